This is an optimization exercise on Yosys and OpenROAD, whose aim is small area and a short achievable clock period, not a production implementation.
Where RTL was checked, it was by simulation tests only, not by an equivalence proof against the original.
Runs are listed by start time; runs that overlapped did not see each other's results, and the first one shown may already differ from the original design.
Some runs may be left out. An edit can pass the tests and still lose a function that they never use.
No functional check of the RTL was part of run 6.

<file path="design.v">
module FPU_normalize (
    input [24:0] src,
    output [22:0] result,
    output [4:0] shifted
);
wire [24:0] layer_0 = src;
wire [24:0] layer_1 = layer_0[24:9]  == 0 ? { layer_0[8:0], 16'd0 } : layer_0;
wire [24:0] layer_2 = layer_1[24:17] == 0 ? { layer_1[16:0], 8'd0 } : layer_1;
wire [24:0] layer_3 = layer_2[24:21] == 0 ? { layer_2[20:0], 4'd0 } : layer_2;
wire [24:0] layer_4 = layer_3[24:23] == 0 ? { layer_3[22:0], 2'd0 } : layer_3;
wire [22:0] layer_5 = layer_4[24]    == 0 ? layer_4[22:0] : layer_4[23:1]; 
assign result = layer_5;
assign shifted = { layer_0[24:9] == 0, layer_1[24:17] == 0, layer_2[24:21] == 0, layer_3[24:23] == 0, layer_4[24] == 0 };
endmodule
module FPU_CAL (clk, start, A, B, sel, round_mode, error, over_flow, Y);
input clk, start;
input [31:0] A, B;
input [1:0] sel;
input round_mode;
output reg error,over_flow;
output reg [31:0] Y;
reg error_n, over_flow_n;
reg [31:0] Y_n;
wire S1, S2;
wire [7:0] E1, E2;
wire [22:0] M1, M2;
wire [22:0] result;
wire [4:0] shifted;
reg [24:0] M1_t, M2_t,M_sum;
reg S;
reg [8:0] E;
reg [47:0] M1M2;
reg [47:0] div;
reg [23:0] divider;
reg [24:0] quotient;
FPU_normalize fpu_normalize(M_sum, result, shifted);	 
assign S1 = A[31];
assign E1 = A[30:23];
assign M1 = A[22:0];
assign S2 = B[31];
assign E2 = B[30:23];
assign M2 = B[22:0];
parameter NaN = 32'b0_11111111_10000000000000000000000,
	  INF = 31'b11111111_00000000000000000000000;
parameter STATE1 = 0,	 
	  STATE2 = 1,	 
	  STATE3 = 2,	 
	  STATE4 = 3;	 
reg [2:0] next_state;
always @(posedge clk) begin
	error_n = error;
	over_flow_n = over_flow;
	Y_n = Y;
        if(start) begin
		error_n=0;
		over_flow_n=0;
 		next_state=STATE1;
	end
	else if(next_state==STATE1) begin
		next_state=STATE2;
		case (sel)
		2'b00, 2'b01 : begin
			if ((A[30:0]==INF && B[30:0]==INF) && (A[31]^B[31]^sel[0])) begin
				Y_n = NaN;
				error_n = 1;
				next_state=STATE4;
			end	
			else begin
				M1_t={2'b01,M1};
				M2_t={2'b01,M2};
				if (E1 > E2) begin
					M2_t = M2_t >> E1-E2;
					E = {1'b0,E1};
				end
				else begin
					M1_t = M1_t >> E2-E1;
					E = {1'b0,E2};
				end
				if (M1_t>M2_t) begin
					S=S1;
					if (S1^S2^sel[0])
						M_sum = M1_t-M2_t;
					else
						M_sum = M1_t+M2_t;
				end
				else begin
					if (S1^S2^sel[0]) begin
						M_sum = M2_t-M1_t;
						S = 1-S1;
					end
					else begin
						M_sum = M2_t+M1_t;
						S = S1;
					end
				end
			end
		end		
		2'b10 : begin
			if ((A[30:23] == 8'b0 && B[30:0]==INF) || (A[30:0] == INF && B[30:23]==8'b0)) begin
				Y_n = NaN;
				error_n = 1;
				next_state=STATE4;
				end	
			else if ((A[30:0] == INF) || (B[30:0] == INF)) begin
				Y_n={S1^S2,INF};
				over_flow_n=1;
				next_state=STATE4;
				end				
			else if ((A[30:23] == 8'b0) || (B[30:23] == 8'b0)) begin
				Y_n={S1^S2,31'b0};
				next_state=STATE4;
				end
			else if (E1+E2<9'b0_0111_1111) begin
				Y_n={S1^S2,31'b0};
				next_state=STATE4;
				end
			else begin
				E=E1+E2-8'b0111_1111;
				M1M2={1'b1,M1}*{1'b1,M2};
			end
		end
		2'b11 : begin
			if ((A[30:0]==INF) && (B[30:0]==INF)) begin
				error_n = 1;
				Y_n=NaN;
				next_state=STATE4;
				end
			else if ((A[30:23]==8'b0) && (B[30:23]==8'b0)) begin
				error_n = 1;
				Y_n=NaN;
				next_state=STATE4;
				end
			else if (B[30:23]==8'b0) begin
				Y_n={S1^S2,INF};
				over_flow_n=1;
				next_state=STATE4;
				end
			else if (E1<=E2-8'b0111_1111) begin 
				Y_n={S1^S2,31'b0};
				next_state=STATE4;
				end
			else begin
				div={1'b1,M1,24'b0};
				divider = {1'b1,M2};
				E=E1-E2+8'b0111_1111;
			end
		  end
	endcase
	end
	else if(next_state==STATE2) begin
	next_state=STATE3;
	case (sel)
		2'b00, 2'b01 : begin
			if (M_sum == 25'b0) begin
				Y_n=0;
				next_state = STATE4;
				end
			else if (E < shifted) begin
				Y_n=0;
				next_state = STATE4;
				end
			else begin
				E = E - shifted + 1; 
			end				
		end		
		2'b10 : begin
			if (M1M2[47]==1) begin
				E=E+1'b1;
			end
			else begin
				M1M2=M1M2 << 1;
			end
		end
		2'b11 : begin
			if (M2>M1)begin
				E=E-1'b1;
				quotient={div/divider,1'b0};
				end				
			else begin
				E=E;
				quotient=div/divider;
			end
		end
	endcase
	end
	else if(next_state==STATE3) begin
	case (sel)
		2'b00, 2'b01 : begin
				if (E >= 9'b0_1111_1111 ) begin	 
					over_flow_n=1;
					Y_n = (S==0) ? {1'b0,INF} : {1'b1,INF};
				end
				else if ({M_sum[15:14],round_mode}==3'b110) 
					Y_n={S,E[7:0],result[22:15]+1'b1,15'b0};
				else
					Y_n={S,E[7:0],result[22:15],15'b0};
		end		
		2'b10 : begin
				if (E >= 9'b0_1111_1111) begin
					Y_n={S1^S2,8'b1111_1111,23'b0};
					over_flow_n = 1;
					end
				else if (E == 9'b0) begin
					Y_n={S1^S2,31'b0};
					end
				else if ({M1M2[39:38],round_mode}==3'b110) begin
					Y_n={S1^S2,E[7:0],M1M2[46:39]+1'b1,15'b0};
					end
				else 
					Y_n={S1^S2,E[7:0],M1M2[46:39],15'b0};
		end
		2'b11 : begin
				if (E >= 9'b0_1111_1111) begin
					Y_n={S1^S2,8'b1111_1111,23'b0};
					over_flow_n = 1;
					end
				else if (E == 9'b0) begin
					Y_n={S1^S2,31'b0};
					end
				else if ({quotient[16:15],round_mode}==3'b110)
					Y_n={S1^S2,E[7:0],quotient[23:16]+1'b1,15'b0};
				else 
					Y_n={S1^S2,E[7:0],quotient[23:16],15'b0};
		end
	endcase
	end
	else begin
		Y_n = Y_n;
	end
	Y <= Y_n;
	error <= error_n;
	over_flow <= over_flow_n;
end
endmodule
module FPU(clk, reset, A, B, sel, round_mode, start, error, over_flow, Y);
input clk, reset;
input [31:0] A, B;
input [1:0] sel;
input round_mode, start;
output reg error, over_flow;
output reg [31:0] Y;
reg [31:0] A_fpu, B_fpu;
reg [1:0] sel_fpu;
reg round_fpu;
wire error_fpu, over_flow_fpu;
wire [31:0] Y_fpu;
FPU_CAL fpu_cal(clk, start, A_fpu, B_fpu, sel_fpu, round_fpu, error_fpu, over_flow_fpu, Y_fpu);
always @(posedge clk, negedge reset) begin
	if(~reset) begin
		A_fpu <=0;
		B_fpu <=0;
		sel_fpu <=0;
		round_fpu <=0;
		Y<=0;
	 end
	else begin
		if(start) begin
			A_fpu <=A;
			B_fpu <=B;
			sel_fpu <=sel;
			round_fpu <=round_mode;
		end
		else begin
			A_fpu <=A_fpu;
			B_fpu <=B_fpu;
			sel_fpu <=sel_fpu;
			round_fpu <=round_fpu;
			Y <= Y_fpu;
		end
	end
end
always @(posedge clk) begin
	if(reset && !start) begin
		over_flow <= over_flow_fpu;
		error <= error_fpu;
	end
end
endmodule
</file>
<file path="run.sh">
#!/bin/bash
# synth_recipe.tcl (not shown) runs the flow's synth.tcl, then flattens the netlist and writes it again
# the make line also repeats each setting of config.mk as NAME=value (left out here)
make -C /OpenROAD-flow-scripts/flow DESIGN_CONFIG=/design/flow/config.mk WORK_HOME=/design/flow/orfs CLKGATE_MAP_FILE= SYNTH_SCRIPT=/design/flow/synth_recipe.tcl finish
</file>
<file path="config.mk">
export PLATFORM = sky130hd
export DESIGN_NAME = FPU
export DESIGN_NICKNAME = FPU
export VERILOG_FILES = /design/flow/design.v
export SDC_FILE = /design/flow/constraint.sdc
export NUM_CORES = 4
export LEC_CHECK = 0
export CAP_MARGIN = 20
export CORE_MARGIN = 2
export CORE_UTILIZATION = 40
export SLEW_MARGIN = 20
</file>
<file path="constraint.sdc">
create_clock -name core_clock -period 37.0 [get_ports {clk}]
set_input_delay 7.4000 -clock core_clock [delete_from_list [all_inputs] [get_ports {clk}]]
set_output_delay 7.4000 -clock core_clock [all_outputs]
set_load 0.01 [all_outputs]
</file>
==> results.yml, run 1 <==
worst_hold_path:
  worstHoldPathCells: 0
  min_to: "over_flow"
  hold_path.startpoint: "fpu_cal.over_flow"
  hp-class: "reg -> reg"
setup_path:
  cp-end-kind: "flop"
  r2r_end: "fpu_cal.quotient[15]"
  cp.buffers_inverters: 11
  critPathRequiredTime_ns: 37.34
  critPathKind: "reg -> reg"
  cp_top_family: "compound AO/OA/AOI/OAI gates"
  cp.depth: 186
  r2r_slack_ns: 1.29
  reg2reg_depth: 186
  startpoint_type: "flop"
  cp.arrival_ns: 36.06
  slowest_delay_ns: 0.54
  cpMostUsedCell: "a21o_1"
  crit_slowest_cell: "or4b_4"
  r2r-start: "fpu_cal.divider[1]"
  crit_fanout: 11
logic_synthesis:
  synth.cell_area_mm2: 0.0528
  ys.flop_type: "edfxtp_1"
  syn_area_per_cell_um2: 8.16
  yosys_warnings: 2
  synth-async-reset-ratio_pct: 34.3
  yosysSeqAreaShare_pct: 13.1
  ys_types: 115
  netlist_instances: 6466
  synth_seq_cells: 245
  synth_edf_count: 157
layout:
  drive_gt1_share_pct: 9.86
  seqCellArea_mm2: 0.00690
  area_delta_synth_final_pct: 11.7
  nets: 7729
  multiInputGateArea_mm2: 0.0428
  nFillCells: 13100
drt:
  drt-initial-drc-count: 3838
  first_pass_iters: 9
  ant_nets: 0
  vias_per_cell: 5.77
  via_count: 48100
  totalWireLength_um: 187000
  wire_per_inst_um: 22.4
  drc: 0
die:
  rows: 133
  die_h_um: 367
  die-area_mm2: 0.135
  io_pins: 104
  coreArea_mm2: 0.131
  die_w_um: 367
  start_util_pct: 40.2
placed_design:
  pre_cts_ws_ns: -0.503
  gp_congestion: 0.944
  dp_hpwl_um: 139000
  numPortBuffers: 88
cts:
  clockRootBuffer: "clkbuf_16"
  clock-sinks: 245
  clockBufferDepth: 3
  path_clk_slew_ns: 0.07
  cts_htree_levels: 1
  clkLatencyLatePin_ns: 0.66
  numCtsBuffers: 31
  postCtsHoldBufs: 0
  cts_tree: "yes"
global_routing:
  grt_max_degree: 89
  antenna_found_initial: 4
  grt_pass1_wl_um: 285000
  grt_pass1_vias: 47100
  grt.overflow.total: 0
  gr-usage-all-layers_pct: 27.0
timing:
  relSlewSlack_pct: 26.4
  worstMarginPinSlew_ns: 1.10
  skew_ns: 0.0338
  fmax_mhz: 28.0
  fin_ws_ns: 1.29
  hold_viol: 0
  period_needed_ns: 35.71
  setup_viol: 0
  period_share_pct: 96.5
  report.final.slew_viol_count: 0
flow_run:
  maxCapViolations: 0
run_status:
  outcome: "complete, no violations"
[worst max path at each step]
| stage | startpoint | end | slack (ns) |
|---|---|---|---|
| floorplan | fpu_cal.divider[1] | fpu_cal.quotient[15] | 0.02 |
| detailed placement | fpu_cal.divider[1] | fpu_cal.quotient[15] | -0.50 |
| finish | fpu_cal.divider[1] | fpu_cal.quotient[15] | 1.29 |
| global placement | fpu_cal.divider[1] | fpu_cal.quotient[15] | -0.02 |
| CTS | fpu_cal.divider[1] | fpu_cal.quotient[15] | 0.008 |
| global route | fpu_cal.divider[1] | fpu_cal.quotient[15] | -0.40 |
[cell families (layout without fill, tap and decap cells)]
family,after synthesis,count (layout),share of synthesized area [%]
buffers and inverters,1051,1152,7.63
XOR/XNOR,326,326,5.42
flip-flops,245,245,13.1
AO/OA/AOI/OAI,1564,1564,18.8
adder cells (fa/ha/maj),1103,1103,33.3
other,1,17,0.00711
AND/OR/NAND/NOR,2000,2000,17.8
multiplexers,176,176,4.09
[per-layer routing]
| layer | part of all wire, % | GRT usage, % | routed length (µm) |
|---|---|---|---|
| met2 | 45 | 43.8 | 84400 |
| met1 | 43 | 36.5 | 79800 |
| met3 | 7.9 | 4.26 | 14800 |
| met4 | 4.2 | 9.43 | 7760 |
| met5 | 0 | 0 | 0 |
[cell type report]
cell class / count / area share [%]
antenna: 2 / 0.00849
multi-input combinational: 5184 / 72.7
clock inverter: 27 / 0.533
sequential: 245 / 11.7
tap: 1755 / 3.73
clock buffer: 31 / 1.32
timing repair buffer: 359 / 5.37
inverter: 735 / 4.69
[through the flow]
stage	instances	hold WS, ns	setup TNS, ns	cell area (µm²)	util, %
global placement	8202	0.425	-0.0185	56300	43.0
detailed placement	8202	0.448	-0.503	56300	43.0
CTS	8262	0.468	0	57500	43.8
global route	8337	0.474	-0.404	58900	45.0
floorplan	6480	0.409	0	53000	-
finish	8338	0.466	0	58900	45.0
[flip-flops by register name, summed over array words and instances (netlist names), 9 cells and up]
name / flops
fpu_cal.M_sum: 25
A_fpu: 32
fpu_cal.M1M2: 48
fpu_cal.E: 9
fpu_cal.Y: 17
fpu_cal.quotient: 9
Y: 17
fpu_cal.div: 23
B_fpu: 32
fpu_cal.divider: 23
[timing repair]
action	CTS	global route
cloned	0	6
resized for setup	9	174
setup buffers	2	68
pin swaps	4	97
endpoints found under the setup margin	1	2
endpoints found under the hold margin	0	0
[cell usage in the layout, fill, tap and decap left out, types with 151 or more instances in the layout]
cell	n
edfxtp_1	157
inv_1	727
buf_4	247
o21ai_0	389
and2_1	176
a21oi_1	396
a21o_1	151
ha_1	585
fa_1	499
nor2_1	449
xnor2_1	218
nand2_1	802
[Yosys cell counts (48+ instances only)]
cell | count | share of area (%)
nor2_1 | 460 | 3.3
clkbuf_1 | 261 | 1.9
nand2_1 | 806 | 5.7
ha_1 | 604 | 14
dfrtp_1 | 84 | 4.0
o21bai_1 | 119 | 1.7
nand3b_1 | 51 | 0.73
inv_1 | 729 | 5.2
o31ai_1 | 50 | 0.71
nand4_1 | 48 | 0.57
a21o_1 | 151 | 2.1
mux2_2 | 87 | 1.9
and2_1 | 177 | 2.1
xnor2_1 | 220 | 3.7
nand2b_1 | 56 | 0.66
nand3_1 | 93 | 0.88
edfxtp_1 | 157 | 8.9
a21oi_1 | 425 | 4.0
mux2i_1 | 63 | 1.2
nor3_1 | 77 | 0.73
o21ai_0 | 413 | 3.9
xor2_1 | 105 | 1.7
fa_1 | 499 | 19
Power of run 1 is left out: the tool's default activity adds up to more than one toggle a clock period on the data nets, which glitch-free logic cannot reach.
==> inputs of run 2 (changes only) <==
==> design.v (replaced) <==
module FPU_normalize (
    input [24:0] src,
    output [22:0] result,
    output [4:0] shifted
);
wire [24:0] layer_0 = src;
wire [24:0] layer_1 = layer_0[24:9]  == 0 ? { layer_0[8:0], 16'd0 } : layer_0;
wire [24:0] layer_2 = layer_1[24:17] == 0 ? { layer_1[16:0], 8'd0 } : layer_1;
wire [24:0] layer_3 = layer_2[24:21] == 0 ? { layer_2[20:0], 4'd0 } : layer_2;
wire [24:0] layer_4 = layer_3[24:23] == 0 ? { layer_3[22:0], 2'd0 } : layer_3;
wire [22:0] layer_5 = layer_4[24]    == 0 ? layer_4[22:0] : layer_4[23:1];
assign result = layer_5;
assign shifted = { layer_0[24:9] == 0, layer_1[24:17] == 0, layer_2[24:21] == 0, layer_3[24:23] == 0, layer_4[24] == 0 };
endmodule
module FPU_CAL (clk, s1, s2, s3, A, B, sel, round_mode, error, over_flow, Y);
input clk, s1, s2, s3;
input [31:0] A, B;
input [1:0] sel;
input round_mode;
output error, over_flow;
output [31:15] Y;
localparam [30:0] INF = 31'b11111111_00000000000000000000000;
wire is_add = ~sel[1];
wire is_mul = sel == 2'b10;
wire is_div = sel == 2'b11;
wire S1 = A[31], S2 = B[31];
wire [7:0] E1 = A[30:23], E2 = B[30:23];
wire [22:0] M1 = A[22:0], M2 = B[22:0];
wire [23:0] X = {1'b1, M1};
wire [23:0] Yb = {1'b1, M2};
reg [26:0] SR, CR;	 
reg cin_r;		 
reg [8:0] QP, QN;	 
reg abig_r;
function [31:0] csa_s(input [31:0] a, input [31:0] b, input [31:0] c);
	csa_s = a ^ b ^ c;
endfunction
function [31:0] csa_c(input [31:0] a, input [31:0] b, input [31:0] c);
	csa_c = {(a[30:0] & b[30:0]) | (a[30:0] & c[30:0]) | (b[30:0] & c[30:0]), 1'b0};
endfunction
wire [5:0] chunk = s1 ? Yb[5:0] : s2 ? Yb[11:6] : s3 ? Yb[17:12] : Yb[23:18];
wire [5:0] mb = chunk & {6{is_mul}};
wire [31:0] pp0 = mb[0] ? {8'b0, X}      : 32'b0;
wire [31:0] pp1 = mb[1] ? {7'b0, X, 1'b0} : 32'b0;
wire [31:0] pp2 = mb[2] ? {6'b0, X, 2'b0} : 32'b0;
wire [31:0] pp3 = mb[3] ? {5'b0, X, 3'b0} : 32'b0;
wire [31:0] pp4 = mb[4] ? {4'b0, X, 4'b0} : 32'b0;
wire [31:0] pp5 = mb[5] ? {3'b0, X, 5'b0} : 32'b0;
wire [31:0] TS = s1 ? 32'b0 : {7'b0, SR[24:0]};
wire [31:0] TC = s1 ? 32'b0 : {7'b0, CR[24:0]};
wire tcin = ~s1 & cin_r;
wire [31:0] sa = csa_s(pp0, pp1, pp2);
wire [31:0] ca = csa_c(pp0, pp1, pp2) | {31'b0, tcin};
wire [31:0] sb = csa_s(pp3, pp4, pp5);
wire [31:0] cb = csa_c(pp3, pp4, pp5);
wire [31:0] sc = csa_s(TS, TC, sa);
wire [31:0] cc = csa_c(TS, TC, sa);
wire [31:0] sd = csa_s(ca, sb, cb);
wire [31:0] cd = csa_c(ca, sb, cb);
wire [31:0] se = csa_s(sc, cc, sd);
wire [31:0] ce = csa_c(sc, cc, sd);
wire [31:0] MS = csa_s(se, ce, cd);
wire [31:0] MC = csa_c(se, ce, cd);
wire [6:0] low = MS[5:0] + MC[5:0];
wire [30:0] R = MS[30:0] + MC[30:0];
wire [24:0] D2 = {Yb, 1'b0};
wire [26:0] dS0 = s1 ? {2'b00, X, 1'b1} : SR;
wire [26:0] dC0 = s1 ? ~{2'b00, D2} : CR;
function [55:0] srt_step(input [26:0] S, input [26:0] C, input [24:0] D);
	reg [3:0] e;
	reg qp, qn;
	reg [26:0] ad, S2, C2, Sn, Cn;
	begin
		e = S[26:23] + C[26:23];
		qp = ~e[3];
		qn = e[3] & ~(&e);
		ad = qp ? ~{2'b00, D} : (qn ? {2'b00, D} : 27'b0);
		S2 = {S[25:0], 1'b0};
		C2 = {C[25:0], 1'b0};
		Sn = S2 ^ C2 ^ ad;
		Cn = {(S2[25:0] & C2[25:0]) | (S2[25:0] & ad[25:0]) | (C2[25:0] & ad[25:0]), qp};
		srt_step = {qp, qn, Sn, Cn};
	end
endfunction
wire [55:0] st1 = srt_step(dS0, dC0, D2);
wire [55:0] st2 = srt_step(st1[53:27], st1[26:0], D2);
wire [55:0] st3 = srt_step(st2[53:27], st2[26:0], D2);
wire abig = A[30:0] > B[30:0];
wire [7:0] Eb = abig ? E1 : E2;
wire [7:0] Es = abig ? E2 : E1;
wire [22:0] Mb = abig ? M1 : M2;
wire [22:0] Ms = abig ? M2 : M1;
wire [7:0] shamt = Eb - Es;
wire [24:0] sml = {2'b01, Ms} >> shamt;
wire eff_sub = S1 ^ S2 ^ sel[0];
always @(posedge clk) begin
	if (is_mul) begin
		SR <= {2'b00, MS[30:6]};
		CR <= {2'b00, MC[30:6]};
		cin_r <= low[6];
	end
	else if (is_div) begin
		SR <= st3[53:27];
		CR <= st3[26:0];
		cin_r <= 1'b0;
	end
	else if (s1) begin
		SR <= {4'b0001, Mb};
		CR <= {2'b00, eff_sub ? ~sml : sml};
		cin_r <= eff_sub;
	end
	else begin
		SR <= {2'b00, R[24:0]};
		CR <= 27'b0;
		cin_r <= 1'b0;
	end
	QP <= {QP[5:0], st1[55], st2[55], st3[55]};
	QN <= {QN[5:0], st1[54], st2[54], st3[54]};
	if (s1) abig_r <= abig;
end
wire [24:0] M_sum = SR[24:0];
wire [22:0] nres;
wire [4:0] shifted;
FPU_normalize fpu_normalize(M_sum, nres, shifted);
wire [7:0] Emax = abig_r ? E1 : E2;
wire S_add = S1 ^ (~abig_r & eff_sub);
wire [8:0] E_add = {1'b0, Emax} - shifted + 1'b1;
wire add_zero = (M_sum == 25'b0) || ({1'b0, Emax} < {4'b0, shifted});
wire add_nan = (A[30:0] == INF) && (B[30:0] == INF) && eff_sub;
wire P47 = R[29];
wire [8:0] E_mul = {1'b0, E1} + {1'b0, E2} - 9'd127 + P47;
wire [7:0] m_mul = P47 ? R[28:21] : R[27:20];
wire [1:0] r_mul = P47 ? R[21:20] : R[20:19];
wire mul_nan = ((E1 == 8'b0) && (B[30:0] == INF)) || ((A[30:0] == INF) && (E2 == 8'b0));
wire mul_inf = (A[30:0] == INF) || (B[30:0] == INF);
wire mul_zero = (E1 == 8'b0) || (E2 == 8'b0) || ({1'b0, E1} + {1'b0, E2} < 9'd127);
wire [55:0] st4 = srt_step(SR, CR, D2);
wire [26:0] wsum = st4[53:27] + st4[26:0];
wire neg = wsum[26];
wire [10:0] Q10 = {1'b1, QP, st4[55]} - {1'b0, QN, st4[54]} - neg;
wire [8:0] E_div0 = {1'b0, E1} - {1'b0, E2} + 9'd127;
wire [8:0] E_div = E_div0 - {8'b0, ~Q10[10]};
wire [7:0] m_div = Q10[10] ? Q10[9:2] : Q10[8:1];
wire [1:0] r_div = Q10[10] ? Q10[2:1] : Q10[1:0];
wire div_nan = ((A[30:0] == INF) && (B[30:0] == INF)) || ((E1 == 8'b0) && (E2 == 8'b0));
wire div_inf = (E2 == 8'b0);
wire div_zero = (E1 <= E2 - 8'b0111_1111);
wire S_md = S1 ^ S2;
reg [31:15] Yo;
reg err_o, ovf_o;
wire [7:0] mant = is_add ? nres[22:15] : is_mul ? m_mul : m_div;
wire [1:0] rbits = is_add ? M_sum[15:14] : is_mul ? r_mul : r_div;
wire [8:0] Ef = is_add ? E_add : is_mul ? E_mul : E_div;
wire sgn = is_add ? S_add : S_md;
wire [7:0] mant_r = mant + {7'b0, (rbits == 2'b11) & ~round_mode};
always @(*) begin
	err_o = 1'b0;
	ovf_o = 1'b0;
	Yo = {sgn, Ef[7:0], mant_r};
	if (is_add) begin
		if (add_nan) begin
			Yo = 17'h0ff80; err_o = 1'b1;
		end else if (add_zero) begin
			Yo = 17'b0;
		end else if (Ef >= 9'd255) begin
			Yo = {sgn, 8'hff, 8'h00}; ovf_o = 1'b1;
		end
	end else begin
		if (is_mul ? mul_nan : div_nan) begin
			Yo = 17'h0ff80; err_o = 1'b1;
		end else if (is_mul ? mul_inf : div_inf) begin
			Yo = {sgn, 8'hff, 8'h00}; ovf_o = 1'b1;
		end else if (is_mul ? mul_zero : div_zero) begin
			Yo = {sgn, 16'b0};
		end else if (Ef >= 9'd255) begin
			Yo = {sgn, 8'hff, 8'h00}; ovf_o = 1'b1;
		end else if (Ef == 9'd0) begin
			Yo = {sgn, 16'b0};
		end
	end
end
assign Y = Yo;
assign error = err_o;
assign over_flow = ovf_o;
endmodule
module FPU(clk, reset, A, B, sel, round_mode, start, error, over_flow, Y);
input clk, reset;
input [31:0] A, B;
input [1:0] sel;
input round_mode, start;
output reg error, over_flow;
output [31:0] Y;
reg s1, s2, s3, s4;
always @(posedge clk, negedge reset) begin
	if (~reset) {s1, s2, s3, s4} <= 4'b0;
	else        {s1, s2, s3, s4} <= {start, s1, s2, s3};
end
wire busy = s1 | s2 | s3;
reg [31:0] A_r, B_r;
reg [1:0] sel_r;
reg rnd_r;
always @(posedge clk) begin
	if (~busy) begin
		A_r <= A;
		B_r <= B;
		sel_r <= sel;
		rnd_r <= round_mode;
	end
end
wire [31:15] Y_n;
wire error_n, over_flow_n;
FPU_CAL fpu_cal(clk, s1, s2, s3, A_r, B_r, sel_r, rnd_r, error_n, over_flow_n, Y_n);
reg [31:15] Y_r;
always @(posedge clk) begin
	if (s4) begin
		Y_r <= Y_n;
		error <= error_n;
		over_flow <= over_flow_n;
	end
end
assign Y = {Y_r, 15'b0};
endmodule
==> run 2 against run 1 <==
Compared with the run above: sequential share of layout area rose by 3.8 points; synthesized cell count down 55%; clock skew shrank 0.016 ns; register-to-register slack improved by 24 ns; final cell count fell by 55%.
==> results.yml, run 2 <==
run_status:
  outcome: "complete, no violations"
drt:
  drt-met1-wl_um: 40500
  wire_per_inst_um: 26.5
  via_count: 22700
  routed.top_layer: "met5"
  first_pass_iters: 6
  totalWireLength_um: 98900
  vias_per_cell: 6.10
  drc: 0
  routed-wl-met3_um: 9350
  drt-initial-drc-count: 2710
  ant_nets: 0
  route.met2.wl_um: 42600
cts:
  cts_htree_levels: 4
  postCtsHoldBufs: 0
  cts_resized: 0
  clkLatencyLatePin_ns: 0.51
  path_clk_slew_ns: 0.08
  clockBufferDepth: 2
  numCtsBuffers: 17
  clockRootBuffer: "clkbuf_16"
  cts_tree: "yes"
  postCtsSetupBuffers: 0
  clock-sinks: 164
die:
  start_util_pct: 40.6
  die_w_um: 252
  io_pins: 104
  die_h_um: 252
  die-area_mm2: 0.0635
  rows: 90
  coreArea_mm2: 0.0606
timing:
  setup_viol: 0
  relSlewSlack_pct: 19.5
  finalSetupTns_ns: 0
  report.final.slew_viol_count: 0
  skew_ns: 0.0182
  rsz0062_at_grt: "no"
  worstMarginPinSlew_ns: 1.20
  hold_viol: 0
  period_needed_ns: 11.90
  fmax_mhz: 84.1
  period_share_pct: 32.2
layout:
  drive_gt1_share_pct: 6.42
  n_antenna_cell: 0
  area_delta_synth_final_pct: 9.49
  nets: 3435
  nFillCells: 5961
  layout_commonest_cell: "inv_1"
  layout_common_cells: "inv_1, nand2_1, fa_1"
logic_synthesis:
  yosys_warnings: 2
  synthTopCellsByCount: "inv_1, nand2_1, fa_1"
  synthXorXnorAreaFrac_pct: 2.49
  synth_compound_area_share_pct: 18.0
  synth_top_family_by_area: "adder cells"
  synth.most_common_cell: "inv_1"
  synthTopCellsByArea: "fa_1, edfxtp_1, ha_1"
  yosys.area_share.simple_pct: 15.9
  synth_seq_cells: 164
  ys.flop_type: "edfxtp_1"
  yosysSeqAreaShare_pct: 17.0
  synth.cell_area_mm2: 0.0246
  yosys.area.top_type: "fa_1"
  synthAdderAreaFrac_pct: 29.6
  synth-async-reset-ratio_pct: 2.44
  synth.top_cell.area_share_pct: 20.0
  synth_mux_area_share_pct: 7.22
  ys_types: 96
  synth_edf_count: 87
  netlist_instances: 2923
  syn_area_per_cell_um2: 8.41
global_routing:
  grt_max_degree: 68
  grt.overflow.total: 0
  gr-usage-all-layers_pct: 31.3
  grt_pass1_vias: 22400
  antenna_found_initial: 1
  grt_pass1_wl_um: 146000
setup_path:
  cp.buffers_inverters: 4
  cp.arrival_ns: 12.15
  crit_fanout: 27
  critPathKind: "reg -> reg"
  cp_top_family: "compound AO/OA/AOI/OAI gates"
  cp.depth: 49
  r2r-start: "fpu_cal.SR[24]"
  crit_path_start: "fpu_cal.SR[24]"
  startpoint_type: "flop"
  critPathRequiredTime_ns: 37.25
  cp-end-kind: "flop"
  slowest_delay_ns: 0.66
  r2r_end: "Y_r[22]"
  reg2reg_depth: 49
  crit_slowest_cell: "xor2_1"
  r2r_slack_ns: 25.10
worst_hold_path:
  hp-class: "reg -> reg"
  worstHoldPathCells: 0
  min_to: "fpu_cal.QP[8]"
  hold_path.startpoint: "fpu_cal.QP[5]"
placed_design:
  gp_congestion: 1.08
  numPortBuffers: 88
  dp_hpwl_um: 77400
flow_run:
  maxCapViolations: 0
-- run 2: area by class of cell --
| cell class | count | area, µm² | area share [%] |
|---|---|---|---|
| flip-flops and latches | 164 | 4180 | 15.5 |
| multi-input cells | 2156 | 18200 | 67.5 |
| clock inverters | 15 | 179 | 0.665 |
| repair buffers | 150 | 1350 | 5.00 |
| clock buffers | 17 | 425 | 1.58 |
| inverters | 441 | 1660 | 6.15 |
| well taps | 782 | 978 | 3.63 |
-- run 2: how the worst max path moves through the flow --
stage | endpoint | slack, ns
after detailed placement | fpu_cal.SR[5] | 25.35
after global placement | fpu_cal.SR[5] | 25.58
after CTS | Y_r[22] | 25.28
after global routing | Y_r[22] | 24.25
final | Y_r[22] | 25.10
after floorplan | Y_r[22] | 26.99
-- run 2: logic make-up (layout without fill, tap and decap cells) --
| group | count (synthesis) | after routing |
|---|---|---|
| AO/OA/AOI/OAI | 692 | 692 |
| XOR/XNOR | 69 | 69 |
| adder cells (fa/ha/maj) | 435 | 435 |
| buffers and inverters | 617 | 623 |
| flip-flops | 164 | 164 |
| multiplexers | 132 | 132 |
| other | 1 | 15 |
| AND/OR/NAND/NOR | 813 | 813 |
-- run 2: stage by stage --
| stage | utilization (%) | hold slack [ns] | setup slack (ns) | std cells | instance area [µm²] |
|---|---|---|---|---|---|
| 2_1_floorplan | - | 0.331 | 26.99 | 2937 | 24600 |
| 3_3_place_gp | 43.4 | 0.343 | 25.58 | 3693 | 26300 |
| 3_5_place_dp | 43.4 | 0.342 | 25.35 | 3693 | 26300 |
| 4_1_cts | 44.4 | 0.349 | 25.28 | 3725 | 26900 |
| 5_1_grt | 44.4 | 0.356 | 24.25 | 3725 | 26900 |
| 6_report | 44.4 | 0.346 | 25.10 | 3725 | 26900 |
-- run 2: per-layer routing --
layer,vias up,track usage (%)
li1,9960,-
met1,11100,41.6
met2,1340,47.6
met3,297,6.11
met4,2,17.7
met5,-,0
-- run 2: worst reg2reg max path, delay by kind of cell (launching register included) --
family / cells / cell delay, ns
buffers and inverters: 4 / 0.85
DFF: 1 / 0.54
AOI/OAI and AO/OA: 22 / 4.41
xor gates and xnor gates: 3 / 0.95
muxes: 1 / 0.15
and+or+nand+nor: 10 / 1.49
adders and majority gates: 9 / 3.28
Power of run 2 is left out for the same reason.
==> inputs of run 3 (changes only) <==
--- a/config.mk
+++ b/config.mk
@@ -5,6 +5,7 @@
 export SDC_FILE = /design/flow/constraint.sdc
 export NUM_CORES = 4
 export LEC_CHECK = 0
+export ABC_AREA = 1
 export CAP_MARGIN = 20
 export CORE_MARGIN = 2
 export CORE_UTILIZATION = 40
==> run 3 against run 2 <==
Compared with the run above: area after synthesis fell by 1.8%; hold slack improved by 0.0042 ns; clock skew rose by 0.0026 ns; sequential share of layout area rose by 0.36 points; non-clock buffer count fell by 28; synthesized cell count rose by 15%; die area fell by 1.8%; critical path depth rose by 9; highest routed layer is now met4.
==> results.yml, run 3 <==
drt:
  wire_per_inst_um: 22.9
  drc: 0
  via_count: 23400
  drt-initial-drc-count: 2559
  ant_nets: 0
  totalWireLength_um: 95400
  first_pass_iters: 8
  vias_per_cell: 5.62
setup_path:
  critPathKind: "reg -> reg"
  r2r-start: "fpu_cal.SR[24]"
  cp.depth: 58
  crit_slowest_cell: "nor2_2"
  crit_fanout: 26
  cp_top_family: "simple AND/OR/NAND/NOR gates"
  reg2reg_depth: 58
  cpMostUsedCell: "nand2_1"
  r2r_end: "Y_r[20]"
  critPathRequiredTime_ns: 37.26
  r2r_slack_ns: 25.56
  cp.buffers_inverters: 7
  slowest_delay_ns: 0.87
  cp-end-kind: "flop"
  cp.arrival_ns: 11.70
  startpoint_type: "flop"
global_routing:
  gr-usage-all-layers_pct: 30.8
  grt.overflow.total: 0
  grt_pass1_vias: 22800
  grt_max_degree: 57
  antenna_found_initial: 1
  grt_pass1_wl_um: 143000
flow_run:
  maxCapViolations: 0
die:
  die-area_mm2: 0.0623
  coreArea_mm2: 0.0600
  die_h_um: 250
  start_util_pct: 40.2
  rows: 90
  io_pins: 104
  die_w_um: 250
logic_synthesis:
  yosys_warnings: 2
  synth_top_family_by_area: "adder cells"
  synthAdderAreaFrac_pct: 30.2
  synthTopCellsByArea: "fa_1, edfxtp_1, nand2_1"
  ys.flop_type: "edfxtp_1"
  ys_types: 66
  synth.cell_area_mm2: 0.0241
  synth_compound_area_share_pct: 12.9
  synthTopCellsByCount: "nand2_1, inv_1, o21ai_0"
  synthXorXnorAreaFrac_pct: 2.29
  yosys.area_share.simple_pct: 24.9
  synth.most_common_cell: "nand2_1"
  synth-async-reset-ratio_pct: 2.44
  synth_edf_count: 87
  netlist_instances: 3351
  syn_area_per_cell_um2: 7.20
  yosysSeqAreaShare_pct: 17.3
  synth_mux_area_share_pct: 0
  synth.top_cell.area_share_pct: 20.4
  yosys.area.top_type: "fa_1"
  synth_seq_cells: 164
timing:
  period_share_pct: 30.9
  period_needed_ns: 11.44
  fmax_mhz: 87.4
  skew_ns: 0.0208
  finalSetupTns_ns: 0
  worstMarginPinSlew_ns: 1.08
  fin_ws_ns: 25.56
  setup_viol: 0
  hold_viol: 0
  relSlewSlack_pct: 28.2
  rsz0062_at_grt: "no"
  report.final.slew_viol_count: 0
run_status:
  outcome: "complete, no violations"
placed_design:
  pre_cts_ws_ns: 25.67
  dp.cells: 4126
  numPortBuffers: 88
  gp_congestion: 1.05
  postPlaceCellArea_mm2: 0.0257
  dp_hpwl_um: 76100
worst_hold_path:
  hold_path.startpoint: "fpu_cal.QP[3]"
  hp-class: "reg -> reg"
  worstHoldPathCells: 0
  min_to: "fpu_cal.QP[6]"
layout:
  nFillCells: 6311
  area_delta_synth_final_pct: 8.92
  drive_gt1_share_pct: 4.86
  layout.cells.non_filler: 4159
  final_area_mm2: 0.0263
  nets: 3868
  layout_commonest_cell: "nand2_1"
  layout_common_cells: "nand2_1, inv_1, o21ai_0"
cts:
  clockRootBuffer: "clkbuf_16"
  postCtsHoldBufs: 0
  numCtsBuffers: 17
  clock-sinks: 164
  cts_htree_levels: 4
  cts_resized: 0
  clkLatencyLatePin_ns: 0.52
  clockBufferDepth: 2
  postCtsSetupBuffers: 0
  path_clk_slew_ns: 0.09
  cts_tree: "yes"
run 3: cell count changes after synthesis, sizes merged, moves of 39 or more:
cell,change
nor2b,-39
mux2i,-84
a21oi,-71
inv,+160
a21o,-45
nand4,+46
and2,-85
nand3,+197
nand2,+445
nor2,+79
o21ai,+141
run 3: worst max-delay path by stage:
stage / from / slack, ns / endpoint
detailed placement: fpu_cal.SR[24] / 25.67 / Y_r[19]
global placement: fpu_cal.SR[24] / 25.77 / Y_r[21]
global route: fpu_cal.SR[24] / 24.53 / Y_r[20]
CTS: fpu_cal.SR[24] / 25.61 / Y_r[20]
finish: fpu_cal.SR[24] / 25.56 / Y_r[20]
floorplan: fpu_cal.SR[24] / 27.63 / Y_r[21]
run 3: cells by family after synthesis:
| kind of cell | Yosys count |
|---|---|
| and+or+nand+nor | 1373 |
| buffers and inverters | 760 |
| AOI/OAI and AO/OA | 557 |
| adders and majority gates | 435 |
| DFF | 164 |
| xor gates and xnor gates | 61 |
| other | 1 |
run 3: per-layer routing:
layer  global-route usage (%)  vias up  part of all wire (%)
met2                     46.8     1204                    43
met5                        0        -                     0
met1                     41.2    11200                    41
met3                     6.05      260                   9.2
li1                         -    10700                     -
met4                     17.2        0                   6.3
run 3: per-stage QoR:
step	util (%)	hold slack [ns]
after floorplan	-	0.331
after global placement	42.8	0.337
after detailed placement	42.8	0.335
after CTS	43.8	0.350
after global routing	43.8	0.360
final	43.8	0.351
run 3: final cells by class:
type | count | area, µm² | share of cell area (%)
multi-input cells | 2441 | 17100 | 65.0
repair buffers | 122 | 1140 | 4.32
clock inverters | 14 | 153 | 0.580
clock buffers | 18 | 450 | 1.71
inverters | 617 | 2320 | 8.83
diodes | 1 | 2.50 | 0.00952
flip-flops and latches | 164 | 4180 | 15.9
well taps | 782 | 978 | 3.72
Power of run 3 is not shown: the default activity estimate is doubtful for this run.
==> inputs of run 4 (changes only) <==
--- a/design.v
+++ b/design.v
@@ -30,7 +30,7 @@
 wire [23:0] Yb = {1'b1, M2};
 reg [26:0] SR, CR;	 
 reg cin_r;		 
-reg [8:0] QP, QN;	 
+reg [10:0] QV, QM;	 
 reg abig_r;
 function [31:0] csa_s(input [31:0] a, input [31:0] b, input [31:0] c);
 	csa_s = a ^ b ^ c;
@@ -46,9 +46,9 @@
 wire [31:0] pp3 = mb[3] ? {5'b0, X, 3'b0} : 32'b0;
 wire [31:0] pp4 = mb[4] ? {4'b0, X, 4'b0} : 32'b0;
 wire [31:0] pp5 = mb[5] ? {3'b0, X, 5'b0} : 32'b0;
-wire [31:0] TS = s1 ? 32'b0 : {7'b0, SR[24:0]};
-wire [31:0] TC = s1 ? 32'b0 : {7'b0, CR[24:0]};
-wire tcin = ~s1 & cin_r;
+wire [31:0] TS = {7'b0, SR[24:0]};
+wire [31:0] TC = {7'b0, CR[24:0]};
+wire tcin = cin_r;
 wire [31:0] sa = csa_s(pp0, pp1, pp2);
 wire [31:0] ca = csa_c(pp0, pp1, pp2) | {31'b0, tcin};
 wire [31:0] sb = csa_s(pp3, pp4, pp5);
@@ -63,28 +63,53 @@
 wire [31:0] MC = csa_c(se, ce, cd);
 wire [6:0] low = MS[5:0] + MC[5:0];
 wire [30:0] R = MS[30:0] + MC[30:0];
-wire [24:0] D2 = {Yb, 1'b0};
-wire [26:0] dS0 = s1 ? {2'b00, X, 1'b1} : SR;
-wire [26:0] dC0 = s1 ? ~{2'b00, D2} : CR;
-function [55:0] srt_step(input [26:0] S, input [26:0] C, input [24:0] D);
-	reg [3:0] e;
-	reg qp, qn;
-	reg [26:0] ad, S2, C2, Sn, Cn;
+localparam [55:0] T2  = {7'd23, 7'd21, 7'd19, 7'd18, 7'd16, 7'd15, 7'd14, 7'd12};
+localparam [55:0] T1  = {7'd7, 7'd6, 7'd6, 7'd6, 7'd5, 7'd4, 7'd4, 7'd3};
+localparam [55:0] T0  = {7'd119, 7'd120, 7'd121, 7'd121, 7'd122, 7'd122, 7'd122, 7'd123};
+localparam [55:0] TN1 = {7'd104, 7'd106, 7'd107, 7'd108, 7'd110, 7'd112, 7'd113, 7'd115};
+function [2:0] srt4_sel(input [6:0] est, input [2:0] di);
+	reg signed [6:0] e;
+	reg signed [6:0] m2, m1, m0, mn1;
 	begin
-		e = S[26:23] + C[26:23];
-		qp = ~e[3];
-		qn = e[3] & ~(&e);
-		ad = qp ? ~{2'b00, D} : (qn ? {2'b00, D} : 27'b0);
-		S2 = {S[25:0], 1'b0};
-		C2 = {C[25:0], 1'b0};
-		Sn = S2 ^ C2 ^ ad;
-		Cn = {(S2[25:0] & C2[25:0]) | (S2[25:0] & ad[25:0]) | (C2[25:0] & ad[25:0]), qp};
-		srt_step = {qp, qn, Sn, Cn};
-	end
-endfunction
-wire [55:0] st1 = srt_step(dS0, dC0, D2);
-wire [55:0] st2 = srt_step(st1[53:27], st1[26:0], D2);
-wire [55:0] st3 = srt_step(st2[53:27], st2[26:0], D2);
+		e = est;
+		m2  = T2[di*7 +: 7];
+		m1  = T1[di*7 +: 7];
+		m0  = T0[di*7 +: 7];
+		mn1 = TN1[di*7 +: 7];
+		if (e >= m2)       srt4_sel = 3'b011;
+		else if (e >= m1)  srt4_sel = 3'b001;
+		else if (e >= m0)  srt4_sel = 3'b000;
+		else if (e >= mn1) srt4_sel = 3'b101;
+		else               srt4_sel = 3'b111;
+	end
+endfunction
+function [52:0] srt4_row(input [26:0] S4, input [26:0] C4, input [23:0] D);
+	reg [6:0] est;
+	reg [2:0] q;
+	reg [26:0] mlt, ad;
+	reg [24:0] Sn, Cn;
+	begin
+		est = S4[26:20] + C4[26:20];
+		q = srt4_sel(est, D[22:20]);
+		mlt = q[1] ? {2'b00, D, 1'b0} : {3'b000, D};
+		ad = ~q[0] ? 27'b0 : (q[2] ? mlt : ~mlt);
+		Sn = S4[24:0] ^ C4[24:0] ^ ad[24:0];
+		Cn = {(S4[23:0] & C4[23:0]) | (S4[23:0] & ad[23:0]) | (C4[23:0] & ad[23:0]), q[0] & ~q[2]};
+		srt4_row = {q, Sn, Cn};
+	end
+endfunction
+wire [26:0] dS0 = {SR[24:0], 2'b00} | {3'b000, X & {24{s1}}};
+wire [26:0] dC0 = {CR[24:0], 2'b00};
+wire [52:0] st1 = srt4_row(dS0, dC0, Yb);
+wire [52:0] st2 = srt4_row({st1[49:25], 2'b00}, {st1[24:0], 2'b00}, Yb);
+wire [4:0] qa = ~st1[50] ? 5'd0 : st1[52] ? (st1[51] ? 5'd24 : 5'd28) : (st1[51] ? 5'd8 : 5'd4);
+wire [4:0] qb = ~st2[50] ? 5'd0 : st2[52] ? (st2[51] ? 5'd30 : 5'd31) : (st2[51] ? 5'd2 : 5'd1);
+wire [4:0] v = qa + qb;
+wire [4:0] vm1 = v - 5'd1;
+wire qsel0 = ~v[4];			 
+wire qsel1 = ~v[4] & (v != 5'd0);	 
+wire [6:0] qv0 = s1 ? 7'd0 : QV[6:0];
+wire [6:0] qm0 = s1 ? 7'h7f : QM[6:0];
 wire abig = A[30:0] > B[30:0];
 wire [7:0] Eb = abig ? E1 : E2;
 wire [7:0] Es = abig ? E2 : E1;
@@ -94,14 +119,19 @@
 wire [24:0] sml = {2'b01, Ms} >> shamt;
 wire eff_sub = S1 ^ S2 ^ sel[0];
 always @(posedge clk) begin
-	if (is_mul) begin
+	if (~(s1 | s2 | s3)) begin
+		SR <= 27'b0;
+		CR <= 27'b0;
+		cin_r <= 1'b0;
+	end
+	else if (is_mul) begin
 		SR <= {2'b00, MS[30:6]};
 		CR <= {2'b00, MC[30:6]};
 		cin_r <= low[6];
 	end
 	else if (is_div) begin
-		SR <= st3[53:27];
-		CR <= st3[26:0];
+		SR <= {2'b00, st2[49:25]};
+		CR <= {2'b00, st2[24:0]};
 		cin_r <= 1'b0;
 	end
 	else if (s1) begin
@@ -114,8 +144,8 @@
 		CR <= 27'b0;
 		cin_r <= 1'b0;
 	end
-	QP <= {QP[5:0], st1[55], st2[55], st3[55]};
-	QN <= {QN[5:0], st1[54], st2[54], st3[54]};
+	QV <= {qsel0 ? qv0 : qm0, v[3:0]};
+	QM <= {qsel1 ? qv0 : qm0, vm1[3:0]};
 	if (s1) abig_r <= abig;
 end
 wire [24:0] M_sum = SR[24:0];
@@ -128,55 +158,59 @@
 wire add_zero = (M_sum == 25'b0) || ({1'b0, Emax} < {4'b0, shifted});
 wire add_nan = (A[30:0] == INF) && (B[30:0] == INF) && eff_sub;
 wire P47 = R[29];
-wire [8:0] E_mul = {1'b0, E1} + {1'b0, E2} - 9'd127 + P47;
+wire [8:0] Em0 = {1'b0, E1} + {1'b0, E2} - 9'd127;
+wire [8:0] Em1 = Em0 + 9'd1;
 wire [7:0] m_mul = P47 ? R[28:21] : R[27:20];
 wire [1:0] r_mul = P47 ? R[21:20] : R[20:19];
 wire mul_nan = ((E1 == 8'b0) && (B[30:0] == INF)) || ((A[30:0] == INF) && (E2 == 8'b0));
 wire mul_inf = (A[30:0] == INF) || (B[30:0] == INF);
 wire mul_zero = (E1 == 8'b0) || (E2 == 8'b0) || ({1'b0, E1} + {1'b0, E2} < 9'd127);
-wire [55:0] st4 = srt_step(SR, CR, D2);
-wire [26:0] wsum = st4[53:27] + st4[26:0];
-wire neg = wsum[26];
-wire [10:0] Q10 = {1'b1, QP, st4[55]} - {1'b0, QN, st4[54]} - neg;
-wire [8:0] E_div0 = {1'b0, E1} - {1'b0, E2} + 9'd127;
-wire [8:0] E_div = E_div0 - {8'b0, ~Q10[10]};
+wire [24:0] wsum = SR[24:0] + CR[24:0];
+wire neg = wsum[24];
+wire [10:0] Q10 = neg ? QM : QV;
+wire [8:0] Ed1 = {1'b0, E1} - {1'b0, E2} + 9'd127;	 
+wire [8:0] Ed0 = Ed1 - 9'd1;				 
 wire [7:0] m_div = Q10[10] ? Q10[9:2] : Q10[8:1];
 wire [1:0] r_div = Q10[10] ? Q10[2:1] : Q10[1:0];
 wire div_nan = ((A[30:0] == INF) && (B[30:0] == INF)) || ((E1 == 8'b0) && (E2 == 8'b0));
 wire div_inf = (E2 == 8'b0);
 wire div_zero = (E1 <= E2 - 8'b0111_1111);
+wire sp_nan  = is_add ? add_nan : is_mul ? mul_nan : div_nan;
+wire sp_inf  = ~is_add & (is_mul ? mul_inf : div_inf);
+wire sp_zero = is_add ? add_zero : (is_mul ? mul_zero : div_zero);
+wire [8:0] Ec0 = is_add ? E_add : is_mul ? Em0 : Ed0;
+wire [8:0] Ec1 = is_add ? E_add : is_mul ? Em1 : Ed1;
+wire ovf0 = Ec0 >= 9'd255, ovf1 = Ec1 >= 9'd255;
+wire zr0 = ~is_add & (Ec0 == 9'd0), zr1 = ~is_add & (Ec1 == 9'd0);
+wire late = is_mul ? P47 : Q10[10];
+wire [7:0] Ef = late ? Ec1[7:0] : Ec0[7:0];
+wire e_ovf = late ? ovf1 : ovf0;
+wire e_zero = late ? zr1 : zr0;
 wire S_md = S1 ^ S2;
+wire sgn = is_add ? S_add : S_md;
+wire [7:0] mant = is_add ? nres[22:15] : is_mul ? m_mul : m_div;
+wire [1:0] rbits = is_add ? M_sum[15:14] : is_mul ? r_mul : r_div;
+wire rnd = (rbits == 2'b11) & ~round_mode;
+wire [7:0] mant_i = {mant[7] ^ (&mant[6:0]), mant[6] ^ (&mant[5:0]), mant[5] ^ (&mant[4:0]),
+		mant[4] ^ (&mant[3:0]), mant[3] ^ (&mant[2:0]), mant[2] ^ (&mant[1:0]),
+		mant[1] ^ mant[0], ~mant[0]};
+wire [7:0] mant_r = rnd ? mant_i : mant;
 reg [31:15] Yo;
 reg err_o, ovf_o;
-wire [7:0] mant = is_add ? nres[22:15] : is_mul ? m_mul : m_div;
-wire [1:0] rbits = is_add ? M_sum[15:14] : is_mul ? r_mul : r_div;
-wire [8:0] Ef = is_add ? E_add : is_mul ? E_mul : E_div;
-wire sgn = is_add ? S_add : S_md;
-wire [7:0] mant_r = mant + {7'b0, (rbits == 2'b11) & ~round_mode};
 always @(*) begin
 	err_o = 1'b0;
 	ovf_o = 1'b0;
-	Yo = {sgn, Ef[7:0], mant_r};
-	if (is_add) begin
-		if (add_nan) begin
-			Yo = 17'h0ff80; err_o = 1'b1;
-		end else if (add_zero) begin
-			Yo = 17'b0;
-		end else if (Ef >= 9'd255) begin
-			Yo = {sgn, 8'hff, 8'h00}; ovf_o = 1'b1;
-		end
-	end else begin
-		if (is_mul ? mul_nan : div_nan) begin
-			Yo = 17'h0ff80; err_o = 1'b1;
-		end else if (is_mul ? mul_inf : div_inf) begin
-			Yo = {sgn, 8'hff, 8'h00}; ovf_o = 1'b1;
-		end else if (is_mul ? mul_zero : div_zero) begin
-			Yo = {sgn, 16'b0};
-		end else if (Ef >= 9'd255) begin
-			Yo = {sgn, 8'hff, 8'h00}; ovf_o = 1'b1;
-		end else if (Ef == 9'd0) begin
-			Yo = {sgn, 16'b0};
-		end
+	Yo = {sgn, Ef, mant_r};
+	if (sp_nan) begin
+		Yo = 17'h0ff80; err_o = 1'b1;
+	end else if (sp_inf) begin
+		Yo = {sgn, 8'hff, 8'h00}; ovf_o = 1'b1;
+	end else if (sp_zero) begin
+		Yo = {sgn & ~is_add, 16'b0};
+	end else if (e_ovf) begin
+		Yo = {sgn, 8'hff, 8'h00}; ovf_o = 1'b1;
+	end else if (e_zero) begin
+		Yo = {sgn, 16'b0};
 	end
 end
 assign Y = Yo;
--- a/config.mk
+++ b/config.mk
@@ -5,7 +5,6 @@
 export SDC_FILE = /design/flow/constraint.sdc
 export NUM_CORES = 4
 export LEC_CHECK = 0
-export ABC_AREA = 1
 export CAP_MARGIN = 20
 export CORE_MARGIN = 2
 export CORE_UTILIZATION = 40
==> run 4 against run 3 <==
Compared with the run above: worst setup slack improved by 1.5 ns; cell area decreased by 0.59%; wire length shrank 0.95%; still clean on timing, DRC and antenna; first-iteration DRC count down 11%; hold slack better by 0.17 ns; critical path type unchanged; non-clock buffer count is 11 higher; core utilization increased by 0.40 points; register-to-register slack improved by 1.5 ns.
==> results.yml, run 4 <==
run_status:
  outcome: "complete, no violations"
layout:
  layout_common_cells: "inv_1, nand2_1, ha_1"
  layout_commonest_cell: "inv_1"
  nFillCells: 5813
  area_delta_synth_final_pct: 9.26
  drive_gt1_share_pct: 5.62
  utilization_pct: 44.2
  nets: 3339
worst_hold_path:
  hp-class: "reg -> reg"
  worstHoldPathCells: 1
  min_to: "fpu_cal.QM[4]"
  hold_path.startpoint: "fpu_cal.QV[0]"
cts:
  clockBufferDepth: 2
  postCtsSetupBuffers: 0
  numCtsBuffers: 17
  cts_tree: "yes"
  cts_resized: 0
  path_clk_slew_ns: 0.07
  cts_htree_levels: 4
  clock-sinks: 164
  postCtsHoldBufs: 0
  clockRootBuffer: "clkbuf_16"
  clkLatencyLatePin_ns: 0.51
global_routing:
  antenna_found_initial: 5
  grt_pass1_vias: 21600
  gr-usage-all-layers_pct: 30.1
  grt_max_degree: 63
  grt_pass1_wl_um: 139000
  grt.overflow.total: 0
flow_run:
  maxCapViolations: 0
logic_synthesis:
  synth.top_cell.area_share_pct: 16.2
  synth_seq_cells: 164
  ys_types: 105
  netlist_instances: 2865
  synth_edf_count: 87
  syn_area_per_cell_um2: 8.35
  synthTopCellsByCount: "inv_1, nand2_1, nor2_1"
  yosys.area.top_type: "fa_1"
  synth.cell_area_mm2: 0.0239
  yosys_warnings: 2
  yosysSeqAreaShare_pct: 17.4
  synth.most_common_cell: "inv_1"
  ys.flop_type: "edfxtp_1"
  synth-async-reset-ratio_pct: 2.44
  synthTopCellsByArea: "fa_1, edfxtp_1, ha_1"
setup_path:
  startpoint_type: "flop"
  r2r_end: "fpu_cal.QM[9]"
  reg2reg_depth: 34
  r2r-start: "s1"
  cp.buffers_inverters: 4
  r2r_slack_ns: 27.07
  cp.arrival_ns: 10.35
  slowest_delay_ns: 0.79
  crit_slowest_cell: "mux2_2"
  critPathRequiredTime_ns: 37.42
  cp_top_family: "adder cells"
  crit_fanout: 48
  critPathKind: "reg -> reg"
  cp-end-kind: "flop"
timing:
  period_needed_ns: 9.93
  fin_hold_ws_ns: 0.519
  relSlewSlack_pct: 27.7
  skew_ns: 0.0223
  rsz0062_at_grt: "no"
  fmax_mhz: 101
  finalSetupTns_ns: 0
  worstMarginPinSlew_ns: 1.08
  hold_viol: 0
  setup_viol: 0
  report.final.slew_viol_count: 0
  period_share_pct: 26.8
die:
  start_util_pct: 40.5
  coreArea_mm2: 0.0591
  die_w_um: 249
  io_pins: 104
  die-area_mm2: 0.0618
  die_h_um: 249
  rows: 89
drt:
  ant_nets: 0
  drc: 0
  vias_per_cell: 6.06
  totalWireLength_um: 94500
  drt-initial-drc-count: 2278
  wire_per_inst_um: 25.8
  via_count: 22100
  first_pass_iters: 21
placed_design:
  gp_congestion: 0.983
  dp_hpwl_um: 73700
  numPortBuffers: 88
## run 4: cell count changes after synthesis, moves of 46 or more
cell | before | now
a211oi_1 | 4 | 59
a21oi_1 | 138 | 184
and2_1 | 2 | 89
fa_1 | 246 | 194
inv_1 | 579 | 328
mux2i_1 | 0 | 159
nand2_1 | 687 | 279
nand3_1 | 223 | 41
nand4_1 | 70 | 18
nor2_1 | 276 | 207
o21ai_0 | 284 | 155
## run 4: cell families (layout without fill, tap and decap cells)
group / Yosys count / count (layout) / share of synthesized area (%)
and+or+nand+nor: 821 / 821 / 16.4
xor gates and xnor gates: 94 / 94 / 3.56
muxes: 189 / 189 / 8.35
buffers and inverters: 497 / 500 / 8.23
DFF: 164 / 164 / 17.4
other: 1 / 17 / 0.0157
adders and majority gates: 400 / 400 / 27.0
AOI/OAI and AO/OA: 699 / 699 / 19.0
## run 4: worst register-to-register path, delay by kind of cell, from the launching register on
kind	cells	cell delay [ns]
xor+xnor	4	1.09
flops	1	0.74
buf+inv	4	0.94
fa+ha+maj	8	2.70
simple gates	7	1.69
mux	1	0.79
compound gates	10	1.92
## run 4: layer usage
layer	GRT usage [%]	vias to the layer above	wire (µm)
li1	-	9916	-
met1	40.2	10800	39600
met2	45.6	1179	40600
met3	6.42	217	8910
met4	16.3	4	5310
met5	0	-	32
## run 4: metrics by stage
step | setup WS (ns) | area [µm²] | std cells
2_1_floorplan | 27.80 | 24000 | 2879
3_3_place_gp | 27.44 | 25500 | 3623
3_5_place_dp | 27.16 | 25500 | 3623
4_1_cts | 27.15 | 26100 | 3655
5_1_grt | 26.21 | 26100 | 3655
6_report | 27.07 | 26100 | 3657
## run 4: final cells by class
| type | count | area [µm²] | share of cell area, % |
|---|---|---|---|
| Antenna cell | 2 | 5.00 | 0.0191 |
| Clock buffer | 17 | 425 | 1.63 |
| Clock inverter | 15 | 215 | 0.823 |
| Inverter | 335 | 1260 | 4.82 |
| Multi-Input combinational cell | 2218 | 17900 | 68.4 |
| Sequential cell | 164 | 4180 | 16.0 |
| Tap cell | 773 | 967 | 3.70 |
| Timing Repair Buffer | 133 | 1220 | 4.66 |
## run 4: how the worst max path moves through the flow
stage,from,endpoint,slack [ns],cells after the start
2_1_floorplan,s1,fpu_cal.QM[10],27.80,41
3_3_place_gp,s1,fpu_cal.QM[9],27.44,34
3_5_place_dp,s1,fpu_cal.QM[9],27.16,34
4_1_cts,s1,fpu_cal.QM[9],27.15,34
5_1_grt,s1,fpu_cal.QM[5],26.21,34
6_report,s1,fpu_cal.QM[9],27.07,34
Power of run 4 is not shown: default switching activity piles up to over one toggle a cycle in this logic, so the estimate is an artifact.
==> inputs of run 5 (changes only) <==
--- a/config.mk
+++ b/config.mk
@@ -5,6 +5,7 @@
 export SDC_FILE = /design/flow/constraint.sdc
 export NUM_CORES = 4
 export LEC_CHECK = 0
+export ABC_AREA = 1
 export CAP_MARGIN = 20
 export CORE_MARGIN = 2
 export CORE_UTILIZATION = 40
==> run 5 against run 4 <==
Compared with the run above: hold slack got worse by 0.015 ns; via count grew 6.9%; highest routed layer is now met4; core utilization down 0.24 points.
==> results.yml, run 5 <==
setup_path:
  critPathKind: "reg -> reg"
  cp.arrival_ns: 10.79
  slowest_delay_ns: 0.64
  critPathRequiredTime_ns: 37.38
  cpMostUsedCell: "o21ai_0"
  cp-end-kind: "flop"
  r2r_slack_ns: 26.59
  crit_slowest_cell: "o21ai_0"
  startpoint_type: "flop"
  crit_fanout: 53
die:
  io_pins: 104
  die_h_um: 248
  start_util_pct: 40.3
  die_w_um: 248
  die-area_mm2: 0.0614
  rows: 89
  coreArea_mm2: 0.0589
timing:
  period_share_pct: 28.1
  fmax_mhz: 96.0
  hold_viol: 0
  worstMarginPinSlew_ns: 1.11
  skew_ns: 0.0191
  setup_viol: 0
  period_needed_ns: 10.41
  finalSetupTns_ns: 0
  relSlewSlack_pct: 25.9
  report.final.slew_viol_count: 0
  rsz0062_at_grt: "no"
logic_synthesis:
  synth_edf_count: 87
  ys_types: 68
  yosysSeqAreaShare_pct: 17.6
  synthTopCellsByCount: "nand2_1, inv_1, nor2_1"
  synth_seq_cells: 164
  synth-async-reset-ratio_pct: 2.44
  ys.flop_type: "edfxtp_1"
  netlist_instances: 3364
  syn_area_per_cell_um2: 7.06
  yosys.area.top_type: "fa_1"
  synth.cell_area_mm2: 0.0238
  synth.most_common_cell: "nand2_1"
  synth.top_cell.area_share_pct: 16.3
  yosys_warnings: 2
  synthTopCellsByArea: "fa_1, nand2_1, edfxtp_1"
global_routing:
  gr-usage-all-layers_pct: 32.0
  grt.overflow.total: 0
  antenna_found_initial: 1
  grt_max_degree: 89
  grt_pass1_vias: 22400
  grt_pass1_wl_um: 144000
placed_design:
  gp_congestion: 1.05
  postPlaceCellArea_mm2: 0.0253
  numPortBuffers: 88
  dp_hpwl_um: 76000
worst_hold_path:
  hp-class: "reg -> reg"
layout:
  utilization_pct: 44.0
  final_area_mm2: 0.0259
  layout_commonest_cell: "nand2_1"
  nets: 3848
  nFillCells: 6176
  area_delta_synth_final_pct: 9.04
  layout_common_cells: "nand2_1, inv_1, nor2_1"
  drive_gt1_share_pct: 4.45
flow_run:
  maxCapViolations: 0
drt:
  totalWireLength_um: 97200
  ant_nets: 0
  wire_per_inst_um: 23.3
  first_pass_iters: 6
  via_count: 23700
  vias_per_cell: 5.68
  drt-initial-drc-count: 2931
  drc: 0
cts:
  clock-sinks: 164
  clockBufferDepth: 2
  clockRootBuffer: "clkbuf_16"
  postCtsSetupBuffers: 0
  cts_tree: "yes"
  cts_htree_levels: 4
  numCtsBuffers: 17
  path_clk_slew_ns: 0.06
  clkLatencyLatePin_ns: 0.52
  cts_resized: 0
  postCtsHoldBufs: 0
run_status:
  outcome: "complete, no violations"
run 5: cell count changes after synthesis, sizes merged, moves of 89 or more:
| cell | previous run | this run |
|---|---|---|
| nand3 | 41 | 255 |
| o21ai | 190 | 299 |
| inv | 330 | 549 |
| mux2i | 159 | 2 |
| and2 | 90 | 1 |
| nand2 | 280 | 742 |
run 5: kinds of logic (layout without fill, tap and decap cells):
kind of cell / Yosys count / in the layout / synth area share [%]
other: 1 / 16 / 0.0158
flip-flops: 164 / 164 / 17.6
multiplexers: 2 / 2 / 0.0843
buffers and inverters: 690 / 703 / 11.4
AO/OA/AOI/OAI: 602 / 602 / 14.4
XOR/XNOR: 81 / 81 / 3.05
AND/OR/NAND/NOR: 1424 / 1424 / 26.3
adder cells (fa/ha/maj): 400 / 400 / 27.2
run 5: area by class of cell:
type | count | area, µm² | share of cell area [%]
Clock inverter | 11 | 178 | 0.686
Tap cell | 773 | 967 | 3.73
Multi-Input combinational cell | 2524 | 16900 | 65.4
Timing Repair Buffer | 116 | 1090 | 4.21
Clock buffer | 21 | 450 | 1.74
Antenna cell | 1 | 2.50 | 0.00966
Inverter | 555 | 2090 | 8.07
Sequential cell | 164 | 4180 | 16.1
run 5: worst paths after layout:
path / start / to / cells past startpoint
min in group asynchronous: reset / s4 / 1
worst min-delay path: fpu_cal.QV[4] / fpu_cal.QV[8] / 2
max in group asynchronous: reset / s1 / 1
worst max register to register: s1 / fpu_cal.QM[7] / 41
worst min register to register: fpu_cal.QV[4] / fpu_cal.QV[8] / 2
worst max-delay path: s1 / fpu_cal.QM[7] / 41
run 5: per-layer routing:
metal / share of wire [%] / global-route usage, %
met3: 11 / 8.52
met1: 41 / 42.0
met4: 4.9 / 14.4
met2: 43 / 49.3
met5: 0 / 0
run 5: critical path: cells and delay by family, from the launching register on:
kind / cells / cell delay, ns
AND/OR/NAND/NOR: 8 / 1.71
AO/OA/AOI/OAI: 14 / 2.46
flip-flops: 1 / 0.34
XOR/XNOR: 2 / 0.75
buffers and inverters: 8 / 1.78
adder cells (fa/ha/maj): 9 / 3.12
run 5: stage by stage:
step                worst slack (ns)  instances  hold WS [ns]
finish                         26.59       4165         0.504
global route                   25.95       4164         0.535
CTS                            26.84       4164         0.507
detailed placement             26.86       4132         0.493
global placement               27.15       4132         0.495
floorplan                      28.49       3378         0.409
Power of run 5 is left out for the same reason.
==> inputs of run 6 (changes only) <==
--- a/design.v
+++ b/design.v
@@ -158,13 +158,14 @@
 wire add_zero = (M_sum == 25'b0) || ({1'b0, Emax} < {4'b0, shifted});
 wire add_nan = (A[30:0] == INF) && (B[30:0] == INF) && eff_sub;
 wire P47 = R[29];
-wire [8:0] Em0 = {1'b0, E1} + {1'b0, E2} - 9'd127;
+wire [9:0] Em = {2'b0, E1} + {2'b0, E2} - 10'd127;
+wire [8:0] Em0 = Em[8:0];
 wire [8:0] Em1 = Em0 + 9'd1;
 wire [7:0] m_mul = P47 ? R[28:21] : R[27:20];
 wire [1:0] r_mul = P47 ? R[21:20] : R[20:19];
 wire mul_nan = ((E1 == 8'b0) && (B[30:0] == INF)) || ((A[30:0] == INF) && (E2 == 8'b0));
 wire mul_inf = (A[30:0] == INF) || (B[30:0] == INF);
-wire mul_zero = (E1 == 8'b0) || (E2 == 8'b0) || ({1'b0, E1} + {1'b0, E2} < 9'd127);
+wire mul_zero = (E1 == 8'b0) || (E2 == 8'b0) || Em[9];
 wire [24:0] wsum = SR[24:0] + CR[24:0];
 wire neg = wsum[24];
 wire [10:0] Q10 = neg ? QM : QV;
@@ -222,35 +223,32 @@
 input [31:0] A, B;
 input [1:0] sel;
 input round_mode, start;
-output reg error, over_flow;
+output error, over_flow;
 output [31:0] Y;
 reg s1, s2, s3, s4;
 always @(posedge clk, negedge reset) begin
 	if (~reset) {s1, s2, s3, s4} <= 4'b0;
 	else        {s1, s2, s3, s4} <= {start, s1, s2, s3};
 end
-wire busy = s1 | s2 | s3;
 reg [31:0] A_r, B_r;
 reg [1:0] sel_r;
 reg rnd_r;
+wire [31:15] Y_n;
+wire error_n, over_flow_n;
 always @(posedge clk) begin
-	if (~busy) begin
+	if (start) begin
 		A_r <= A;
 		B_r <= B;
 		sel_r <= sel;
 		rnd_r <= round_mode;
 	end
-end
-wire [31:15] Y_n;
-wire error_n, over_flow_n;
+	else if (s4) begin
+		A_r[31:15] <= Y_n;
+		B_r[1:0] <= {error_n, over_flow_n};
+	end
+end
 FPU_CAL fpu_cal(clk, s1, s2, s3, A_r, B_r, sel_r, rnd_r, error_n, over_flow_n, Y_n);
-reg [31:15] Y_r;
-always @(posedge clk) begin
-	if (s4) begin
-		Y_r <= Y_n;
-		error <= error_n;
-		over_flow <= over_flow_n;
-	end
-end
-assign Y = {Y_r, 15'b0};
+assign Y = {A_r[31:15], 15'b0};
+assign error = B_r[1];
+assign over_flow = B_r[0];
 endmodule
==> flow/run.sh (new file) <==
#!/bin/bash
# standard layout; timing repair aims for 9 ns paths (setup margin 28 ns at the 37 ns clock)
bash standard.sh SETUP_SLACK_MARGIN=28 TNS_END_PERCENT=100 finish > standard.log 2>&1
==> standard.sh (new file) <==
#!/bin/bash
# synth_recipe.tcl (not shown) runs the flow's synth.tcl, then flattens the netlist and writes it again
# the make line also repeats each setting of config.mk as NAME=value (left out here)
make -C /OpenROAD-flow-scripts/flow DESIGN_CONFIG=/design/flow/config.mk WORK_HOME=/design/flow/orfs CLKGATE_MAP_FILE= SYNTH_SCRIPT=/design/flow/synth_recipe.tcl "${@:-finish}"
--- a/config.mk
+++ b/config.mk
@@ -5,7 +5,6 @@
 export SDC_FILE = /design/flow/constraint.sdc
 export NUM_CORES = 4
 export LEC_CHECK = 0
-export ABC_AREA = 1
 export CAP_MARGIN = 20
 export CORE_MARGIN = 2
 export CORE_UTILIZATION = 40
removed: run.sh
==> run 6 against run 5 <==
Compared with the run above: still clean; final cell count is 9.9% lower; clock skew is 0.0020 ns lower; die area is 3.4% higher; via count is 0.63% higher; hold slack hardly changed; global-route usage is 0.65 points higher; critical path type is now reg -> out.
==> results.yml, run 6 <==
logic_synthesis:
  yosys_warnings: 2
  synth_seq_cells: 145
  netlist_instances: 2941
  ys_types: 107
  synth-async-reset-ratio_pct: 2.76
  synth.top_cell.area_share_pct: 15.8
  yosysSeqAreaShare_pct: 14.7
  syn_area_per_cell_um2: 8.36
  ys.flop_type: "dfxtp_1"
  synth_edf_count: 68
  synthTopCellsByArea: "fa_1, ha_1, edfxtp_1"
  yosys.area.top_type: "fa_1"
  synth.cell_area_mm2: 0.0246
  synth.most_common_cell: "inv_1"
  synthTopCellsByCount: "inv_1, nand2_1, nor2_1"
drt:
  ant_nets: 0
  vias_per_cell: 6.35
  via_count: 23800
  drt-initial-drc-count: 3047
  first_pass_iters: 6
  drc: 0
  wire_per_inst_um: 27.9
  totalWireLength_um: 105000
global_routing:
  grt.overflow.total: 0
  gr-usage-all-layers_pct: 32.7
  grt_pass1_vias: 23100
  grt_max_degree: 60
  antenna_found_initial: 0
  grt_pass1_wl_um: 153000
cts:
  clockRootBuffer: "clkbuf_16"
  clkLatencyLatePin_ns: 0.51
  cts_tree: "yes"
  cts_htree_levels: 4
  path_clk_slew_ns: 0.07
  clock-sinks: 145
  clockBufferDepth: 2
  postCtsHoldBufs: 0
  numCtsBuffers: 17
timing:
  fin_hold_ws_ns: 0.503
  worstMarginPinSlew_ns: 1.05
  rsz0062_at_grt: "no"
  setup_viol: 0
  period_needed_ns: 8.95
  hold_viol: 0
  period_share_pct: 24.2
  relSlewSlack_pct: 29.6
  finalSetupTns_ns: 0
  report.final.slew_viol_count: 0
  skew_ns: 0.0171
  fin_ws_ns: 28.05
  fmax_mhz: 112
setup_path:
  crit_slowest_cell: "clkdlybuf4s50_1"
  critPathRequiredTime_ns: 29.60
  cp-end-kind: "primary output"
  cp.arrival_ns: 1.55
  crit_fanout: 2
  startpoint_type: "flop"
  crit_chain: "buf_12, clkdlybuf4s50_1"
  critPathKind: "reg -> out"
  slowest_delay_ns: 0.47
layout:
  utilization_pct: 44.9
  nets: 3427
  layout_commonest_cell: "inv_1"
  drive_gt1_share_pct: 9.23
  area_delta_synth_final_pct: 10.7
  layout_common_cells: "inv_1, nand2_1, ha_1"
  nFillCells: 5936
die:
  die-area_mm2: 0.0634
  die_w_um: 252
  io_pins: 104
  start_util_pct: 40.6
  rows: 90
  die_h_um: 252
  coreArea_mm2: 0.0606
placed_design:
  pre_cts_ws_ns: 27.02
  dp_hpwl_um: 80300
  gp_congestion: 1.05
  numPortBuffers: 88
run_status:
  outcome: "complete, no violations"
flow_run:
  maxCapViolations: 0
worst_hold_path:
  hp-class: "reg -> reg"
[run 6: layout make-up]
type | instances | area [µm²] | share of cell area [%]
diodes | 1 | 2.50 | 0.00920
clock inverters | 14 | 144 | 0.529
clock buffers | 18 | 429 | 1.58
well taps | 782 | 978 | 3.60
inverters | 350 | 1330 | 4.87
repair buffers | 181 | 1720 | 6.34
flip-flops and latches | 145 | 3610 | 13.3
multi-input cells | 2262 | 19000 | 69.8
[run 6: through the flow]
stage,area (µm²),std cells
after detailed placement,26000,3682
after global routing,27200,3752
after floorplan,24600,2955
after global placement,26000,3682
after CTS,27000,3743
final,27200,3753
[run 6: metal layers]
layer	track usage [%]	routed length, µm
met1	42.0	41400
met2	49.8	45200
met3	9.67	12100
met4	16.7	6070
met5	0	0
[run 6: logic make-up (layout without fill, tap and decap cells)]
family | count (synthesis) | after routing | synth area share (%)
buffers and inverters | 549 | 563 | 9.12
flip-flops | 145 | 145 | 14.7
AO/OA/AOI/OAI | 728 | 728 | 20.0
multiplexers | 200 | 200 | 9.85
other | 1 | 16 | 0.0153
adder cells (fa/ha/maj) | 400 | 400 | 26.3
XOR/XNOR | 89 | 89 | 3.29
AND/OR/NAND/NOR | 829 | 830 | 16.7
[run 6: timing repair]
item                                    in CTS  in global routing
endpoints found under the setup margin      76                 76
gates cloned                                 1                  0
pin swaps                                    2                  4
setup buffers                               28                  8
endpoints found under the hold margin        0                  0
resized for setup                           34                 36
[run 6: path summary, 6_finish.rpt]
check	slack (ns)	to	from	cells after the start
worst min register to register	0.50	fpu_cal.QM[4]	fpu_cal.QV[0]	2
worst max register to register	28.14	A_r[22]	B_r[6]	27
worst min-delay path	0.50	fpu_cal.QM[4]	fpu_cal.QV[0]	2
worst max-delay path	28.05	Y[16]	A_r[16]	2
min in group asynchronous	7.11	s1	reset	1
max in group asynchronous	29.69	s1	reset	1
[run 6: critical path: cells and delay by family, from the launching register on]
kind	cells	cell delay, ns
buf+inv	2	0.63
flops	1	0.42
Power of run 6 is left out for the same reason.
==> inputs of run 7 (changes only) <==
--- a/design.v
+++ b/design.v
@@ -38,6 +38,25 @@
 function [31:0] csa_c(input [31:0] a, input [31:0] b, input [31:0] c);
 	csa_c = {(a[30:0] & b[30:0]) | (a[30:0] & c[30:0]) | (b[30:0] & c[30:0]), 1'b0};
 endfunction
+function [30:0] bk_gen31(input [30:0] g, input [30:0] p);
+	reg [30:0] G, P;
+	integer s, i;
+	begin
+		G = g;
+		P = p;
+		for (s = 1; s < 31; s = s * 2)
+			for (i = 2 * s - 1; i < 31; i = i + 2 * s) begin
+				G[i] = G[i] | (P[i] & G[i - s]);
+				P[i] = P[i] & P[i - s];
+			end
+		for (s = 8; s >= 1; s = s / 2)
+			for (i = 3 * s - 1; i < 31; i = i + 2 * s) begin
+				G[i] = G[i] | (P[i] & G[i - s]);
+				P[i] = P[i] & P[i - s];
+			end
+		bk_gen31 = G;
+	end
+endfunction
 wire [5:0] chunk = s1 ? Yb[5:0] : s2 ? Yb[11:6] : s3 ? Yb[17:12] : Yb[23:18];
 wire [5:0] mb = chunk & {6{is_mul}};
 wire [31:0] pp0 = mb[0] ? {8'b0, X}      : 32'b0;
@@ -62,7 +81,9 @@
 wire [31:0] MS = csa_s(se, ce, cd);
 wire [31:0] MC = csa_c(se, ce, cd);
 wire [6:0] low = MS[5:0] + MC[5:0];
-wire [30:0] R = MS[30:0] + MC[30:0];
+wire [30:0] Rp = MS[30:0] ^ MC[30:0];
+wire [30:0] Rg = bk_gen31(MS[30:0] & MC[30:0], Rp);
+wire [30:0] R = Rp ^ {Rg[29:0], 1'b0};
 localparam [55:0] T2  = {7'd23, 7'd21, 7'd19, 7'd18, 7'd16, 7'd15, 7'd14, 7'd12};
 localparam [55:0] T1  = {7'd7, 7'd6, 7'd6, 7'd6, 7'd5, 7'd4, 7'd4, 7'd3};
 localparam [55:0] T0  = {7'd119, 7'd120, 7'd121, 7'd121, 7'd122, 7'd122, 7'd122, 7'd123};
@@ -166,8 +187,9 @@
 wire mul_nan = ((E1 == 8'b0) && (B[30:0] == INF)) || ((A[30:0] == INF) && (E2 == 8'b0));
 wire mul_inf = (A[30:0] == INF) || (B[30:0] == INF);
 wire mul_zero = (E1 == 8'b0) || (E2 == 8'b0) || Em[9];
-wire [24:0] wsum = SR[24:0] + CR[24:0];
-wire neg = wsum[24];
+wire [30:0] Wp = {6'b0, SR[24:0] ^ CR[24:0]};
+wire [30:0] Wg = bk_gen31({6'b0, SR[24:0] & CR[24:0]}, Wp);
+wire neg = Wp[24] ^ Wg[23];
 wire [10:0] Q10 = neg ? QM : QV;
 wire [8:0] Ed1 = {1'b0, E1} - {1'b0, E2} + 9'd127;	 
 wire [8:0] Ed0 = Ed1 - 9'd1;				 
==> flow/run.sh (replaced) <==
#!/bin/bash
# Standard ORFS layout (standard.sh: standard synthesis, floorplan, place,
# CTS, route, finish) with the timing repair steps asked to leave a setup margin of
# 28.3 ns at the design's 37 ns clock, i.e. to shorten every register path to about
# 8.7 ns. The SDC and clock period are unchanged. ORFS writes each
# tool's log under orfs/logs; make's own output goes to standard.log.
bash standard.sh SETUP_SLACK_MARGIN=28.3 TNS_END_PERCENT=100 finish > standard.log 2>&1
==> run 7 against run 6 <==
Compared with the run above: register-to-register slack better by 0.06 ns; critical path depth rose by 35; cell area down 1.2%; sequential share of layout area up 0.18 points; hold slack worse by 0.010 ns; first-iteration DRC count is 17% lower; wire length fell by 7.3%; non-clock buffer count increased by 69; clock-buffer cell count stayed put; final cell count shrank 3.7%; via count fell by 7.2%; sequential cell count is the same; critical endpoint is now A_r[22]; largest cell class unchanged; highest routed layer is now met5.
==> results.yml, run 7 <==
run_status:
  outcome: "complete, no violations"
global_routing:
  grt.overflow.total: 0
  grt_pass1_wl_um: 140000
  grt_max_degree: 68
  antenna_found_initial: 2
  gr-usage-all-layers_pct: 31.7
  grt_pass1_vias: 21700
setup_path:
  r2r_slack_ns: 28.20
  r2r-start: "s3"
  cp.buffers_inverters: 8
  critPathKind: "reg -> reg"
  crit_slowest_cell: "fa_2"
  slowest_delay_ns: 0.58
  cp_top_family: "adder cells"
  crit_path_start: "s3"
  critPathRequiredTime_ns: 37.24
  r2r_end: "A_r[22]"
  startpoint_type: "flop"
  cp.arrival_ns: 9.04
  reg2reg_depth: 37
  cpMostUsedCell: "buf_4"
  crit_fanout: 14
  cp-end-kind: "flop"
  cp.depth: 37
  worstSetupEndpoint: "A_r[22]"
logic_synthesis:
  yosys_warnings: 2
  synth_compound_area_share_pct: 17.2
  netlist_instances: 2743
  ys.flop_type: "dfxtp_1"
  synth.top_cell.area_share_pct: 17.9
  synth_top_family_by_area: "adder cells"
  synth_edf_count: 68
  yosys.area.top_type: "fa_1"
  synthAdderAreaFrac_pct: 28.9
  ys_types: 98
  yosysSeqAreaShare_pct: 15.6
  synthTopCellsByCount: "inv_1, nand2_1, fa_1"
  syn_area_per_cell_um2: 8.43
  synthXorXnorAreaFrac_pct: 4.05
  synthTopCellsByArea: "fa_1, ha_1, edfxtp_1"
  synth.most_common_cell: "inv_1"
  synth.cell_area_mm2: 0.0231
  synth-async-reset-ratio_pct: 2.76
  synth_mux_area_share_pct: 8.98
  synth_seq_cells: 145
  yosys.area_share.simple_pct: 16.0
timing:
  worstMarginPinSlew_ns: 1.20
  period_share_pct: 23.8
  relSlewSlack_pct: 19.5
  report.final.slew_viol_count: 0
  skew_ns: 0.0120
  period_needed_ns: 8.80
  rsz0062_at_grt: "yes"
  hold_viol: 0
  fin_hold_ws_ns: 0.493
  finalSetupTns_ns: 0
  setup_viol: 0
  fmax_mhz: 114
cts:
  cts_tree: "yes"
  postCtsHoldBufs: 0
  clockBufferDepth: 2
  clockRootBuffer: "clkbuf_16"
  numCtsBuffers: 17
  clock-sinks: 145
  clkLatencyLatePin_ns: 0.51
  cts_htree_levels: 4
  path_clk_slew_ns: 0.07
die:
  die_w_um: 245
  rows: 88
  coreArea_mm2: 0.0575
  start_util_pct: 40.3
  io_pins: 104
  die_h_um: 245
  die-area_mm2: 0.0598
layout:
  layout_commonest_cell: "inv_1"
  nets: 3317
  nFillCells: 5557
  layout_common_cells: "inv_1, nand2_1, fa_1"
  drive_gt1_share_pct: 13.5
  area_delta_synth_final_pct: 16.1
worst_hold_path:
  hp-class: "reg -> reg"
drt:
  drc: 0
  via_count: 22100
  drt-initial-drc-count: 2519
  wire_per_inst_um: 26.9
  ant_nets: 0
  totalWireLength_um: 97100
  vias_per_cell: 6.12
  first_pass_iters: 7
placed_design:
  numPortBuffers: 88
  gp_congestion: 0.997
  dp_hpwl_um: 69900
flow_run:
  maxCapViolations: 0
run 7: cell types whose count changed in the layout (fill, tap and decap cells not counted), sizes merged, moves of 13 or more:
cell    before  now
buf         92  169
o22ai        4   26
nor3        50   30
nand2b      35   17
nor2b       17   34
xor2        29   43
a211oi      55   42
fa         194  207
run 7: logic make-up (layout without fill, tap and decap cells):
kind of cell    after synthesis  in the layout
simple gates                764            764
compound gates              614            615
buf+inv                     532            623
flops                       145            145
xor+xnor                    102            102
other cells                   1             17
mux                         174            174
fa+ha+maj                   411            411
run 7: worst reg2reg max path: cells and delay by family, from the launching register on:
kind	cells	cell delay, ns
buf+inv	8	1.03
flops	1	0.48
fa+ha+maj	7	3.00
xor+xnor	2	0.44
simple gates	7	0.97
compound gates	13	2.62
run 7: timing repair:
item / 4_1_cts / 5_1_grt
setup endpoints to repair: 98 / 76
gates resized for setup: 137 / 99
gates cloned: 1 / 6
pin swaps: 11 / 46
buffers inserted: 51 / 54
run 7: metrics by stage:
step	utilization, %	worst slack [ns]	instance area [µm²]	std cells
floorplan	-	28.33	23200	2757
global placement	42.9	26.55	24600	3470
detailed placement	42.9	26.41	24600	3470
CTS	45.1	28.18	25900	3554
global route	46.7	27.93	26900	3614
finish	46.7	28.20	26900	3616
run 7: layer usage:
layer	vias to the layer above	GRT usage (%)	part of all wire (%)
li1	9553	-	-
met1	10800	40.6	39
met2	1435	48.1	43
met3	334	10.2	13
met4	2	15.8	6.0
met5	-	0	0.039
run 7: layout make-up:
cell class	instances	area, µm²	area share (%)
Clock buffer	18	429	1.60
Clock inverter	14	123	0.456
Tap cell	765	957	3.56
Multi-Input combinational cell	2081	18000	67.1
Timing Repair Buffer	250	2410	8.96
Antenna cell	2	5.00	0.0186
Inverter	341	1290	4.82
Sequential cell	145	3610	13.4
run 7: worst min path at each step:
stage          slack, ns          start  depth (start not counted)             to
6_report            0.49  fpu_cal.QV[0]                          1  fpu_cal.QM[4]
5_1_grt             0.51             s3                          0             s4
4_1_cts             0.49  fpu_cal.QV[0]                          1  fpu_cal.QM[4]
3_5_place_dp        0.49  fpu_cal.QV[0]                          1  fpu_cal.QM[4]
3_3_place_gp        0.48  fpu_cal.QV[0]                          1  fpu_cal.QM[4]
2_1_floorplan       0.41             s3                          0             s4
Power of run 7 is left out for the same reason.
==> inputs of run 8 (changes only) <==
==> flow/run.sh (replaced) <==
#!/bin/bash
# Standard ORFS layout (standard.sh: standard synthesis, floorplan, place,
# CTS, route, finish) with the timing repair steps asked to leave a setup margin of
# 28.8 ns at the design's 37 ns clock, i.e. to shorten every register path to about
# 8.2 ns. The SDC and clock period are unchanged. ORFS writes each
# tool's log under orfs/logs; make's own output goes to standard.log.
bash standard.sh SETUP_SLACK_MARGIN=28.8 TNS_END_PERCENT=100 finish > standard.log 2>&1
==> run 8 against run 7 <==
Compared with the run above: synthesized cell count stayed put; cell area grew 5.9%; critical path depth down 3; via count increased by 2.6%; final cell count rose by 2.0%; sequential cell count is the same; first-iteration DRC count rose by 9.5%; wire length increased by 3.4%; worst setup slack better by 0.14 ns; critical endpoint is now A_r[19]; highest routed layer unchanged.
==> results.yml, run 8 <==
logic_synthesis:
  synth_compound_area_share_pct: 17.2
  synthTopCellsByCount: "inv_1, nand2_1, fa_1"
  yosys.area.top_type: "fa_1"
  netlist_instances: 2743
  ys_types: 98
  ys.flop_type: "dfxtp_1"
  synth-async-reset-ratio_pct: 2.76
  synth_seq_cells: 145
  synth.cell_area_mm2: 0.0231
  yosys_warnings: 2
  synth.top_cell.area_share_pct: 17.9
  synth_mux_area_share_pct: 8.98
  synthTopCellsByArea: "fa_1, ha_1, edfxtp_1"
  yosysSeqAreaShare_pct: 15.6
  syn_area_per_cell_um2: 8.43
  synthAdderAreaFrac_pct: 28.9
  synthXorXnorAreaFrac_pct: 4.05
  synth.most_common_cell: "inv_1"
  synth_top_family_by_area: "adder cells"
  yosys.area_share.simple_pct: 16.0
  synth_edf_count: 68
setup_path:
  startpoint_type: "flop"
  critPathKind: "reg -> reg"
  slowest_delay_ns: 0.69
  cp-end-kind: "flop"
  critPathRequiredTime_ns: 37.21
  cp.arrival_ns: 8.86
  crit_slowest_cell: "edfxtp_1"
  crit_fanout: 15
die:
  die-area_mm2: 0.0598
  die_w_um: 245
  coreArea_mm2: 0.0575
  die_h_um: 245
  io_pins: 104
  rows: 88
  start_util_pct: 40.3
timing:
  hold_viol: 0
  worstMarginPinSlew_ns: 1.03
  setup_viol: 0
  relSlewSlack_pct: 30.8
  skew_ns: 0.0102
  report.final.slew_viol_count: 0
  period_share_pct: 23.4
  rsz0062_at_grt: "yes"
  fmax_mhz: 116
  period_needed_ns: 8.66
  finalSetupTns_ns: 0
placed_design:
  dp_hpwl_um: 69800
  gp_congestion: 0.993
  numPortBuffers: 88
layout:
  n_antenna_cell: 0
  drive_gt1_share_pct: 19.3
  layout_common_cells: "inv_1, nand2_1, fa_1"
  nFillCells: 5372
  layout_commonest_cell: "inv_1"
  area_delta_synth_final_pct: 23.0
  nets: 3390
global_routing:
  grt_pass1_wl_um: 145000
  gr-usage-all-layers_pct: 32.9
  antenna_found_initial: 1
  grt.overflow.total: 0
  grt_pass1_vias: 21900
  grt_max_degree: 70
cts:
  path_clk_slew_ns: 0.06
  clkLatencyLatePin_ns: 0.47
  cts_tree: "yes"
  cts_htree_levels: 4
  clockBufferDepth: 2
  clock-sinks: 145
  clockRootBuffer: "clkbuf_16"
  numCtsBuffers: 17
flow_run:
  maxCapViolations: 0
worst_hold_path:
  hp-class: "reg -> reg"
drt:
  wire_per_inst_um: 27.2
  vias_per_cell: 6.16
  drt-initial-drc-count: 2758
  drc: 0
  first_pass_iters: 7
  via_count: 22700
  ant_nets: 0
  totalWireLength_um: 100000
run_status:
  outcome: "complete, no violations"
[run 8: changes by cell type in the layout (fill, tap and decap cells not counted), moves of 8 or more]
| cell | change |
|---|---|
| buf_4 | +42 |
| a21oi_1 | -28 |
| a21oi_2 | +23 |
| buf_6 | +16 |
| buf_12 | +15 |
| mux2i_1 | -14 |
| inv_1 | -9 |
| mux2i_2 | +9 |
| o21ai_0 | -9 |
| dlygate4sd2_1 | -8 |
[run 8: what timing repair did]
| action | in CTS | in global routing |
|---|---|---|
| endpoints found under the setup margin | 127 | 98 |
| hold endpoints to repair | 0 | 0 |
| hold buffers | 0 | 0 |
| cloned | 12 | 3 |
| setup buffers | 121 | 52 |
| pin swaps | 56 | 110 |
| resized for setup | 279 | 154 |
[run 8: per-stage QoR]
| stage | util, % | instances | instance area, µm² | hold WS (ns) | setup WS (ns) |
|---|---|---|---|---|---|
| global route | 49.5 | 3687 | 28500 | 0.511 | 28.07 |
| finish | 49.5 | 3687 | 28500 | 0.485 | 28.34 |
| detailed placement | 43.0 | 3467 | 24700 | 0.484 | 26.69 |
| floorplan | - | 2757 | 23300 | 0.407 | 28.76 |
| global placement | 43.0 | 3467 | 24700 | 0.478 | 26.86 |
| CTS | 47.3 | 3632 | 27200 | 0.489 | 28.39 |
[run 8: worst paths after layout]
check,slack [ns],to,from,cells past startpoint
max reg2reg,28.34,A_r[19],B_r[16],34
min,0.49,fpu_cal.QV[4],fpu_cal.QV[0],1
max,28.34,A_r[19],B_r[16],34
max in group asynchronous,29.50,s1,reset,1
min reg2reg,0.49,fpu_cal.QV[4],fpu_cal.QV[0],1
min in group asynchronous,7.21,s4,reset,1
[run 8: kinds of logic (layout without fill, tap and decap cells)]
family,count (synthesis),after routing
flops,145,145
mux,174,174
xor+xnor,102,102
buf+inv,532,694
fa+ha+maj,411,411
simple gates,764,766
compound gates,614,615
other cells,1,15
[run 8: layout make-up]
type / count / area (µm²) / share of cell area, %
sequential: 145 / 3610 / 12.7
multi-input combinational: 2083 / 18700 / 65.7
clock inverter: 12 / 111 / 0.391
timing repair buffer: 321 / 3350 / 11.8
inverter: 341 / 1300 / 4.57
tap: 765 / 957 / 3.36
clock buffer: 20 / 437 / 1.53
[run 8: per-layer routing]
| metal | vias up | routed length (µm) | global-route usage, % |
|---|---|---|---|
| li1 | 9669 | - | - |
| met1 | 11100 | 37900 | 42.3 |
| met2 | 1549 | 42800 | 49.1 |
| met3 | 390 | 12400 | 8.91 |
| met4 | 2 | 7350 | 20.0 |
| met5 | - | 15 | 0 |
[run 8: critical path, delay by kind of cell, from the launching register on]
family,cells,cell delay (ns)
muxes,1,0.13
AOI/OAI and AO/OA,13,2.59
xor gates and xnor gates,1,0.22
DFF,1,0.69
and+or+nand+nor,6,0.83
adders and majority gates,8,3.33
buffers and inverters,5,0.59
Power of run 8 is left out for the same reason.
==> inputs of run 9 (changes only) <==
==> flow/run.sh (replaced) <==
#!/bin/bash
# Layout flow: the standard synthesis, then a polarity pass over the mapped
# netlist (flow/polarity.py: full adders are self-dual, so their polarity is
# chosen to need as few inverters as possible; registers are untouched), then
# the standard ORFS floorplan/place/CTS/route/finish with the timing repair steps
# asked for a 28.3 ns setup margin at the design's 37 ns clock (paths of about
# 8.7 ns). The SDC and the clock period are unchanged.
set -euo pipefail
RES=$PWD/orfs/results/sky130hd/FPU/base
bash standard.sh $RES/1_2_yosys.v > synth.log 2>&1
cp $RES/1_2_yosys.v $RES/1_2_yosys_std.v
python3 flow/polarity.py $RES/1_2_yosys_std.v $RES/1_2_yosys.v > polarity.log 2>&1
bash standard.sh SETUP_SLACK_MARGIN=28.3 TNS_END_PERCENT=100 finish > layout.log 2>&1
==> flow/polarity.py (new file) <==
#!/usr/bin/env python3
"""Re-assign the polarity of full-adder cells in a mapped sky130 netlist to remove
inverters. A full adder is self-dual (FA(~a,~b,~c) = ~FA(a,b,c) for SUM and COUT),
so a cell may take complemented inputs and give complemented outputs. All
inverters (except those driving module ports) are dissolved, each load is
traced to its true source and polarity, FA polarities are chosen greedily to
minimize the number of inverters that must be rebuilt, and inverters are
re-created only where needed. Registers and all other cells are unchanged.
usage: polarity.py in.v out.v"""
import re, sys
from collections import defaultdict

src = open(sys.argv[1]).read()
m = re.search(r'(module\s+\w+\s*\(.*?\);)(.*?)(endmodule)', src, re.S)
head, body = m.group(1), m.group(2)
cell_re = re.compile(r'^\s*(sky130_fd_sc_hd__\w+)\s+(\S+)\s*\((.*?)\);\s*$', re.S | re.M)
pin_re = re.compile(r'\.(\w+)\(\s*(.*?)\s*\)(?=\s*,|\s*$)', re.S)
decls = []
cells = []
pos = 0
first_cell = None
for cm in cell_re.finditer(body):
    if first_cell is None:
        first_cell = cm.start()
    typ, name, pins = cm.group(1), cm.group(2), cm.group(3)
    pl = [(p, n.strip()) for p, n in pin_re.findall(pins)]
    cells.append([typ, name, pl])
decl_text = body[:first_cell]
tail_text = body[cell_re.finditer(body).__iter__().__next__().start():]  # unused
OUTS = {'X', 'Y', 'Q', 'Q_N', 'SUM', 'COUT', 'HI', 'LO'}
ports_out = set()
for dm in re.finditer(r'^\s*output\s+(\[[^\]]*\]\s*)?(\S+);', decl_text, re.M):
    rng, nm = dm.group(1), dm.group(2)
    if rng:
        hi, lo = map(int, re.findall(r'-?\d+', rng))
        for i in range(min(hi, lo), max(hi, lo) + 1):
            ports_out.add(f'{nm}[{i}]')
    ports_out.add(nm)

def is_inv(t):
    return re.match(r'sky130_fd_sc_hd__(clk)?inv_\d+$', t) is not None
def is_fa(t):
    return re.match(r'sky130_fd_sc_hd__fa_\d+$', t) is not None

driver = {}
for ci, (t, n, pl) in enumerate(cells):
    for p, net in pl:
        if p in OUTS:
            driver[net] = (ci, p)
# inverters that are kept: those driving a module output port
fixed = set()
for ci, (t, n, pl) in enumerate(cells):
    if is_inv(t):
        y = dict(pl)['Y']
        if y in ports_out:
            fixed.add(ci)

def resolve(net):
    """true source net and inversion of a net, looking through removable inverters"""
    k = 0
    seen = 0
    while net in driver and is_inv(cells[driver[net][0]][0]) and driver[net][0] not in fixed:
        net = dict(cells[driver[net][0]][2])['A']
        k ^= 1
        seen += 1
        if seen > 100:
            raise SystemExit('inverter loop')
    return net, k

# loads: (cell index, pin) -> (source net, k)
loads = []
for ci, (t, n, pl) in enumerate(cells):
    if is_inv(t) and ci not in fixed:
        continue
    for p, net in pl:
        if p in OUTS or not net or net.startswith("1'") :
            continue
        s, k = resolve(net)
        loads.append((ci, p, s, k))
by_src = defaultdict(list)
for L in loads:
    by_src[L[2]].append(L)
fa_cells = [ci for ci, c in enumerate(cells) if is_fa(c[0])]
flip = defaultdict(int)
def src_flip(s):
    d = driver.get(s)
    return flip[d[0]] if d and is_fa(cells[d[0]][0]) else 0
def cost(s):
    fs = src_flip(s)
    for (ci, p, _, k) in by_src[s]:
        if k ^ (flip[ci] if is_fa(cells[ci][0]) else 0) ^ fs:
            return 1
    return 0
def touched(ci):
    ss = set()
    for p, net in cells[ci][2]:
        if p in OUTS:
            ss.add(net)
        else:
            ss.add(resolve(net)[0])
    return ss
before = sum(cost(s) for s in by_src)
improved = True
passes = 0
while improved and passes < 50:
    improved = False
    passes += 1
    for ci in fa_cells:
        ss = touched(ci)
        c0 = sum(cost(s) for s in ss)
        flip[ci] ^= 1
        c1 = sum(cost(s) for s in ss)
        if c1 < c0:
            improved = True
        else:
            flip[ci] ^= 1
after = sum(cost(s) for s in by_src)
n_inv_orig = sum(1 for c in cells if is_inv(c[0]))
sys.stderr.write(f'inverters: {n_inv_orig} originally ({len(fixed)} kept); needed {before} before flips, {after} after {passes} passes\n')

# rebuild
invnet = {}
new_cells = []
new_wires = []
cnt = [0]
def inv_of(s):
    if s not in invnet:
        cnt[0] += 1
        nn = f'_polinv{cnt[0]}_'
        invnet[s] = nn
        new_wires.append(nn)
        new_cells.append(['sky130_fd_sc_hd__inv_1', f'_polinvc{cnt[0]}_', [('A', s), ('Y', nn)]])
    return invnet[s]
out_cells = []
for ci, (t, n, pl) in enumerate(cells):
    if is_inv(t) and ci not in fixed:
        continue
    f = flip[ci] if is_fa(t) else 0
    npl = []
    for p, net in pl:
        if p in OUTS or not net or net.startswith("1'"):
            npl.append((p, net))
            continue
        s, k = resolve(net)
        need = k ^ f ^ src_flip(s)
        npl.append((p, inv_of(s) if need else s))
    out_cells.append([t, n, npl])
def fmt(c):
    t, n, pl = c
    esc = lambda x: x + ' ' if x.startswith('\\') else x
    return f'  {t} {esc(n)} (\n' + ',\n'.join(f'    .{p}({esc(net)})' for p, net in pl) + '\n  );\n'
out = head + decl_text + ''.join(f'  wire {w};\n' for w in new_wires) + ''.join(fmt(c) for c in out_cells + new_cells) + 'endmodule\n'
open(sys.argv[2], 'w').write(src[:m.start()] + out + src[m.end():])
==> run 9 against run 8 <==
Compared with the run above: first-iteration DRC count grew 4.1%; die area shrank 2.1%; via count shrank 4.4%; critical endpoint is now A_r[22]; wire length shrank 4.2%; non-clock buffer count shrank 82; critical path depth grew 2; cell area shrank 7.9%; sequential share of layout area grew 1.1 points; hold slack gained 0.014 ns.
==> results.yml, run 9 <==
run_status:
  outcome: "complete, no violations"
timing:
  hold_viol: 0
  rsz0062_at_grt: "yes"
  finalSetupTns_ns: 0
  skew_ns: 0.0121
  report.final.slew_viol_count: 0
  setup_viol: 0
  relSlewSlack_pct: 13.4
  period_share_pct: 23.7
  worstMarginPinSlew_ns: 1.30
  period_needed_ns: 8.77
  fmax_mhz: 114
flow_run:
  maxCapViolations: 0
cts:
  clock-sinks: 145
  clkLatencyLatePin_ns: 0.47
  cts_htree_levels: 4
  postCtsHoldBufs: 0
  clockBufferDepth: 2
  clockRootBuffer: "clkbuf_16"
  cts_tree: "yes"
  path_clk_slew_ns: 0.07
  numCtsBuffers: 17
global_routing:
  antenna_found_initial: 6
  grt.overflow.total: 0
  grt_max_degree: 58
  grt_pass1_wl_um: 139000
  gr-usage-all-layers_pct: 32.1
  grt_pass1_vias: 21100
placed_design:
  dp_hpwl_um: 69900
  gp_congestion: 0.985
  postPlaceCellArea_mm2: 0.0242
  numPortBuffers: 88
setup_path:
  critPathKind: "reg -> reg"
  crit_slowest_cell: "fa_1"
  slowest_delay_ns: 0.57
  cp_top_family: "compound AO/OA/AOI/OAI gates"
  startpoint_type: "flop"
  cp.buffers_inverters: 2
  critPathRequiredTime_ns: 37.21
  cpMostUsedCell: "fa_1"
  cp.arrival_ns: 8.98
  crit_fanout: 7
  cp-end-kind: "flop"
drt:
  first_pass_iters: 8
  via_count: 21700
  totalWireLength_um: 96200
  drt-initial-drc-count: 2870
  vias_per_cell: 6.26
  wire_per_inst_um: 27.8
  drc: 0
  ant_nets: 0
layout:
  area_delta_synth_final_pct: 15.7
  layout_commonest_cell: "nand2_1"
  drive_gt1_share_pct: 13.2
  layout_common_cells: "nand2_1, inv_1, fa_1, ha_1"
  final_area_mm2: 0.0262
  nets: 3176
  nFillCells: 5354
logic_synthesis:
  yosys_warnings: 2
  synth.cell_area_mm2: 0.0226
  syn_area_per_cell_um2: 8.67
  netlist_instances: 2613
die:
  die_h_um: 242
  start_util_pct: 40.3
  io_pins: 104
  die-area_mm2: 0.0585
  rows: 87
  coreArea_mm2: 0.0562
  die_w_um: 242
worst_hold_path:
  hp-class: "reg -> reg"
-- run 9: repair_timing --
item,CTS,global route
setup endpoints to repair,97,78
gates cloned,2,4
setup buffers,48,41
pin swaps,12,46
resized for setup,129,82
-- run 9: worst reg2reg max path: cells and delay by family (launching register included) --
kind                     cells  cell delay (ns)
XOR/XNOR                     2             0.46
flip-flops                   1             0.55
adder cells (fa/ha/maj)      7             3.05
buffers and inverters        2             0.29
AO/OA/AOI/OAI               17             3.14
AND/OR/NAND/NOR              8             1.02
-- run 9: per-stage QoR --
stage	utilization (%)	hold slack, ns	instances	setup slack, ns
finish	46.6	0.499	3465	28.23
global route	46.6	0.519	3464	28.01
CTS	45.5	0.502	3419	28.21
detailed placement	43.0	0.496	3337	26.82
global placement	43.0	0.480	3337	26.95
floorplan	-	0.407	2627	28.42
-- run 9: per-layer routing --
| layer | part of all wire, % | vias to the layer above | track usage (%) |
|---|---|---|---|
| met5 | 0.022 | - | 0 |
| met4 | 6.6 | 4 | 18.0 |
| met3 | 13 | 353 | 9.72 |
| met2 | 42 | 1491 | 47.8 |
| met1 | 38 | 10600 | 41.4 |
| li1 | - | 9255 | - |
-- run 9: final cells by class --
class | instances | area (µm²) | area share (%)
Multi-Input combinational cell | 2081 | 17900 | 68.5
Clock buffer | 21 | 504 | 1.92
Antenna cell | 1 | 2.50 | 0.00955
Inverter | 211 | 806 | 3.08
Tap cell | 756 | 946 | 3.61
Sequential cell | 145 | 3610 | 13.8
Clock inverter | 11 | 85.1 | 0.325
Timing Repair Buffer | 239 | 2310 | 8.81
-- run 9: final timing paths --
path	startpoint	endpoint	slack, ns	cells after the start
max	B_r[12]	A_r[22]	28.23	36
min	fpu_cal.QV[0]	fpu_cal.QV[4]	0.50	1
max reg2reg	B_r[12]	A_r[22]	28.23	36
min reg2reg	fpu_cal.QV[0]	fpu_cal.QV[4]	0.50	1
max in group asynchronous	reset	s2	29.53	1
min in group asynchronous	reset	s3	7.19	1
Power of run 9 is left out for the same reason.
==> inputs of run 10 (changes only) <==
==> flow/run.sh (replaced) <==
#!/bin/bash
# Layout flow: the standard synthesis, then a polarity pass over the mapped
# netlist (flow/polarity.py: full adders are self-dual, so their polarity is
# chosen to need as few inverters as possible; registers are untouched), then
# the standard ORFS floorplan/place/CTS/route/finish with the timing repair steps
# asked for a 28.3 ns setup margin at the design's 37 ns clock (ABC area mapping; paths of about
# 8.7 ns). The SDC and the clock period are unchanged.
set -euo pipefail
RES=$PWD/orfs/results/sky130hd/FPU/base
bash standard.sh ABC_AREA=1 $RES/1_2_yosys.v > synth.log 2>&1
cp $RES/1_2_yosys.v $RES/1_2_yosys_std.v
python3 flow/polarity.py $RES/1_2_yosys_std.v $RES/1_2_yosys.v > polarity.log 2>&1
bash standard.sh SETUP_SLACK_MARGIN=28.3 TNS_END_PERCENT=100 finish > layout.log 2>&1
==> run 10 against run 9 <==
Compared with the run above: critical endpoint is now Y[29]; critical path depth decreased by 35; sequential share of layout area about the same; clock skew increased by 0.010 ns; via count increased by 8.7%.
==> results.yml, run 10 <==
cts:
  cts_tree: "yes"
  cts_htree_levels: 4
  clockRootBuffer: "clkbuf_16"
  postCtsHoldBufs: 0
  numCtsBuffers: 17
  clockBufferDepth: 2
  path_clk_slew_ns: 0.07
  clkLatencyLatePin_ns: 0.52
  clock-sinks: 145
logic_synthesis:
  yosys_warnings: 2
  syn_area_per_cell_um2: 7.18
  synth.cell_area_mm2: 0.0227
  netlist_instances: 3161
drt:
  drt-initial-drc-count: 2993
  totalWireLength_um: 99500
  wire_per_inst_um: 24.6
  first_pass_iters: 10
  vias_per_cell: 5.84
  via_count: 23600
  drc: 0
  ant_nets: 0
timing:
  finalSetupTns_ns: 0
  fin_hold_ws_ns: 0.518
  worstMarginPinSlew_ns: 1.15
  rsz0062_at_grt: "yes"
  period_share_pct: 23.5
  fin_ws_ns: 28.30
  fmax_mhz: 115
  hold_viol: 0
  setup_viol: 0
  period_needed_ns: 8.70
  relSlewSlack_pct: 23.1
  skew_ns: 0.0225
  report.final.slew_viol_count: 0
layout:
  layout_common_cells: "nand2_1, inv_1, nor2_1"
  drive_gt1_share_pct: 10.4
  nets: 3750
  layout_commonest_cell: "nand2_1"
  area_delta_synth_final_pct: 14.8
die:
  die_h_um: 242
  rows: 87
  coreArea_mm2: 0.0563
  die-area_mm2: 0.0587
  io_pins: 104
  die_w_um: 242
  start_util_pct: 40.3
setup_path:
  cp-end-kind: "primary output"
  r2r_slack_ns: 28.64
  crit_chain: "clkdlybuf4s15_1"
  critPathKind: "reg -> out"
  r2r-start: "s1"
  crit_fanout: 2
  startpoint_type: "flop"
  cp.buffers_inverters: 1
  critPathRequiredTime_ns: 29.60
  cp.arrival_ns: 1.30
  cp.depth: 1
  reg2reg_depth: 52
  r2r_end: "A_r[19]"
  crit_slowest_cell: "edfxtp_1"
  slowest_delay_ns: 0.51
  cp_top_family: "flip-flops"
global_routing:
  antenna_found_initial: 3
  grt.overflow.total: 0
  grt_max_degree: 95
  gr-usage-all-layers_pct: 33.3
  grt_pass1_vias: 21900
  grt_pass1_wl_um: 144000
flow_run:
  maxCapViolations: 0
placed_design:
  numPortBuffers: 88
  gp_congestion: 1.05
  dp_hpwl_um: 72200
  pre_cts_ws_ns: 26.11
worst_hold_path:
  worstHoldPathCells: 2
  hold_path.startpoint: "fpu_cal.QV[5]"
  min_to: "fpu_cal.QM[9]"
  hp-class: "reg -> reg"
run_status:
  outcome: "complete, no violations"
-- run 10: per-layer routing --
layer	routed length (µm)	GRT usage, %	up-vias
li1	-	-	10600
met4	7460	19.9	4
met5	33	0	-
met3	13200	10.8	383
met2	40200	47.9	1583
met1	38700	43.5	11000
-- run 10: area by class of cell --
type                            instances  area (µm²)
Sequential cell                       145        3600
Clock inverter                         13         130
Multi-Input combinational cell       2470       17100
Tap cell                              756         946
Fill cell                            5784       30200
Antenna cell                            2        5.00
Clock buffer                           19         433
Timing Repair Buffer                  228        2220
Inverter                              405        1570
Timing Repair inverter                  2        13.8
-- run 10: how the worst max path moves through the flow --
stage              from      end  slack (ns)
6_report        A_r[29]    Y[29]       28.30
5_1_grt              s1  A_r[19]       28.14
4_1_cts              s1  A_r[19]       28.20
3_5_place_dp   sel_r[1]  A_r[19]       26.11
3_3_place_gp   sel_r[1]  A_r[19]       26.27
2_1_floorplan  sel_r[0]  A_r[19]       28.42
-- run 10: metrics by stage --
stage	std cells	area, µm²	util [%]
2_1_floorplan	3175	22800	-
3_3_place_gp	3897	24000	42.7
3_5_place_dp	3897	24000	42.7
4_1_cts	3990	25400	45.2
5_1_grt	4038	26100	46.3
6_report	4040	26100	46.3
-- run 10: what timing repair did --
item,in CTS,in global routing
resized for setup,113,66
pin swaps,9,30
endpoints found under the setup margin,121,101
cloned,10,3
buffers inserted,51,45
Power of run 10 is left out for the same reason.
==> inputs of run 11 (changes only) <==
--- a/design.v
+++ b/design.v
@@ -66,21 +66,17 @@
 wire [31:0] pp4 = mb[4] ? {4'b0, X, 4'b0} : 32'b0;
 wire [31:0] pp5 = mb[5] ? {3'b0, X, 5'b0} : 32'b0;
 wire [31:0] TS = {7'b0, SR[24:0]};
-wire [31:0] TC = {7'b0, CR[24:0]};
-wire tcin = cin_r;
-wire [31:0] sa = csa_s(pp0, pp1, pp2);
-wire [31:0] ca = csa_c(pp0, pp1, pp2) | {31'b0, tcin};
+wire [31:0] pp0x = pp0 | {7'b0, CR[24:0]};
+wire [31:0] sa = csa_s(pp0x, pp1, pp2);
+wire [31:0] ca = csa_c(pp0x, pp1, pp2) | {31'b0, cin_r};
 wire [31:0] sb = csa_s(pp3, pp4, pp5);
 wire [31:0] cb = csa_c(pp3, pp4, pp5);
-wire [31:0] sc = csa_s(TS, TC, sa);
-wire [31:0] cc = csa_c(TS, TC, sa);
-wire [31:0] sd = csa_s(ca, sb, cb);
-wire [31:0] cd = csa_c(ca, sb, cb);
-wire [31:0] se = csa_s(sc, cc, sd);
-wire [31:0] ce = csa_c(sc, cc, sd);
-wire [31:0] MS = csa_s(se, ce, cd);
-wire [31:0] MC = csa_c(se, ce, cd);
-wire [6:0] low = MS[5:0] + MC[5:0];
+wire [31:0] sc = csa_s(TS, sa, ca);
+wire [31:0] cc = csa_c(TS, sa, ca);
+wire [31:0] sd = csa_s(sb, cb, sc);
+wire [31:0] cd = csa_c(sb, cb, sc);
+wire [31:0] MS = csa_s(cc, sd, cd);
+wire [31:0] MC = csa_c(cc, sd, cd);
 wire [30:0] Rp = MS[30:0] ^ MC[30:0];
 wire [30:0] Rg = bk_gen31(MS[30:0] & MC[30:0], Rp);
 wire [30:0] R = Rp ^ {Rg[29:0], 1'b0};
@@ -137,7 +133,7 @@
 wire [22:0] Mb = abig ? M1 : M2;
 wire [22:0] Ms = abig ? M2 : M1;
 wire [7:0] shamt = Eb - Es;
-wire [24:0] sml = {2'b01, Ms} >> shamt;
+wire [24:0] sml = (shamt[7:5] != 3'b0) ? 25'b0 : {2'b01, Ms} >> shamt[4:0];
 wire eff_sub = S1 ^ S2 ^ sel[0];
 always @(posedge clk) begin
 	if (~(s1 | s2 | s3)) begin
@@ -146,9 +142,9 @@
 		cin_r <= 1'b0;
 	end
 	else if (is_mul) begin
-		SR <= {2'b00, MS[30:6]};
-		CR <= {2'b00, MC[30:6]};
-		cin_r <= low[6];
+		SR <= {2'b00, R[30:6]};
+		CR <= 27'b0;
+		cin_r <= 1'b0;
 	end
 	else if (is_div) begin
 		SR <= {2'b00, st2[49:25]};
@@ -175,24 +171,18 @@
 FPU_normalize fpu_normalize(M_sum, nres, shifted);
 wire [7:0] Emax = abig_r ? E1 : E2;
 wire S_add = S1 ^ (~abig_r & eff_sub);
-wire [8:0] E_add = {1'b0, Emax} - shifted + 1'b1;
 wire add_zero = (M_sum == 25'b0) || ({1'b0, Emax} < {4'b0, shifted});
 wire add_nan = (A[30:0] == INF) && (B[30:0] == INF) && eff_sub;
 wire P47 = R[29];
-wire [9:0] Em = {2'b0, E1} + {2'b0, E2} - 10'd127;
-wire [8:0] Em0 = Em[8:0];
-wire [8:0] Em1 = Em0 + 9'd1;
 wire [7:0] m_mul = P47 ? R[28:21] : R[27:20];
 wire [1:0] r_mul = P47 ? R[21:20] : R[20:19];
 wire mul_nan = ((E1 == 8'b0) && (B[30:0] == INF)) || ((A[30:0] == INF) && (E2 == 8'b0));
 wire mul_inf = (A[30:0] == INF) || (B[30:0] == INF);
-wire mul_zero = (E1 == 8'b0) || (E2 == 8'b0) || Em[9];
+wire mul_zero = (E1 == 8'b0) || (E2 == 8'b0) || Ec[9];	 
 wire [30:0] Wp = {6'b0, SR[24:0] ^ CR[24:0]};
 wire [30:0] Wg = bk_gen31({6'b0, SR[24:0] & CR[24:0]}, Wp);
 wire neg = Wp[24] ^ Wg[23];
 wire [10:0] Q10 = neg ? QM : QV;
-wire [8:0] Ed1 = {1'b0, E1} - {1'b0, E2} + 9'd127;	 
-wire [8:0] Ed0 = Ed1 - 9'd1;				 
 wire [7:0] m_div = Q10[10] ? Q10[9:2] : Q10[8:1];
 wire [1:0] r_div = Q10[10] ? Q10[2:1] : Q10[1:0];
 wire div_nan = ((A[30:0] == INF) && (B[30:0] == INF)) || ((E1 == 8'b0) && (E2 == 8'b0));
@@ -201,12 +191,18 @@
 wire sp_nan  = is_add ? add_nan : is_mul ? mul_nan : div_nan;
 wire sp_inf  = ~is_add & (is_mul ? mul_inf : div_inf);
 wire sp_zero = is_add ? add_zero : (is_mul ? mul_zero : div_zero);
-wire [8:0] Ec0 = is_add ? E_add : is_mul ? Em0 : Ed0;
-wire [8:0] Ec1 = is_add ? E_add : is_mul ? Em1 : Ed1;
-wire ovf0 = Ec0 >= 9'd255, ovf1 = Ec1 >= 9'd255;
-wire zr0 = ~is_add & (Ec0 == 9'd0), zr1 = ~is_add & (Ec1 == 9'd0);
-wire late = is_mul ? P47 : Q10[10];
-wire [7:0] Ef = late ? Ec1[7:0] : Ec0[7:0];
+wire [9:0] eA = {2'b0, is_add ? Emax : E1};
+wire [9:0] eB = is_add ? {5'b11111, ~shifted} : is_mul ? {2'b0, E2} : ~{2'b0, E2};
+wire [9:0] eK = is_add ? 10'd2 : is_mul ? 10'h381 : 10'd127;
+wire [9:0] Ec = eA + eB + eK;
+wire [8:0] Ec0 = Ec[8:0];
+wire [7:0] Ec1 = Ec0[7:0] + 8'd1;
+wire ovf0 = Ec0 >= 9'd255;
+wire ovf1 = (Ec0 >= 9'd254) & (Ec0 != 9'd511);
+wire zr0 = ~is_add & (Ec0 == 9'd0);
+wire zr1 = ~is_add & (Ec0 == 9'd511);
+wire late = ~is_add & (is_mul ? P47 : Q10[10]);
+wire [7:0] Ef = late ? Ec1 : Ec0[7:0];
 wire e_ovf = late ? ovf1 : ovf0;
 wire e_zero = late ? zr1 : zr0;
 wire S_md = S1 ^ S2;
==> flow/run.sh (replaced) <==
#!/bin/bash
# Layout flow: the standard synthesis (ABC area script, set in config.mk),
# then a polarity pass over the mapped netlist (flow/polarity.py: full adders
# are self-dual, so their polarity is chosen to need as few inverters as
# possible; registers are untouched), then the standard ORFS floorplan, place,
# CTS, route and finish with the timing repair steps asked for a 28.3 ns setup
# margin at the design's 37 ns clock (paths of about 8.7 ns). The SDC and the
# clock period are unchanged. Logs: synth.log, polarity.log, layout.log and
# ORFS's per-step logs under orfs/logs.
set -euo pipefail
RES=$PWD/orfs/results/sky130hd/FPU/base
bash standard.sh $RES/1_2_yosys.v > synth.log 2>&1
cp $RES/1_2_yosys.v $RES/1_2_yosys_std.v
python3 flow/polarity.py $RES/1_2_yosys_std.v $RES/1_2_yosys.v > polarity.log 2>&1
bash standard.sh SETUP_SLACK_MARGIN=28.3 TNS_END_PERCENT=100 finish > layout.log 2>&1
--- a/config.mk
+++ b/config.mk
@@ -5,6 +5,7 @@
 export SDC_FILE = /design/flow/constraint.sdc
 export NUM_CORES = 4
 export LEC_CHECK = 0
+export ABC_AREA = 1
 export CAP_MARGIN = 20
 export CORE_MARGIN = 2
 export CORE_UTILIZATION = 40
==> run 11 against run 10 <==
Compared with the run above: die area shrank 5.3%; core utilization grew 1.3 points; critical endpoint is now Y[18]; global-route usage grew 0.23 points.
==> results.yml, run 11 <==
run_status:
  outcome: "complete, no violations"
setup_path:
  cp.buffers_inverters: 1
  critPathKind: "reg -> out"
  crit_fanout: 2
  cp-end-kind: "primary output"
  critPathRequiredTime_ns: 29.60
  slowest_delay_ns: 0.48
  crit_chain: "dlygate4sd2_1"
  cp_top_family: "flip-flops"
  crit_slowest_cell: "edfxtp_1"
  cp.arrival_ns: 1.30
  startpoint_type: "flop"
drt:
  drt-initial-drc-count: 3004
  first_pass_iters: 7
  via_count: 23000
  ant_nets: 0
  vias_per_cell: 5.88
  drc: 0
  totalWireLength_um: 96000
  wire_per_inst_um: 24.5
die:
  start_util_pct: 40.6
  die_w_um: 236
  io_pins: 104
  coreArea_mm2: 0.0529
  die-area_mm2: 0.0556
  rows: 84
  die_h_um: 236
placed_design:
  numPortBuffers: 88
  dp.cells: 3751
  dp_hpwl_um: 72800
  gp_congestion: 1.04
cts:
  path_clk_slew_ns: 0.07
  clockRootBuffer: "clkbuf_16"
  clock-sinks: 145
  clockBufferDepth: 2
  clkLatencyLatePin_ns: 0.49
  cts_htree_levels: 4
  numCtsBuffers: 17
  cts_tree: "yes"
layout:
  layout_commonest_cell: "nand2_1"
  area_delta_synth_final_pct: 17.2
  layout_common_cells: "nand2_1, inv_1, nand3_1"
  layout.cells.non_filler: 3915
  drive_gt1_share_pct: 10.4
  nets: 3649
  nFillCells: 5427
global_routing:
  gr-usage-all-layers_pct: 33.6
  antenna_found_initial: 4
  grt_max_degree: 77
  grt_pass1_wl_um: 139000
  grt.overflow.total: 0
  grt_pass1_vias: 22000
timing:
  report.final.slew_viol_count: 0
  setup_viol: 0
  fmax_mhz: 115
  finalSetupTns_ns: 0
  rsz0062_at_grt: "yes"
  period_share_pct: 23.5
  skew_ns: 0.0101
  relSlewSlack_pct: 22.1
  hold_viol: 0
  worstMarginPinSlew_ns: 1.17
  period_needed_ns: 8.70
logic_synthesis:
  synth.cell_area_mm2: 0.0215
  netlist_instances: 3079
  yosys_warnings: 2
  syn_area_per_cell_um2: 6.98
worst_hold_path:
  hp-class: "reg -> reg"
flow_run:
  maxCapViolations: 0
run 11: cell types whose count changed in the layout (fill, tap and decap cells not counted), moves of 11 or more:
cell and change:
nor2_1 -53, nand3_1 +25, o21ai_0 -26, o21ai_1 -11, dlygate4sd2_1 +13, a21oi_1 -18, buf_6 -12, nand2_1 +96
buf_4 +18, ha_1 -21, fa_1 -26, xor2_1 -16
run 11: final timing paths:
check	from	to	slack (ns)	cells after the start
hold / removal	s3	s4	0.50	0
min in group asynchronous	reset	s3	7.15	1
max in group asynchronous	reset	s1	29.61	1
hold reg to reg	s3	s4	0.50	0
setup / recovery	A_r[18]	Y[18]	28.30	1
setup reg to reg	s1	fpu_cal.SR[8]	28.60	37
run 11: layout make-up:
cell class / instances / area [µm²] / area share (%)
antenna: 1 / 2.50 / 0.00994
multi-input combinational: 2409 / 16400 / 64.9
sequential: 145 / 3600 / 14.3
clock inverter: 15 / 183 / 0.725
tap: 688 / 861 / 3.42
timing repair inverter: 3 / 17.5 / 0.0696
timing repair buffer: 229 / 2170 / 8.60
inverter: 408 / 1570 / 6.25
clock buffer: 17 / 425 / 1.69
run 11: timing repair:
action / in CTS / in global routing
endpoints found under the setup margin: 126 / 78
hold buffers: 0 / 0
endpoints found under the hold margin: 0 / 0
buffers inserted: 57 / 54
gates cloned: 14 / 6
pin swaps: 15 / 36
gates resized for setup: 111 / 56
run 11: stage by stage:
| stage | hold WS, ns | area [µm²] | worst slack (ns) | util [%] |
|---|---|---|---|---|
| after global routing | 0.511 | 25200 | 28.26 | 47.6 |
| after floorplan | 0.381 | 21500 | 28.65 | - |
| after detailed placement | 0.448 | 22800 | 25.28 | 43.1 |
| final | 0.504 | 25200 | 28.30 | 47.6 |
| after CTS | 0.476 | 24400 | 28.30 | 46.1 |
| after global placement | 0.457 | 22800 | 25.64 | 43.1 |
run 11: layer usage:
| layer | vias to the layer above | track usage, % | routed length (µm) |
|---|---|---|---|
| li1 | 10300 | - | - |
| met1 | 10900 | 43.6 | 38500 |
| met2 | 1416 | 53.1 | 41800 |
| met3 | 312 | 7.06 | 10000 |
| met4 | 6 | 16.3 | 5620 |
| met5 | - | 0 | 34 |
Power of run 11 is left out for the same reason.
==> inputs of run 12 (changes only) <==
==> flow/run.sh (replaced) <==
#!/bin/bash
# Layout flow: the standard synthesis (ABC area script, set in config.mk),
# then a polarity pass over the mapped netlist (flow/polarity.py: full adders
# are self-dual, so their polarity is chosen to need as few inverters as
# possible; registers are untouched), then the standard ORFS floorplan, place,
# CTS, route and finish with the timing repair steps asked for a 28.5 ns setup
# margin at the design's 37 ns clock (paths of about 8.5 ns); ports are buffered with buf_2. The SDC and the
# clock period are unchanged. Logs: synth.log, polarity.log, layout.log and
# ORFS's per-step logs under orfs/logs.
set -euo pipefail
RES=$PWD/orfs/results/sky130hd/FPU/base
bash standard.sh $RES/1_2_yosys.v > synth.log 2>&1
cp $RES/1_2_yosys.v $RES/1_2_yosys_std.v
python3 flow/polarity.py $RES/1_2_yosys_std.v $RES/1_2_yosys.v > polarity.log 2>&1
bash standard.sh SETUP_SLACK_MARGIN=28.5 "BUFFER_PORTS_ARGS=-buffer_cell sky130_fd_sc_hd__buf_2" TNS_END_PERCENT=100 finish > layout.log 2>&1
==> run 12 against run 11 <==
Compared with the run above: area after synthesis stayed put; hold slack worse by 0.029 ns; register-to-register slack better by 0.11 ns; still clean on timing, DRC and antenna; wire length is 2.5% higher; clock skew is 0.014 ns higher; first-iteration DRC count is 1.0% higher; critical path depth is 1 higher; core utilization is 0.58 points lower; cell area is 1.2% lower; maximum frequency is 1.3% higher; worst setup slack better by 0.11 ns.
==> results.yml, run 12 <==
cts:
  path_clk_slew_ns: 0.09
  clkLatencyLatePin_ns: 0.49
  postCtsHoldBufs: 0
  clockBufferDepth: 2
  cts_tree: "yes"
  clock-sinks: 145
  clockRootBuffer: "clkbuf_16"
  cts_htree_levels: 4
  numCtsBuffers: 17
global_routing:
  grt_pass1_wl_um: 142000
  grt_pass1_vias: 22500
  grt.overflow.total: 0
  gr-usage-all-layers_pct: 34.4
  antenna_found_initial: 3
  grt_max_degree: 59
layout:
  nets: 3657
  n_antenna_cell: 0
  layout_commonest_cell: "nand2_1"
  drive_gt1_share_pct: 13.6
  area_delta_synth_final_pct: 15.8
  seqCellArea_mm2: 0.00360
  final_area_mm2: 0.0249
  nFillCells: 5387
  layout_common_cells: "nand2_1, inv_1, nand3_1"
  multiInputGateArea_mm2: 0.0164
timing:
  skew_ns: 0.0237
  period_share_pct: 23.2
  rsz0062_at_grt: "yes"
  hold_viol: 0
  report.final.slew_viol_count: 0
  finalSetupTns_ns: 0
  period_needed_ns: 8.59
  fmax_mhz: 116
  worstMarginPinSlew_ns: 1.07
  fin_ws_ns: 28.41
  setup_viol: 0
  relSlewSlack_pct: 28.4
placed_design:
  numPortBuffers: 88
  postPlaceCellArea_mm2: 0.0223
  gp_congestion: 1.03
  dp_hpwl_um: 73900
  pre_cts_ws_ns: 25.59
setup_path:
  cp-end-kind: "primary output"
  crit_slowest_cell: "edfxtp_1"
  critPathKind: "reg -> out"
  cp_top_family: "flip-flops"
  crit_chain: "buf_6, buf_6"
  critPathRequiredTime_ns: 29.60
  crit_fanout: 2
  cp.buffers_inverters: 2
  cp.arrival_ns: 1.19
  startpoint_type: "flop"
  slowest_delay_ns: 0.44
  cpMostUsedCell: "buf_6"
logic_synthesis:
  synth.cell_area_mm2: 0.0215
  yosys_warnings: 2
  netlist_instances: 3079
  syn_area_per_cell_um2: 6.98
die:
  start_util_pct: 40.6
  io_pins: 104
  die-area_mm2: 0.0556
  rows: 84
  coreArea_mm2: 0.0529
  die_w_um: 236
  die_h_um: 236
drt:
  via_count: 23400
  wire_per_inst_um: 25.1
  first_pass_iters: 10
  drt-initial-drc-count: 3034
  vias_per_cell: 5.96
  totalWireLength_um: 98300
  ant_nets: 0
  drc: 0
run_status:
  outcome: "complete, no violations"
worst_hold_path:
  hp-class: "reg -> reg"
flow_run:
  maxCapViolations: 0
==> run 12: cell count changes in the layout (fill, tap and decap cells not counted), sizes merged, moves of 3 or more <==
| cell | change |
|---|---|
| dlygate4sd2 | -17 |
| clkdlybuf4s50 | -68 |
| buf | +94 |
| inv | +4 |
| clkbuf | +3 |
==> run 12: path summary, 6_finish.rpt <==
kind                         start        endpoint  slack, ns  depth (start not counted)
hold / removal                  s3              s4       0.48                          0
setup / recovery           A_r[22]           Y[22]      28.41                          2
setup reg to reg           A_r[22]  fpu_cal.SR[10]      28.71                         38
min in group asynchronous    reset              s4       6.70                          1
max in group asynchronous    reset              s1      30.16                          1
hold reg to reg                 s3              s4       0.48                          0
==> run 12: final cells by class <==
type / instances / share of cell area [%]
Multi-Input combinational cell: 2409 / 66.0
Timing Repair Buffer: 237 / 7.32
Timing Repair inverter: 3 / 0.0704
Clock buffer: 19 / 1.83
Tap cell: 688 / 3.46
Clock inverter: 13 / 0.503
Inverter: 408 / 6.30
Sequential cell: 145 / 14.5
==> run 12: metal layers <==
layer | track usage [%] | wire length, µm | up-vias
met5 | 0 | 13 | -
met4 | 18.4 | 6720 | 2
met3 | 7.14 | 11300 | 371
met2 | 52.2 | 41500 | 1584
met1 | 45.9 | 38800 | 11100
li1 | - | - | 10400
==> run 12: worst register-to-register path, delay by kind of cell (launching register included) <==
kind | cells | cell delay [ns]
compound gates | 8 | 1.31
xor+xnor | 2 | 0.49
simple gates | 15 | 2.22
fa+ha+maj | 6 | 2.45
buf+inv | 7 | 1.24
flops | 1 | 0.44
==> run 12: timing repair <==
item,in CTS,in global routing
pin swaps,17,35
resized for setup,105,51
buffers inserted,53,64
gates cloned,13,7
endpoints found under the setup margin,106,96
==> run 12: per-stage QoR <==
stage	utilization, %	cells	hold WS [ns]
3_5_place_dp	42.3	3753	0.439
5_1_grt	47.1	3922	0.481
3_3_place_gp	42.3	3753	0.455
2_1_floorplan	-	3093	0.381
6_report	47.1	3922	0.475
4_1_cts	45.4	3851	0.449
Power of run 12 is left out for the same reason.
==> inputs of run 13 (changes only) <==
--- a/design.v
+++ b/design.v
@@ -12,13 +12,15 @@
 assign result = layer_5;
 assign shifted = { layer_0[24:9] == 0, layer_1[24:17] == 0, layer_2[24:21] == 0, layer_3[24:23] == 0, layer_4[24] == 0 };
 endmodule
-module FPU_CAL (clk, s1, s2, s3, A, B, sel, round_mode, error, over_flow, Y);
+module FPU_CAL (clk, s1, s2, s3, A, B, sel, round_mode, error, over_flow, Y, q_we, q_n);
 input clk, s1, s2, s3;
 input [31:0] A, B;
 input [1:0] sel;
 input round_mode;
 output error, over_flow;
 output [31:15] Y;
+output q_we;		 
+output [21:0] q_n;
 localparam [30:0] INF = 31'b11111111_00000000000000000000000;
 wire is_add = ~sel[1];
 wire is_mul = sel == 2'b10;
@@ -30,8 +32,10 @@
 wire [23:0] Yb = {1'b1, M2};
 reg [26:0] SR, CR;	 
 reg cin_r;		 
-reg [10:0] QV, QM;	 
+wire [10:0] QV = A[21:11];
+wire [10:0] QM = A[10:0];
 reg abig_r;
+reg am_zero;	 
 function [31:0] csa_s(input [31:0] a, input [31:0] b, input [31:0] c);
 	csa_s = a ^ b ^ c;
 endfunction
@@ -127,6 +131,8 @@
 wire qsel1 = ~v[4] & (v != 5'd0);	 
 wire [6:0] qv0 = s1 ? 7'd0 : QV[6:0];
 wire [6:0] qm0 = s1 ? 7'h7f : QM[6:0];
+assign q_we = is_div & (s1 | s2 | s3);
+assign q_n = {qsel0 ? qv0 : qm0, v[3:0], qsel1 ? qv0 : qm0, vm1[3:0]};
 wire abig = A[30:0] > B[30:0];
 wire [7:0] Eb = abig ? E1 : E2;
 wire [7:0] Es = abig ? E2 : E1;
@@ -161,10 +167,12 @@
 		CR <= 27'b0;
 		cin_r <= 1'b0;
 	end
-	QV <= {qsel0 ? qv0 : qm0, v[3:0]};
-	QM <= {qsel1 ? qv0 : qm0, vm1[3:0]};
-	if (s1) abig_r <= abig;
-end
+	if (s1) begin
+		abig_r <= abig;
+		am_zero <= (M1 == 23'b0);
+	end
+end
+wire A_inf = (E1 == 8'hff) & am_zero;
 wire [24:0] M_sum = SR[24:0];
 wire [22:0] nres;
 wire [4:0] shifted;
@@ -172,20 +180,18 @@
 wire [7:0] Emax = abig_r ? E1 : E2;
 wire S_add = S1 ^ (~abig_r & eff_sub);
 wire add_zero = (M_sum == 25'b0) || ({1'b0, Emax} < {4'b0, shifted});
-wire add_nan = (A[30:0] == INF) && (B[30:0] == INF) && eff_sub;
+wire add_nan = A_inf && (B[30:0] == INF) && eff_sub;
 wire P47 = R[29];
 wire [7:0] m_mul = P47 ? R[28:21] : R[27:20];
 wire [1:0] r_mul = P47 ? R[21:20] : R[20:19];
-wire mul_nan = ((E1 == 8'b0) && (B[30:0] == INF)) || ((A[30:0] == INF) && (E2 == 8'b0));
-wire mul_inf = (A[30:0] == INF) || (B[30:0] == INF);
+wire mul_nan = ((E1 == 8'b0) && (B[30:0] == INF)) || (A_inf && (E2 == 8'b0));
+wire mul_inf = A_inf || (B[30:0] == INF);
 wire mul_zero = (E1 == 8'b0) || (E2 == 8'b0) || Ec[9];	 
-wire [30:0] Wp = {6'b0, SR[24:0] ^ CR[24:0]};
-wire [30:0] Wg = bk_gen31({6'b0, SR[24:0] & CR[24:0]}, Wp);
-wire neg = Wp[24] ^ Wg[23];
+wire neg = R[24];
 wire [10:0] Q10 = neg ? QM : QV;
 wire [7:0] m_div = Q10[10] ? Q10[9:2] : Q10[8:1];
 wire [1:0] r_div = Q10[10] ? Q10[2:1] : Q10[1:0];
-wire div_nan = ((A[30:0] == INF) && (B[30:0] == INF)) || ((E1 == 8'b0) && (E2 == 8'b0));
+wire div_nan = (A_inf && (B[30:0] == INF)) || ((E1 == 8'b0) && (E2 == 8'b0));
 wire div_inf = (E2 == 8'b0);
 wire div_zero = (E1 <= E2 - 8'b0111_1111);
 wire sp_nan  = is_add ? add_nan : is_mul ? mul_nan : div_nan;
@@ -253,19 +259,32 @@
 reg rnd_r;
 wire [31:15] Y_n;
 wire error_n, over_flow_n;
+wire q_we;
+wire [21:0] q_n;
+wire busy = s1 | s2 | s3;
 always @(posedge clk) begin
 	if (start) begin
-		A_r <= A;
-		B_r <= B;
-		sel_r <= sel;
-		rnd_r <= round_mode;
+		A_r[31:15] <= A[31:15];
+		B_r[1:0] <= B[1:0];
 	end
 	else if (s4) begin
 		A_r[31:15] <= Y_n;
 		B_r[1:0] <= {error_n, over_flow_n};
 	end
-end
-FPU_CAL fpu_cal(clk, s1, s2, s3, A_r, B_r, sel_r, rnd_r, error_n, over_flow_n, Y_n);
+	else if (q_we) begin
+		A_r[21:15] <= q_n[21:15];
+	end
+	if (~busy) begin
+		A_r[14:0] <= A[14:0];
+		B_r[31:2] <= B[31:2];
+		sel_r <= sel;
+		rnd_r <= round_mode;
+	end
+	else if (q_we) begin
+		A_r[14:0] <= q_n[14:0];
+	end
+end
+FPU_CAL fpu_cal(clk, s1, s2, s3, A_r, B_r, sel_r, rnd_r, error_n, over_flow_n, Y_n, q_we, q_n);
 assign Y = {A_r[31:15], 15'b0};
 assign error = B_r[1];
 assign over_flow = B_r[0];
==> run 13 against run 12 <==
Compared with the run above: cell area fell by 4.3%; hold slack improved by 0.036 ns; largest cell class unchanged; area after synthesis fell by 5.5%; synthesized cell count fell by 3.6%; non-clock buffer count rose by 25; worst setup slack improved by 0.040 ns; register-to-register slack barely moved; clock-buffer cell count fell by 1; sequential share of layout area fell by 1.1 points; still clean.
==> results.yml, run 13 <==
run_status:
  outcome: "complete, no violations"
drt:
  drc: 0
  first_pass_iters: 7
  totalWireLength_um: 96800
  drt-initial-drc-count: 2806
  via_count: 22600
  wire_per_inst_um: 25.5
  vias_per_cell: 5.95
  ant_nets: 0
timing:
  period_share_pct: 23.1
  skew_ns: 0.00952
  relSlewSlack_pct: 31.5
  finalSetupTns_ns: 0
  setup_viol: 0
  rsz0062_at_grt: "yes"
  report.final.slew_viol_count: 0
  fmax_mhz: 117
  hold_viol: 0
  worstMarginPinSlew_ns: 1.03
  period_needed_ns: 8.54
cts:
  cts_tree: "yes"
  clkLatencyLatePin_ns: 0.46
  clockRootBuffer: "clkbuf_16"
  postCtsHoldBufs: 0
  clock-sinks: 124
  clockBufferDepth: 2
  path_clk_slew_ns: 0.07
  numCtsBuffers: 17
  cts_htree_levels: 4
die:
  die_h_um: 229
  die_w_um: 229
  coreArea_mm2: 0.0502
  io_pins: 104
  rows: 82
  start_util_pct: 40.5
  die-area_mm2: 0.0526
logic_synthesis:
  synth.cell_area_mm2: 0.0203
  syn_area_per_cell_um2: 6.84
  yosys_warnings: 2
  netlist_instances: 2969
layout:
  layout_common_cells: "nand2_1, inv_1, nand3_1"
  layout_commonest_cell: "nand2_1"
  area_delta_synth_final_pct: 17.3
  drive_gt1_share_pct: 13.9
  layout.cells.non_filler: 3800
  nets: 3522
placed_design:
  dp.cells: 3632
  gp_congestion: 1.03
  dp_hpwl_um: 71600
  numPortBuffers: 88
setup_path:
  r2r-start: "B_r[7]"
  cp-end-kind: "primary output"
  startpoint_type: "flop"
  reg2reg_depth: 40
  crit_fanout: 2
  cp.arrival_ns: 1.14
  r2r_end: "A_r[16]"
  critPathRequiredTime_ns: 29.60
  r2r_slack_ns: 28.70
  critPathKind: "reg -> out"
global_routing:
  grt_pass1_vias: 21400
  antenna_found_initial: 5
  grt_max_degree: 64
  grt.overflow.total: 0
  gr-usage-all-layers_pct: 35.9
  grt_pass1_wl_um: 139000
worst_hold_path:
  worstHoldPathCells: 0
  min_to: "s4"
  hp-class: "reg -> reg"
  hold_path.startpoint: "s3"
flow_run:
  maxCapViolations: 0
## run 13: cell count changes in the layout (fill, tap and decap cells not counted), sizes merged, moves of 21 or more
cell / previous run / this run
nor2: 237 / 272
ha: 185 / 160
dfxtp: 73 / 51
or2: 40 / 5
nand3: 291 / 315
nand2: 800 / 770
buf: 231 / 252
inv: 405 / 354
## run 13: worst max-delay path, cell delays in order (launching register included)
cell      delay (ns)
edfxtp_1        0.41
buf_12          0.16
buf_6           0.11
## run 13: timing repair
item,in CTS,in global routing
buffers inserted,69,49
setup endpoints to repair,105,86
gates resized for setup,116,85
gates cloned,10,4
pin swaps,14,31
## run 13: worst max-delay path by stage
stage          cells past startpoint  startpoint              to  slack (ns)
2_1_floorplan                      4       start         A_r[15]       28.54
3_3_place_gp                      41     A_r[22]  fpu_cal.SR[20]       26.31
5_1_grt                            2      B_r[0]       over_flow       28.43
4_1_cts                            1     A_r[29]           Y[29]       28.44
3_5_place_dp                      41     A_r[22]  fpu_cal.SR[20]       26.34
6_report                           2      B_r[0]       over_flow       28.46
## run 13: through the flow
step | worst slack [ns] | instance area [µm²] | util (%) | hold WS (ns)
after floorplan | 28.54 | 20400 | - | 0.390
after global placement | 26.31 | 21200 | 42.3 | 0.444
after detailed placement | 26.34 | 21300 | 42.4 | 0.433
after CTS | 28.44 | 23100 | 46.0 | 0.478
after global routing | 28.43 | 23800 | 47.4 | 0.529
final | 28.46 | 23800 | 47.4 | 0.512
## run 13: layout make-up
type	instances	area, µm²
fill	5074	26400
multi-input combinational	2345	15500
sequential	124	3190
timing repair buffer	262	2230
inverter	361	1410
tap	672	841
clock buffer	18	439
clock inverter	14	144
antenna	4	10.0
## run 13: metal layers
layer,global-route usage [%],wire length (µm)
met1,44.8,36700
met2,56.1,42600
met3,8.54,10600
met4,21.9,6970
met5,0,0
Power of run 13 is left out for the same reason.
==> inputs of run 14 (changes only) <==
--- a/config.mk
+++ b/config.mk
@@ -8,5 +8,5 @@
 export ABC_AREA = 1
 export CAP_MARGIN = 20
 export CORE_MARGIN = 2
-export CORE_UTILIZATION = 40
+export CORE_UTILIZATION = 55
 export SLEW_MARGIN = 20
==> run 14 against run 13 <==
Compared with the run above: still clean; wire length down 6.8%; clock-buffer cell count down 1; sequential cell count unchanged; cell area down 1.1%; die area down 27%; maximum frequency up 0.12%; global-route usage up 10 points; via count up 1.6%; critical path type unchanged; critical endpoint is now Y[20].
==> results.yml, run 14 <==
drt:
  routed.top_layer: "met5"
  first_pass_iters: 10
  routed-wl-met3_um: 13000
  drt-met1-wl_um: 32800
  vias_per_cell: 6.41
  ant_nets: 0
  via_count: 23000
  wire_per_inst_um: 25.2
  drt-initial-drc-count: 3635
  totalWireLength_um: 90200
  drc: 0
  route.met2.wl_um: 36500
timing:
  period_share_pct: 23.1
  setup_viol: 0
  skew_ns: 0.0203
  report.final.slew_viol_count: 0
  rsz0062_at_grt: "yes"
  hold_viol: 0
  fmax_mhz: 117
  relSlewSlack_pct: 30.5
  period_needed_ns: 8.53
  worstMarginPinSlew_ns: 1.04
  finalSetupTns_ns: 0
die:
  die_h_um: 196
  die-area_mm2: 0.0385
  coreArea_mm2: 0.0364
  rows: 70
  io_pins: 104
  die_w_um: 196
  start_util_pct: 55.7
setup_path:
  r2r_slack_ns: 28.64
  startpoint_type: "flop"
  crit_fanout: 2
  critPathKind: "reg -> out"
  critPathRequiredTime_ns: 29.60
  cp-end-kind: "primary output"
  cp.arrival_ns: 1.13
run_status:
  outcome: "complete, no violations"
cts:
  numCtsBuffers: 17
  clock-sinks: 124
  clkLatencyLatePin_ns: 0.46
  clockRootBuffer: "clkbuf_16"
  postCtsHoldBufs: 0
  cts_tree: "yes"
  cts_htree_levels: 4
  path_clk_slew_ns: 0.07
  clockBufferDepth: 2
global_routing:
  grt_pass1_vias: 21400
  grt.overflow.total: 0
  gr-usage-all-layers_pct: 46.1
  grt_max_degree: 64
  grt_pass1_wl_um: 132000
  antenna_found_initial: 1
logic_synthesis:
  synth.cell_area_mm2: 0.0203
  netlist_instances: 2969
  yosys_warnings: 2
  syn_area_per_cell_um2: 6.84
layout:
  nets: 3514
  nFillCells: 3337
  drive_gt1_share_pct: 14.6
  seqCellArea_mm2: 0.00319
  multiInputGateArea_mm2: 0.0158
  layout_common_cells: "nand2_1, inv_1, nand3_1"
  layout_commonest_cell: "nand2_1"
  area_delta_synth_final_pct: 16.0
worst_hold_path:
  hp-class: "reg -> reg"
flow_run:
  maxCapViolations: 0
placed_design:
  gp_congestion: 1.05
  numPortBuffers: 88
  dp_hpwl_um: 65700
-- run 14: area by class of cell --
| class | instances | share of cell area [%] |
|---|---|---|
| Multi-Input combinational cell | 2345 | 67.0 |
| Sequential cell | 124 | 13.6 |
| Timing Repair Buffer | 251 | 8.39 |
| Inverter | 361 | 5.98 |
| Tap cell | 468 | 2.49 |
| Clock buffer | 17 | 1.81 |
| Clock inverter | 15 | 0.707 |
| Timing Repair inverter | 3 | 0.0744 |
| Antenna cell | 2 | 0.0213 |
-- run 14: repair_timing --
action	4_1_cts	5_1_grt
setup endpoints to repair	96	75
pin swaps	17	45
gates cloned	9	5
setup buffers	71	47
gates resized for setup	114	136
-- run 14: final timing paths --
kind / startpoint / end / depth (start not counted)
max reg2reg: s1 / A_r[22] / 44
min: s3 / s4 / 0
max in group asynchronous: reset / s3 / 1
min in group asynchronous: reset / s1 / 1
min reg2reg: s3 / s4 / 0
max: A_r[20] / Y[20] / 2
-- run 14: metal layers --
layer | vias to the layer above | GRT usage [%]
met1 | 10600 | 59.3
met2 | 1838 | 67.3
met4 | 2 | 29.6
met5 | - | 0
li1 | 9980 | -
met3 | 541 | 14.2
-- run 14: stage by stage --
stage	area [µm²]	instances	hold WS (ns)	worst slack, ns	utilization (%)
floorplan	20400	2983	0.390	28.54	-
global placement	20900	3418	0.463	25.86	57.4
detailed placement	20900	3419	0.461	25.51	57.4
CTS	22600	3531	0.492	28.47	62.0
global route	23500	3584	0.521	28.44	64.6
finish	23500	3586	0.510	28.47	64.6
-- run 14: worst max-delay path, stage by stage (launching register included) --
cell and delay, ns:
edfxtp_1 0.42, buf_6 0.15, buf_6 0.11
Power of run 14 is left out for the same reason.
==> inputs of run 15 (changes only) <==
==> flow/run.sh (replaced) <==
#!/bin/bash
# Layout flow:
#  1. the standard synthesis (standard.sh; ABC area script set in config.mk);
#  2. three rounds of: flow/polarity.py (full adders are self-dual, so each
#     one's polarity is chosen to need as few inverters as possible), then
#     flow/remap.sh (the combinational logic between the registers and full
#     adders (half adders included) is re-mapped by ABC for area (flow/abc_remap.script),
#     which now sees through the dissolved inverters); the smallest of the three netlists is kept.
#     Registers keep their names and cells throughout;
#  4. the standard ORFS floorplan, place, CTS, route and finish, with the timing
#     repair steps asked for a 28.5 ns setup margin at the design's 37 ns clock
#     (paths of about 8.5 ns) and ports buffered with buf_2 cells.
# The SDC and the clock period are unchanged. Each tool's output goes to its own
# log here (synth.log, polarity*.log, remap*.log, layout.log) and ORFS's per-step
# logs are under orfs/logs.
set -euo pipefail
RES=$PWD/orfs/results/sky130hd/FPU/base
bash standard.sh $RES/1_2_yosys.v > synth.log 2>&1
cp $RES/1_2_yosys.v $RES/1_2_yosys_std.v
python3 flow/polarity.py $RES/1_2_yosys_std.v net_p1.v > polarity1.log 2>&1
bash flow/remap.sh net_p1.v net_r1.v remap1
python3 flow/polarity.py net_r1.v net_p2.v > polarity2.log 2>&1
bash flow/remap.sh net_p2.v net_r2.v remap2
python3 flow/polarity.py net_r2.v net_p3.v > polarity3.log 2>&1
bash flow/remap.sh net_p3.v net_r3.v remap3
# keep the smallest of the three re-mapped netlists
best=$(for i in 1 2 3; do echo "$(grep 'Chip area' remap$i.log | tail -1 | awk '{print $NF}') net_r$i.v"; done | sort -g | head -1 | awk '{print $2}')
echo "using $best" > remap_choice.log
cp $best $RES/1_2_yosys.v
bash standard.sh SETUP_SLACK_MARGIN=28.5 "BUFFER_PORTS_ARGS=-buffer_cell sky130_fd_sc_hd__buf_2" TNS_END_PERCENT=100 finish > layout.log 2>&1
==> flow/abc_remap.script (new file) <==
strash
dc2
dch -f
map -a
topo
==> flow/comb_cells.py (new file) <==
#!/usr/bin/env python3
"""From yosys' functional models of the liberty cells (cells_all.v), keep the
combinational cells except the full adders, for re-mapping.
usage: comb_cells.py cells_all.v comb_cells.v"""
import re, sys
src = open(sys.argv[1]).read()
keep = []
for text, name in re.findall(r'(module\s+(sky130_fd_sc_hd__\w+)\s*\(.*?endmodule\n)', src, re.S):
    short = name[len('sky130_fd_sc_hd__'):]
    if re.match(r'fa_\d', short):
        continue
    if 'always' in text or re.search(r'\breg\b', text):
        continue
    if re.match(r'(df|edf|sdf|dl|sdl|lpflow|probe|tap|fill|decap|conb|diode|clkdly|dly)', short):
        continue
    keep.append(text)
open(sys.argv[2], 'w').write(''.join(keep))
--- a/flow/polarity.py
+++ b/flow/polarity.py
@@ -25,7 +25,15 @@
     typ, name, pins = cm.group(1), cm.group(2), cm.group(3)
     pl = [(p, n.strip()) for p, n in pin_re.findall(pins)]
     cells.append([typ, name, pl])
-decl_text = body[:first_cell]
+decl_text = re.sub(r'^\s*assign\s+[^;]*;\s*\n', '', body[:first_cell], flags=re.M)
+# continuous assignments (yosys writes them after the cells): kept as they are;
+# every net they read keeps its true polarity
+assigns = re.findall(r'^\s*assign\s+[^;]*;\s*$', body, re.M)
+fixed_nets = set()
+for a in assigns:
+    rhs = a.split('=', 1)[1].rstrip().rstrip(';')
+    for tok in re.findall(r'\\\S+|[A-Za-z_][A-Za-z0-9_$]*(?:\s*\[\d+\])?', rhs):
+        fixed_nets.add(tok.replace(' ', ''))
 tail_text = body[cell_re.finditer(body).__iter__().__next__().start():]  # unused
 OUTS = {'X', 'Y', 'Q', 'Q_N', 'SUM', 'COUT', 'HI', 'LO'}
 ports_out = set()
@@ -52,7 +60,7 @@
 for ci, (t, n, pl) in enumerate(cells):
     if is_inv(t):
         y = dict(pl)['Y']
-        if y in ports_out:
+        if y in ports_out or y in fixed_nets:
             fixed.add(ci)
 
 def resolve(net):
@@ -80,7 +88,8 @@
 by_src = defaultdict(list)
 for L in loads:
     by_src[L[2]].append(L)
-fa_cells = [ci for ci, c in enumerate(cells) if is_fa(c[0])]
+fa_cells = [ci for ci, c in enumerate(cells) if is_fa(c[0])
+            and not any(p in OUTS and net in fixed_nets for p, net in c[2])]
 flip = defaultdict(int)
 def src_flip(s):
     d = driver.get(s)
@@ -122,7 +131,8 @@
 invnet = {}
 new_cells = []
 new_wires = []
-cnt = [0]
+# fresh names: continue after any _polinv<N>_ / _polinvc<N>_ already in the netlist
+cnt = [max([int(x) for x in re.findall(r'_polinvc?(\d+)_', src)] + [0])]
 def inv_of(s):
     if s not in invnet:
         cnt[0] += 1
@@ -149,5 +159,5 @@
     t, n, pl = c
     esc = lambda x: x + ' ' if x.startswith('\\') else x
     return f'  {t} {esc(n)} (\n' + ',\n'.join(f'    .{p}({esc(net)})' for p, net in pl) + '\n  );\n'
-out = head + decl_text + ''.join(f'  wire {w};\n' for w in new_wires) + ''.join(fmt(c) for c in out_cells + new_cells) + 'endmodule\n'
+out = head + decl_text + ''.join(f'  wire {w};\n' for w in new_wires) + ''.join(fmt(c) for c in out_cells + new_cells) + ''.join(a.rstrip() + '\n' for a in assigns) + 'endmodule\n'
 open(sys.argv[2], 'w').write(src[:m.start()] + out + src[m.end():])
==> flow/remap.sh (new file) <==
#!/bin/bash
# remap.sh IN.v OUT.v LOGPREFIX: re-map the combinational logic of a mapped
# netlist with an area-only ABC script (flow/abc_remap.script), keeping every register and full
# adder cell (and its instance name) as it is.
set -euo pipefail
IN=$1; OUT=$2; LP=$3
YOSYS=/OpenROAD-flow-scripts/tools/install/yosys/bin/yosys
[ -x $YOSYS ] || YOSYS=yosys
LIB=$FLOW_HOME/platforms/sky130hd/lib/sky130_fd_sc_hd__tt_025C_1v80.lib
if [ ! -f comb_cells.v ]; then
  $YOSYS -q -p "read_liberty -ignore_miss_func $LIB; write_verilog -noattr cells_all.v" > ${LP}_cells.log 2>&1
  python3 flow/comb_cells.py cells_all.v comb_cells.v
fi
DONTUSE=$(grep -m1 "^abc -script" orfs/logs/sky130hd/FPU/base/1_2_yosys.log | grep -o "\-dont_use [^ ]*" | tr '\n' ' ')
cat > ${LP}.ys <<EOS
read_verilog comb_cells.v
read_liberty -lib -ignore_redef $LIB
read_verilog $IN
hierarchy -top $FLOW_TOP
flatten
proc
techmap
opt -fast
opt_clean -purge
abc -script $PWD/flow/abc_remap.script -liberty $LIB $DONTUSE
setundef -zero
splitnets
opt_clean -purge
hilomap -singleton -hicell sky130_fd_sc_hd__conb_1 HI -locell sky130_fd_sc_hd__conb_1 LO
opt_clean -purge
stat -liberty $LIB
write_verilog -noattr -noexpr -nohex -nodec $OUT
EOS
$YOSYS -s ${LP}.ys > ${LP}.log 2>&1
--- a/config.mk
+++ b/config.mk
@@ -8,5 +8,5 @@
 export ABC_AREA = 1
 export CAP_MARGIN = 20
 export CORE_MARGIN = 2
-export CORE_UTILIZATION = 55
+export CORE_UTILIZATION = 40
 export SLEW_MARGIN = 20
==> run 15 against run 14 <==
Compared with the run above: cell area down 9.1%; area after synthesis down 19%; worst setup slack worse by 0.94 ns; final cell count down 9.8%; via count down 12%; sequential share of layout area up 1.4 points; wire length up 3.8%; hold slack better by 0.012 ns; critical path depth up 53; clock skew down 0.0073 ns.
==> results.yml, run 15 <==
timing:
  fmax_mhz: 106
  setup_viol: 0
  fin_hold_ws_ns: 0.522
  report.final.slew_viol_count: 0
  period_share_pct: 25.6
  period_needed_ns: 9.47
  worstMarginPinSlew_ns: 1.19
  finalSetupTns_ns: 0
  hold_viol: 0
  rsz0062_at_grt: "yes"
  relSlewSlack_pct: 19.9
  fin_ws_ns: 27.53
  skew_ns: 0.0130
global_routing:
  gr-usage-all-layers_pct: 42.0
  grt_use_met3_pct: 13.5
  antenna_found_initial: 7
  grt_max_degree: 64
  grt-busiest-layer: "met2"
  grt.overflow.total: 0
  grt_pass1_wl_um: 132000
  met1_usage_pct: 53.6
  use_met2_pct: 63.0
  grt_pass1_vias: 19500
layout:
  multiInputGateArea_mm2: 0.0131
  layout_common_cells: "nand2_1, nor2_1, o21ai_0"
  layout_commonest_cell: "nand2_1"
  nets: 2937
  drive_gt1_share_pct: 20.3
  layout.cells.non_filler: 3233
  area_delta_synth_final_pct: 29.5
  nFillCells: 3998
  seqCellArea_mm2: 0.00320
cts:
  path_clk_slew_ns: 0.07
  clkLatencyLatePin_ns: 0.46
  clockRootBuffer: "clkbuf_16"
  clockBufferDepth: 2
  numCtsBuffers: 17
  cts_tree: "yes"
  postCtsHoldBufs: 0
  cts_htree_levels: 4
  clock-sinks: 124
setup_path:
  cp.depth: 55
  r2r_end: "A_r[22]"
  cp-end-kind: "flop"
  cp_top_family: "compound AO/OA/AOI/OAI gates"
  crit_path_start: "s1"
  r2r-start: "s1"
  critPathRequiredTime_ns: 37.20
  crit_slowest_cell: "fa_1"
  critPathKind: "reg -> reg"
  r2r_slack_ns: 27.53
  slowest_delay_ns: 0.58
  crit_fanout: 11
  cp.buffers_inverters: 9
  reg2reg_depth: 55
  cpMostUsedCell: "a21oi_2"
  startpoint_type: "flop"
  cp.arrival_ns: 9.67
placed_design:
  dp.cells: 3012
  numPortBuffers: 88
  dp_hpwl_um: 66900
  pre_cts_ws_ns: 25.47
  gp_congestion: 1.04
drt:
  drt-initial-drc-count: 2459
  totalWireLength_um: 93600
  via_count: 20300
  first_pass_iters: 8
  drc: 0
  vias_per_cell: 6.28
  wire_per_inst_um: 29.0
  ant_nets: 0
worst_hold_path:
  hp-class: "reg -> reg"
  min_to: "s4"
  hold_path.startpoint: "s3"
  worstHoldPathCells: 0
die:
  die-area_mm2: 0.0430
  start_util_pct: 40.5
  rows: 74
  coreArea_mm2: 0.0408
  die_w_um: 207
  die_h_um: 207
  io_pins: 104
logic_synthesis:
  syn_area_per_cell_um2: 7.07
  synth.cell_area_mm2: 0.0165
  yosys_warnings: 2
  netlist_instances: 2337
run_status:
  outcome: "complete, no violations"
flow_run:
  maxCapViolations: 0
run 15: worst reg2reg max path, delay by kind of cell (launching register included):
family / cells / cell delay (ns)
flops: 1 / 0.57
simple gates: 16 / 1.91
xor+xnor: 1 / 0.19
compound gates: 25 / 3.69
buf+inv: 9 / 0.86
fa+ha+maj: 4 / 2.01
run 15: stage by stage:
stage	util (%)	cell area, µm²
2_1_floorplan	-	16800
4_1_cts	50.7	20700
6_report	52.4	21400
3_5_place_dp	44.6	18200
5_1_grt	52.4	21400
3_3_place_gp	44.6	18200
run 15: what timing repair did:
action	4_1_cts	5_1_grt
resized for setup	189	97
gates cloned	8	4
setup endpoints to repair	93	81
buffers inserted	142	33
pin swaps	72	82
run 15: worst max-delay path by stage:
| stage | slack [ns] | end |
|---|---|---|
| after floorplan | 25.89 | A_r[22] |
| after global placement | 25.59 | A_r[22] |
| after detailed placement | 25.47 | A_r[22] |
| after CTS | 27.86 | A_r[22] |
| after global routing | 27.10 | A_r[22] |
| final | 27.53 | A_r[22] |
run 15: cell type report:
| class | count | area share [%] |
|---|---|---|
| multi-input cells | 1928 | 61.4 |
| flip-flops and latches | 124 | 14.9 |
| repair buffers | 309 | 12.2 |
| inverters | 304 | 5.84 |
| well taps | 532 | 3.11 |
| clock buffers | 17 | 1.99 |
| clock inverters | 15 | 0.468 |
| repair inverters | 2 | 0.0468 |
| diodes | 2 | 0.0234 |
run 15: metal layers:
metal | vias to the layer above | part of all wire [%] | wire length (µm)
met5 | - | 0.029 | 27
met4 | 4 | 7.3 | 6800
met3 | 355 | 12 | 11300
met2 | 1399 | 42 | 39600
met1 | 9805 | 38 | 35900
li1 | 8742 | - | -
Power of run 15 is left out for the same reason.
==> inputs of run 16 (changes only) <==
--- a/flow/run.sh
+++ b/flow/run.sh
@@ -8,8 +8,8 @@
 #     which now sees through the dissolved inverters); the smallest of the three netlists is kept.
 #     Registers keep their names and cells throughout;
 #  4. the standard ORFS floorplan, place, CTS, route and finish, with the timing
-#     repair steps asked for a 28.5 ns setup margin at the design's 37 ns clock
-#     (paths of about 8.5 ns) and ports buffered with buf_2 cells.
+#     repair steps asked for a 28.7 ns setup margin at the design's 37 ns clock
+#     (paths of about 8.3 ns) and ports buffered with buf_2 cells.
 # The SDC and the clock period are unchanged. Each tool's output goes to its own
 # log here (synth.log, polarity*.log, remap*.log, layout.log) and ORFS's per-step
 # logs are under orfs/logs.
@@ -27,4 +27,4 @@
 best=$(for i in 1 2 3; do echo "$(grep 'Chip area' remap$i.log | tail -1 | awk '{print $NF}') net_r$i.v"; done | sort -g | head -1 | awk '{print $2}')
 echo "using $best" > remap_choice.log
 cp $best $RES/1_2_yosys.v
-bash standard.sh SETUP_SLACK_MARGIN=28.5 "BUFFER_PORTS_ARGS=-buffer_cell sky130_fd_sc_hd__buf_2" TNS_END_PERCENT=100 finish > layout.log 2>&1
+bash standard.sh SETUP_SLACK_MARGIN=28.7 "BUFFER_PORTS_ARGS=-buffer_cell sky130_fd_sc_hd__buf_2" TNS_END_PERCENT=100 finish > layout.log 2>&1
==> run 16 against run 15 <==
Compared with the run above: still clean; critical path depth down 4; sequential share of layout area grew 0.25 points; wire length down 2.9%; cell area decreased by 1.7%; first-iteration DRC count is 3.4% lower; register-to-register slack improved by 0.26 ns; die area stayed put; final cell count decreased by 1.4%; sequential cell count stayed put; critical path type unchanged; critical endpoint unchanged.
==> results.yml, run 16 <==
timing:
  fmax_mhz: 108
  rsz0062_at_grt: "yes"
  fin_ws_ns: 27.78
  hold_viol: 0
  report.final.slew_viol_count: 0
  period_needed_ns: 9.22
  setup_viol: 0
  skew_ns: 0.0209
  period_share_pct: 24.9
  worstMarginPinSlew_ns: 1.28
  finalSetupTns_ns: 0
  relSlewSlack_pct: 13.8
cts:
  numCtsBuffers: 17
  clkLatencyLatePin_ns: 0.47
  clockRootBuffer: "clkbuf_16"
  clockBufferDepth: 2
  cts_htree_levels: 4
  clock-sinks: 124
  cts_tree: "yes"
  path_clk_slew_ns: 0.06
setup_path:
  cp.arrival_ns: 9.43
  cpMostUsedCell: "nor2_4"
  critPathKind: "reg -> reg"
  slowest_delay_ns: 0.72
  reg2reg_depth: 51
  crit_fanout: 31
  r2r_slack_ns: 27.78
  critPathRequiredTime_ns: 37.21
  cp-end-kind: "flop"
  startpoint_type: "flop"
  crit_slowest_cell: "fa_2"
  r2r_end: "A_r[22]"
  r2r-start: "sel_r[1]"
drt:
  drc: 0
  first_pass_iters: 8
  drt-initial-drc-count: 2376
  ant_nets: 0
  totalWireLength_um: 90900
  via_count: 20200
  vias_per_cell: 6.33
  wire_per_inst_um: 28.5
die:
  die_w_um: 207
  die-area_mm2: 0.0430
  coreArea_mm2: 0.0408
  die_h_um: 207
  start_util_pct: 40.5
  rows: 74
  io_pins: 104
logic_synthesis:
  syn_area_per_cell_um2: 7.07
  yosys_warnings: 2
  netlist_instances: 2337
  synth.cell_area_mm2: 0.0165
layout:
  utilization_pct: 51.5
  area_delta_synth_final_pct: 27.3
  n_antenna_cell: 0
  nets: 2895
  layout_common_cells: "nand2_1, nor2_1, o21ai_0"
  drive_gt1_share_pct: 18.7
  layout_commonest_cell: "nand2_1"
  layout.cells.non_filler: 3189
placed_design:
  numPortBuffers: 88
  dp_hpwl_um: 65400
  dp.cells: 3009
  gp_congestion: 1.05
  pre_cts_ws_ns: 25.86
global_routing:
  grt.overflow.total: 0
  gr-usage-all-layers_pct: 41.1
  antenna_found_initial: 4
  grt_max_degree: 45
  grt_pass1_vias: 19300
  grt_pass1_wl_um: 129000
worst_hold_path:
  hold_path.startpoint: "s2"
  worstHoldPathCells: 0
  hp-class: "reg -> reg"
  min_to: "s3"
run_status:
  outcome: "complete, no violations"
flow_run:
  maxCapViolations: 0
-- run 16: final cells by class --
type | instances | area (µm²)
fill | 4024 | 19800
multi-input combinational | 1928 | 13100
sequential | 124 | 3200
timing repair buffer | 267 | 2280
inverter | 304 | 1220
tap | 532 | 666
clock buffer | 19 | 433
clock inverter | 13 | 125
timing repair inverter | 2 | 10.0
-- run 16: layer usage --
| metal | GRT usage [%] | vias to the layer above | wire [µm] |
|---|---|---|---|
| li1 | - | 8657 | - |
| met1 | 53.5 | 9664 | 34500 |
| met2 | 60.5 | 1480 | 38000 |
| met3 | 12.7 | 373 | 11800 |
| met4 | 23.8 | 4 | 6600 |
| met5 | 0 | - | 27 |
-- run 16: what timing repair did --
| item | in CTS | in global routing |
|---|---|---|
| gates resized for setup | 137 | 105 |
| pin swaps | 64 | 65 |
| buffers inserted | 84 | 48 |
| setup endpoints to repair | 96 | 100 |
| gates cloned | 13 | 3 |
| hold buffers | 0 | 0 |
-- run 16: how the worst max path moves through the flow --
stage	slack, ns	cells past startpoint	endpoint	from
finish	27.78	51	A_r[22]	sel_r[1]
global route	27.39	51	A_r[22]	s1
CTS	27.69	56	A_r[22]	s1
detailed placement	25.86	52	A_r[22]	s1
global placement	26.09	52	A_r[22]	s1
floorplan	25.90	50	A_r[22]	s1
-- run 16: metrics by stage --
| step | area, µm² | hold WS, ns |
|---|---|---|
| 3_3_place_gp | 18200 | 0.492 |
| 4_1_cts | 20200 | 0.499 |
| 6_report | 21000 | 0.502 |
| 3_5_place_dp | 18200 | 0.501 |
| 2_1_floorplan | 16800 | 0.421 |
| 5_1_grt | 21000 | 0.511 |
-- run 16: critical path: cells and delay by family, from the launching register on --
family	cells	cell delay [ns]
AOI/OAI and AO/OA	20	2.71
adders and majority gates	4	2.37
and+or+nand+nor	14	1.87
buffers and inverters	12	1.43
DFF	1	0.37
xor gates and xnor gates	1	0.17
Power of run 16 is left out for the same reason.
==> inputs of run 17 (changes only) <==
--- a/flow/run.sh
+++ b/flow/run.sh
@@ -8,8 +8,8 @@
 #     which now sees through the dissolved inverters); the smallest of the three netlists is kept.
 #     Registers keep their names and cells throughout;
 #  4. the standard ORFS floorplan, place, CTS, route and finish, with the timing
-#     repair steps asked for a 28.7 ns setup margin at the design's 37 ns clock
-#     (paths of about 8.3 ns) and ports buffered with buf_2 cells.
+#     repair steps asked for a 28.5 ns setup margin at the design's 37 ns clock
+#     (paths of about 8.5 ns) and ports buffered with buf_2 cells.
 # The SDC and the clock period are unchanged. Each tool's output goes to its own
 # log here (synth.log, polarity*.log, remap*.log, layout.log) and ORFS's per-step
 # logs are under orfs/logs.
@@ -27,4 +27,4 @@
 best=$(for i in 1 2 3; do echo "$(grep 'Chip area' remap$i.log | tail -1 | awk '{print $NF}') net_r$i.v"; done | sort -g | head -1 | awk '{print $2}')
 echo "using $best" > remap_choice.log
 cp $best $RES/1_2_yosys.v
-bash standard.sh SETUP_SLACK_MARGIN=28.7 "BUFFER_PORTS_ARGS=-buffer_cell sky130_fd_sc_hd__buf_2" TNS_END_PERCENT=100 finish > layout.log 2>&1
+bash standard.sh SETUP_SLACK_MARGIN=28.5 "BUFFER_PORTS_ARGS=-buffer_cell sky130_fd_sc_hd__buf_2" TNS_END_PERCENT=100 finish > layout.log 2>&1
==> flow/abc_remap.script (replaced) <==
strash
dc2
dch -f
map -a
topo
stime -c
buffer -c
upsize -c
dnsize -c
--- a/flow/remap.sh
+++ b/flow/remap.sh
@@ -1,6 +1,6 @@
 #!/bin/bash
 # remap.sh IN.v OUT.v LOGPREFIX: re-map the combinational logic of a mapped
-# netlist with an area-only ABC script (flow/abc_remap.script), keeping every register and full
+# netlist with an area-oriented ABC script (flow/abc_remap.script), keeping every register and full
 # adder cell (and its instance name) as it is.
 set -euo pipefail
 IN=$1; OUT=$2; LP=$3
==> run 17 against run 16 <==
Compared with the run above: still clean; final cell count decreased by 1.4%; clock skew fell by 0.0088 ns; sequential share of layout area grew 0.52 points; synthesized cell count grew 2.7%; highest routed layer unchanged.
==> results.yml, run 17 <==
timing:
  relSlewSlack_pct: 24.8
  finalSetupTns_ns: 0
  period_needed_ns: 9.16
  worstMarginPinSlew_ns: 1.12
  report.final.slew_viol_count: 0
  skew_ns: 0.0120
  setup_viol: 0
  period_share_pct: 24.8
  fmax_mhz: 109
  hold_viol: 0
  rsz0062_at_grt: "yes"
drt:
  drc: 0
  drt-initial-drc-count: 2763
  first_pass_iters: 9
  totalWireLength_um: 87800
  via_count: 19700
  vias_per_cell: 6.26
  wire_per_inst_um: 27.9
  ant_nets: 0
setup_path:
  r2r_slack_ns: 27.84
  critPathKind: "reg -> reg"
  r2r-start: "sel_r[0]"
  startpoint_type: "flop"
  worstSetupEndpoint: "A_r[29]"
  r2r_end: "A_r[29]"
  reg2reg_depth: 56
  slowest_delay_ns: 0.67
  crit_path_start: "sel_r[0]"
  crit_slowest_cell: "fa_2"
  crit_fanout: 21
  critPathRequiredTime_ns: 37.18
  cp.arrival_ns: 9.35
  cp-end-kind: "flop"
  cpMostUsedCell: "buf_6"
layout:
  area_delta_synth_final_pct: 19.7
  seqCellArea_mm2: 0.00320
  drive_gt1_share_pct: 17.8
  layout.cells.non_filler: 3144
  final_area_mm2: 0.0203
  layout_common_cells: "nand2_1, nor2_1, o21ai_0"
  layout_commonest_cell: "nand2_1"
  multiInputGateArea_mm2: 0.0130
  nFillCells: 4212
  nets: 2841
cts:
  postCtsHoldBufs: 0
  cts_htree_levels: 4
  clockRootBuffer: "clkbuf_16"
  numCtsBuffers: 17
  clock-sinks: 124
  cts_tree: "yes"
  clkLatencyLatePin_ns: 0.45
  path_clk_slew_ns: 0.07
  clockBufferDepth: 2
run_status:
  outcome: "complete, no violations"
die:
  coreArea_mm2: 0.0419
  die_w_um: 210
  die_h_um: 210
  io_pins: 104
  start_util_pct: 40.5
  die-area_mm2: 0.0441
  rows: 75
global_routing:
  grt_pass1_vias: 18600
  antenna_found_initial: 6
  grt_max_degree: 65
  grt_pass1_wl_um: 125000
  gr-usage-all-layers_pct: 39.4
  grt.overflow.total: 0
placed_design:
  gp_congestion: 1.08
  numPortBuffers: 88
  dp.cells: 2986
  dp_hpwl_um: 66400
  postPlaceCellArea_mm2: 0.0182
logic_synthesis:
  yosys_warnings: 2
  syn_area_per_cell_um2: 7.08
  netlist_instances: 2401
  synth.cell_area_mm2: 0.0170
worst_hold_path:
  hp-class: "reg -> reg"
flow_run:
  maxCapViolations: 0
## run 17: worst max-delay path: cells and delay by family, from the launching register on
kind | cells | cell delay, ns
AOI/OAI and AO/OA | 18 | 2.23
adders and majority gates | 4 | 2.33
buffers and inverters | 18 | 1.92
DFF | 1 | 0.62
and+or+nand+nor | 16 | 1.73
## run 17: worst min-delay path by stage
stage | from | endpoint | slack [ns] | depth (start not counted)
finish | s2 | s3 | 0.50 | 0
global route | s2 | s3 | 0.52 | 0
detailed placement | s3 | s4 | 0.46 | 0
global placement | s3 | s4 | 0.47 | 0
floorplan | s3 | s4 | 0.40 | 0
CTS | s2 | s3 | 0.51 | 0
## run 17: final cells by class
cell class / count / share of cell area, %
flip-flops and latches: 124 / 15.7
clock inverters: 8 / 0.387
repair buffers: 237 / 8.67
well taps: 539 / 3.32
inverters: 281 / 5.39
multi-input cells: 1928 / 64.0
repair inverters: 1 / 0.0431
diodes: 2 / 0.0246
clock buffers: 24 / 2.49
## run 17: repair_timing
item,4_1_cts,5_1_grt
cloned,2,1
setup buffers,104,17
pin swaps,47,16
resized for setup,113,34
endpoints found under the setup margin,115,79
## run 17: layer usage
| metal | track usage, % | routed length [µm] | up-vias |
|---|---|---|---|
| li1 | - | - | 8518 |
| met1 | 52.4 | 34200 | 9402 |
| met2 | 56.8 | 35700 | 1397 |
| met3 | 11.7 | 11700 | 348 |
| met4 | 22.3 | 6070 | 12 |
| met5 | 0 | 71 | - |
## run 17: metrics by stage
stage	util, %	setup slack, ns	hold WS (ns)
after floorplan	-	27.98	0.395
after global placement	43.4	26.48	0.467
after detailed placement	43.4	26.28	0.465
after CTS	47.8	28.16	0.509
after global routing	48.5	27.36	0.518
final	48.5	27.84	0.504
Power of run 17 is left out for the same reason.
==> inputs of run 18 (changes only) <==
--- a/flow/run.sh
+++ b/flow/run.sh
@@ -8,8 +8,8 @@
 #     which now sees through the dissolved inverters); the smallest of the three netlists is kept.
 #     Registers keep their names and cells throughout;
 #  4. the standard ORFS floorplan, place, CTS, route and finish, with the timing
-#     repair steps asked for a 28.5 ns setup margin at the design's 37 ns clock
-#     (paths of about 8.5 ns) and ports buffered with buf_2 cells.
+#     repair steps asked for a 28.7 ns setup margin at the design's 37 ns clock
+#     (paths of about 8.3 ns) and ports buffered with buf_2 cells.
 # The SDC and the clock period are unchanged. Each tool's output goes to its own
 # log here (synth.log, polarity*.log, remap*.log, layout.log) and ORFS's per-step
 # logs are under orfs/logs.
@@ -27,4 +27,4 @@
 best=$(for i in 1 2 3; do echo "$(grep 'Chip area' remap$i.log | tail -1 | awk '{print $NF}') net_r$i.v"; done | sort -g | head -1 | awk '{print $2}')
 echo "using $best" > remap_choice.log
 cp $best $RES/1_2_yosys.v
-bash standard.sh SETUP_SLACK_MARGIN=28.5 "BUFFER_PORTS_ARGS=-buffer_cell sky130_fd_sc_hd__buf_2" TNS_END_PERCENT=100 finish > layout.log 2>&1
+bash standard.sh SETUP_SLACK_MARGIN=28.7 "BUFFER_PORTS_ARGS=-buffer_cell sky130_fd_sc_hd__buf_2" TNS_END_PERCENT=100 finish > layout.log 2>&1
==> run 18 against run 17 <==
Compared with the run above: critical path depth is 2 higher; highest routed layer is now met4; non-clock buffer count rose by 13; clock-buffer cell count fell by 7; sequential cell count is the same; clock skew grew 0.0032 ns; area after synthesis is the same; synthesized cell count stayed put; largest cell class unchanged; maximum frequency down 0.40%; die area unchanged; hold slack got worse by 0.014 ns; cell area increased by 2.6%.
==> results.yml, run 18 <==
run_status:
  outcome: "complete, no violations"
setup_path:
  crit_slowest_cell: "fa_1"
  cp-end-kind: "flop"
  critPathRequiredTime_ns: 37.30
  cp.arrival_ns: 9.50
  slowest_delay_ns: 0.54
  startpoint_type: "flop"
  critPathKind: "reg -> reg"
  cpMostUsedCell: "a21oi_2"
  crit_fanout: 5
timing:
  relSlewSlack_pct: 22.1
  worstMarginPinSlew_ns: 1.16
  period_needed_ns: 9.20
  setup_viol: 0
  hold_viol: 0
  fin_hold_ws_ns: 0.490
  skew_ns: 0.0152
  fmax_mhz: 109
  finalSetupTns_ns: 0
  fin_ws_ns: 27.80
  report.final.slew_viol_count: 0
  period_share_pct: 24.9
  rsz0062_at_grt: "yes"
drt:
  totalWireLength_um: 92900
  drc: 0
  ant_nets: 0
  via_count: 20000
  wire_per_inst_um: 29.4
  vias_per_cell: 6.33
  first_pass_iters: 8
  drt-initial-drc-count: 3014
die:
  io_pins: 104
  start_util_pct: 40.5
  coreArea_mm2: 0.0419
  die_w_um: 210
  die_h_um: 210
  die-area_mm2: 0.0441
  rows: 75
global_routing:
  grt_pass1_wl_um: 131000
  grt_pass1_vias: 18500
  antenna_found_initial: 5
  grt.overflow.total: 0
  grt_max_degree: 57
  gr-usage-all-layers_pct: 41.6
logic_synthesis:
  netlist_instances: 2401
  syn_area_per_cell_um2: 7.08
  yosys_warnings: 2
  synth.cell_area_mm2: 0.0170
layout:
  layout_common_cells: "nand2_1, nor2_1, o21ai_0"
  final_area_mm2: 0.0209
  drive_gt1_share_pct: 19.4
  nets: 2855
  area_delta_synth_final_pct: 22.8
  layout_commonest_cell: "nand2_1"
cts:
  numCtsBuffers: 17
  clockRootBuffer: "clkbuf_16"
  clockBufferDepth: 2
  clock-sinks: 124
  cts_htree_levels: 4
  clkLatencyLatePin_ns: 0.47
  cts_tree: "yes"
  postCtsHoldBufs: 0
  path_clk_slew_ns: 0.07
placed_design:
  pre_cts_ws_ns: 25.51
  postPlaceCellArea_mm2: 0.0182
  gp_congestion: 1.04
  numPortBuffers: 88
  dp_hpwl_um: 68800
flow_run:
  maxCapViolations: 0
worst_hold_path:
  hp-class: "reg -> reg"
==> run 18: what timing repair did <==
item,CTS,global route
gates cloned,6,3
buffers inserted,101,26
pin swaps,67,45
hold endpoints to repair,0,0
gates resized for setup,145,71
setup endpoints to repair,117,89
==> run 18: per-layer routing <==
metal / vias to the layer above / wire, µm / share of wire (%) / track usage [%]
met5: - / 0 / 0 / 0
met4: 0 / 6070 / 6.5 / 23.1
met3: 322 / 11600 / 12 / 11.2
met2: 1512 / 38100 / 41 / 60.2
met1: 9602 / 37100 / 40 / 56.3
li1: 8546 / - / - / -
==> run 18: worst paths after layout <==
check,from,end,slack (ns),depth (start not counted)
max reg2reg,s1,A_r[17],27.80,58
min,s2,s3,0.49,0
min in group asynchronous,reset,s1,6.74,1
min reg2reg,s2,s3,0.49,0
max in group asynchronous,reset,s1,30.09,1
max,s1,A_r[17],27.80,58
==> run 18: worst max-delay path, delay by kind of cell (launching register included) <==
kind,cells,cell delay [ns]
flip-flops,1,0.51
adder cells (fa/ha/maj),5,2.21
AO/OA/AOI/OAI,22,2.86
AND/OR/NAND/NOR,22,2.43
buffers and inverters,9,0.96
==> run 18: metrics by stage <==
step,utilization (%),cells
6_report,49.7,3157
5_1_grt,49.7,3156
4_1_cts,48.6,3127
2_1_floorplan,-,2415
3_5_place_dp,43.5,2988
3_3_place_gp,43.5,2988
==> run 18: layout make-up <==
type	instances	area, µm²
Timing Repair inverter	1	8.76
Antenna cell	1	2.50
Sequential cell	124	3200
Timing Repair Buffer	250	2060
Tap cell	539	674
Clock buffer	17	425
Multi-Input combinational cell	1929	13200
Clock inverter	15	149
Inverter	281	1100
Fill cell	4241	21100
Power of run 18 is left out for the same reason.
==> inputs of run 19 (changes only) <==
--- a/flow/run.sh
+++ b/flow/run.sh
@@ -8,8 +8,8 @@
 #     which now sees through the dissolved inverters); the smallest of the three netlists is kept.
 #     Registers keep their names and cells throughout;
 #  4. the standard ORFS floorplan, place, CTS, route and finish, with the timing
-#     repair steps asked for a 28.7 ns setup margin at the design's 37 ns clock
-#     (paths of about 8.3 ns) and ports buffered with buf_2 cells.
+#     repair steps asked for a 28.6 ns setup margin at the design's 37 ns clock
+#     (paths of about 8.4 ns) and ports buffered with buf_2 cells.
 # The SDC and the clock period are unchanged. Each tool's output goes to its own
 # log here (synth.log, polarity*.log, remap*.log, layout.log) and ORFS's per-step
 # logs are under orfs/logs.
@@ -27,4 +27,4 @@
 best=$(for i in 1 2 3; do echo "$(grep 'Chip area' remap$i.log | tail -1 | awk '{print $NF}') net_r$i.v"; done | sort -g | head -1 | awk '{print $2}')
 echo "using $best" > remap_choice.log
 cp $best $RES/1_2_yosys.v
-bash standard.sh SETUP_SLACK_MARGIN=28.7 "BUFFER_PORTS_ARGS=-buffer_cell sky130_fd_sc_hd__buf_2" TNS_END_PERCENT=100 finish > layout.log 2>&1
+bash standard.sh SETUP_SLACK_MARGIN=28.6 "BUFFER_PORTS_ARGS=-buffer_cell sky130_fd_sc_hd__buf_2" TNS_END_PERCENT=100 finish > layout.log 2>&1
--- a/config.mk
+++ b/config.mk
@@ -8,5 +8,5 @@
 export ABC_AREA = 1
 export CAP_MARGIN = 20
 export CORE_MARGIN = 2
-export CORE_UTILIZATION = 40
+export CORE_UTILIZATION = 50
 export SLEW_MARGIN = 20
==> run 19 against run 18 <==
Compared with the run above: wire length fell by 8.6%; register-to-register slack improved by 0.03 ns; area after synthesis unchanged; worst setup slack improved by 0.034 ns; synthesized cell count did not move; non-clock buffer count decreased by 18; cell area fell by 3.0%; via count grew 1.1%; first-iteration DRC count increased by 7.7%; maximum frequency grew 0.37%; die area shrank 20%.
==> results.yml, run 19 <==
timing:
  period_needed_ns: 9.17
  skew_ns: 0.0141
  worstMarginPinSlew_ns: 1.06
  report.final.slew_viol_count: 0
  period_share_pct: 24.8
  setup_viol: 0
  relSlewSlack_pct: 28.9
  finalSetupTns_ns: 0
  fmax_mhz: 109
  hold_viol: 0
  rsz0062_at_grt: "yes"
cts:
  clock-sinks: 124
  cts_tree: "yes"
  numCtsBuffers: 17
  clockBufferDepth: 2
  clockRootBuffer: "clkbuf_16"
  path_clk_slew_ns: 0.07
  postCtsHoldBufs: 0
  clkLatencyLatePin_ns: 0.45
  cts_htree_levels: 4
setup_path:
  crit_slowest_cell: "dfrtp_4"
  worstSetupEndpoint: "A_r[15]"
  cpMostUsedCell: "a21oi_2"
  r2r_slack_ns: 27.83
  reg2reg_depth: 58
  critPathKind: "reg -> reg"
  critPathRequiredTime_ns: 37.29
  slowest_delay_ns: 0.53
  r2r-start: "s1"
  cp.buffers_inverters: 6
  cp.arrival_ns: 9.46
  startpoint_type: "flop"
  cp_top_family: "compound AO/OA/AOI/OAI gates"
  r2r_end: "A_r[15]"
  crit_path_start: "s1"
  cp-end-kind: "flop"
  crit_fanout: 5
  cp.depth: 58
drt:
  wire_per_inst_um: 27.8
  ant_nets: 0
  totalWireLength_um: 84900
  drc: 0
  vias_per_cell: 6.63
  drt-initial-drc-count: 3246
  via_count: 20200
  first_pass_iters: 10
layout:
  area_delta_synth_final_pct: 19.1
  nets: 2835
  seqCellArea_mm2: 0.00320
  nFillCells: 3170
  drive_gt1_share_pct: 17.6
  final_area_mm2: 0.0202
  layout_common_cells: "nand2_1, nor2_1, o21ai_0"
  layout_commonest_cell: "nand2_1"
  multiInputGateArea_mm2: 0.0131
die:
  die_h_um: 188
  io_pins: 104
  die_w_um: 188
  start_util_pct: 50.7
  coreArea_mm2: 0.0335
  die-area_mm2: 0.0355
  rows: 67
global_routing:
  antenna_found_initial: 4
  gr-usage-all-layers_pct: 46.7
  grt_max_degree: 49
  grt_pass1_wl_um: 121000
  grt_pass1_vias: 18500
  grt.overflow.total: 0
placed_design:
  gp_congestion: 1.09
  numPortBuffers: 88
  postPlaceCellArea_mm2: 0.0181
  dp_hpwl_um: 63300
run_status:
  outcome: "complete, no violations"
worst_hold_path:
  hp-class: "reg -> reg"
logic_synthesis:
  synth.cell_area_mm2: 0.0170
  syn_area_per_cell_um2: 7.08
  netlist_instances: 2401
  yosys_warnings: 2
flow_run:
  maxCapViolations: 0
[run 19: repair_timing]
action,4_1_cts,5_1_grt
endpoints found under the setup margin,114,87
gates cloned,1,1
pin swaps,59,33
setup buffers,91,26
resized for setup,97,47
[run 19: through the flow]
step | hold WS (ns) | cells | util (%) | worst slack [ns]
after floorplan | 0.395 | 2415 | - | 27.98
after global placement | 0.404 | 2893 | 53.9 | 26.07
after detailed placement | 0.415 | 2894 | 54.0 | 25.98
after CTS | 0.462 | 3018 | 59.1 | 28.13
after global routing | 0.476 | 3045 | 60.3 | 27.42
final | 0.466 | 3048 | 60.4 | 27.83
[run 19: final cells by class]
| type | count | area share (%) |
|---|---|---|
| antenna | 3 | 0.0371 |
| clock buffer | 17 | 2.10 |
| clock inverter | 15 | 0.927 |
| inverter | 281 | 5.42 |
| multi-input combinational | 1927 | 64.5 |
| sequential | 124 | 15.8 |
| tap | 448 | 2.77 |
| timing repair buffer | 232 | 8.43 |
| timing repair inverter | 1 | 0.0309 |
[run 19: worst min path at each step]
stage	slack, ns	to	from	depth (start not counted)
CTS	0.46	s3	s2	0
finish	0.47	s3	s2	0
detailed placement	0.41	s4	s3	0
global route	0.48	s3	s2	0
global placement	0.40	s4	s3	0
floorplan	0.40	s4	s3	0
[run 19: layer usage]
layer	global-route usage, %	up-vias	part of all wire, %	wire, µm
met5	0	-	0.046	39
met4	29.1	6	8.3	7070
met3	14.1	424	14	12100
met2	67.5	1732	41	34600
met1	61.3	9549	37	31100
li1	-	8496	-	-
Power of run 19 is left out for the same reason.
==> inputs of run 20 (changes only) <==
--- a/flow/run.sh
+++ b/flow/run.sh
@@ -8,8 +8,9 @@
 #     which now sees through the dissolved inverters); the smallest of the three netlists is kept.
 #     Registers keep their names and cells throughout;
 #  4. the standard ORFS floorplan, place, CTS, route and finish, with the timing
-#     repair steps asked for a 28.6 ns setup margin at the design's 37 ns clock
-#     (paths of about 8.4 ns) and ports buffered with buf_2 cells.
+#     repair steps asked for a 28.5 ns setup margin at the design's 37 ns clock
+#     (paths of about 8.5 ns) and ports buffered with buf_2 cells;
+#     the repair may resize cells to any footprint.
 # The SDC and the clock period are unchanged. Each tool's output goes to its own
 # log here (synth.log, polarity*.log, remap*.log, layout.log) and ORFS's per-step
 # logs are under orfs/logs.
@@ -27,4 +28,4 @@
 best=$(for i in 1 2 3; do echo "$(grep 'Chip area' remap$i.log | tail -1 | awk '{print $NF}') net_r$i.v"; done | sort -g | head -1 | awk '{print $2}')
 echo "using $best" > remap_choice.log
 cp $best $RES/1_2_yosys.v
-bash standard.sh SETUP_SLACK_MARGIN=28.6 "BUFFER_PORTS_ARGS=-buffer_cell sky130_fd_sc_hd__buf_2" TNS_END_PERCENT=100 finish > layout.log 2>&1
+bash standard.sh SETUP_SLACK_MARGIN=28.5 "BUFFER_PORTS_ARGS=-buffer_cell sky130_fd_sc_hd__buf_2" TNS_END_PERCENT=100 MATCH_CELL_FOOTPRINT=0 finish > layout.log 2>&1
--- a/config.mk
+++ b/config.mk
@@ -8,5 +8,5 @@
 export ABC_AREA = 1
 export CAP_MARGIN = 20
 export CORE_MARGIN = 2
-export CORE_UTILIZATION = 50
+export CORE_UTILIZATION = 40
 export SLEW_MARGIN = 20
==> run 20 against run 19 <==
Compared with the run above: critical endpoint unchanged; register-to-register slack improved by 0.05 ns; critical path depth is 1 lower; sequential share of layout area fell by 0.074 points; hold slack better by 0.048 ns; clock-buffer cell count grew 5; sequential cell count did not move; non-clock buffer count is 10 lower.
==> results.yml, run 20 <==
run_status:
  outcome: "complete, no violations"
layout:
  area_delta_synth_final_pct: 19.7
  layout_commonest_cell: "nand2_1"
  drive_gt1_share_pct: 17.3
  layout_common_cells: "nand2_1, nor2_1, o21ai_0"
  final_area_mm2: 0.0203
  nets: 2826
  layout.cells.non_filler: 3128
  utilization_pct: 48.5
die:
  start_util_pct: 40.5
  die_w_um: 210
  die-area_mm2: 0.0441
  io_pins: 104
  die_h_um: 210
  coreArea_mm2: 0.0419
  rows: 75
timing:
  period_needed_ns: 9.11
  worstMarginPinSlew_ns: 1.20
  hold_viol: 0
  report.final.slew_viol_count: 0
  relSlewSlack_pct: 19.5
  period_share_pct: 24.6
  rsz0062_at_grt: "yes"
  fmax_mhz: 110
  skew_ns: 0.00888
  setup_viol: 0
  finalSetupTns_ns: 0
drt:
  first_pass_iters: 9
  wire_per_inst_um: 28.3
  vias_per_cell: 6.31
  totalWireLength_um: 88600
  via_count: 19700
  drc: 0
  drt-initial-drc-count: 3000
  ant_nets: 0
global_routing:
  use_met2_pct: 55.7
  met1_usage_pct: 52.1
  grt_pass1_wl_um: 123000
  grt_pass1_vias: 18300
  grt-busiest-layer: "met2"
  antenna_found_initial: 3
  grt_use_met3_pct: 12.4
  grt_max_degree: 65
  grt.overflow.total: 0
  gr-usage-all-layers_pct: 38.9
setup_path:
  cpMostUsedCell: "nand2_2"
  critPathKind: "reg -> reg"
  critPathRequiredTime_ns: 37.30
  crit_fanout: 10
  crit_slowest_cell: "fa_1"
  slowest_delay_ns: 0.55
  cp.arrival_ns: 9.41
  cp-end-kind: "flop"
  startpoint_type: "flop"
logic_synthesis:
  yosys_warnings: 2
  netlist_instances: 2401
  synth.cell_area_mm2: 0.0170
  syn_area_per_cell_um2: 7.08
flow_run:
  maxCapViolations: 0
placed_design:
  numPortBuffers: 88
  postPlaceCellArea_mm2: 0.0182
  dp.cells: 2984
  dp_hpwl_um: 66400
  gp_congestion: 1.10
cts:
  clock-sinks: 124
  clockRootBuffer: "clkbuf_16"
  clkLatencyLatePin_ns: 0.45
  postCtsHoldBufs: 0
  numCtsBuffers: 17
  path_clk_slew_ns: 0.06
  clockBufferDepth: 2
  cts_htree_levels: 4
  cts_tree: "yes"
worst_hold_path:
  hp-class: "reg -> reg"
==> run 20: area by class of cell <==
class                           count  area [µm²]
Inverter                          281        1100
Clock buffer                       22         497
Tap cell                          539         674
Clock inverter                     10        86.3
Fill cell                        4264       21600
Timing Repair Buffer              222        1750
Sequential cell                   124        3200
Antenna cell                        1        2.50
Multi-Input combinational cell   1928       13000
Timing Repair inverter              1        8.76
==> run 20: worst max-delay path: cells and delay by family (launching register included) <==
family / cells / cell delay [ns]
AND/OR/NAND/NOR: 22 / 2.43
AO/OA/AOI/OAI: 23 / 3.20
adder cells (fa/ha/maj): 5 / 2.25
flip-flops: 1 / 0.49
buffers and inverters: 7 / 0.58
==> run 20: final timing paths <==
path,startpoint,end,slack [ns],cells past startpoint
min in group asynchronous,reset,s1,6.76,1
min reg2reg,s3,s4,0.51,0
max,s1,A_r[15],27.89,57
max reg2reg,s1,A_r[15],27.89,57
min,s3,s4,0.51,0
max in group asynchronous,reset,s1,30.09,1
==> run 20: per-stage QoR <==
step / worst slack [ns] / hold slack (ns)
6_report: 27.89 / 0.514
5_1_grt: 27.40 / 0.533
4_1_cts: 28.13 / 0.483
3_5_place_dp: 26.27 / 0.441
3_3_place_gp: 26.31 / 0.441
2_1_floorplan: 28.03 / 0.395
==> run 20: timing repair <==
action	in CTS	in global routing
resized for setup	78	66
pin swaps	36	40
hold endpoints to repair	0	0
setup buffers	82	22
gates cloned	2	5
endpoints found under the setup margin	115	93
==> run 20: layer usage <==
metal / vias to the layer above / part of all wire, %
li1: 8492 / -
met1: 9526 / 39
met2: 1391 / 41
met3: 314 / 13
met4: 0 / 6.5
met5: - / 0
Power of run 20 is left out for the same reason.
==> inputs of run 21 (changes only) <==
--- a/flow/run.sh
+++ b/flow/run.sh
@@ -1,11 +1,11 @@
 #!/bin/bash
 # Layout flow:
 #  1. the standard synthesis (standard.sh; ABC area script set in config.mk);
-#  2. three rounds of: flow/polarity.py (full adders are self-dual, so each
+#  2. five rounds of: flow/polarity.py (full adders are self-dual, so each
 #     one's polarity is chosen to need as few inverters as possible), then
 #     flow/remap.sh (the combinational logic between the registers and full
 #     adders (half adders included) is re-mapped by ABC for area (flow/abc_remap.script),
-#     which now sees through the dissolved inverters); the smallest of the three netlists is kept.
+#     which now sees through the dissolved inverters); the smallest of the five netlists is kept.
 #     Registers keep their names and cells throughout;
 #  4. the standard ORFS floorplan, place, CTS, route and finish, with the timing
 #     repair steps asked for a 28.5 ns setup margin at the design's 37 ns clock
@@ -24,8 +24,12 @@
 bash flow/remap.sh net_p2.v net_r2.v remap2
 python3 flow/polarity.py net_r2.v net_p3.v > polarity3.log 2>&1
 bash flow/remap.sh net_p3.v net_r3.v remap3
-# keep the smallest of the three re-mapped netlists
-best=$(for i in 1 2 3; do echo "$(grep 'Chip area' remap$i.log | tail -1 | awk '{print $NF}') net_r$i.v"; done | sort -g | head -1 | awk '{print $2}')
+python3 flow/polarity.py net_r3.v net_p4.v > polarity4.log 2>&1
+bash flow/remap.sh net_p4.v net_r4.v remap4
+python3 flow/polarity.py net_r4.v net_p5.v > polarity5.log 2>&1
+bash flow/remap.sh net_p5.v net_r5.v remap5
+# keep the smallest of the five re-mapped netlists
+best=$(for i in 1 2 3 4 5; do echo "$(grep 'Chip area' remap$i.log | tail -1 | awk '{print $NF}') net_r$i.v"; done | sort -g | head -1 | awk '{print $2}')
 echo "using $best" > remap_choice.log
 cp $best $RES/1_2_yosys.v
 bash standard.sh SETUP_SLACK_MARGIN=28.5 "BUFFER_PORTS_ARGS=-buffer_cell sky130_fd_sc_hd__buf_2" TNS_END_PERCENT=100 MATCH_CELL_FOOTPRINT=0 finish > layout.log 2>&1
==> run 21 against run 20 <==
Compared with the run above: critical path depth fell by 10; sequential share of layout area is 0.58 points lower; synthesized cell count down 0.29%; maximum frequency decreased by 3.9%; clock skew up 0.0082 ns; cell area grew 3.9%; die area shrank 0.51%; wire length shrank 0.25%; first-iteration DRC count increased by 6.9%; register-to-register slack worse by 0.37 ns; critical endpoint is now A_r[25].
==> results.yml, run 21 <==
setup_path:
  cpMostUsedCell: "buf_4"
  crit_slowest_cell: "clkinv_1"
  critPathKind: "reg -> reg"
  critPathRequiredTime_ns: 37.19
  cp.arrival_ns: 9.67
  cp-end-kind: "flop"
  crit_fanout: 10
  cp_top_family: "adder cells"
  slowest_delay_ns: 0.78
  startpoint_type: "flop"
  cp.buffers_inverters: 14
layout:
  layout.cells.non_filler: 3194
  layout_commonest_cell: "nand2_1"
  nFillCells: 4143
  area_delta_synth_final_pct: 25.0
  layout_common_cells: "nand2_1, nor2_1, o21ai_0"
  drive_gt1_share_pct: 19.9
  nets: 2891
timing:
  skew_ns: 0.0171
  rsz0062_at_grt: "yes"
  finalSetupTns_ns: 0
  worstMarginPinSlew_ns: 1.02
  period_needed_ns: 9.48
  period_share_pct: 25.6
  report.final.slew_viol_count: 0
  fmax_mhz: 105
  fin_hold_ws_ns: 0.482
  relSlewSlack_pct: 31.7
  hold_viol: 0
  setup_viol: 0
placed_design:
  numPortBuffers: 88
  dp_hpwl_um: 64200
  gp_congestion: 1.05
  dp.cells: 2986
cts:
  path_clk_slew_ns: 0.08
  clkLatencyLatePin_ns: 0.46
  clock-sinks: 124
  clockBufferDepth: 2
  clockRootBuffer: "clkbuf_16"
  postCtsHoldBufs: 0
  cts_htree_levels: 4
  numCtsBuffers: 17
  cts_tree: "yes"
logic_synthesis:
  netlist_instances: 2394
  yosys_warnings: 2
  synth.cell_area_mm2: 0.0169
  syn_area_per_cell_um2: 7.06
die:
  die_h_um: 210
  die_w_um: 210
  io_pins: 104
  rows: 75
  die-area_mm2: 0.0439
  coreArea_mm2: 0.0419
  start_util_pct: 40.4
drt:
  drt-initial-drc-count: 3207
  drc: 0
  ant_nets: 0
  via_count: 20100
  totalWireLength_um: 88400
  vias_per_cell: 6.28
  first_pass_iters: 6
  wire_per_inst_um: 27.7
global_routing:
  gr-usage-all-layers_pct: 39.3
  grt_max_degree: 54
  met1_usage_pct: 51.8
  grt_pass1_wl_um: 125000
  grt-busiest-layer: "met2"
  grt.overflow.total: 0
  grt_pass1_vias: 18800
  antenna_found_initial: 6
  grt_use_met3_pct: 10.0
  use_met2_pct: 58.5
worst_hold_path:
  hp-class: "reg -> reg"
flow_run:
  maxCapViolations: 0
run_status:
  outcome: "complete, no violations"
run 21: metrics by stage:
| step | utilization, % | worst slack (ns) | instance area (µm²) |
|---|---|---|---|
| floorplan | - | 28.05 | 17100 |
| global placement | 43.3 | 26.09 | 18100 |
| detailed placement | 43.3 | 25.91 | 18100 |
| CTS | 48.7 | 27.92 | 20400 |
| global route | 50.5 | 27.14 | 21100 |
| finish | 50.5 | 27.52 | 21100 |
run 21: final cells by class:
type	instances	area (µm²)	area share, %
clock buffer	17	425	2.01
tap	539	674	3.19
timing repair buffer	291	2400	11.4
multi-input combinational	1920	13100	62.1
sequential	124	3200	15.1
clock inverter	15	186	0.883
antenna	2	5.00	0.0237
inverter	285	1120	5.30
timing repair inverter	1	7.51	0.0355
run 21: final timing paths:
kind / to / slack, ns / from / depth (start not counted)
worst max register to register: A_r[25] / 27.52 / A_r[6] / 47
max in group asynchronous: s1 / 30.04 / reset / 1
worst min-delay path: s4 / 0.48 / s3 / 0
worst min register to register: s4 / 0.48 / s3 / 0
worst max-delay path: A_r[25] / 27.52 / A_r[6] / 47
min in group asynchronous: s3 / 6.77 / reset / 1
run 21: worst register-to-register path, delay by kind of cell (launching register included):
kind	cells	cell delay (ns)
DFF	1	0.71
xor gates and xnor gates	1	0.15
and+or+nand+nor	8	0.73
AOI/OAI and AO/OA	19	2.58
buffers and inverters	14	2.34
adders and majority gates	5	2.72
run 21: what timing repair did:
action / in CTS / in global routing
endpoints found under the setup margin: 114 / 85
gates cloned: 6 / 1
buffers inserted: 134 / 33
resized for setup: 133 / 131
pin swaps: 50 / 58
run 21: layer usage:
layer | share of wire [%] | wire (µm)
met4 | 7.1 | 6310
met5 | 0.043 | 38
met1 | 39 | 34000
met2 | 42 | 37500
met3 | 12 | 10500
Power of run 21 is left out for the same reason.

static timing again, ports no longer ideal:
Ports are ideal in the flow. The routed layouts listed here were re-timed in OpenROAD. Step 1, drivers: a clkbuf_16 drives clk and a buf_2 each remaining input, both assumed. Step 2 adds t to the input delays and takes it off the output delays; t is the mean of the earliest and latest rising clock arrival at the registers after step 1. Input paths then give back, and output paths get back, about the clock's delay inside the block. a / b / c = no drivers / after step 1 / after step 2; a / b = the first two.
run	shift t [ns]	setup WS [ns]	worst hold slack (ns)	clock arrival spread, ns
run 1	0.719	1.285 / 1.285 / 1.285	0.466 / 0.466 / 0.466	0.034 / 0.034
run 2	0.569	25.103 / 25.103 / 25.103	0.346 / 0.346 / 0.346	0.018 / 0.018
run 3	0.573	25.559 / 25.559 / 25.559	0.351 / 0.351 / 0.351	0.021 / 0.021
run 4	0.566	27.074 / 27.074 / 27.074	0.519 / 0.519 / 0.519	0.023 / 0.023
run 5	0.579	26.588 / 26.588 / 26.588	0.504 / 0.504 / 0.504	0.019 / 0.019
run 6	0.560	28.047 / 27.984 / 27.804	0.503 / 0.503 / 0.503	0.017 / 0.017
run 7	0.563	28.201 / 28.201 / 28.046	0.493 / 0.493 / 0.493	0.012 / 0.012
run 8	0.521	28.344 / 28.344 / 28.148	0.485 / 0.486 / 0.486	0.010 / 0.010
run 9	0.528	28.234 / 28.234 / 27.886	0.499 / 0.499 / 0.499	0.012 / 0.012
run 10	0.561	28.303 / 28.247 / 28.000	0.518 / 0.518 / 0.518	0.022 / 0.022
run 11	0.538	28.300 / 28.246 / 27.945	0.504 / 0.504 / 0.504	0.010 / 0.010
run 12	0.539	28.415 / 28.355 / 28.128	0.475 / 0.475 / 0.475	0.023 / 0.024
run 13	0.518	28.455 / 28.395 / 28.080	0.512 / 0.512 / 0.512	0.009 / 0.009
run 14	0.509	28.465 / 28.409 / 28.177	0.510 / 0.510 / 0.510	0.020 / 0.020
run 15	0.503	27.525 / 27.525 / 27.525	0.522 / 0.522 / 0.522	0.013 / 0.014
run 16	0.518	27.781 / 27.781 / 27.781	0.502 / 0.502 / 0.502	0.021 / 0.021
run 17	0.499	27.836 / 27.836 / 27.836	0.504 / 0.504 / 0.504	0.013 / 0.012
run 18	0.518	27.800 / 27.800 / 27.800	0.490 / 0.490 / 0.490	0.015 / 0.015
run 19	0.508	27.833 / 27.833 / 27.833	0.466 / 0.466 / 0.466	0.015 / 0.015
run 20	0.504	27.886 / 27.886 / 27.886	0.514 / 0.514 / 0.514	0.009 / 0.009
run 21	0.510	27.517 / 27.517 / 27.517	0.482 / 0.482 / 0.482	0.017 / 0.017
After both steps every run listed still meets setup and hold. For run 13, which loses most, drivers alone change the setup slack by -0.060 ns; drivers and shift together by -0.375 ns.
